This design comes from an exercise in tuning for small area on the open sky130 flow, not from production work. The RTL was checked by simulation tests, not by an equivalence proof against the original design. The runs stand in the order in which they began. Some may have run side by side, so a run need not build on the results above it, and the first need not be the original design. The series may have gaps, and a smaller design here may also do less where the tests do not look. No driver is modelled on the clock port, so clocking that relies on it looks cheaper here than on a real chip.

<file path="run.sh">
#!/bin/bash
# synth_recipe.tcl (not shown) runs the flow's synth.tcl, then flattens the netlist and writes it again
# the make line also repeats each setting of config.mk as NAME=value (left out here)
make -C /OpenROAD-flow-scripts/flow DESIGN_CONFIG=/design/flow/config.mk WORK_HOME=/design/flow/orfs CLKGATE_MAP_FILE= SYNTH_SCRIPT=/design/flow/synth_recipe.tcl finish
</file>
<file path="config.mk">
export PLATFORM = sky130hd
export DESIGN_NAME = freqMeter
export DESIGN_NICKNAME = freqMeter
export VERILOG_FILES = /design/flow/design.v
export SDC_FILE = /design/flow/constraint.sdc
export NUM_CORES = 4
export LEC_CHECK = 0
export CAP_MARGIN = 20
export CORE_MARGIN = 2
export CORE_UTILIZATION = 40
export SLEW_MARGIN = 20
</file>
<file path="constraint.sdc">
create_clock -name core_clock -period 100.0 [get_ports {clk}]
set_input_delay 20.0000 -clock core_clock [delete_from_list [all_inputs] [get_ports {clk}]]
set_output_delay 20.0000 -clock core_clock [all_outputs]
set_load 0.01 [all_outputs]
</file>
<file path="design.v">
`timescale 1ns / 1ps
module freqMeter(clk, rst, signal, d, z);
  input clk;                          
  input rst;                          
  input signal;                       
  output reg [1:4]d;                  
  output reg [7:0]z;                  
  reg [19:0]counter;                  
  reg [19:0]counted;                  
  reg [15:0] period;                  
  reg isLowPeriod;                    
  reg [7:0] x;                        
  reg [5:0]signalPast;                
  reg [15:0] c;
  reg [3:0] w;
  always @(posedge clk) begin
    if (rst) begin                                         
      counter <= 0;                                        
      counted <= 10000;
      signalPast <= 6'b010101;
      c <= 16'b0;
    end else begin
    if (signalPast == 6'b000000 && signal == 1) begin      
      counted <= counter;                                  
      counter <= 0;                                        
    end else begin                                         
      counter <= counter + 1;                              
    end                                                    
    signalPast <= {signalPast[4:0], signal};
    c <= c+1;
    end
  end
  always @(*) begin
    period = counted / 10;
    isLowPeriod = period < 1000;
  end
  always @(*) begin
    if (isLowPeriod) begin
      x[7:4] = (period       - period % 100)/100;
      x[3:0] = (period % 100 - period % 10 )/10 ;
    end else begin
      x[7:4] = (period        - period % 1000)/1000;
      x[3:0] = (period % 1000 - period % 100 )/100 ;
    end
  end
  always @(*) begin
    case (c[15:14])
      2'b00: begin d[1]=1'b1; d[2]=1'b0; d[3]=1'b1; d[4]=1'b1; w=4'b1111; z[0] = isLowPeriod ? 1 : 0; end
      2'b01: begin d[1]=1'b1; d[2]=1'b1; d[3]=1'b0; d[4]=1'b1; w=x[7:4];  z[0] = isLowPeriod ? 0 : 1; end
      default: begin d[1]=1'b1; d[2]=1'b1; d[3]=1'b1; d[4]=1'b0; w=x[3:0];  z[0] = 0;                   end
    endcase
    case (w)
      4'b0000 :  z[7:1] = 7'b1111110;
      4'b0001 :  z[7:1] = 7'b0110000;
      4'b0010 :  z[7:1] = 7'b1101101; 
      4'b0011 :  z[7:1] = 7'b1111001;
      4'b0100 :	 z[7:1] = 7'b0110011;
      4'b0101 :	 z[7:1] = 7'b1011011;  
      4'b0110 :	 z[7:1] = 7'b1011111;
      4'b0111 :	 z[7:1] = 7'b1110000;
      4'b1000 :  z[7:1] = 7'b1111111;
      4'b1001 :  z[7:1] = 7'b1111011;
      default :  z[7:1] = 7'b0000000;
    endcase
  end
endmodule
</file>
==> results of run 1 <==
[critical path: cells and delay by family, from the launching register on]
kind | cells | cell delay (ns)
DFF | 1 | 0.76
xor gates and xnor gates | 13 | 4.52
buffers and inverters | 4 | 0.77
and+or+nand+nor | 52 | 11.63
muxes | 3 | 1.18
AOI/OAI and AO/OA | 75 | 19.37
adders and majority gates | 9 | 3.20
[metal layers]
metal  track usage [%]  up-vias  wire length (um)
met3              1.15       71              3740
met1              30.1    15700             42300
met5                 0        -                 0
met4              3.12        0               979
met2              36.1      850             40200
li1                  -    17000                 -
[logic make-up after synthesis]
kind of cell | count (synthesis) | synth area share, %
buffers and inverters | 439 | 6.59
DFF | 61 | 4.05
muxes | 106 | 3.66
adders and majority gates | 147 | 5.72
AOI/OAI and AO/OA | 1633 | 38.3
other | 2 | 0.0249
and+or+nand+nor | 1818 | 30.1
xor gates and xnor gates | 388 | 11.5
[cell usage after synthesis (24+ instances only)]
master and n:
sky130_fd_sc_hd__a211o_1 27, sky130_fd_sc_hd__a211oi_1 53, sky130_fd_sc_hd__a21o_1 87, sky130_fd_sc_hd__a21oi_1 352, sky130_fd_sc_hd__a22oi_1 25, sky130_fd_sc_hd__a31oi_1 57
sky130_fd_sc_hd__and2_1 66, sky130_fd_sc_hd__and3_1 55, sky130_fd_sc_hd__buf_2 53, sky130_fd_sc_hd__buf_4 39, sky130_fd_sc_hd__clkbuf_1 107, sky130_fd_sc_hd__dfxtp_1 61
sky130_fd_sc_hd__ha_1 102, sky130_fd_sc_hd__inv_1 197, sky130_fd_sc_hd__maj3_1 45, sky130_fd_sc_hd__mux2_2 31, sky130_fd_sc_hd__mux2i_1 72, sky130_fd_sc_hd__nand2_1 428
sky130_fd_sc_hd__nand2b_1 55, sky130_fd_sc_hd__nand3_1 167, sky130_fd_sc_hd__nand4_1 56, sky130_fd_sc_hd__nor2_1 490, sky130_fd_sc_hd__nor2b_1 43, sky130_fd_sc_hd__nor3_1 159
sky130_fd_sc_hd__nor4_1 42, sky130_fd_sc_hd__o2111ai_1 24, sky130_fd_sc_hd__o211ai_1 54, sky130_fd_sc_hd__o21a_1 59, sky130_fd_sc_hd__o21ai_0 293, sky130_fd_sc_hd__o21ai_1 57
sky130_fd_sc_hd__o21bai_1 25, sky130_fd_sc_hd__o22ai_1 39, sky130_fd_sc_hd__o31ai_1 56, sky130_fd_sc_hd__or2_2 42, sky130_fd_sc_hd__or3_1 48, sky130_fd_sc_hd__xnor2_1 255
sky130_fd_sc_hd__xor2_1 127
[sequential cells by signal, indices dropped and copies added (netlist names)]
name / flops
counted: 19
signalPast: 6
counter: 20
c: 16
[layout by cell type (no fill, tap or decap), types with 59 or more instances in the layout]
master / instances
sky130_fd_sc_hd__xor2_1: 127
sky130_fd_sc_hd__nor2_1: 489
sky130_fd_sc_hd__a21o_1: 87
sky130_fd_sc_hd__xnor2_1: 255
sky130_fd_sc_hd__ha_1: 102
sky130_fd_sc_hd__dfxtp_1: 61
sky130_fd_sc_hd__mux2i_1: 72
sky130_fd_sc_hd__nor3_1: 157
sky130_fd_sc_hd__nand2_1: 428
sky130_fd_sc_hd__nand3_1: 167
sky130_fd_sc_hd__a21oi_1: 352
sky130_fd_sc_hd__and2_1: 66
sky130_fd_sc_hd__inv_1: 197
sky130_fd_sc_hd__o21a_1: 59
sky130_fd_sc_hd__o21ai_0: 293
[metrics by stage]
| stage | setup slack, ns | hold WS, ns | area (sq um) |
|---|---|---|---|
| after floorplan | 46.91 | 0.418 | 30200 |
| after global placement | 40.51 | 0.427 | 30700 |
| after detailed placement | 39.42 | 0.429 | 30700 |
| after CTS | 38.87 | 0.441 | 31000 |
| after global routing | 33.99 | 0.463 | 31000 |
| final | 38.12 | 0.443 | 31000 |
[path summary, 6_finish.rpt]
kind              cells past startpoint             to  slack, ns
setup / recovery                    156           z[3]      38.12
hold / removal                        1  signalPast[2]       0.44
setup reg to reg                      4    counter[19]      97.93
hold reg to reg                       1  signalPast[2]       0.44
[area by class of cell]
class	count	area, sq um	share of cell area (%)
Clock inverter	7	98.8	0.319
Timing Repair Buffer	58	465	1.50
Inverter	206	776	2.50
Tap cell	969	1210	3.91
Sequential cell	61	1220	3.94
Clock buffer	9	225	0.726
Multi-Input combinational cell	4099	27000	87.1
==> impl_metrics.yaml, run 1 <==
clock_tree:
  cts_made_buffers: 9
  clock_sink_count: 61
  cts-htree-levels: 3
  clock_tree.root_cell: "sky130_fd_sc_hd__clkbuf_16"
  cts_hold_buf: 0
  worstSkewPairLatency_ns: 0.33
  post-cts-setup-buffer-count: 0
  clock_tree_from_tritoncts: "yes"
  post_cts_resize_count: 0
  cts.clk_slew.worst_paths_ns: 0.06
  clock_tree.buffer_depth: 2
synth:
  synth_edf_count: 0
  ys_seq_elements: 61
  post_synth_num_cell_types: 154
  syn-cell-area_sq_um: 30200
  synth.top_cells.by_area: "sky130_fd_sc_hd__xnor2_1, sky130_fd_sc_hd__nor2_1, sky130_fd_sc_hd__a21oi_1"
  synth_seq_area_share_pct: 4.05
  post_synthesis_cell_count: 4594
  postSynthAreaPerCell_sq_um: 6.57
  ys.flop_type: "sky130_fd_sc_hd__dfxtp_1"
  synth_top_area_share_pct: 7.40
  asyncSetResetFlopFracSynth_pct: 0
  yosys.area.top_type: "sky130_fd_sc_hd__xnor2_1"
  warning_count_from_the_yosys_run: 1
placed_design:
  globalplace.congestion: 0.910
  dpl.cell_count: 5392
  io_buffer_count: 13
  dpl.hpwl_um: 68100
sta:
  worstMarginPinSlew_ns: 1.04
  period_minus_slack_ns: 61.88
  grt_setup_unrepaired: "no"
  period_share_pct: 61.9
  report.final.setup_viol: 0
  drv_slew: 0
  timing.slew.headroom_pct: 30.2
  final_hold_viol_count: 0
  setup_total_negative_slack_ns: 0
  clk_skew_ns: 0.00500
  timing.fmax_mhz: 16.2
worst_setup_path:
  cp_slowest_stage_delay_ns: 0.93
  critical_path_peak_fanout: 21
  critPathRequiredTime_ns: 80.00
  cpMaxStageDelayCell: "sky130_fd_sc_hd__o41ai_2"
  worstSetupStartpointType: "flop"
  critical_path.endpoint_type: "output port"
  worst_path_class_setup: "flop to output port"
  startpoint: "counted[15]"
  rr_startpoint: "signalPast[2]"
  worst_path_arrival_time_ns: 41.88
  critical_path.most_common_cell: "sky130_fd_sc_hd__a21oi_1"
final_layout:
  design.final.nets: 4540
  fin_util_pct: 41.6
  ratio_of_cells_with_drive_above_1_in_the_final_layout_pct: 6.67
  syn2layout_area_growth_pct: 2.80
  layoutNonFillerInstCount: 5409
  antennaDiodeCount: 0
  fillerInstances: 7933
floorplan:
  ioPinCount: 15
  die_height_um: 279
  row_count: 100
  design.die.area_sq_um: 77700
  initial_core_utilization_pct: 40.5
  die_width_um: 279
  floorplan.core_area_sq_um: 74600
detailed_routing:
  drt_iter0_drc: 2908
  detail-route-antenna-nets: 0
  route.vias.total: 33600
  routed_wl_um: 87300
  vias_per_cell: 6.20
  routed_wire_length_per_instance_um: 16.1
  firstDrtPassIters: 6
  route.detailed.drc: 0
global_route:
  grt_start_max_net_pins: 42
  antenna_violations_before_repair: 0
  grt_overflow_total: 0
  number_of_global_route_vias_before_repair: 29400
  grt_pass1_wl_um: 146000
  grt_util_all_layers_pct: 21.2
hold_path:
  min_from: "signalPast[1]"
  hp-class: "flop to flop"
flow_run:
  max-cap-violations: 0
run_status:
  outcome: "finished clean"
Power of run 1 is left out: the tool's default activity adds up to more than one toggle a clock period on the data nets, which glitch-free logic cannot reach.
==> run 2: changes to the inputs <==
==> design.v (replaced) <==
`timescale 1ns / 1ps
module freqMeter(clk, rst, signal, d, z);
  input clk;
  input rst;
  input signal;
  output reg [1:4] d;
  output reg [7:0] z;
  reg [6:0] pre;
  reg [3:0] T;
  reg [3:0] H;
  reg [6:0] K;
  reg       f;
  reg [2:0] run;                      
  reg       lowP;                     
  reg [3:0] hi;                       
  reg [3:0] lo;                       
  reg [15:0] c;
  wire edge_in = signal & (run == 3'd6);
  wire pre99 = pre[6] & pre[5] & pre[1] & pre[0];
  wire T9    = T[3] & T[0];
  wire H9    = H[3] & H[0];
  wire wrapP = K[6] & K[0] & H[2] & H[0] & T[1] & T[0] &
               pre[5] & pre[4] & pre[3] & pre[1] & pre[0];           
  wire wrapC = f & K[5] & K[2] & K[1] & K[0] & H[1] & H[0] & T[1] &
               pre[3] & pre[2] & pre[1] & pre[0];                   
  wire kzero = (K == 7'd0);
  always @(posedge clk) begin
    if (rst) begin
      pre <= 0; T <= 0; H <= 0; K <= 0; f <= 0;
      run <= 3'd0;
      lowP <= 1'b0; hi <= 4'd1; lo <= 4'd0;
      c <= 16'b0;
    end else begin
      if (edge_in) begin
        lowP <= kzero;
        hi   <= kzero ? H : K[3:0];
        lo   <= kzero ? T : H;
      end
      if (edge_in || wrapC) begin
        pre <= 0; T <= 0; H <= 0; K <= 0; f <= 0;
      end else if (wrapP) begin
        pre <= 0; T <= 0; H <= 0; K <= 0; f <= 1'b1;
      end else begin
        pre <= pre99 ? 7'd0 : pre + 7'd1;
        if (pre99) begin
          T <= T9 ? 4'd0 : T + 4'd1;
          if (T9) begin
            H <= H9 ? 4'd0 : H + 4'd1;
            if (H9) K <= K + 7'd1;
          end
        end
      end
      run <= signal ? 3'd0 : (run == 3'd6 ? 3'd6 : run + 3'd1);
      c <= c + 16'd1;
    end
  end
  reg [3:0] w;
  always @(*) begin
    case (c[15:14])
      2'b00:   begin d = 4'b1011; w = 4'b1111; z[0] = lowP;  end
      2'b01:   begin d = 4'b1101; w = hi;      z[0] = ~lowP; end
      default: begin d = 4'b1110; w = lo;      z[0] = 1'b0;  end
    endcase
    case (w)
      4'd0: z[7:1] = 7'b1111110;
      4'd1: z[7:1] = 7'b0110000;
      4'd2: z[7:1] = 7'b1101101;
      4'd3: z[7:1] = 7'b1111001;
      4'd4: z[7:1] = 7'b0110011;
      4'd5: z[7:1] = 7'b1011011;
      4'd6: z[7:1] = 7'b1011111;
      4'd7: z[7:1] = 7'b1110000;
      4'd8: z[7:1] = 7'b1111111;
      4'd9: z[7:1] = 7'b1111011;
      default: z[7:1] = 7'b0000000;
    endcase
  end
endmodule
==> impl_metrics.yaml, run 2 <==
synth:
  syn-cell-area_sq_um: 2660
  ys_seq_elements: 51
  synth_mux_area_share_pct: 2.44
  synth_seq_area_share_pct: 38.3
  post_synthesis_cell_count: 307
  asyncSetResetFlopFracSynth_pct: 0
  post_synth_num_cell_types: 53
  synth.top_cells.by_count: "sky130_fd_sc_hd__dfxtp_1, sky130_fd_sc_hd__nor2_1, sky130_fd_sc_hd__nand2_1"
  synth_compound_area_share_pct: 9.87
  yosys.area.top_type: "sky130_fd_sc_hd__dfxtp_1"
  ys.flop_type: "sky130_fd_sc_hd__dfxtp_1"
  synthAdderAreaFrac_pct: 6.58
  synth.top_cells.by_area: "sky130_fd_sc_hd__dfxtp_1, sky130_fd_sc_hd__xnor2_1, sky130_fd_sc_hd__ha_1"
  cell_with_the_most_instances_after_synthesis: "sky130_fd_sc_hd__dfxtp_1"
  synth_xor_area_share_pct: 9.21
  warning_count_from_the_yosys_run: 1
  synth_top_family_by_area: "simple AND/OR/NAND/NOR gates"
  postSynthAreaPerCell_sq_um: 8.67
  synth_edf_count: 0
  synth_top_area_share_pct: 38.3
  post_synth_and_or_nand_nor_area_fraction_pct: 28.7
global_route:
  grt_pass1_wl_um: 8780
  grt_start_max_net_pins: 33
  number_of_global_route_vias_before_repair: 1938
  grt_util_all_layers_pct: 14.4
  antenna_violations_before_repair: 0
  grt_overflow_total: 0
detailed_routing:
  routed_wl_um: 4930
  route.vias.total: 2018
  vias_per_cell: 5.16
  firstDrtPassIters: 4
  route.detailed.drc: 0
  routed_wire_length_per_instance_um: 12.6
  detail-route-antenna-nets: 0
  drt_iter0_drc: 111
worst_setup_path:
  cp_slowest_stage_delay_ns: 0.54
  worst_path_class_setup: "flop to output port"
  critical_path_peak_fanout: 10
  worst_path_arrival_time_ns: 2.87
  critPathRequiredTime_ns: 80.00
  worstSetupStartpointType: "flop"
  cpLargestDelayFamily: "buffers and inverters"
  critical_path.most_common_cell: "sky130_fd_sc_hd__inv_1"
  critical_path.endpoint_type: "output port"
  crit_chain: "or3b_2 -> o21ai_0 -> inv_1 -> ha_1 -> inv_1 -> a21oi_1 -> nor2_1 -> clkdlybuf4s50_1"
  cpMaxStageDelayCell: "sky130_fd_sc_hd__clkdlybuf4s50_1"
  timing.critical_path.buf_inv: 3
clock_tree:
  clock_tree_from_tritoncts: "yes"
  clock_tree.buffer_depth: 2
  cts-htree-levels: 2
  worstSkewPairLatency_ns: 0.31
  cts_made_buffers: 5
  post-cts-setup-buffer-count: 0
  clock_sink_count: 51
  cts_hold_buf: 0
  post_cts_resize_count: 0
  cts.clk_slew.worst_paths_ns: 0.10
  clock_tree.root_cell: "sky130_fd_sc_hd__clkbuf_8"
placed_design:
  io_buffer_count: 13
  globalplace.congestion: 0.787
  dpl.cell_count: 383
  dpl.hpwl_um: 3440
final_layout:
  multi_input_area_sq_um: 1520
  largest-register: "c"
  design.final.nets: 330
  largest_register_ffs: 16
  fillerInstances: 621
  layoutNonFillerInstCount: 391
  ratio_of_cells_with_drive_above_1_in_the_final_layout_pct: 8.28
  syn2layout_area_growth_pct: 10.0
  layout.cells.most_common_list: "sky130_fd_sc_hd__dfxtp_1, sky130_fd_sc_hd__nor2_1, sky130_fd_sc_hd__nand2_1, sky130_fd_sc_hd__xnor2_1, sky130_fd_sc_hd__nor3_1"
  seqCellArea_sq_um: 1020
  antennaDiodeCount: 0
  reg.largest.list: "c x16, K x7, pre x7"
  most_common_library_cell_in_the_layout_ignoring_fill_and_taps: "sky130_fd_sc_hd__dfxtp_1"
floorplan:
  die_width_um: 85.6
  floorplan.core_area_sq_um: 6390
  initial_core_utilization_pct: 41.7
  row_count: 29
  die_height_um: 85.6
  ioPinCount: 15
  design.die.area_sq_um: 7320
sta:
  grt_setup_unrepaired: "no"
  timing.fmax_mhz: 43.7
  clk_skew_ns: 0.0135
  worstMarginPinSlew_ns: 0.945
  final_hold_viol_count: 0
  period_minus_slack_ns: 22.87
  period_share_pct: 22.9
  timing.slew.headroom_pct: 37.0
  drv_slew: 0
  report.final.setup_viol: 0
  setup_total_negative_slack_ns: 0
run_status:
  outcome: "finished clean"
hold_path:
  hp-class: "flop to flop"
flow_run:
  max-cap-violations: 0
run 2: cell types whose count changed in the layout (fill, tap and decap cells not counted), moves of 186 or more:
cell / change
sky130_fd_sc_hd__nor2_1: -447
sky130_fd_sc_hd__nand2_1: -396
sky130_fd_sc_hd__a21oi_1: -343
sky130_fd_sc_hd__o21ai_0: -288
sky130_fd_sc_hd__xnor2_1: -234
sky130_fd_sc_hd__inv_1: -186
run 2: area by class of cell:
class                   instances  area share, %
repair buffers                 14           4.70
clock buffers                   6           2.82
inverters                      11           1.41
clock inverters                 2           1.20
multi-input cells             230           51.7
well taps                      77           3.29
flip-flops and latches         51           34.9
run 2: layer usage:
| layer | up-vias | part of all wire [%] | global-route usage (%) |
|---|---|---|---|
| met1 | 903 | 51 | 19.6 |
| met5 | - | 0 | 0 |
| li1 | 1074 | - | - |
| met4 | 0 | 1.3 | 4.76 |
| met3 | 7 | 3.8 | 2.98 |
| met2 | 34 | 43 | 22.9 |
run 2: logic make-up (layout without fill, tap and decap cells):
logic type,count (synthesis),count (layout)
AND/OR/NAND/NOR,143,143
other,1,1
flip-flops,51,51
AO/OA/AOI/OAI,38,38
buffers and inverters,26,33
adder cells (fa/ha/maj),14,14
multiplexers,6,6
XOR/XNOR,28,28
run 2: path summary, 6_finish.rpt:
path | start | end | slack, ns | depth (start not counted)
worst max register to register | K[0] | H[2] | 97.87 | 4
worst min-delay path | run[0] | run[0] | 0.46 | 1
worst min register to register | run[0] | run[0] | 0.46 | 1
worst max-delay path | c[14] | z[6] | 77.13 | 8
run 2: per-stage QoR:
stage	util [%]	hold WS, ns	worst slack (ns)	cell area [sq um]
floorplan	-	0.427	78.18	2660
global placement	44.0	0.444	77.57	2810
detailed placement	44.0	0.455	77.48	2810
CTS	45.9	0.469	77.12	2930
global route	45.9	0.500	76.92	2930
finish	45.9	0.460	77.13	2930
Power of run 2 is not shown: the default activity estimate is doubtful for this run.
==> run 3: changes to the inputs <==
==> design.v (replaced) <==
`timescale 1ns / 1ps
module freqMeter(clk, rst, signal, d, z);
  input clk;
  input rst;
  input signal;
  output reg [1:4] d;
  output reg [7:0] z;
  reg [13:0] L;
  reg [1:0]  p;
  wire lz13  = ~|L[12:0];
  wire lzero = lz13 & ~L[13];
  wire lfb   = L[13] ^ L[11] ^ L[1] ^ L[0] ^ lz13;
  reg [2:0] run;
  wire edge_in = signal & (run == 3'd6);
  reg [6:0] pre;
  reg [3:0] T;
  reg [3:0] H;
  reg [6:0] K;
  wire pre99 = (pre[5:0] == 6'b011001);               
  wire pre15 = pre[2] & pre[5] & ~pre[6];             
  wire pre59 = ~pre[0] & pre[1] & ~pre[5] & pre[6];   
  wire pfb   = pre[6] ^ pre[2] ^ pre99;
  wire T9 = T[3] & T[0];
  wire H9 = H[3] & H[0];
  wire cT = pre99;
  wire cH = cT & T9;
  wire cK = cH & H9;
  wire wrapP = K[6] & ~K[5] & ~K[4] & K[0] & H[2] & H[0] & T[1] & T[0] & pre59;
  wire wrapC = K[6] & K[5] & K[4] & K[2] & K[1] & K[0] & H[1] & H[0] & T[1] & pre15;
  wire clrA = edge_in | wrapC;
  wire clrB = clrA | wrapP;
  wire kzero = (K[3:0] == 4'd0) & ~K[5] & (K[6] == K[4]);
  reg       lowP;
  reg [3:0] x;
  reg [3:0] mid;
  always @(posedge clk) begin
    if (rst) begin
      L <= 14'd1;
      p <= 2'd0;
      run <= 3'd0;
      pre <= 7'd50;
      T <= 4'd0;
      H <= 4'd0;
      K <= 7'd0;
      lowP <= 1'b0;
      x <= 4'd1;
      mid <= 4'd0;
    end else begin
      L <= {L[12:0], lfb};
      if (lzero) p <= p + 2'd1;
      run <= signal ? 3'd0 : (run == 3'd6 ? 3'd6 : run + 3'd1);
      if (edge_in) begin
        lowP <= kzero;
        mid  <= H;
        x    <= kzero ? T : K[3:0];
      end
      if (clrB) begin
        pre <= 7'd50;
        T <= 4'd0;
        H <= 4'd0;
        K[3:0] <= 4'd0;
      end else begin
        pre <= {pre[5:0], pfb};
        if (cT) T <= T9 ? 4'd0 : T + 4'd1;
        if (cH) H <= H9 ? 4'd0 : H + 4'd1;
        if (cK) K[3:0] <= K[3:0] + 4'd1;
      end
      if (clrA)
        K[6:4] <= 3'd0;
      else if (wrapP)
        K[4] <= 1'b1;
      else if (cK && K[3:0] == 4'd15)
        K[6:4] <= K[6:4] + 3'd1;
    end
  end
  wire ph0  = (p == 2'd0);
  wire ph1  = (p == 2'd1);
  wire selx = ph1 ^ lowP;
  reg [3:0] w;
  always @(*) begin
    d[1] = 1'b1;
    d[2] = ~ph0;
    d[3] = ~ph1;
    d[4] = ph0 | ph1;
    z[0] = ph0 ? lowP : (ph1 & ~lowP);
    w = ph0 ? 4'hF : (selx ? x : mid);
    case (w)
      4'd0: z[7:1] = 7'b1111110;
      4'd1: z[7:1] = 7'b0110000;
      4'd2: z[7:1] = 7'b1101101;
      4'd3: z[7:1] = 7'b1111001;
      4'd4: z[7:1] = 7'b0110011;
      4'd5: z[7:1] = 7'b1011011;
      4'd6: z[7:1] = 7'b1011111;
      4'd7: z[7:1] = 7'b1110000;
      4'd8: z[7:1] = 7'b1111111;
      4'd9: z[7:1] = 7'b1111011;
      default: z[7:1] = 7'b0000000;
    endcase
  end
endmodule
==> impl_metrics.yaml, run 3 <==
worst_setup_path:
  critical_path.most_common_cell: "sky130_fd_sc_hd__ha_1"
  r2r_depth: 5
  cp_slowest_stage_delay_ns: 0.56
  cpMaxStageDelayCell: "sky130_fd_sc_hd__clkdlybuf4s50_1"
  critical_path.endpoint_type: "output port"
  crit_chain: "inv_1 -> ha_1 -> ha_1 -> nor2b_1 -> a211oi_1 -> inv_1 -> ha_1 -> nor3_1 -> o21ai_0 -> o21ai_0 -> clkdlybuf4s50_1"
  regToRegSetupSlack_ns: 97.94
  worst_path_class_setup: "flop to output port"
  critPathRequiredTime_ns: 80.00
  worstSetupStartpointType: "flop"
  critical_path_peak_fanout: 8
  worst_path_arrival_time_ns: 3.16
floorplan:
  initial_core_utilization_pct: 41.3
  design.die.area_sq_um: 6710
  ioPinCount: 15
  row_count: 28
  floorplan.core_area_sq_um: 5890
  die_width_um: 81.9
  die_height_um: 81.9
placed_design:
  io_buffer_count: 13
  dpl.hpwl_um: 3100
  globalplace.congestion: 0.726
  dpl.cell_count: 342
synth:
  synth_seq_area_share_pct: 41.2
  postSynthAreaPerCell_sq_um: 9.23
  cell_with_the_most_instances_after_synthesis: "sky130_fd_sc_hd__dfxtp_1"
  synth.top_cells.by_count: "sky130_fd_sc_hd__dfxtp_1, sky130_fd_sc_hd__nand2_1, sky130_fd_sc_hd__nor2b_1"
  syn-cell-area_sq_um: 2430
  warning_count_from_the_yosys_run: 1
  asyncSetResetFlopFracSynth_pct: 0
  yosys.area.top_type: "sky130_fd_sc_hd__dfxtp_1"
  synth_top_area_share_pct: 41.2
  synth.top_cells.by_area: "sky130_fd_sc_hd__dfxtp_1, sky130_fd_sc_hd__ha_1, sky130_fd_sc_hd__nor2b_1"
  post_synthesis_cell_count: 263
  ys_seq_elements: 50
  synth_edf_count: 0
  ys.flop_type: "sky130_fd_sc_hd__dfxtp_1"
  post_synth_num_cell_types: 46
sta:
  period_minus_slack_ns: 23.16
  timing.fmax_mhz: 43.2
  worstMarginPinSlew_ns: 0.715
  clk_skew_ns: 0.0129
  timing.slew.headroom_pct: 52.4
  final_hold_viol_count: 0
  drv_slew: 0
  period_share_pct: 23.2
  report.final.setup_viol: 0
  setup_total_negative_slack_ns: 0
  grt_setup_unrepaired: "no"
global_route:
  gr-max-usage-layer: "met2"
  grt_util_met2_pct: 22.8
  grt_pass1_wl_um: 7450
  antenna_violations_before_repair: 0
  number_of_global_route_vias_before_repair: 1605
  grt_util_all_layers_pct: 14.5
  use_met1_pct: 18.7
  groute.layer.met3.usage_pct: 4.62
  grt_start_max_net_pins: 33
  grt_overflow_total: 0
clock_tree:
  post_cts_resize_count: 0
  cts_made_buffers: 5
  clock_tree_from_tritoncts: "yes"
  cts-htree-levels: 2
  worstSkewPairLatency_ns: 0.32
  clock_tree.root_cell: "sky130_fd_sc_hd__clkbuf_8"
  cts_hold_buf: 0
  post-cts-setup-buffer-count: 0
  clock_tree.buffer_depth: 2
  cts.clk_slew.worst_paths_ns: 0.11
  clock_sink_count: 50
final_layout:
  layout.cells.most_common_list: "sky130_fd_sc_hd__dfxtp_1, sky130_fd_sc_hd__nand2_1, sky130_fd_sc_hd__nor2b_1, sky130_fd_sc_hd__ha_1, sky130_fd_sc_hd__nor2_1"
  largest_register_ffs: 14
  largest-register: "L"
  layoutNonFillerInstCount: 350
  design.final.nets: 293
  reg.largest.list: "L x14, K x7, pre x7"
  antennaDiodeCount: 0
  syn2layout_area_growth_pct: 11.5
  most_common_library_cell_in_the_layout_ignoring_fill_and_taps: "sky130_fd_sc_hd__dfxtp_1"
  ratio_of_cells_with_drive_above_1_in_the_final_layout_pct: 9.09
detailed_routing:
  routed_wl_um: 4470
  route.detailed.drc: 0
  detail-route-antenna-nets: 0
  firstDrtPassIters: 5
  vias_per_cell: 5.11
  route.vias.total: 1790
  drt_iter0_drc: 47
  routed_wire_length_per_instance_um: 12.8
flow_run:
  max-cap-violations: 0
hold_path:
  hp-class: "flop to flop"
  timing.hold.worst_path_depth: 2
run_status:
  outcome: "finished clean"
run 3: per-layer routing:
metal  vias up  wire length, um
met2        33             1900
li1        936                -
met1       817             2350
met3         4              169
met4         0               38
met5         -                0
run 3: worst max-delay path, delay by kind of cell (launching register included):
kind / cells / cell delay (ns)
DFF: 1 / 0.35
and+or+nand+nor: 2 / 0.24
adders and majority gates: 3 / 0.79
buffers and inverters: 3 / 0.75
AOI/OAI and AO/OA: 3 / 0.70
run 3: final timing paths:
path,start,endpoint
worst max register to register,run[0],pre[5]
worst min-delay path,mid[1],mid[1]
worst min register to register,mid[1],mid[1]
worst max-delay path,p[1],z[7]
run 3: layout make-up:
cell class | count | area, sq um
fillers | 576 | 3180
multi-input cells | 191 | 1330
flip-flops and latches | 50 | 1000
repair buffers | 14 | 138
well taps | 75 | 93.8
clock buffers | 5 | 68.8
inverters | 12 | 45.0
clock inverters | 3 | 28.8
run 3: kinds of logic (layout without fill, tap and decap cells):
group | count (synthesis) | count (layout) | share of synthesized area [%]
xor gates and xnor gates | 15 | 15 | 5.41
other | 1 | 1 | 0.154
AOI/OAI and AO/OA | 34 | 34 | 9.02
and+or+nand+nor | 115 | 115 | 27.8
muxes | 10 | 10 | 4.28
DFF | 50 | 50 | 41.2
buffers and inverters | 22 | 34 | 3.92
adders and majority gates | 16 | 16 | 8.24
run 3: metrics by stage:
step	instance area [sq um]	hold WS (ns)	setup slack, ns	utilization (%)
6_report	2710	0.454	76.84	46.0
3_3_place_gp	2610	0.442	77.29	44.3
2_1_floorplan	2430	0.432	77.82	-
3_5_place_dp	2610	0.445	77.21	44.3
4_1_cts	2710	0.459	76.84	46.0
5_1_grt	2710	0.479	76.50	46.0
Power of run 3 is not shown: the default activity estimate is doubtful for this run.
==> run 4: changes to the inputs <==
--- a/config.mk
+++ b/config.mk
@@ -10,2 +10,5 @@
 export CORE_UTILIZATION = 40
+export CTS_BUF_LIST = sky130_fd_sc_hd__clkbuf_16
+export CTS_CLUSTER_DIAMETER = 500
+export CTS_CLUSTER_SIZE = 100
 export SLEW_MARGIN = 20
==> impl_metrics.yaml, run 4 <==
final_layout:
  antennaDiodeCount: 0
  fillerInstances: 568
  largest-register: "L"
  multi_input_area_sq_um: 1330
  largest_register_ffs: 14
  ratio_of_cells_with_drive_above_1_in_the_final_layout_pct: 9.09
  syn2layout_area_growth_pct: 13.8
  design.final.nets: 293
  layout.cells.most_common_list: "sky130_fd_sc_hd__dfxtp_1, sky130_fd_sc_hd__nand2_1, sky130_fd_sc_hd__nor2b_1, sky130_fd_sc_hd__ha_1, sky130_fd_sc_hd__nor2_1"
  reg.largest.list: "L x14, K x7, pre x7"
  seqCellArea_sq_um: 1000
  layoutNonFillerInstCount: 350
  most_common_library_cell_in_the_layout_ignoring_fill_and_taps: "sky130_fd_sc_hd__dfxtp_1"
global_route:
  grt_util_all_layers_pct: 14.4
  grt_start_max_net_pins: 33
  grt_pass1_wl_um: 7480
  antenna_violations_before_repair: 0
  number_of_global_route_vias_before_repair: 1621
  grt_overflow_total: 0
clock_tree:
  clock_tree.root_cell: "sky130_fd_sc_hd__clkbuf_16"
  clock_tree_from_tritoncts: "yes"
  cts-htree-levels: 2
  worstSkewPairLatency_ns: 0.29
  post_cts_resize_count: 0
  clock_tree.buffer_depth: 2
  cts_hold_buf: 0
  clock_sink_count: 50
  cts_made_buffers: 5
  post-cts-setup-buffer-count: 0
  cts.clk_slew.worst_paths_ns: 0.07
sta:
  final_hold_viol_count: 0
  grt_setup_unrepaired: "no"
  setup_total_negative_slack_ns: 0
  clk_skew_ns: 0.00662
  period_share_pct: 23.1
  drv_slew: 0
  timing.fmax_mhz: 43.2
  period_minus_slack_ns: 23.12
  report.final.setup_viol: 0
  timing.final.ws_setup_ns: 76.88
  worstMarginPinSlew_ns: 0.718
  timing.slew.headroom_pct: 52.2
synth:
  syn-cell-area_sq_um: 2430
  post_synthesis_cell_count: 263
  synth_edf_count: 0
  asyncSetResetFlopFracSynth_pct: 0
  ys_seq_elements: 50
  synth_top_area_share_pct: 41.2
  warning_count_from_the_yosys_run: 1
  post_synth_num_cell_types: 46
  synth_seq_area_share_pct: 41.2
  ys.flop_type: "sky130_fd_sc_hd__dfxtp_1"
  postSynthAreaPerCell_sq_um: 9.23
  cell_with_the_most_instances_after_synthesis: "sky130_fd_sc_hd__dfxtp_1"
  synth.top_cells.by_area: "sky130_fd_sc_hd__dfxtp_1, sky130_fd_sc_hd__ha_1, sky130_fd_sc_hd__nor2b_1"
  synth.top_cells.by_count: "sky130_fd_sc_hd__dfxtp_1, sky130_fd_sc_hd__nand2_1, sky130_fd_sc_hd__nor2b_1"
  yosys.area.top_type: "sky130_fd_sc_hd__dfxtp_1"
detailed_routing:
  firstDrtPassIters: 4
  routed_wire_length_per_instance_um: 12.6
  detail-route-antenna-nets: 0
  route.vias.total: 1788
  vias_per_cell: 5.11
  route.detailed.drc: 0
  routed_wl_um: 4420
  drt_iter0_drc: 71
worst_setup_path:
  worstReg2RegEnd: "pre[5]"
  worstSetupEndpoint: "z[7]"
  worstSetupStartpointType: "flop"
  critical_path.endpoint_type: "output port"
  rr_startpoint: "run[0]"
  worst_path_arrival_time_ns: 3.12
  startpoint: "p[1]"
  r2r_depth: 5
  regToRegSetupSlack_ns: 97.95
  worst_path_class_setup: "flop to output port"
  critical_path_peak_fanout: 8
  critPathRequiredTime_ns: 80.00
placed_design:
  dpl.hpwl_um: 3100
  globalplace.congestion: 0.726
  dpl.cell_count: 342
  io_buffer_count: 13
  dp_worst_setup_slack_ns: 77.21
floorplan:
  initial_core_utilization_pct: 41.3
  die_height_um: 81.9
  ioPinCount: 15
  floorplan.core_area_sq_um: 5890
  design.die.area_sq_um: 6710
  die_width_um: 81.9
  row_count: 28
hold_path:
  timing.hold.worst_path_depth: 2
  hp-class: "flop to flop"
flow_run:
  max-cap-violations: 0
run_status:
  outcome: "finished clean"
-- run 4: layer usage --
metal  share of wire [%]  vias to the layer above  GRT usage [%]
met3                 3.8                        4           3.63
met2                  43                       35           23.2
li1                    -                      937              -
met4                0.77                        0           5.00
met1                  52                      812           18.6
met5                   0                        -              0
-- run 4: worst min-delay path by stage --
stage / start / end
finish: mid[1] / mid[1]
global route: mid[3] / mid[3]
CTS: mid[1] / mid[1]
detailed placement: mid[3] / mid[3]
global placement: mid[3] / mid[3]
floorplan: run[0] / run[0]
-- run 4: cell type report --
type / count / area share, %
Inverter: 12 / 1.63
Tap cell: 75 / 3.40
Clock inverter: 3 / 1.04
Clock buffer: 5 / 4.53
Sequential cell: 50 / 36.2
Multi-Input combinational cell: 191 / 48.2
Timing Repair Buffer: 14 / 4.98
-- run 4: worst max-delay path, stage by stage, from the launching register on --
cell and delay, ns:
sky130_fd_sc_hd__dfxtp_1 0.34, sky130_fd_sc_hd__inv_1 0.06, sky130_fd_sc_hd__ha_1 0.19, sky130_fd_sc_hd__ha_1 0.40, sky130_fd_sc_hd__nor2b_1 0.07, sky130_fd_sc_hd__a211oi_1 0.47, sky130_fd_sc_hd__inv_1 0.13, sky130_fd_sc_hd__ha_1 0.20
sky130_fd_sc_hd__nor3_1 0.17, sky130_fd_sc_hd__o21ai_0 0.11, sky130_fd_sc_hd__o21ai_0 0.12, sky130_fd_sc_hd__clkdlybuf4s50_1 0.56
-- run 4: kinds of logic (layout without fill, tap and decap cells) --
logic type	Yosys count	in the layout	share of synthesized area, %
xor gates and xnor gates	15	15	5.41
other	1	1	0.154
and+or+nand+nor	115	115	27.8
muxes	10	10	4.28
AOI/OAI and AO/OA	34	34	9.02
DFF	50	50	41.2
buffers and inverters	22	34	3.92
adders and majority gates	16	16	8.24
-- run 4: per-stage QoR --
stage	hold slack [ns]	utilization [%]	area, sq um
2_1_floorplan	0.432	-	2430
3_3_place_gp	0.442	44.3	2610
3_5_place_dp	0.445	44.3	2610
4_1_cts	0.455	47.0	2760
5_1_grt	0.475	47.0	2760
6_report	0.449	47.0	2760
Power of run 4 is not shown: the default activity estimate is doubtful for this run.
==> run 5: changes to the inputs <==
--- a/config.mk
+++ b/config.mk
@@ -10,3 +10,2 @@
 export CORE_UTILIZATION = 40
-export CTS_BUF_LIST = sky130_fd_sc_hd__clkbuf_16
 export CTS_CLUSTER_DIAMETER = 500
==> impl_metrics.yaml, run 5 <==
synth:
  synth_top_area_share_pct: 41.2
  ys.flop_type: "sky130_fd_sc_hd__dfxtp_1"
  post_synthesis_cell_count: 263
  post_synth_num_cell_types: 46
  asyncSetResetFlopFracSynth_pct: 0
  postSynthAreaPerCell_sq_um: 9.23
  synth.top_cells.by_count: "sky130_fd_sc_hd__dfxtp_1, sky130_fd_sc_hd__nand2_1, sky130_fd_sc_hd__nor2b_1"
  syn-cell-area_sq_um: 2430
  yosys.area.top_type: "sky130_fd_sc_hd__dfxtp_1"
  synth_edf_count: 0
  synth.top_cells.by_area: "sky130_fd_sc_hd__dfxtp_1, sky130_fd_sc_hd__ha_1, sky130_fd_sc_hd__nor2b_1"
  synth_seq_area_share_pct: 41.2
  warning_count_from_the_yosys_run: 1
  ys_seq_elements: 50
  cell_with_the_most_instances_after_synthesis: "sky130_fd_sc_hd__dfxtp_1"
final_layout:
  design.final.nets: 293
  layout.cells.most_common_list: "sky130_fd_sc_hd__dfxtp_1, sky130_fd_sc_hd__nand2_1, sky130_fd_sc_hd__nor2b_1, sky130_fd_sc_hd__ha_1, sky130_fd_sc_hd__nor2_1"
  ratio_of_cells_with_drive_above_1_in_the_final_layout_pct: 9.09
  seqCellArea_sq_um: 1000
  reg.largest.list: "L x14, K x7, pre x7"
  largest_register_ffs: 14
  largest-register: "L"
  multi_input_area_sq_um: 1330
  syn2layout_area_growth_pct: 11.5
  most_common_library_cell_in_the_layout_ignoring_fill_and_taps: "sky130_fd_sc_hd__dfxtp_1"
  antennaDiodeCount: 0
  fillerInstances: 576
global_route:
  grt_start_max_net_pins: 33
  number_of_global_route_vias_before_repair: 1605
  grt_util_all_layers_pct: 14.5
  grt_pass1_wl_um: 7450
  grt_overflow_total: 0
  antenna_violations_before_repair: 0
sta:
  timing.fmax_mhz: 43.2
  period_share_pct: 23.2
  grt_setup_unrepaired: "no"
  period_minus_slack_ns: 23.16
  timing.slew.headroom_pct: 52.4
  clk_skew_ns: 0.0129
  report.final.setup_viol: 0
  drv_slew: 0
  final_hold_viol_count: 0
  setup_total_negative_slack_ns: 0
  fin_worst_hold_slack_ns: 0.454
  worstMarginPinSlew_ns: 0.715
clock_tree:
  clock_tree.buffer_depth: 2
  cts.clk_slew.worst_paths_ns: 0.11
  clock_tree_from_tritoncts: "yes"
  post-cts-setup-buffer-count: 0
  cts_hold_buf: 0
  post_cts_resize_count: 0
  cts_made_buffers: 5
  clock_sink_count: 50
  clock_tree.root_cell: "sky130_fd_sc_hd__clkbuf_8"
  cts-htree-levels: 2
  worstSkewPairLatency_ns: 0.32
worst_setup_path:
  critical_path_peak_fanout: 8
  worstSetupStartpointType: "flop"
  critPathRequiredTime_ns: 80.00
  worst_path_class_setup: "flop to output port"
  critical_path.endpoint_type: "output port"
  worst_path_arrival_time_ns: 3.16
detailed_routing:
  drt_iter0_drc: 47
  routed_wire_length_per_instance_um: 12.8
  route.vias.total: 1790
  detail-route-antenna-nets: 0
  vias_per_cell: 5.11
  route.detailed.drc: 0
  firstDrtPassIters: 5
  routed_wl_um: 4470
floorplan:
  die_width_um: 81.9
  die_height_um: 81.9
  design.die.area_sq_um: 6710
  ioPinCount: 15
  initial_core_utilization_pct: 41.3
  row_count: 28
  floorplan.core_area_sq_um: 5890
run_status:
  outcome: "finished clean"
placed_design:
  dpl.hpwl_um: 3100
  io_buffer_count: 13
  globalplace.congestion: 0.726
hold_path:
  hp-class: "flop to flop"
flow_run:
  max-cap-violations: 0
==> run 5: final timing paths <==
kind                from      to  slack [ns]  depth (start not counted)
hold / removal    mid[1]  mid[1]        0.45                          2
setup / recovery    p[1]    z[7]       76.84                         11
setup reg to reg  run[0]  pre[5]       97.94                          5
hold reg to reg   mid[1]  mid[1]        0.45                          2
==> run 5: worst max-delay path, stage by stage, from the launching register on <==
cell,delay [ns]
sky130_fd_sc_hd__dfxtp_1,0.35
sky130_fd_sc_hd__inv_1,0.06
sky130_fd_sc_hd__ha_1,0.19
sky130_fd_sc_hd__ha_1,0.40
sky130_fd_sc_hd__nor2b_1,0.07
sky130_fd_sc_hd__a211oi_1,0.47
sky130_fd_sc_hd__inv_1,0.13
sky130_fd_sc_hd__ha_1,0.20
sky130_fd_sc_hd__nor3_1,0.17
sky130_fd_sc_hd__o21ai_0,0.11
sky130_fd_sc_hd__o21ai_0,0.12
sky130_fd_sc_hd__clkdlybuf4s50_1,0.56
==> run 5: cells by family (layout without fill, tap and decap cells) <==
group / count (synthesis) / in the layout / synth area share (%)
buf+inv: 22 / 34 / 3.92
xor+xnor: 15 / 15 / 5.41
fa+ha+maj: 16 / 16 / 8.24
compound gates: 34 / 34 / 9.02
mux: 10 / 10 / 4.28
flops: 50 / 50 / 41.2
simple gates: 115 / 115 / 27.8
other cells: 1 / 1 / 0.154
==> run 5: per-stage QoR <==
step | cell area (sq um) | instances | worst slack, ns | utilization [%]
finish | 2710 | 350 | 76.84 | 46.0
global route | 2710 | 350 | 76.50 | 46.0
CTS | 2710 | 350 | 76.84 | 46.0
detailed placement | 2610 | 342 | 77.21 | 44.3
global placement | 2610 | 342 | 77.29 | 44.3
floorplan | 2430 | 263 | 77.82 | -
==> run 5: area by class of cell <==
class | instances | share of cell area (%)
flip-flops and latches | 50 | 37.0
well taps | 75 | 3.47
clock inverters | 3 | 1.06
inverters | 12 | 1.66
multi-input cells | 191 | 49.2
clock buffers | 5 | 2.54
repair buffers | 14 | 5.08
==> run 5: per-layer routing <==
| layer | up-vias | GRT usage (%) | wire length [um] |
|---|---|---|---|
| met4 | 0 | 4.50 | 38 |
| met2 | 33 | 22.8 | 1900 |
| met1 | 817 | 18.7 | 2350 |
| met5 | - | 0 | 0 |
| met3 | 4 | 4.62 | 169 |
| li1 | 936 | - | - |
Power of run 5 is not shown: the default activity estimate is doubtful for this run.
==> run 6: changes to the inputs <==
==> flow/run.sh (new file) <==
#!/bin/bash
# Layout flow: the standard flow, except that synthesis maps the logic with an
# area-oriented ABC script (flow/area.abc) and skips the adder extraction, and
# the ports get the smallest buffer cell.
set -euo pipefail
W=$(pwd)
F=$W/flow

# ORFS's synth.tcl with the ABC script replaced
sed 's|^  log_cmd abc {\*}\$abc_args$|  set abc_args [list -script $::env(MY_ABC_SCRIPT) {*}$lib_args {*}$lib_dont_use_args -constr $::env(OBJECTS_DIR)/abc.constr]\n  log_cmd abc {*}$abc_args|' \
  "$FLOW_HOME/scripts/synth.tcl" > "$W/my_synth_core.tcl"
grep -q 'MY_ABC_SCRIPT' "$W/my_synth_core.tcl"

export MY_SYNTH_CORE=$W/my_synth_core.tcl
export MY_ABC_SCRIPT=$F/area.abc

make -C "$FLOW_HOME" DESIGN_CONFIG="$W/config.mk" WORK_HOME="$W/orfs" CLKGATE_MAP_FILE= \
  SYNTH_SCRIPT="$F/synth.tcl" ADDER_MAP_FILE= synth > "$W/synth.log" 2>&1

bash "$W/standard.sh" finish "BUFFER_PORTS_ARGS=-buffer_cell sky130_fd_sc_hd__buf_1" > "$W/layout.log" 2>&1
==> flow/area.abc (new file) <==
&get -n
&st
&dch
&nf -R 1000
&put
==> flow/synth.tcl (new file) <==
# Standard synthesis (synth_recipe.tcl) with an area-oriented ABC mapping and
# without the adder extraction step; registers are mapped exactly as in the
# standard synthesis.
proc synth {args} { yosys synth -nofsm -noshare {*}$args }
source $::env(MY_SYNTH_CORE)
# left out here: clear keep_hierarchy, flatten, clean up, hide names made inside functions, write 1_2_yosys.v
==> standard.sh (new file) <==
#!/bin/bash
# synth_recipe.tcl (not shown) runs the flow's synth.tcl, then flattens the netlist and writes it again
# the make line also repeats each setting of config.mk as NAME=value (left out here)
make -C /OpenROAD-flow-scripts/flow DESIGN_CONFIG=/design/flow/config.mk WORK_HOME=/design/flow/orfs CLKGATE_MAP_FILE= SYNTH_SCRIPT=/design/flow/synth_recipe.tcl "${@:-finish}"
--- a/config.mk
+++ b/config.mk
@@ -10,4 +10,2 @@
 export CORE_UTILIZATION = 40
-export CTS_CLUSTER_DIAMETER = 500
-export CTS_CLUSTER_SIZE = 100
 export SLEW_MARGIN = 20
removed: run.sh
==> impl_metrics.yaml, run 6 <==
sta:
  period_share_pct: 22.3
  grt_setup_unrepaired: "no"
  timing.final.ws_setup_ns: 77.66
  drv_slew: 0
  final_hold_viol_count: 0
  timing.fmax_mhz: 44.8
  setup_total_negative_slack_ns: 0
  clk_skew_ns: 0.0104
  timing.slew.headroom_pct: 56.7
  worstMarginPinSlew_ns: 0.644
  report.final.setup_viol: 0
  period_minus_slack_ns: 22.34
clock_tree:
  cts-htree-levels: 2
  clock_tree_from_tritoncts: "yes"
  post_cts_resize_count: 0
  post-cts-setup-buffer-count: 0
  cts.clk_slew.worst_paths_ns: 0.09
  clock_sink_count: 50
  worstSkewPairLatency_ns: 0.30
  clock_tree.buffer_depth: 2
  clock_tree.root_cell: "sky130_fd_sc_hd__clkbuf_8"
  cts_made_buffers: 5
  cts_hold_buf: 0
final_layout:
  largest-register: "L"
  fin_util_pct: 46.3
  most_common_library_cell_in_the_layout_ignoring_fill_and_taps: "sky130_fd_sc_hd__dfxtp_1"
  fillerInstances: 474
  reg.largest.list: "L x14, K x7, pre x7"
  antennaDiodeCount: 0
  ratio_of_cells_with_drive_above_1_in_the_final_layout_pct: 3.35
  syn2layout_area_growth_pct: 11.8
  largest_register_ffs: 14
  design.final.nets: 241
  layout.cells.most_common_list: "sky130_fd_sc_hd__dfxtp_1, sky130_fd_sc_hd__nor2_1, sky130_fd_sc_hd__nor3_1, sky130_fd_sc_hd__a21oi_1, sky130_fd_sc_hd__nor2b_1"
hold_path:
  hp-class: "flop to flop"
synth:
  ys.flop_type: "sky130_fd_sc_hd__dfxtp_1"
  asyncSetResetFlopFracSynth_pct: 0
  warning_count_from_the_yosys_run: 1
  cell_with_the_most_instances_after_synthesis: "sky130_fd_sc_hd__dfxtp_1"
  ys_seq_elements: 50
  postSynthAreaPerCell_sq_um: 8.91
  synth.top_cells.by_count: "sky130_fd_sc_hd__dfxtp_1, sky130_fd_sc_hd__nor2_1, sky130_fd_sc_hd__nor3_1"
  synth.top_cells.by_area: "sky130_fd_sc_hd__dfxtp_1, sky130_fd_sc_hd__nor2_1, sky130_fd_sc_hd__nor3_1"
  post_synth_num_cell_types: 28
  synth_edf_count: 0
  yosys.area.top_type: "sky130_fd_sc_hd__dfxtp_1"
  post_synthesis_cell_count: 218
  synth_seq_area_share_pct: 51.5
  syn-cell-area_sq_um: 1940
  synth_top_area_share_pct: 51.5
worst_setup_path:
  critical_path_peak_fanout: 6
  cp_slowest_stage_delay_ns: 0.40
  worstSetupStartpointType: "flop"
  cpMaxStageDelayCell: "sky130_fd_sc_hd__dfxtp_1"
  timing.critical_path.buf_inv: 1
  worst_path_arrival_time_ns: 2.34
  worst_path_class_setup: "flop to output port"
  critical_path.endpoint_type: "output port"
  crit_chain: "nor2b_1 -> xor2_1 -> nand2_1 -> nand3_1 -> nor2_1 -> a31oi_1 -> nor3_1 -> buf_1"
  critPathRequiredTime_ns: 80.00
  cpLargestDelayFamily: "simple AND/OR/NAND/NOR gates"
placed_design:
  globalplace.congestion: 0.831
  dp_worst_setup_slack_ns: 78.00
  io_buffer_count: 13
  dpl.hpwl_um: 2540
floorplan:
  row_count: 25
  die_height_um: 73.7
  die_width_um: 73.7
  floorplan.core_area_sq_um: 4690
  ioPinCount: 15
  design.die.area_sq_um: 5430
  initial_core_utilization_pct: 41.4
detailed_routing:
  routed_wire_length_per_instance_um: 12.6
  vias_per_cell: 5.31
  firstDrtPassIters: 4
  route.detailed.drc: 0
  drt_iter0_drc: 82
  detail-route-antenna-nets: 0
  routed_wl_um: 3680
  route.vias.total: 1555
global_route:
  number_of_global_route_vias_before_repair: 1349
  antenna_violations_before_repair: 0
  grt_util_all_layers_pct: 15.1
  grt_start_max_net_pins: 30
  grt_pass1_wl_um: 6270
  grt_overflow_total: 0
flow_run:
  max-cap-violations: 0
run_status:
  outcome: "finished clean"
[run 6: cell types whose count changed after synthesis, moves of 5 or more]
cell	delta
sky130_fd_sc_hd__a21oi_1	+5
sky130_fd_sc_hd__and3_1	+8
sky130_fd_sc_hd__clkbuf_1	-7
sky130_fd_sc_hd__ha_1	-16
sky130_fd_sc_hd__inv_1	-12
sky130_fd_sc_hd__mux2i_1	-7
sky130_fd_sc_hd__nand2_1	-8
sky130_fd_sc_hd__nand2b_1	-6
sky130_fd_sc_hd__nand4_1	-6
sky130_fd_sc_hd__nor2_1	+18
sky130_fd_sc_hd__nor3_1	+6
sky130_fd_sc_hd__or3_1	+5
[run 6: path summary, 6_finish.rpt]
check        slack [ns]     end  startpoint  cells after the start
max               77.66    z[3]        p[0]                      8
max reg2reg       97.67    K[6]      pre[0]                      8
min                0.45  pre[4]      pre[3]                      1
min reg2reg        0.45  pre[4]      pre[3]                      1
[run 6: per-stage QoR]
step / hold WS (ns) / cells / area, sq um
after floorplan: 0.416 / 218 / 1940
after global placement: 0.429 / 285 / 2060
final: 0.454 / 293 / 2170
after global routing: 0.478 / 293 / 2170
after CTS: 0.455 / 293 / 2160
after detailed placement: 0.434 / 285 / 2060
[run 6: routing by layer]
layer | routed length, um | GRT usage, %
met5 | 0 | 0
met4 | 47 | 6.06
met3 | 143 | 4.66
met2 | 1530 | 21.3
met1 | 1960 | 21.2
[run 6: cells by family after synthesis]
group,share of synthesized area [%]
simple gates,31.4
flops,51.5
compound gates,10.1
xor+xnor,5.86
buf+inv,0.967
other cells,0.193
[run 6: final cells by class]
type | count | area (sq um) | share of cell area (%)
Timing Repair Buffer | 14 | 56.3 | 2.59
Clock buffer | 7 | 76.3 | 3.52
Inverter | 3 | 11.3 | 0.519
Tap cell | 54 | 67.6 | 3.11
Sequential cell | 50 | 1000 | 46.1
Clock inverter | 1 | 30.0 | 1.38
Multi-Input combinational cell | 164 | 928 | 42.8
Power of run 6 is not shown: the default activity estimate is doubtful for this run.
==> run 7: changes to the inputs <==
--- a/design.v
+++ b/design.v
@@ -7,13 +7,18 @@
   output reg [7:0] z;
-  reg [13:0] L;
-  reg [1:0]  p;
+  localparam [13:0] L_INV = 14'b01010101010101;
+  reg  [13:0] Ls;                     
+  wire [13:0] L = Ls ^ L_INV;
+  reg  [1:0]  p;
   wire lz13  = ~|L[12:0];
-  wire lzero = lz13 & ~L[13];
+  wire lzero = lz13 & ~L[13];         
   wire lfb   = L[13] ^ L[11] ^ L[1] ^ L[0] ^ lz13;
-  reg [2:0] run;
-  wire edge_in = signal & (run == 3'd6);
-  reg [6:0] pre;
-  reg [3:0] T;
-  reg [3:0] H;
-  reg [6:0] K;
+  reg  [2:0] run;
+  wire run_in = ~((run == 3'b100) | (run == 3'b001));
+  wire edge_in = signal & (run == 3'b111);
+  localparam [6:0] PRE_INV = 7'b0110010;
+  reg  [6:0] preS;                    
+  wire [6:0] pre = preS ^ PRE_INV;
+  reg  [3:0] T;
+  reg  [3:0] H;
+  reg  [6:0] K;
   wire pre99 = (pre[5:0] == 6'b011001);               
@@ -37,6 +42,6 @@
     if (rst) begin
-      L <= 14'd1;
+      Ls <= 14'd1 ^ L_INV;
       p <= 2'd0;
-      run <= 3'd0;
-      pre <= 7'd50;
+      run <= 3'b100;
+      preS <= 7'd50 ^ PRE_INV;
       T <= 4'd0;
@@ -48,5 +53,5 @@
     end else begin
-      L <= {L[12:0], lfb};
+      Ls <= {L[12:0], lfb} ^ L_INV;
       if (lzero) p <= p + 2'd1;
-      run <= signal ? 3'd0 : (run == 3'd6 ? 3'd6 : run + 3'd1);
+      run <= signal ? 3'b100 : {run[1:0], run_in};
       if (edge_in) begin
@@ -57,3 +62,3 @@
       if (clrB) begin
-        pre <= 7'd50;
+        preS <= 7'd50 ^ PRE_INV;
         T <= 4'd0;
@@ -62,3 +67,3 @@
       end else begin
-        pre <= {pre[5:0], pfb};
+        preS <= {pre[5:0], pfb} ^ PRE_INV;
         if (cT) T <= T9 ? 4'd0 : T + 4'd1;
==> flow/run.sh (replaced) <==
#!/bin/bash
# Layout flow: the standard flow, except that
#  - synthesis skips the adder extraction and maps the logic with several
#    area-oriented ABC scripts (flow/abc), keeping the smallest result;
#    registers and their names are as in the standard synthesis;
#  - the ports get the smallest buffer cell;
#  - CTS adds no dummy loads.
set -euo pipefail
W=$(pwd)
F=$W/flow

# ORFS's synth.tcl with its abc call replaced by flow/abc_pick.tcl
python3 - "$FLOW_HOME/scripts/synth.tcl" "$W/my_synth_core.tcl" "$F/abc_pick.tcl" <<'PY'
import sys
src, dst, pick = sys.argv[1:4]
s = open(src).read()
old = "  log_cmd abc {*}$abc_args\n"
assert s.count(old) == 1
s = s.replace(old, "  source " + pick + "\n")
open(dst, "w").write(s)
PY

export MY_SYNTH_CORE=$W/my_synth_core.tcl
export MY_ABC_DIR=$F/abc

make -C "$FLOW_HOME" DESIGN_CONFIG="$W/config.mk" WORK_HOME="$W/orfs" CLKGATE_MAP_FILE= \
  SYNTH_SCRIPT="$F/synth.tcl" ADDER_MAP_FILE= synth > "$W/synth.log" 2>&1
grep ABC_PICK "$W/orfs/logs/sky130hd/freqMeter/base/1_2_yosys.log" >> "$W/synth.log" || true

bash "$W/standard.sh" finish "BUFFER_PORTS_ARGS=-buffer_cell sky130_fd_sc_hd__buf_1" \
  "CTS_ARGS=-sink_clustering_enable -repair_clock_nets -dont_use_dummy_load" > "$W/layout.log" 2>&1
==> flow/abc/a1.abc (new file) <==
&get -n
&st
&dch
&nf -R 1000
&put
==> flow/abc/a2.abc (new file) <==
&get -n
&st
&dch -x
&nf -R 1000
&put
==> flow/abc/a3.abc (new file) <==
strash
dch -f
amap
==> flow/abc/a4.abc (new file) <==
strash
dch -f
amap -F 10 -A 10
==> flow/abc/a5.abc (new file) <==
&get -n
&st
&dch
&nf -R 1000 -F 10 -A 10 -C 32
&put
==> flow/abc/a6.abc (new file) <==
&get -n
&deepsyn -T 30
&dch
&nf -R 1000
&put
==> flow/abc/a7.abc (new file) <==
&get -n
&deepsyn -T 30
&put
dch -f
amap
==> flow/abc/a8.abc (new file) <==
strash
ifraig
dch -f
amap
==> flow/abc_pick.tcl (new file) <==
# Replaces ORFS's single abc call: maps the logic with each script in
# MY_ABC_DIR and keeps the one with the smallest cell area.
design -save pre_abc
set best_area -1
set best_script ""
foreach s [lsort [glob $::env(MY_ABC_DIR)/*.abc]] {
  design -load pre_abc
  abc -script $s {*}$lib_args {*}$lib_dont_use_args -constr $::env(OBJECTS_DIR)/abc.constr
  set st [tee -q -s result.string stat {*}$lib_args]
  if {[regexp {Chip area for module[^:]*:\s*([0-9.]+)} $st -> area]} {
    puts "ABC_PICK [file tail $s] area $area"
    if {$best_area < 0 || $area < $best_area} {
      set best_area $area
      set best_script $s
      design -save best_abc
    }
  }
}
puts "ABC_PICK best [file tail $best_script] area $best_area"
design -load best_abc
--- a/flow/synth.tcl
+++ b/flow/synth.tcl
@@ -1,2 +1,3 @@
-# Standard synthesis (synth_recipe.tcl) with an area-oriented ABC mapping and
+# Standard synthesis (synth_recipe.tcl) with the logic mapped by several
+# area-oriented ABC scripts (flow/abc/*.abc, the smallest result is kept) and
 # without the adder extraction step; registers are mapped exactly as in the
removed: flow/area.abc
==> impl_metrics.yaml, run 7 <==
run_status:
  outcome: "finished clean"
detailed_routing:
  route.detailed.drc: 0
  route.met3.wl_um: 152
  dr_wl_met2_um: 1440
  routedLengthMet1_um: 1670
  route.vias.total: 1430
  vias_per_cell: 5.28
  detail-route-antenna-nets: 0
  routed_wl_um: 3290
  routed_wire_length_per_instance_um: 12.1
  drt_iter0_drc: 49
  dr.max_layer_used: "met4"
  firstDrtPassIters: 4
global_route:
  grt_start_max_net_pins: 25
  antenna_violations_before_repair: 0
  grt_pass1_wl_um: 5910
  grt_util_all_layers_pct: 14.6
  number_of_global_route_vias_before_repair: 1334
  grt_overflow_total: 0
synth:
  yosys.area.top_type: "sky130_fd_sc_hd__dfxtp_1"
  synth_top_family_by_area: "simple AND/OR/NAND/NOR gates"
  ys_seq_elements: 50
  asyncSetResetFlopFracSynth_pct: 0
  post_synth_num_cell_types: 38
  synth_top_area_share_pct: 53.8
  warning_count_from_the_yosys_run: 1
  synth_seq_area_share_pct: 53.8
  synth.top_cells.by_count: "sky130_fd_sc_hd__dfxtp_1, sky130_fd_sc_hd__nor2_1, sky130_fd_sc_hd__nand2_1"
  synth_mux_area_share_pct: 0.605
  synthAdderAreaFrac_pct: 0
  synth.top_cells.by_area: "sky130_fd_sc_hd__dfxtp_1, sky130_fd_sc_hd__nor2_1, sky130_fd_sc_hd__a21oi_1"
  ys.flop_type: "sky130_fd_sc_hd__dfxtp_1"
  synth_edf_count: 0
  post_synth_and_or_nand_nor_area_fraction_pct: 25.7
  postSynthAreaPerCell_sq_um: 9.26
  cell_with_the_most_instances_after_synthesis: "sky130_fd_sc_hd__dfxtp_1"
  syn-cell-area_sq_um: 1860
  synth_xor_area_share_pct: 4.23
  synth_compound_area_share_pct: 14.1
  post_synthesis_cell_count: 201
clock_tree:
  post-cts-setup-buffer-count: 0
  cts.clk_slew.worst_paths_ns: 0.09
  worstSkewPairLatency_ns: 0.30
  cts_hold_buf: 0
  cts-htree-levels: 2
  clock_tree_from_tritoncts: "yes"
  clock_tree.root_cell: "sky130_fd_sc_hd__clkbuf_8"
  cts_made_buffers: 5
  clock_sink_count: 50
  clock_tree.buffer_depth: 2
  post_cts_resize_count: 0
final_layout:
  seqCellArea_sq_um: 1000
  antennaDiodeCount: 0
  largest_register_ffs: 14
  design.final.nets: 224
  ratio_of_cells_with_drive_above_1_in_the_final_layout_pct: 2.74
  syn2layout_area_growth_pct: 9.81
  layout.cells.most_common_list: "sky130_fd_sc_hd__dfxtp_1, sky130_fd_sc_hd__nor2_1, sky130_fd_sc_hd__nand2_1, sky130_fd_sc_hd__buf_1, sky130_fd_sc_hd__a21oi_1"
  reg.largest.list: "Ls x14, K x7, preS x7"
  most_common_library_cell_in_the_layout_ignoring_fill_and_taps: "sky130_fd_sc_hd__dfxtp_1"
  fillerInstances: 443
  multi_input_area_sq_um: 835
  largest-register: "Ls"
sta:
  period_minus_slack_ns: 22.43
  clk_skew_ns: 0.0274
  report.final.setup_viol: 0
  final_hold_viol_count: 0
  timing.fmax_mhz: 44.6
  drv_slew: 0
  period_share_pct: 22.4
  setup_total_negative_slack_ns: 0
  grt_setup_unrepaired: "no"
  timing.slew.headroom_pct: 46.3
  worstMarginPinSlew_ns: 0.805
worst_setup_path:
  timing.critical_path.buf_inv: 1
  worst_path_class_setup: "flop to output port"
  crit_chain: "xnor2_1 -> mux2_1 -> o21ai_0 -> o21ai_0 -> a21oi_1 -> o21bai_1 -> buf_1"
  worst_path_arrival_time_ns: 2.43
  cpMaxStageDelayCell: "sky130_fd_sc_hd__mux2_1"
  cp_slowest_stage_delay_ns: 0.42
  critical_path.endpoint_type: "output port"
  critical_path_peak_fanout: 6
  worstSetupStartpointType: "flop"
  critical_path.most_common_cell: "sky130_fd_sc_hd__o21ai_0"
  critPathRequiredTime_ns: 80.00
  cpLargestDelayFamily: "compound AO/OA/AOI/OAI gates"
floorplan:
  die_height_um: 72.2
  row_count: 24
  die_width_um: 72.2
  design.die.area_sq_um: 5220
  initial_core_utilization_pct: 42.2
  ioPinCount: 15
  floorplan.core_area_sq_um: 4410
placed_design:
  globalplace.congestion: 0.755
  io_buffer_count: 13
  dpl.hpwl_um: 2380
flow_run:
  max-cap-violations: 0
hold_path:
  hp-class: "flop to flop"
run 7: cell count changes in the layout (fill, tap and decap cells not counted), moves of 4 or more:
cell	delta
sky130_fd_sc_hd__a211oi_1	-5
sky130_fd_sc_hd__a21oi_1	-5
sky130_fd_sc_hd__a22o_1	+4
sky130_fd_sc_hd__nand2b_1	+6
sky130_fd_sc_hd__nand3_1	-5
sky130_fd_sc_hd__nand4_1	+4
sky130_fd_sc_hd__nor2b_1	-11
sky130_fd_sc_hd__nor3_1	-8
sky130_fd_sc_hd__or3_1	-4
run 7: worst paths after layout:
kind,to,from,slack [ns],depth (start not counted)
max,z[5],p[1],77.57,7
min,Ls[8],Ls[7],0.40,1
max reg2reg,K[6],preS[5],97.14,10
min reg2reg,Ls[8],Ls[7],0.40,1
run 7: routing by layer:
| metal | up-vias | GRT usage [%] |
|---|---|---|
| met2 | 25 | 22.3 |
| met1 | 651 | 19.0 |
| met3 | 4 | 5.42 |
| met4 | 0 | 5.03 |
| met5 | - | 0 |
| li1 | 750 | - |
run 7: worst register-to-register path: stages, from the launching register on:
cell                      delay [ns]
sky130_fd_sc_hd__dfxtp_1        0.37
sky130_fd_sc_hd__nand2_1        0.06
sky130_fd_sc_hd__nor4_1         0.41
sky130_fd_sc_hd__and2_0         0.38
sky130_fd_sc_hd__and3_1         0.38
sky130_fd_sc_hd__and3_1         0.25
sky130_fd_sc_hd__and2_0         0.27
sky130_fd_sc_hd__and3_1         0.29
sky130_fd_sc_hd__nand3_1        0.13
sky130_fd_sc_hd__xor2_1         0.17
sky130_fd_sc_hd__nor2_1         0.05
run 7: area by class of cell:
class                      instances  area share, %
clock buffer                       5           3.37
inverter                           5          0.918
tap                               52           3.18
multi-input combinational        145           40.8
sequential                        50           49.0
timing repair buffer              14           2.75
run 7: through the flow:
| step | utilization, % | cells | setup WS (ns) | area, sq um | hold slack, ns |
|---|---|---|---|---|---|
| after floorplan | - | 201 | 78.08 | 1860 | 0.370 |
| after global placement | 44.8 | 266 | 77.67 | 1980 | 0.375 |
| after detailed placement | 44.8 | 266 | 77.55 | 1980 | 0.379 |
| after CTS | 46.3 | 271 | 77.56 | 2040 | 0.407 |
| after global routing | 46.3 | 271 | 77.25 | 2040 | 0.431 |
| final | 46.3 | 271 | 77.57 | 2040 | 0.402 |
run 7: logic make-up (layout without fill, tap and decap cells):
logic type / Yosys count / count (layout)
AOI/OAI and AO/OA: 39 / 39
xor gates and xnor gates: 9 / 9
buffers and inverters: 6 / 24
DFF: 50 / 50
muxes: 1 / 1
other: 1 / 1
and+or+nand+nor: 95 / 95
Power of run 7 is not shown: the default activity estimate is doubtful for this run.
==> run 8: changes to the inputs <==
--- a/flow/run.sh
+++ b/flow/run.sh
@@ -30,2 +30,3 @@
 bash "$W/standard.sh" finish "BUFFER_PORTS_ARGS=-buffer_cell sky130_fd_sc_hd__buf_1" \
-  "CTS_ARGS=-sink_clustering_enable -repair_clock_nets -dont_use_dummy_load" > "$W/layout.log" 2>&1
+  "CTS_ARGS=-sink_clustering_enable -repair_clock_nets -dont_use_dummy_load" \
+  "POST_CTS_TCL=$F/clkresize.tcl" > "$W/layout.log" 2>&1
==> flow/clkresize.tcl (new file) <==
# POST_CTS_TCL hook: size each clock buffer that CTS placed to the smallest
# clkbuf cell whose flip-flop clock pins keep a slew (placement estimate)
# under CLK_SLEW_TARGET, leaves first, then the root.
set db [ord::get_db]
set block [ord::get_db_block]
set sizes {sky130_fd_sc_hd__clkbuf_1 sky130_fd_sc_hd__clkbuf_2 sky130_fd_sc_hd__clkbuf_4 sky130_fd_sc_hd__clkbuf_8 sky130_fd_sc_hd__clkbuf_16}
set limit [expr {[info exists ::env(CLK_SLEW_TARGET)] ? $::env(CLK_SLEW_TARGET) : 1.2e-10}]

proc pin_slew {pin} {
  set w 0
  foreach p {slew_max_rise slew_max_fall} {
    set s [get_property $pin $p]
    if {$s > $w} { set w $s }
  }
  return $w
}
proc sinks_slew {pins} {
  estimate_parasitics -placement
  set w 0
  foreach pin $pins { set s [pin_slew $pin]; if {$s > $w} { set w $s } }
  return $w
}
proc clk_pins_of {net} {
  set pins {}
  foreach it [$net getITerms] {
    if {[[$it getMTerm] getName] eq "CLK"} {
      lappend pins [get_pins [[$it getInst] getName]/CLK]
    }
  }
  return $pins
}

set all_clk_pins [get_pins -hierarchical */CLK]
set leaves {}
set roots {}
foreach inst [$block getInsts] {
  set m [[$inst getMaster] getName]
  if {![string match "sky130_fd_sc_hd__clkbuf_*" $m]} { continue }
  set a [[$inst findITerm A] getNet]
  if {$a ne "NULL" && [$a getName] eq "clk"} { lappend roots $inst } else { lappend leaves $inst }
}
puts "clkresize: start, worst clock-pin slew [sinks_slew $all_clk_pins]"
foreach inst $leaves {
  set pins [clk_pins_of [[$inst findITerm X] getNet]]
  if {[llength $pins] == 0} { continue }
  foreach cell $sizes {
    $inst swapMaster [$db findMaster $cell]
    set s [sinks_slew $pins]
    if {$s <= $limit} { break }
  }
  puts "clkresize: leaf [$inst getName] ([llength $pins] sinks) -> [[$inst getMaster] getName], slew $s"
}
set base [sinks_slew $all_clk_pins]
foreach inst $roots {
  foreach cell $sizes {
    $inst swapMaster [$db findMaster $cell]
    set s [sinks_slew $all_clk_pins]
    if {$s <= [expr {max($limit, $base)}]} { break }
  }
  puts "clkresize: root [$inst getName] -> [[$inst getMaster] getName], worst slew $s"
}
detailed_placement
check_placement -verbose
estimate_parasitics -placement
repair_timing -hold -hold_margin 0
detailed_placement
check_placement -verbose
puts "clkresize: end, worst clock-pin slew [sinks_slew $all_clk_pins]"
--- a/config.mk
+++ b/config.mk
@@ -9,3 +9,3 @@
 export CORE_MARGIN = 2
-export CORE_UTILIZATION = 40
+export CORE_UTILIZATION = 60
 export SLEW_MARGIN = 20
==> impl_metrics.yaml, run 8 <==
sta:
  final_hold_viol_count: 0
  worstMarginPinSlew_ns: 0.814
  report.final.setup_viol: 0
  setup_total_negative_slack_ns: 0
  period_minus_slack_ns: 22.50
  drv_slew: 0
  timing.slew.headroom_pct: 45.7
  fin_worst_hold_slack_ns: 0.395
  clk_skew_ns: 0.00800
  grt_setup_unrepaired: "no"
  timing.fmax_mhz: 44.4
  period_share_pct: 22.5
synth:
  syn-cell-area_sq_um: 1860
  asyncSetResetFlopFracSynth_pct: 0
  ys.flop_type: "sky130_fd_sc_hd__dfxtp_1"
  synth_seq_area_share_pct: 53.8
  cell_with_the_most_instances_after_synthesis: "sky130_fd_sc_hd__dfxtp_1"
  synth_edf_count: 0
  post_synth_num_cell_types: 38
  synth.top_cells.by_count: "sky130_fd_sc_hd__dfxtp_1, sky130_fd_sc_hd__nor2_1, sky130_fd_sc_hd__nand2_1"
  ys_seq_elements: 50
  post_synthesis_cell_count: 201
  synth_top_area_share_pct: 53.8
  postSynthAreaPerCell_sq_um: 9.26
  yosys.area.top_type: "sky130_fd_sc_hd__dfxtp_1"
  warning_count_from_the_yosys_run: 1
  synth.top_cells.by_area: "sky130_fd_sc_hd__dfxtp_1, sky130_fd_sc_hd__nor2_1, sky130_fd_sc_hd__a21oi_1"
clock_tree:
  clock_sink_count: 50
  cts.clk_slew.worst_paths_ns: 0.06
  clock_tree_from_tritoncts: "yes"
  worstSkewPairLatency_ns: 0.37
global_route:
  grt_util_all_layers_pct: 22.1
  groute.layer.met3.usage_pct: 6.71
  grt_util_met2_pct: 38.2
  antenna_violations_before_repair: 0
  grt_overflow_total: 0
  grt_pass1_wl_um: 5890
  number_of_global_route_vias_before_repair: 1406
  gr-max-usage-layer: "met2"
  use_met1_pct: 25.5
  grt_start_max_net_pins: 25
final_layout:
  most_common_library_cell_in_the_layout_ignoring_fill_and_taps: "sky130_fd_sc_hd__dfxtp_1"
  ratio_of_cells_with_drive_above_1_in_the_final_layout_pct: 2.29
  largest-register: "Ls"
  layout.cells.most_common_list: "sky130_fd_sc_hd__dfxtp_1, sky130_fd_sc_hd__nor2_1, sky130_fd_sc_hd__nand2_1, sky130_fd_sc_hd__buf_1, sky130_fd_sc_hd__a21oi_1"
  fillerInstances: 238
  reg.largest.list: "Ls x14, K x7, preS x7"
  fin_util_pct: 68.3
  multi_input_area_sq_um: 835
  design.final.nets: 223
  seqCellArea_sq_um: 1000
  largest_register_ffs: 14
  syn2layout_area_growth_pct: 10.2
  antennaDiodeCount: 0
flow_run:
  max-cap-violations: 0
detailed_routing:
  vias_per_cell: 6.00
  route.detailed.drc: 0
  route.vias.total: 1505
  routed_wire_length_per_instance_um: 13.7
  detail-route-antenna-nets: 0
  drt_iter0_drc: 115
  routed_wl_um: 3450
  firstDrtPassIters: 4
floorplan:
  row_count: 20
  die_height_um: 59.7
  design.die.area_sq_um: 3560
  initial_core_utilization_pct: 62.0
  die_width_um: 59.7
  floorplan.core_area_sq_um: 3000
  ioPinCount: 15
hold_path:
  hp-class: "flop to flop"
run_status:
  outcome: "finished clean"
placed_design:
  dpl.hpwl_um: 2560
  globalplace.congestion: 0.779
  io_buffer_count: 13
worst_setup_path:
  worstSetupStartpointType: "flop"
  worst_path_arrival_time_ns: 2.50
  critical_path_peak_fanout: 6
  worst_path_class_setup: "flop to output port"
  critical_path.endpoint_type: "output port"
  critPathRequiredTime_ns: 80.00
## run 8: cell counts after synthesis
Identical to the previous run, type by type.
## run 8: through the flow
| stage | setup slack [ns] | std cells | area, sq um |
|---|---|---|---|
| 3_5_place_dp | 77.48 | 246 | 1940 |
| 6_report | 77.50 | 251 | 2050 |
| 2_1_floorplan | 78.08 | 201 | 1860 |
| 5_1_grt | 77.24 | 251 | 2050 |
| 3_3_place_gp | 77.65 | 246 | 1940 |
## run 8: path summary, 6_finish.rpt
| kind | start | end | slack [ns] | depth (start not counted) |
|---|---|---|---|---|
| max | p[1] | z[5] | 77.50 | 7 |
| min | Ls[5] | Ls[6] | 0.39 | 1 |
| max reg2reg | preS[5] | K[6] | 97.02 | 10 |
| min reg2reg | Ls[5] | Ls[6] | 0.39 | 1 |
## run 8: cells by family (layout without fill, tap and decap cells)
kind of cell	count (synthesis)	in the layout	share of synthesized area [%]
AO/OA/AOI/OAI	39	39	14.1
buffers and inverters	6	23	1.41
XOR/XNOR	9	9	4.23
flip-flops	50	50	53.8
AND/OR/NAND/NOR	95	95	25.7
other	1	1	0.201
multiplexers	1	1	0.605
## run 8: final cells by class
class                      instances  area share [%]
inverter                           5           0.915
sequential                        50            48.8
clock buffer                       5            5.24
tap                               33            2.01
timing repair buffer              13            2.38
multi-input combinational        145            40.7
## run 8: critical path, cell delays in order, from the launching register on
cell,delay [ns]
sky130_fd_sc_hd__dfxtp_1,0.36
sky130_fd_sc_hd__xnor2_1,0.34
sky130_fd_sc_hd__mux2_1,0.42
sky130_fd_sc_hd__o21ai_0,0.32
sky130_fd_sc_hd__o21ai_0,0.20
sky130_fd_sc_hd__a21oi_1,0.19
sky130_fd_sc_hd__o21bai_1,0.13
sky130_fd_sc_hd__buf_1,0.16
## run 8: routing by layer
layer  vias to the layer above  routed length (um)
met5                         -                   0
met4                         0                  88
met3                        12                 184
met2                        37                1690
met1                       707                1490
li1                        749                   -
Power of run 8 is not shown: the default activity estimate is doubtful for this run.
==> run 9: changes to the inputs <==
--- a/config.mk
+++ b/config.mk
@@ -9,3 +9,3 @@
 export CORE_MARGIN = 2
-export CORE_UTILIZATION = 60
+export CORE_UTILIZATION = 40
 export SLEW_MARGIN = 20
==> impl_metrics.yaml, run 9 <==
run_status:
  outcome: "finished clean"
final_layout:
  largest-register: "Ls"
  fillerInstances: 439
  layoutNonFillerInstCount: 271
  layout.cells.most_common_list: "sky130_fd_sc_hd__dfxtp_1, sky130_fd_sc_hd__nor2_1, sky130_fd_sc_hd__nand2_1, sky130_fd_sc_hd__buf_1, sky130_fd_sc_hd__a21oi_1"
  antennaDiodeCount: 0
  reg.largest.list: "Ls x14, K x7, preS x7"
  post-route-cell-area_sq_um: 2090
  ratio_of_cells_with_drive_above_1_in_the_final_layout_pct: 2.74
  largest_register_ffs: 14
  syn2layout_area_growth_pct: 12.2
  design.final.nets: 224
  most_common_library_cell_in_the_layout_ignoring_fill_and_taps: "sky130_fd_sc_hd__dfxtp_1"
worst_setup_path:
  rr_startpoint: "preS[5]"
  worstReg2RegEnd: "K[6]"
  critical_path_peak_fanout: 6
  startpoint: "p[1]"
  worst_path_arrival_time_ns: 2.43
  critical_path.endpoint_type: "output port"
  worst_path_class_setup: "flop to output port"
  critPathRequiredTime_ns: 80.00
  r2r_depth: 10
  regToRegSetupSlack_ns: 97.14
  worstSetupEndpoint: "z[5]"
  worstSetupStartpointType: "flop"
detailed_routing:
  vias_per_cell: 5.26
  drt_iter0_drc: 62
  routed_wl_um: 3340
  route.detailed.drc: 0
  firstDrtPassIters: 4
  detail-route-antenna-nets: 0
  routed_wire_length_per_instance_um: 12.3
  route.vias.total: 1425
synth:
  synth_edf_count: 0
  ys.flop_type: "sky130_fd_sc_hd__dfxtp_1"
  postSynthAreaPerCell_sq_um: 9.26
  ys_seq_elements: 50
  asyncSetResetFlopFracSynth_pct: 0
  synth.top_cells.by_count: "sky130_fd_sc_hd__dfxtp_1, sky130_fd_sc_hd__nor2_1, sky130_fd_sc_hd__nand2_1"
  synth_seq_area_share_pct: 53.8
  synth_top_area_share_pct: 53.8
  warning_count_from_the_yosys_run: 1
  syn-cell-area_sq_um: 1860
  post_synth_num_cell_types: 38
  cell_with_the_most_instances_after_synthesis: "sky130_fd_sc_hd__dfxtp_1"
  post_synthesis_cell_count: 201
  synth.top_cells.by_area: "sky130_fd_sc_hd__dfxtp_1, sky130_fd_sc_hd__nor2_1, sky130_fd_sc_hd__a21oi_1"
  yosys.area.top_type: "sky130_fd_sc_hd__dfxtp_1"
sta:
  grt_setup_unrepaired: "no"
  drv_slew: 0
  period_minus_slack_ns: 22.43
  report.final.setup_viol: 0
  clk_skew_ns: 0.0176
  worstMarginPinSlew_ns: 0.795
  timing.fmax_mhz: 44.6
  period_share_pct: 22.4
  timing.slew.headroom_pct: 47.0
  final_hold_viol_count: 0
  setup_total_negative_slack_ns: 0
floorplan:
  die_width_um: 72.2
  row_count: 24
  ioPinCount: 15
  design.die.area_sq_um: 5220
  die_height_um: 72.2
  initial_core_utilization_pct: 42.2
  floorplan.core_area_sq_um: 4410
placed_design:
  globalplace.congestion: 0.755
  dpl.cell_count: 266
  dpl.hpwl_um: 2380
  io_buffer_count: 13
  placement.cell_area_sq_um: 1980
hold_path:
  hp-class: "flop to flop"
clock_tree:
  clock_sink_count: 50
  cts.clk_slew.worst_paths_ns: 0.07
  worstSkewPairLatency_ns: 0.31
  clock_tree_from_tritoncts: "yes"
global_route:
  grt_overflow_total: 0
  grt_pass1_wl_um: 5950
  number_of_global_route_vias_before_repair: 1347
  grt_start_max_net_pins: 25
  antenna_violations_before_repair: 0
  grt_util_all_layers_pct: 14.7
flow_run:
  max-cap-violations: 0
==> run 9: cell counts after synthesis <==
No cell type changed its count.
==> run 9: kinds of logic after synthesis <==
logic type	share of synthesized area, %
xor gates and xnor gates	4.23
and+or+nand+nor	25.7
other	0.201
AOI/OAI and AO/OA	14.1
DFF	53.8
buffers and inverters	1.41
muxes	0.605
==> run 9: how the worst min path moves through the flow <==
stage	start	to	slack (ns)	depth (start not counted)
global route	Ls[5]	Ls[6]	0.42	1
detailed placement	Ls[3]	Ls[4]	0.38	1
finish	Ls[7]	Ls[8]	0.40	1
floorplan	Ls[7]	Ls[8]	0.37	1
global placement	Ls[7]	Ls[8]	0.37	1
==> run 9: critical path, cell delays in order (launching register included) <==
cell	delay, ns
sky130_fd_sc_hd__dfxtp_1	0.35
sky130_fd_sc_hd__xnor2_1	0.34
sky130_fd_sc_hd__mux2_1	0.42
sky130_fd_sc_hd__o21ai_0	0.34
sky130_fd_sc_hd__o21ai_0	0.19
sky130_fd_sc_hd__a21oi_1	0.19
sky130_fd_sc_hd__o21bai_1	0.13
sky130_fd_sc_hd__buf_1	0.16
==> run 9: final cells by class <==
cell class              count  area [sq um]  area share (%)
clock buffers               5           114            5.45
inverters                   5          18.8           0.898
multi-input cells         145           835            39.9
flip-flops and latches     50          1000            47.9
well taps                  52          65.1            3.11
repair buffers             14          56.3            2.69
==> run 9: layer usage <==
layer  track usage (%)  routed length [um]  vias to the layer above
met5                 0                   0                        -
met4              5.03                  18                        0
met3              5.42                  82                        2
met2              22.7                1520                       16
met1              18.9                1730                      657
li1                  -                   -                      750
==> run 9: through the flow <==
step / setup WS, ns / util (%) / hold WS [ns]
3_5_place_dp: 77.55 / 44.8 / 0.379
2_1_floorplan: 78.08 / - / 0.370
3_3_place_gp: 77.67 / 44.8 / 0.375
6_report: 77.57 / 47.3 / 0.396
5_1_grt: 77.25 / 47.3 / 0.425
Power of run 9 is not shown: the default activity estimate is doubtful for this run.
==> run 10: changes to the inputs <==
--- a/flow/clkresize.tcl
+++ b/flow/clkresize.tcl
@@ -2,3 +2,3 @@
 # clkbuf cell whose flip-flop clock pins keep a slew (placement estimate)
-# under CLK_SLEW_TARGET, leaves first, then the root.
+# under CLK_SLEW_TARGET (ns), leaves first, then the root.
 set db [ord::get_db]
@@ -6,3 +6,3 @@
 set sizes {sky130_fd_sc_hd__clkbuf_1 sky130_fd_sc_hd__clkbuf_2 sky130_fd_sc_hd__clkbuf_4 sky130_fd_sc_hd__clkbuf_8 sky130_fd_sc_hd__clkbuf_16}
-set limit [expr {[info exists ::env(CLK_SLEW_TARGET)] ? $::env(CLK_SLEW_TARGET) : 1.2e-10}]
+set limit [expr {[info exists ::env(CLK_SLEW_TARGET)] ? $::env(CLK_SLEW_TARGET) : 0.12}]
 
--- a/config.mk
+++ b/config.mk
@@ -9,3 +9,3 @@
 export CORE_MARGIN = 2
-export CORE_UTILIZATION = 40
+export CORE_UTILIZATION = 60
 export SLEW_MARGIN = 20
==> impl_metrics.yaml, run 10 <==
detailed_routing:
  routed_wl_um: 3390
  firstDrtPassIters: 4
  vias_per_cell: 5.92
  routed_wire_length_per_instance_um: 13.5
  detail-route-antenna-nets: 0
  route.vias.total: 1487
  drt_iter0_drc: 119
  route.detailed.drc: 0
synth:
  synth_edf_count: 0
  synth.top_cells.by_count: "sky130_fd_sc_hd__dfxtp_1, sky130_fd_sc_hd__nor2_1, sky130_fd_sc_hd__nand2_1"
  asyncSetResetFlopFracSynth_pct: 0
  post_synth_num_cell_types: 38
  synth_seq_area_share_pct: 53.8
  cell_with_the_most_instances_after_synthesis: "sky130_fd_sc_hd__dfxtp_1"
  post_synthesis_cell_count: 201
  postSynthAreaPerCell_sq_um: 9.26
  syn-cell-area_sq_um: 1860
  warning_count_from_the_yosys_run: 1
  synth_top_area_share_pct: 53.8
  ys.flop_type: "sky130_fd_sc_hd__dfxtp_1"
  ys_seq_elements: 50
  synth.top_cells.by_area: "sky130_fd_sc_hd__dfxtp_1, sky130_fd_sc_hd__nor2_1, sky130_fd_sc_hd__a21oi_1"
  yosys.area.top_type: "sky130_fd_sc_hd__dfxtp_1"
run_status:
  outcome: "finished clean"
final_layout:
  syn2layout_area_growth_pct: 6.59
  layoutNonFillerInstCount: 251
  largest_register_ffs: 14
  ratio_of_cells_with_drive_above_1_in_the_final_layout_pct: 1.83
  most_common_library_cell_in_the_layout_ignoring_fill_and_taps: "sky130_fd_sc_hd__dfxtp_1"
  largest-register: "Ls"
  reg.largest.list: "Ls x14, K x7, preS x7"
  design.final.nets: 223
  antennaDiodeCount: 0
  layout.cells.most_common_list: "sky130_fd_sc_hd__dfxtp_1, sky130_fd_sc_hd__nor2_1, sky130_fd_sc_hd__nand2_1, sky130_fd_sc_hd__buf_1, sky130_fd_sc_hd__a21oi_1"
floorplan:
  die_height_um: 59.7
  initial_core_utilization_pct: 62.0
  floorplan.core_area_sq_um: 3000
  ioPinCount: 15
  design.die.area_sq_um: 3560
  die_width_um: 59.7
  row_count: 20
worst_setup_path:
  worstSetupStartpointType: "flop"
  worst_path_arrival_time_ns: 2.67
  worst_path_class_setup: "flop to output port"
  critical_path.endpoint_type: "output port"
  critPathRequiredTime_ns: 80.00
  critical_path_peak_fanout: 6
clock_tree:
  clock_tree_from_tritoncts: "yes"
  cts.clk_slew.worst_paths_ns: 0.11
  clock_sink_count: 50
  worstSkewPairLatency_ns: 0.51
sta:
  setup_total_negative_slack_ns: 0
  final_hold_viol_count: 0
  report.final.setup_viol: 0
  grt_setup_unrepaired: "no"
  timing.slew.headroom_pct: 46.0
  period_minus_slack_ns: 22.67
  drv_slew: 0
  clk_skew_ns: 0.0283
  worstMarginPinSlew_ns: 0.811
  period_share_pct: 22.7
  timing.fmax_mhz: 44.1
global_route:
  antenna_violations_before_repair: 0
  grt_util_all_layers_pct: 21.9
  grt_overflow_total: 0
  number_of_global_route_vias_before_repair: 1381
  grt_pass1_wl_um: 5810
  grt_start_max_net_pins: 25
placed_design:
  io_buffer_count: 13
  globalplace.congestion: 0.779
  dpl.cell_count: 246
  dpl.hpwl_um: 2560
hold_path:
  hp-class: "flop to flop"
flow_run:
  max-cap-violations: 0
-- run 10: metal layers --
metal / wire length [um] / up-vias / GRT usage [%]
met5: 0 / - / 0
met2: 1710 / 35 / 37.7
met1: 1470 / 696 / 25.2
met3: 144 / 8 / 7.36
met4: 61 / 0 / 7.62
li1: - / 748 / -
-- run 10: final timing paths --
path	from	slack (ns)	cells after the start	end
max	p[1]	77.33	7	z[5]
min	Ls[5]	0.40	1	Ls[6]
max reg2reg	preS[5]	97.01	10	K[6]
min reg2reg	Ls[5]	0.40	1	Ls[6]
-- run 10: logic make-up after synthesis --
logic type | synth area share, %
AND/OR/NAND/NOR | 25.7
flip-flops | 53.8
AO/OA/AOI/OAI | 14.1
XOR/XNOR | 4.23
buffers and inverters | 1.41
multiplexers | 0.605
other | 0.201
-- run 10: critical path: stages, from the launching register on --
cell                       delay (ns)
sky130_fd_sc_hd__dfxtp_1         0.38
sky130_fd_sc_hd__xnor2_1         0.34
sky130_fd_sc_hd__mux2_1          0.43
sky130_fd_sc_hd__or3_1           0.38
sky130_fd_sc_hd__o21ai_0         0.25
sky130_fd_sc_hd__a21oi_1         0.09
sky130_fd_sc_hd__o21bai_1        0.16
sky130_fd_sc_hd__buf_1           0.13
-- run 10: cell type report --
| class | instances | area [sq um] |
|---|---|---|
| clock buffers | 5 | 40.0 |
| fillers | 250 | 1020 |
| inverters | 5 | 18.8 |
| multi-input cells | 145 | 835 |
| flip-flops and latches | 50 | 1000 |
| well taps | 33 | 41.3 |
| repair buffers | 13 | 48.8 |
-- run 10: per-stage QoR --
step	hold slack, ns	util (%)	area, sq um	setup slack, ns
6_report	0.401	66.1	1980	77.33
3_3_place_gp	0.374	64.8	1940	77.65
2_1_floorplan	0.370	-	1860	78.08
5_1_grt	0.426	66.1	1980	77.05
3_5_place_dp	0.384	64.8	1940	77.48
Power of run 10 is not shown: the default activity estimate is doubtful for this run.
==> run 11: changes to the inputs <==
--- a/config.mk
+++ b/config.mk
@@ -9,3 +9,3 @@
 export CORE_MARGIN = 2
-export CORE_UTILIZATION = 60
+export CORE_UTILIZATION = 40
 export SLEW_MARGIN = 20
==> impl_metrics.yaml, run 11 <==
clock_tree:
  cts.clk_slew.worst_paths_ns: 0.10
  worstSkewPairLatency_ns: 0.51
  clock_tree_from_tritoncts: "yes"
  clock_sink_count: 50
hold_path:
  hp-class: "flop to flop"
  min_from: "Ls[7]"
synth:
  post_synthesis_cell_count: 201
  warning_count_from_the_yosys_run: 1
  synth_top_area_share_pct: 53.8
  asyncSetResetFlopFracSynth_pct: 0
  synth.top_cells.by_area: "sky130_fd_sc_hd__dfxtp_1, sky130_fd_sc_hd__nor2_1, sky130_fd_sc_hd__a21oi_1"
  yosys.area.top_type: "sky130_fd_sc_hd__dfxtp_1"
  post_synth_num_cell_types: 38
  ys.flop_type: "sky130_fd_sc_hd__dfxtp_1"
  synth_seq_area_share_pct: 53.8
  synth.top_cells.by_count: "sky130_fd_sc_hd__dfxtp_1, sky130_fd_sc_hd__nor2_1, sky130_fd_sc_hd__nand2_1"
  syn-cell-area_sq_um: 1860
  synthAdderAreaFrac_pct: 0
  synth_top_family_by_area: "simple AND/OR/NAND/NOR gates"
  cell_with_the_most_instances_after_synthesis: "sky130_fd_sc_hd__dfxtp_1"
  synth_compound_area_share_pct: 14.1
  ys_seq_elements: 50
  post_synth_and_or_nand_nor_area_fraction_pct: 25.7
  synth_xor_area_share_pct: 4.23
  synth_edf_count: 0
  synth_mux_area_share_pct: 0.605
  postSynthAreaPerCell_sq_um: 9.26
worst_setup_path:
  regToRegSetupSlack_ns: 97.10
  critical_path.most_common_cell: "sky130_fd_sc_hd__o21ai_0"
  critical_path_peak_fanout: 6
  worstReg2RegEnd: "K[6]"
  critPathRequiredTime_ns: 80.00
  timing.critical_path.buf_inv: 1
  startpoint: "p[1]"
  cp_slowest_stage_delay_ns: 0.42
  rr_startpoint: "preS[5]"
  cpLargestDelayFamily: "compound AO/OA/AOI/OAI gates"
  crit_chain: "xnor2_1 -> mux2_1 -> o21ai_0 -> o21ai_0 -> a21oi_1 -> o21bai_1 -> buf_1"
  critical_path.endpoint_type: "output port"
  worst_path_arrival_time_ns: 2.61
  timing.critical_path.depth: 7
  r2r_depth: 10
  worstSetupEndpoint: "z[5]"
  worst_path_class_setup: "flop to output port"
  cpMaxStageDelayCell: "sky130_fd_sc_hd__mux2_1"
  worstSetupStartpointType: "flop"
global_route:
  grt_start_max_net_pins: 25
  number_of_global_route_vias_before_repair: 1335
  antenna_violations_before_repair: 0
  grt_util_all_layers_pct: 14.6
  grt_overflow_total: 0
  grt_pass1_wl_um: 5910
final_layout:
  syn2layout_area_growth_pct: 8.60
  layout.cells.most_common_list: "sky130_fd_sc_hd__dfxtp_1, sky130_fd_sc_hd__nor2_1, sky130_fd_sc_hd__nand2_1, sky130_fd_sc_hd__buf_1, sky130_fd_sc_hd__a21oi_1"
  largest_register_ffs: 14
  reg.largest.list: "Ls x14, K x7, preS x7"
  fillerInstances: 447
  ratio_of_cells_with_drive_above_1_in_the_final_layout_pct: 2.28
  layoutNonFillerInstCount: 271
  seqCellArea_sq_um: 1000
  most_common_library_cell_in_the_layout_ignoring_fill_and_taps: "sky130_fd_sc_hd__dfxtp_1"
  design.final.nets: 224
  largest-register: "Ls"
  antennaDiodeCount: 0
  multi_input_area_sq_um: 835
floorplan:
  row_count: 24
  die_height_um: 72.2
  ioPinCount: 15
  initial_core_utilization_pct: 42.2
  die_width_um: 72.2
  floorplan.core_area_sq_um: 4410
  design.die.area_sq_um: 5220
placed_design:
  dp_worst_setup_slack_ns: 77.55
  dpl.hpwl_um: 2380
  globalplace.congestion: 0.755
  dpl.cell_count: 266
  io_buffer_count: 13
sta:
  grt_setup_unrepaired: "no"
  setup_total_negative_slack_ns: 0
  period_share_pct: 22.6
  period_minus_slack_ns: 22.61
  final_hold_viol_count: 0
  timing.fmax_mhz: 44.2
  timing.final.ws_setup_ns: 77.39
  timing.slew.headroom_pct: 46.0
  worstMarginPinSlew_ns: 0.810
  clk_skew_ns: 0.0336
  drv_slew: 0
  report.final.setup_viol: 0
detailed_routing:
  firstDrtPassIters: 4
  routed_wire_length_per_instance_um: 12.1
  detail-route-antenna-nets: 0
  vias_per_cell: 5.25
  drt_iter0_drc: 44
  route.detailed.drc: 0
  routed_wl_um: 3280
  route.vias.total: 1424
run_status:
  outcome: "finished clean"
flow_run:
  max-cap-violations: 0
-- run 11: through the flow --
step                instance area, sq um  utilization (%)  hold slack, ns
detailed placement                  1980             44.8           0.379
floorplan                           1860                -           0.370
global placement                    1980             44.8           0.375
finish                              2020             45.8           0.403
global route                        2020             45.8           0.434
-- run 11: kinds of logic (layout without fill, tap and decap cells) --
| logic type | after synthesis | count (layout) |
|---|---|---|
| muxes | 1 | 1 |
| xor gates and xnor gates | 9 | 9 |
| AOI/OAI and AO/OA | 39 | 39 |
| other | 1 | 1 |
| and+or+nand+nor | 95 | 95 |
| DFF | 50 | 50 |
| buffers and inverters | 6 | 24 |
-- run 11: worst min path at each step --
stage,to,slack [ns],depth (start not counted)
2_1_floorplan,Ls[8],0.37,1
3_3_place_gp,Ls[8],0.37,1
3_5_place_dp,Ls[4],0.38,1
5_1_grt,Ls[3],0.43,1
6_report,Ls[8],0.40,1
-- run 11: layer usage --
layer	GRT usage (%)	share of wire (%)	vias up
li1	-	-	750
met1	19.0	51	653
met2	22.3	45	21
met3	5.42	4.1	0
met4	5.03	0	0
met5	0	0	-
-- run 11: cell type report --
class	instances	share of cell area (%)
Sequential cell	50	49.5
Clock buffer	5	2.29
Inverter	5	0.928
Tap cell	52	3.22
Multi-Input combinational cell	145	41.3
Timing Repair Buffer	14	2.78
Power of run 11 is not shown: the default activity estimate is doubtful for this run.
==> run 12: changes to the inputs <==
--- a/design.v
+++ b/design.v
@@ -37,2 +37,9 @@
   wire kzero = (K[3:0] == 4'd0) & ~K[5] & (K[6] == K[4]);
+  wire [3:0] T_n = clrB ? 4'd0 : (cT ? (T9 ? 4'd0 : T + 4'd1) : T);
+  wire [3:0] H_n = clrB ? 4'd0 : (cH ? (H9 ? 4'd0 : H + 4'd1) : H);
+  wire [3:0] K_nl = clrB ? 4'd0 : (cK ? K[3:0] + 4'd1 : K[3:0]);
+  wire [2:0] K_nh = clrA ? 3'd0 :
+                    wrapP ? {K[6:5], 1'b1} :
+                    ((cK && K[3:0] == 4'd15) ? K[6:4] + 3'd1 : K[6:4]);
+  wire [6:0] K_n = {K_nh, K_nl};
   reg       lowP;
@@ -59,21 +66,8 @@
         mid  <= H;
-        x    <= kzero ? T : K[3:0];
+        x    <= K[3:0] | (T & {4{kzero}});
       end
-      if (clrB) begin
-        preS <= 7'd50 ^ PRE_INV;
-        T <= 4'd0;
-        H <= 4'd0;
-        K[3:0] <= 4'd0;
-      end else begin
-        preS <= {pre[5:0], pfb} ^ PRE_INV;
-        if (cT) T <= T9 ? 4'd0 : T + 4'd1;
-        if (cH) H <= H9 ? 4'd0 : H + 4'd1;
-        if (cK) K[3:0] <= K[3:0] + 4'd1;
-      end
-      if (clrA)
-        K[6:4] <= 3'd0;
-      else if (wrapP)
-        K[4] <= 1'b1;
-      else if (cK && K[3:0] == 4'd15)
-        K[6:4] <= K[6:4] + 3'd1;
+      preS <= (clrB ? 7'd50 : {pre[5:0], pfb}) ^ PRE_INV;
+      T <= T_n;
+      H <= H_n;
+      K <= K_n;
     end
@@ -90,3 +84,3 @@
     z[0] = ph0 ? lowP : (ph1 & ~lowP);
-    w = ph0 ? 4'hF : (selx ? x : mid);
+    w = selx ? x : mid;
     case (w)
@@ -104,2 +98,3 @@
     endcase
+    if (ph0) z[7:1] = 7'b0000000;
   end
--- a/flow/run.sh
+++ b/flow/run.sh
@@ -5,4 +5,7 @@
 #    registers and their names are as in the standard synthesis;
-#  - the ports get the smallest buffer cell;
-#  - CTS adds no dummy loads.
+#  - the ports, and the output that is a constant, get the smallest buffer
+#    cell;
+#  - CTS adds no dummy loads, and each clock buffer it places is then sized
+#    down to the smallest one that keeps the flip-flop clock-pin slews under
+#    115 ps (flow/clkresize.tcl).
 set -euo pipefail
@@ -26,3 +29,4 @@
 make -C "$FLOW_HOME" DESIGN_CONFIG="$W/config.mk" WORK_HOME="$W/orfs" CLKGATE_MAP_FILE= \
-  SYNTH_SCRIPT="$F/synth.tcl" ADDER_MAP_FILE= synth > "$W/synth.log" 2>&1
+  SYNTH_SCRIPT="$F/synth.tcl" ADDER_MAP_FILE= \
+  "MIN_BUF_CELL_AND_PORTS=sky130_fd_sc_hd__buf_1 A X" synth > "$W/synth.log" 2>&1
 grep ABC_PICK "$W/orfs/logs/sky130hd/freqMeter/base/1_2_yosys.log" >> "$W/synth.log" || true
==> flow/abc/a6s1.abc (new file) <==
&get -n
&deepsyn -T 30 -S 1
&dch
&nf -R 1000
&put
==> flow/abc/a6s2.abc (new file) <==
&get -n
&deepsyn -T 30 -S 2
&dch
&nf -R 1000
&put
==> flow/abc/a6s4.abc (new file) <==
&get -n
&deepsyn -T 30 -S 4
&dch
&nf -R 1000
&put
--- a/flow/clkresize.tcl
+++ b/flow/clkresize.tcl
@@ -6,3 +6,3 @@
 set sizes {sky130_fd_sc_hd__clkbuf_1 sky130_fd_sc_hd__clkbuf_2 sky130_fd_sc_hd__clkbuf_4 sky130_fd_sc_hd__clkbuf_8 sky130_fd_sc_hd__clkbuf_16}
-set limit [expr {[info exists ::env(CLK_SLEW_TARGET)] ? $::env(CLK_SLEW_TARGET) : 0.12}]
+set limit [expr {[info exists ::env(CLK_SLEW_TARGET)] ? $::env(CLK_SLEW_TARGET) : 0.115}]
 
--- a/config.mk
+++ b/config.mk
@@ -9,3 +9,3 @@
 export CORE_MARGIN = 2
-export CORE_UTILIZATION = 40
+export CORE_UTILIZATION = 65
 export SLEW_MARGIN = 20
==> impl_metrics.yaml, run 12 <==
synth:
  synth.top_cells.by_area: "sky130_fd_sc_hd__dfxtp_1, sky130_fd_sc_hd__nor2_1, sky130_fd_sc_hd__nor3_1"
  yosys.area.top_type: "sky130_fd_sc_hd__dfxtp_1"
  postSynthAreaPerCell_sq_um: 9.19
  synth_edf_count: 0
  post_synthesis_cell_count: 201
  synth_seq_area_share_pct: 54.2
  ys_seq_elements: 50
  cell_with_the_most_instances_after_synthesis: "sky130_fd_sc_hd__dfxtp_1"
  synth_top_area_share_pct: 54.2
  warning_count_from_the_yosys_run: 1
  syn-cell-area_sq_um: 1850
  synth.top_cells.by_count: "sky130_fd_sc_hd__dfxtp_1, sky130_fd_sc_hd__nor2_1, sky130_fd_sc_hd__nor3_1"
  asyncSetResetFlopFracSynth_pct: 0
  post_synth_num_cell_types: 35
  ys.flop_type: "sky130_fd_sc_hd__dfxtp_1"
sta:
  period_share_pct: 22.7
  drv_slew: 0
  report.final.setup_viol: 0
  timing.fmax_mhz: 44.1
  setup_total_negative_slack_ns: 0
  period_minus_slack_ns: 22.69
  grt_setup_unrepaired: "no"
  worstMarginPinSlew_ns: 0.990
  clk_skew_ns: 0.0286
  final_hold_viol_count: 0
  timing.slew.headroom_pct: 33.5
  fin_worst_hold_slack_ns: 0.413
worst_setup_path:
  worstReg2RegEnd: "T[3]"
  regToRegSetupSlack_ns: 96.89
  worstSetupStartpointType: "input port"
  critical_path.endpoint_type: "flop"
  rr_startpoint: "run[0]"
  worstSetupEndpoint: "T[3]"
  critPathRequiredTime_ns: 100.30
  r2r_depth: 9
  startpoint: "rst"
  worst_path_class_setup: "input port to flop"
  critical_path_peak_fanout: 22
  worst_path_arrival_time_ns: 22.99
floorplan:
  floorplan.core_area_sq_um: 2730
  ioPinCount: 15
  die_width_um: 57.3
  die_height_um: 57.3
  design.die.area_sq_um: 3280
  initial_core_utilization_pct: 67.6
  row_count: 19
final_layout:
  ratio_of_cells_with_drive_above_1_in_the_final_layout_pct: 2.29
  fin_util_pct: 72.1
  most_common_library_cell_in_the_layout_ignoring_fill_and_taps: "sky130_fd_sc_hd__dfxtp_1"
  largest_register_ffs: 14
  largest-register: "Ls"
  antennaDiodeCount: 0
  layout.cells.most_common_list: "sky130_fd_sc_hd__dfxtp_1, sky130_fd_sc_hd__nor2_1, sky130_fd_sc_hd__nor3_1, sky130_fd_sc_hd__buf_1, sky130_fd_sc_hd__a21oi_1"
  syn2layout_area_growth_pct: 6.78
  reg.largest.list: "Ls x14, K x7, preS x7"
  layoutNonFillerInstCount: 249
  design.final.nets: 223
placed_design:
  dpl.hpwl_um: 2440
  io_buffer_count: 13
  dpl.cell_count: 244
  globalplace.congestion: 0.867
clock_tree:
  clock_tree_from_tritoncts: "yes"
  cts.clk_slew.worst_paths_ns: 0.11
  clock_sink_count: 50
  worstSkewPairLatency_ns: 0.38
detailed_routing:
  detail-route-antenna-nets: 0
  drt_iter0_drc: 118
  route.detailed.drc: 0
  routed_wire_length_per_instance_um: 13.1
  routed_wl_um: 3260
  firstDrtPassIters: 5
  vias_per_cell: 5.76
  route.vias.total: 1433
global_route:
  antenna_violations_before_repair: 0
  grt_util_all_layers_pct: 22.5
  grt_pass1_wl_um: 5580
  grt_start_max_net_pins: 23
  number_of_global_route_vias_before_repair: 1345
  grt_overflow_total: 0
run_status:
  outcome: "finished clean"
flow_run:
  max-cap-violations: 0
hold_path:
  hp-class: "flop to flop"
run 12: cell count changes in the layout (fill, tap and decap cells not counted), moves of 3 or more:
| cell | delta |
|---|---|
| sky130_fd_sc_hd__nor3_1 | +5 |
| sky130_fd_sc_hd__clkinv_1 | +3 |
| sky130_fd_sc_hd__nor2_1 | +3 |
| sky130_fd_sc_hd__nand2_1 | -4 |
| sky130_fd_sc_hd__and2_0 | +4 |
run 12: cell type report:
type | instances | area (sq um)
Sequential cell | 50 | 1000
Multi-Input combinational cell | 142 | 812
Fill cell | 214 | 762
Timing Repair Buffer | 13 | 48.8
Clock buffer | 5 | 41.3
Tap cell | 31 | 38.8
Inverter | 8 | 30.0
run 12: worst max-delay path: stages:
cell                      delay (ns)
sky130_fd_sc_hd__buf_1          0.30
sky130_fd_sc_hd__nor3_1         0.90
sky130_fd_sc_hd__nor2_1         0.34
sky130_fd_sc_hd__o21ai_0        0.28
sky130_fd_sc_hd__or2_0          0.68
sky130_fd_sc_hd__a21oi_1        0.15
sky130_fd_sc_hd__nand2_1        0.16
sky130_fd_sc_hd__a21oi_1        0.08
sky130_fd_sc_hd__nor2b_1        0.10
run 12: worst min path at each step:
stage                     cells past startpoint  startpoint     end  slack [ns]
after global placement                        1       Ls[9]  Ls[10]        0.38
after detailed placement                      1       Ls[9]  Ls[10]        0.39
after floorplan                               1       Ls[7]   Ls[8]        0.37
after global routing                          1       Ls[9]  Ls[10]        0.43
final                                         1       Ls[5]   Ls[6]        0.41
run 12: per-layer routing:
metal,track usage (%),wire length (um),vias up
met5,0,0,-
li1,-,-,741
met1,26.0,1440,647
met3,8.62,180,7
met2,36.3,1560,38
met4,12.0,76,0
run 12: metrics by stage:
step,worst slack (ns),instance area (sq um)
floorplan,77.92,1850
finish,77.31,1970
global route,76.84,1970
global placement,77.21,1930
detailed placement,77.00,1930
run 12: cell families after synthesis:
logic type                Yosys count  synth area share (%)
and+or+nand+nor                    99                  27.0
xor gates and xnor gates            9                  4.27
muxes                               2                  1.08
DFF                                50                  54.2
buffers and inverters               9                  1.83
AOI/OAI and AO/OA                  31                  11.4
other                               1                 0.203
Power of run 12 is not shown: the default activity estimate is doubtful for this run.
==> run 13: changes to the inputs <==
--- a/config.mk
+++ b/config.mk
@@ -8,4 +8,4 @@
 export CAP_MARGIN = 20
-export CORE_MARGIN = 2
-export CORE_UTILIZATION = 65
+export CORE_AREA = 2.5 2.5 59.5 59.5
+export DIE_AREA = 0 0 62 62
 export SLEW_MARGIN = 20
==> impl_metrics.yaml, run 13 <==
run_status:
  outcome: "finished clean"
floorplan:
  initial_core_utilization_pct: 60.0
  ioPinCount: 15
  design.die.area_sq_um: 3840
  floorplan.core_area_sq_um: 3080
  die_height_um: 62
  die_width_um: 62
  row_count: 20
synth:
  post_synth_and_or_nand_nor_area_fraction_pct: 27.0
  synth_xor_area_share_pct: 4.27
  postSynthAreaPerCell_sq_um: 9.19
  warning_count_from_the_yosys_run: 1
  synth.top_cells.by_area: "sky130_fd_sc_hd__dfxtp_1, sky130_fd_sc_hd__nor2_1, sky130_fd_sc_hd__nor3_1"
  synth_seq_area_share_pct: 54.2
  yosys.area.top_type: "sky130_fd_sc_hd__dfxtp_1"
  asyncSetResetFlopFracSynth_pct: 0
  cell_with_the_most_instances_after_synthesis: "sky130_fd_sc_hd__dfxtp_1"
  syn-cell-area_sq_um: 1850
  synth.top_cells.by_count: "sky130_fd_sc_hd__dfxtp_1, sky130_fd_sc_hd__nor2_1, sky130_fd_sc_hd__nor3_1"
  ys_seq_elements: 50
  synth_edf_count: 0
  synth_top_family_by_area: "simple AND/OR/NAND/NOR gates"
  synth_mux_area_share_pct: 1.08
  synthAdderAreaFrac_pct: 0
  synth_compound_area_share_pct: 11.4
  ys.flop_type: "sky130_fd_sc_hd__dfxtp_1"
  post_synth_num_cell_types: 35
  synth_top_area_share_pct: 54.2
  post_synthesis_cell_count: 201
worst_setup_path:
  cp_slowest_stage_delay_ns: 0.40
  critical_path_peak_fanout: 5
  worstSetupStartpointType: "flop"
  crit_chain: "xnor2_1 -> mux2i_1 -> nand4_1 -> a22oi_1 -> and2_0 -> a22oi_1 -> buf_1"
  worst_path_arrival_time_ns: 2.59
  regToRegSetupSlack_ns: 96.96
  cpMaxStageDelayCell: "sky130_fd_sc_hd__xnor2_1"
  critical_path.most_common_cell: "sky130_fd_sc_hd__a22oi_1"
  worst_path_class_setup: "flop to output port"
  critical_path.endpoint_type: "output port"
  critPathRequiredTime_ns: 80.00
global_route:
  grt_overflow_total: 0
  number_of_global_route_vias_before_repair: 1295
  antenna_violations_before_repair: 0
  grt_pass1_wl_um: 5490
  grt_util_all_layers_pct: 19.6
  grt_start_max_net_pins: 23
sta:
  period_share_pct: 22.6
  setup_total_negative_slack_ns: 0
  final_hold_viol_count: 0
  worstMarginPinSlew_ns: 0.989
  timing.fmax_mhz: 44.3
  clk_skew_ns: 0.0246
  timing.slew.headroom_pct: 33.6
  drv_slew: 0
  period_minus_slack_ns: 22.59
  grt_setup_unrepaired: "no"
  report.final.setup_viol: 0
hold_path:
  hp-class: "flop to flop"
final_layout:
  syn2layout_area_growth_pct: 7.93
  antennaDiodeCount: 0
  multi_input_area_sq_um: 812
  seqCellArea_sq_um: 1000
  fillerInstances: 267
  ratio_of_cells_with_drive_above_1_in_the_final_layout_pct: 1.83
  layout.cells.most_common_list: "sky130_fd_sc_hd__dfxtp_1, sky130_fd_sc_hd__nor2_1, sky130_fd_sc_hd__nor3_1, sky130_fd_sc_hd__buf_1, sky130_fd_sc_hd__a21oi_1"
  largest-register: "Ls"
  most_common_library_cell_in_the_layout_ignoring_fill_and_taps: "sky130_fd_sc_hd__dfxtp_1"
  reg.largest.list: "Ls x14, K x7, preS x7"
  largest_register_ffs: 14
  design.final.nets: 223
clock_tree:
  clock_tree_from_tritoncts: "yes"
  cts.clk_slew.worst_paths_ns: 0.10
  worstSkewPairLatency_ns: 0.49
  clock_sink_count: 50
placed_design:
  globalplace.congestion: 0.853
  dpl.hpwl_um: 2550
  io_buffer_count: 13
detailed_routing:
  route.vias.total: 1450
  routed_wire_length_per_instance_um: 12.7
  firstDrtPassIters: 4
  drt_iter0_drc: 54
  route.detailed.drc: 0
  routed_wl_um: 3340
  detail-route-antenna-nets: 0
  vias_per_cell: 5.53
flow_run:
  max-cap-violations: 0
[run 13: cell count changes in the layout (fill, tap and decap cells not counted)]
cell,delta
sky130_fd_sc_hd__clkbuf_1,+1
sky130_fd_sc_hd__clkbuf_8,+1
sky130_fd_sc_hd__clkbuf_4,-1
sky130_fd_sc_hd__clkbuf_2,-1
[run 13: final timing paths]
check	startpoint	cells past startpoint	endpoint
worst max-delay path	lowP	7	z[6]
worst min-delay path	Ls[9]	1	Ls[10]
worst max register to register	run[0]	9	T[3]
worst min register to register	Ls[9]	1	Ls[10]
[run 13: layout make-up]
class	instances	share of cell area, %
Sequential cell	50	50.2
Multi-Input combinational cell	142	40.7
Tap cell	44	2.76
Timing Repair Buffer	13	2.45
Clock buffer	5	2.32
Inverter	8	1.51
[run 13: cell families (layout without fill, tap and decap cells)]
logic type | count (synthesis) | after routing
multiplexers | 2 | 2
XOR/XNOR | 9 | 9
other | 1 | 1
AO/OA/AOI/OAI | 31 | 31
flip-flops | 50 | 50
buffers and inverters | 9 | 26
AND/OR/NAND/NOR | 99 | 99
[run 13: per-layer routing]
layer	track usage, %	wire length [um]	vias up
met5	0	0	-
met4	9.42	55	0
met3	6.21	168	8
met2	31.3	1600	50
met1	23.9	1520	653
li1	-	-	739
[run 13: through the flow]
stage	util, %	setup slack [ns]	instances	area (sq um)	hold slack (ns)
floorplan	-	77.92	201	1850	0.370
global placement	63.3	77.18	257	1950	0.382
detailed placement	63.3	76.98	257	1950	0.388
global route	64.8	77.13	262	1990	0.429
finish	64.8	77.41	262	1990	0.406
[run 13: critical path, delay by kind of cell (launching register included)]
family	cells	cell delay, ns
AOI/OAI and AO/OA	2	0.39
and+or+nand+nor	2	0.45
DFF	1	0.38
xor gates and xnor gates	1	0.40
buffers and inverters	1	0.14
muxes	1	0.33
Power of run 13 is not shown: the default activity estimate is doubtful for this run.
==> run 14: changes to the inputs <==
==> flow/abc/a10.abc (new file) <==
&get -n
&deepsyn -T 90 -S 2
&put
dch -f
amap
==> flow/abc/a6s3.abc (new file) <==
&get -n
&deepsyn -T 30 -S 3
&dch
&nf -R 1000
&put
==> flow/abc/a6s5.abc (new file) <==
&get -n
&deepsyn -T 30 -S 5
&dch
&nf -R 1000
&put
==> flow/abc/a6s6.abc (new file) <==
&get -n
&deepsyn -T 30 -S 6
&dch
&nf -R 1000
&put
==> flow/abc/a9s1.abc (new file) <==
&get -n
&deepsyn -T 90 -S 1
&dch
&nf -R 1000
&put
==> flow/abc/a9s2.abc (new file) <==
&get -n
&deepsyn -T 90 -S 2
&dch
&nf -R 1000
&put
==> flow/abc_pick.tcl (replaced) <==
# Replaces ORFS's single abc call: maps the logic with each script in
# MY_ABC_DIR, in parallel yosys processes that start from the same design,
# and keeps the mapping with the smallest cell area. Only the combinational
# logic changes; the registers are left as they are.
set pick_dir $::env(OBJECTS_DIR)/abc_pick
file delete -force $pick_dir
file mkdir $pick_dir
set top $::env(DESIGN_NAME)
write_rtlil $pick_dir/pre.il
set scripts [lsort [glob $::env(MY_ABC_DIR)/*.abc]]
set yosys_exe [info nameofexecutable]
set max_jobs [expr {[info exists ::env(MY_ABC_JOBS)] ? $::env(MY_ABC_JOBS) : 4}]
set abc_opts [concat $lib_args $lib_dont_use_args [list -constr $::env(OBJECTS_DIR)/abc.constr]]

proc pick_start {i s} {
  global pick_dir top yosys_exe abc_opts
  set ys $pick_dir/c$i.ys
  set f [open $ys w]
  puts $f "read_rtlil $pick_dir/pre.il"
  puts $f "abc -script $s $abc_opts"
  puts $f "tee -q -o $pick_dir/c$i.stat stat [lrange $abc_opts 0 1]"
  puts $f "select $top"
  puts $f "write_rtlil -selected $pick_dir/c$i.il"
  close $f
  exec sh -c "'$yosys_exe' -q -l '$pick_dir/c$i.log' -s '$ys' >/dev/null 2>&1; echo \$? > '$pick_dir/c$i.done'" &
}

set n [llength $scripts]
set next 0
set running {}
while {1} {
  set still {}
  foreach i $running { if {![file exists $pick_dir/c$i.done]} { lappend still $i } }
  set running $still
  while {[llength $running] < $max_jobs && $next < $n} {
    pick_start $next [lindex $scripts $next]
    lappend running $next
    incr next
  }
  if {$next >= $n && [llength $running] == 0} { break }
  after 500
}

set best -1
set best_area -1
for {set i 0} {$i < $n} {incr i} {
  set name [file tail [lindex $scripts $i]]
  set rc [string trim [exec cat $pick_dir/c$i.done]]
  if {$rc ne "0" || ![file exists $pick_dir/c$i.stat] || ![file exists $pick_dir/c$i.il]} {
    puts "ABC_PICK $name failed"
    continue
  }
  set st [exec cat $pick_dir/c$i.stat]
  if {[regexp {Chip area for module[^:]*:\s*([0-9.]+)} $st -> area]} {
    puts "ABC_PICK $name area $area"
    if {$best < 0 || $area < $best_area} { set best $i; set best_area $area }
  }
}
if {$best < 0} { error "abc_pick: no ABC script gave a result" }
puts "ABC_PICK best [file tail [lindex $scripts $best]] area $best_area"
delete $top
read_rtlil $pick_dir/c$best.il
hierarchy -top $top
==> impl_metrics.yaml, run 14 <==
run_status:
  error_message: "ERROR: TCL interpreter returned an error: abc_pick: no ABC script gave a result"
  haltStage: "synthesis (1_2_yosys)"
  outcome: "aborted with a tool error"
synth:
  warning_count_from_the_yosys_run: 1
==> run 15: changes to the inputs <==
--- a/flow/abc_pick.tcl
+++ b/flow/abc_pick.tcl
@@ -10,3 +10,4 @@
 set scripts [lsort [glob $::env(MY_ABC_DIR)/*.abc]]
-set yosys_exe [info nameofexecutable]
+set yosys_exe [expr {[info exists ::env(YOSYS_EXE)] && $::env(YOSYS_EXE) ne "" ? $::env(YOSYS_EXE) : [auto_execok yosys]}]
+puts "ABC_PICK yosys: $yosys_exe"
 set max_jobs [expr {[info exists ::env(MY_ABC_JOBS)] ? $::env(MY_ABC_JOBS) : 4}]
==> impl_metrics.yaml, run 15 <==
synth:
  synth_seq_area_share_pct: 54.3
  ys_seq_elements: 50
  post_synthesis_cell_count: 225
  syn-cell-area_sq_um: 1840
  synth.top_cells.by_count: "sky130_fd_sc_hd__dfxtp_1, sky130_fd_sc_hd__nor2_1, sky130_fd_sc_hd__clkinv_1"
  warning_count_from_the_yosys_run: 1
  postSynthAreaPerCell_sq_um: 8.19
  asyncSetResetFlopFracSynth_pct: 0
  yosys.area.top_type: "sky130_fd_sc_hd__dfxtp_1"
  ys.flop_type: "sky130_fd_sc_hd__dfxtp_1"
  post_synth_num_cell_types: 27
  synth.top_cells.by_area: "sky130_fd_sc_hd__dfxtp_1, sky130_fd_sc_hd__nor2_1, sky130_fd_sc_hd__clkinv_1"
  synth_top_area_share_pct: 54.3
  synth_edf_count: 0
  cell_with_the_most_instances_after_synthesis: "sky130_fd_sc_hd__dfxtp_1"
sta:
  clk_skew_ns: 0.0235
  setup_total_negative_slack_ns: 0
  drv_slew: 0
  period_minus_slack_ns: 22.92
  timing.slew.headroom_pct: 55.9
  grt_setup_unrepaired: "no"
  worstMarginPinSlew_ns: 0.653
  timing.final.ws_setup_ns: 77.08
  report.final.setup_viol: 0
  final_hold_viol_count: 0
  timing.fmax_mhz: 43.6
  period_share_pct: 22.9
placed_design:
  dpl.cell_count: 281
  dp_worst_setup_slack_ns: 77.35
  io_buffer_count: 13
  dpl.hpwl_um: 2640
  globalplace.congestion: 0.880
final_layout:
  layout.cells.most_common_list: "sky130_fd_sc_hd__dfxtp_1, sky130_fd_sc_hd__nor2_1, sky130_fd_sc_hd__clkinv_1, sky130_fd_sc_hd__nand2_1, sky130_fd_sc_hd__o21ai_0"
  design.final.nets: 247
  antennaDiodeCount: 0
  largest_register_ffs: 14
  syn2layout_area_growth_pct: 7.95
  reg.largest.list: "Ls x14, K x7, preS x7"
  layoutNonFillerInstCount: 286
  largest-register: "Ls"
  fillerInstances: 299
  ratio_of_cells_with_drive_above_1_in_the_final_layout_pct: 1.65
  most_common_library_cell_in_the_layout_ignoring_fill_and_taps: "sky130_fd_sc_hd__dfxtp_1"
run_status:
  outcome: "finished clean"
floorplan:
  floorplan.core_area_sq_um: 3080
  ioPinCount: 15
  row_count: 20
  die_width_um: 62
  die_height_um: 62
  design.die.area_sq_um: 3840
  initial_core_utilization_pct: 59.8
global_route:
  grt_util_all_layers_pct: 20.0
  grt_util_met2_pct: 34.1
  grt_pass1_wl_um: 5580
  antenna_violations_before_repair: 0
  grt_overflow_total: 0
  number_of_global_route_vias_before_repair: 1338
  grt_start_max_net_pins: 16
  use_met1_pct: 24.4
  groute.layer.met3.usage_pct: 4.35
  gr-max-usage-layer: "met2"
worst_setup_path:
  worst_path_class_setup: "flop to output port"
  critPathRequiredTime_ns: 80.00
  critical_path_peak_fanout: 5
  worst_path_arrival_time_ns: 2.92
  critical_path.endpoint_type: "output port"
  worstSetupStartpointType: "flop"
detailed_routing:
  routed_wl_um: 3330
  detail-route-antenna-nets: 0
  firstDrtPassIters: 4
  vias_per_cell: 5.29
  routed_wire_length_per_instance_um: 11.7
  route.detailed.drc: 0
  drt_iter0_drc: 69
  route.vias.total: 1514
flow_run:
  max-cap-violations: 0
clock_tree:
  worstSkewPairLatency_ns: 0.50
  clock_sink_count: 50
  cts.clk_slew.worst_paths_ns: 0.10
  clock_tree_from_tritoncts: "yes"
hold_path:
  hp-class: "flop to flop"
-- run 15: cell families after synthesis --
| kind of cell | after synthesis | synth area share [%] |
|---|---|---|
| DFF | 50 | 54.3 |
| AOI/OAI and AO/OA | 43 | 15.1 |
| other | 1 | 0.204 |
| and+or+nand+nor | 101 | 24.3 |
| buffers and inverters | 30 | 6.11 |
-- run 15: critical path, cell delays in order (launching register included) --
cell and delay [ns]:
sky130_fd_sc_hd__dfxtp_1 0.38, sky130_fd_sc_hd__clkinv_1 0.13, sky130_fd_sc_hd__o22ai_1 0.31, sky130_fd_sc_hd__clkinv_1 0.22, sky130_fd_sc_hd__o22ai_1 0.29, sky130_fd_sc_hd__nand2_1 0.14
sky130_fd_sc_hd__or2_0 0.25, sky130_fd_sc_hd__o21ai_0 0.13, sky130_fd_sc_hd__clkinv_1 0.16, sky130_fd_sc_hd__o31a_1 0.30, sky130_fd_sc_hd__buf_1 0.13
-- run 15: path summary, 6_finish.rpt --
kind | from | end | slack, ns | cells past startpoint
hold / removal | Ls[7] | Ls[8] | 0.39 | 1
hold reg to reg | Ls[7] | Ls[8] | 0.39 | 1
setup reg to reg | preS[0] | K[6] | 97.32 | 14
setup / recovery | p[1] | z[6] | 77.08 | 10
-- run 15: area by class of cell --
class / instances / area [sq um] / area share, %
Sequential cell: 50 / 1000 / 50.3
Tap cell: 44 / 55.1 / 2.77
Inverter: 29 / 109 / 5.48
Multi-Input combinational cell: 145 / 728 / 36.6
Clock buffer: 5 / 46.3 / 2.33
Timing Repair Buffer: 13 / 48.8 / 2.45
-- run 15: metrics by stage --
step | hold slack (ns) | cell area (sq um) | utilization [%]
2_1_floorplan | 0.358 | 1840 | -
3_5_place_dp | 0.366 | 1940 | 63.1
5_1_grt | 0.407 | 1990 | 64.6
3_3_place_gp | 0.363 | 1940 | 63.1
6_report | 0.389 | 1990 | 64.6
-- run 15: metal layers --
layer / vias up / share of wire, %
met4: 0 / 1.3
li1: 796 / -
met5: - / 0
met2: 30 / 48
met1: 681 / 47
met3: 7 / 3.8
Power of run 15 is not shown: the default activity estimate is doubtful for this run.
==> run 16: changes to the inputs <==
--- a/flow/run.sh
+++ b/flow/run.sh
@@ -34,3 +34,3 @@
 bash "$W/standard.sh" finish "BUFFER_PORTS_ARGS=-buffer_cell sky130_fd_sc_hd__buf_1" \
-  "CTS_ARGS=-sink_clustering_enable -repair_clock_nets -dont_use_dummy_load" \
+  "CTS_ARGS=-sink_clustering_enable -repair_clock_nets -dont_use_dummy_load -sink_clustering_size 13 -sink_clustering_max_diameter 25" \
   "POST_CTS_TCL=$F/clkresize.tcl" > "$W/layout.log" 2>&1
--- a/config.mk
+++ b/config.mk
@@ -10,2 +10,3 @@
 export DIE_AREA = 0 0 62 62
+export PLACE_DENSITY = 0.9
 export SLEW_MARGIN = 20
==> impl_metrics.yaml, run 16 <==
detailed_routing:
  drt_iter0_drc: 59
  route.vias.total: 1552
  routed_wl_um: 3400
  firstDrtPassIters: 4
  detail-route-antenna-nets: 0
  route.detailed.drc: 0
  routed_wire_length_per_instance_um: 11.9
  vias_per_cell: 5.43
floorplan:
  die_width_um: 62
  design.die.area_sq_um: 3840
  row_count: 20
  ioPinCount: 15
  floorplan.core_area_sq_um: 3080
  die_height_um: 62
  initial_core_utilization_pct: 59.8
synth:
  synth_seq_area_share_pct: 54.3
  synth.top_cells.by_area: "sky130_fd_sc_hd__dfxtp_1, sky130_fd_sc_hd__nor2_1, sky130_fd_sc_hd__clkinv_1"
  ys.flop_type: "sky130_fd_sc_hd__dfxtp_1"
  post_synth_num_cell_types: 27
  warning_count_from_the_yosys_run: 1
  cell_with_the_most_instances_after_synthesis: "sky130_fd_sc_hd__dfxtp_1"
  synth.top_cells.by_count: "sky130_fd_sc_hd__dfxtp_1, sky130_fd_sc_hd__nor2_1, sky130_fd_sc_hd__clkinv_1"
  asyncSetResetFlopFracSynth_pct: 0
  yosys.area.top_type: "sky130_fd_sc_hd__dfxtp_1"
  postSynthAreaPerCell_sq_um: 8.19
  post_synthesis_cell_count: 225
  synth_top_area_share_pct: 54.3
  ys_seq_elements: 50
  synth_edf_count: 0
  syn-cell-area_sq_um: 1840
worst_setup_path:
  timing.critical_path.buf_inv: 4
  critical_path_peak_fanout: 5
  worst_path_class_setup: "flop to output port"
  cp_slowest_stage_delay_ns: 0.38
  critPathRequiredTime_ns: 80.00
  crit_chain: "clkinv_1 -> o22ai_1 -> clkinv_1 -> o22ai_1 -> nand2_1 -> or2_0 -> o21ai_0 -> clkinv_1 -> o31a_1 -> buf_1"
  worst_path_arrival_time_ns: 2.95
  cpMaxStageDelayCell: "sky130_fd_sc_hd__dfxtp_1"
  worstSetupStartpointType: "flop"
  cpLargestDelayFamily: "compound AO/OA/AOI/OAI gates"
  critical_path.most_common_cell: "sky130_fd_sc_hd__clkinv_1"
  critical_path.endpoint_type: "output port"
global_route:
  grt_overflow_total: 0
  grt_pass1_wl_um: 5740
  antenna_violations_before_repair: 0
  groute.layer.met3.usage_pct: 7.87
  grt_start_max_net_pins: 15
  gr-max-usage-layer: "met2"
  grt_util_met2_pct: 32.4
  number_of_global_route_vias_before_repair: 1374
  use_met1_pct: 25.5
  grt_util_all_layers_pct: 20.7
final_layout:
  most_common_library_cell_in_the_layout_ignoring_fill_and_taps: "sky130_fd_sc_hd__dfxtp_1"
  largest-register: "Ls"
  reg.largest.list: "Ls x14, K x7, preS x7"
  ratio_of_cells_with_drive_above_1_in_the_final_layout_pct: 1.65
  layout.cells.most_common_list: "sky130_fd_sc_hd__dfxtp_1, sky130_fd_sc_hd__nor2_1, sky130_fd_sc_hd__clkinv_1, sky130_fd_sc_hd__nand2_1, sky130_fd_sc_hd__o21ai_0"
  syn2layout_area_growth_pct: 8.29
  design.final.nets: 247
  largest_register_ffs: 14
  antennaDiodeCount: 0
sta:
  timing.fmax_mhz: 43.6
  clk_skew_ns: 0.0370
  period_minus_slack_ns: 22.95
  grt_setup_unrepaired: "no"
  setup_total_negative_slack_ns: 0
  timing.slew.headroom_pct: 56.3
  drv_slew: 0
  period_share_pct: 22.9
  worstMarginPinSlew_ns: 0.647
  final_hold_viol_count: 0
  report.final.setup_viol: 0
placed_design:
  globalplace.congestion: 0.924
  io_buffer_count: 13
  dpl.hpwl_um: 2590
hold_path:
  hp-class: "flop to flop"
clock_tree:
  worstSkewPairLatency_ns: 0.57
  clock_tree_from_tritoncts: "yes"
  clock_sink_count: 50
  cts.clk_slew.worst_paths_ns: 0.09
run_status:
  outcome: "finished clean"
flow_run:
  max-cap-violations: 0
## run 16: changes by cell type in the layout (fill, tap and decap cells not counted)
cell,change
sky130_fd_sc_hd__clkbuf_8,+1
sky130_fd_sc_hd__clkbuf_4,-1
## run 16: cells by family after synthesis
group                  after synthesis  synth area share (%)
other                                1                 0.204
and+or+nand+nor                    101                  24.3
buffers and inverters               30                  6.11
AOI/OAI and AO/OA                   43                  15.1
DFF                                 50                  54.3
## run 16: path summary, 6_finish.rpt
check	from	end	slack [ns]	cells past startpoint
hold / removal	Ls[3]	Ls[4]	0.39	1
setup reg to reg	preS[0]	K[6]	97.36	14
setup / recovery	p[1]	z[6]	77.05	10
hold reg to reg	Ls[3]	Ls[4]	0.39	1
## run 16: cell type report
| cell class | instances | area, sq um |
|---|---|---|
| timing repair buffer | 13 | 48.8 |
| multi-input combinational | 145 | 728 |
| inverter | 29 | 109 |
| fill | 262 | 1080 |
| clock buffer | 5 | 52.6 |
| tap | 44 | 55.1 |
| sequential | 50 | 1000 |
## run 16: layer usage
layer,share of wire (%),vias up
met4,2.7,0
met3,5.2,10
met2,45,41
met1,47,697
li1,-,804
met5,0,-
## run 16: stage by stage
stage,area [sq um],util [%],worst slack [ns],instances,hold slack (ns)
finish,1990,64.8,77.05,286,0.389
global route,1990,64.8,76.71,286,0.406
detailed placement,1940,63.1,77.35,281,0.371
global placement,1940,63.1,77.55,281,0.365
floorplan,1840,-,77.83,225,0.358
Power of run 16 is not shown: the default activity estimate is doubtful for this run.
==> run 17: changes to the inputs <==
--- a/flow/run.sh
+++ b/flow/run.sh
@@ -34,3 +34,3 @@
 bash "$W/standard.sh" finish "BUFFER_PORTS_ARGS=-buffer_cell sky130_fd_sc_hd__buf_1" \
-  "CTS_ARGS=-sink_clustering_enable -repair_clock_nets -dont_use_dummy_load -sink_clustering_size 13 -sink_clustering_max_diameter 25" \
+  "CTS_ARGS=-sink_clustering_enable -repair_clock_nets -dont_use_dummy_load" \
   "POST_CTS_TCL=$F/clkresize.tcl" > "$W/layout.log" 2>&1
==> impl_metrics.yaml, run 17 <==
sta:
  drv_slew: 0
  timing.slew.headroom_pct: 56.3
  worstMarginPinSlew_ns: 0.647
  clk_skew_ns: 0.0370
  timing.fmax_mhz: 43.6
  period_share_pct: 22.9
  period_minus_slack_ns: 22.95
  report.final.setup_viol: 0
  final_hold_viol_count: 0
  grt_setup_unrepaired: "no"
  setup_total_negative_slack_ns: 0
clock_tree:
  worstSkewPairLatency_ns: 0.57
  cts.clk_slew.worst_paths_ns: 0.09
  clock_sink_count: 50
  clock_tree_from_tritoncts: "yes"
detailed_routing:
  vias_per_cell: 5.43
  firstDrtPassIters: 4
  routed_wire_length_per_instance_um: 11.9
  drt_iter0_drc: 59
  route.detailed.drc: 0
  route.vias.total: 1552
  routed_wl_um: 3400
  detail-route-antenna-nets: 0
flow_run:
  max-cap-violations: 0
worst_setup_path:
  cpLargestDelayFamily: "compound AO/OA/AOI/OAI gates"
  cp_slowest_stage_delay_ns: 0.38
  timing.critical_path.buf_inv: 4
  critical_path.most_common_cell: "sky130_fd_sc_hd__clkinv_1"
  critical_path_peak_fanout: 5
  worstSetupStartpointType: "flop"
  crit_chain: "clkinv_1 -> o22ai_1 -> clkinv_1 -> o22ai_1 -> nand2_1 -> or2_0 -> o21ai_0 -> clkinv_1 -> o31a_1 -> buf_1"
  critical_path.endpoint_type: "output port"
  worst_path_arrival_time_ns: 2.95
  worst_path_class_setup: "flop to output port"
  cpMaxStageDelayCell: "sky130_fd_sc_hd__dfxtp_1"
  critPathRequiredTime_ns: 80.00
final_layout:
  seqCellArea_sq_um: 1000
  design.final.nets: 247
  post-route-cell-area_sq_um: 1990
  reg.largest.list: "Ls x14, K x7, preS x7"
  fin_util_pct: 64.8
  syn2layout_area_growth_pct: 8.29
  largest_register_ffs: 14
  multi_input_area_sq_um: 728
  ratio_of_cells_with_drive_above_1_in_the_final_layout_pct: 1.65
  antennaDiodeCount: 0
  fillerInstances: 262
  most_common_library_cell_in_the_layout_ignoring_fill_and_taps: "sky130_fd_sc_hd__dfxtp_1"
  layout.cells.most_common_list: "sky130_fd_sc_hd__dfxtp_1, sky130_fd_sc_hd__nor2_1, sky130_fd_sc_hd__clkinv_1, sky130_fd_sc_hd__nand2_1, sky130_fd_sc_hd__o21ai_0"
  largest-register: "Ls"
synth:
  yosys.area.top_type: "sky130_fd_sc_hd__dfxtp_1"
  postSynthAreaPerCell_sq_um: 8.19
  synth_edf_count: 0
  cell_with_the_most_instances_after_synthesis: "sky130_fd_sc_hd__dfxtp_1"
  post_synth_num_cell_types: 27
  post_synthesis_cell_count: 225
  synth.top_cells.by_area: "sky130_fd_sc_hd__dfxtp_1, sky130_fd_sc_hd__nor2_1, sky130_fd_sc_hd__clkinv_1"
  asyncSetResetFlopFracSynth_pct: 0
  warning_count_from_the_yosys_run: 1
  synth.top_cells.by_count: "sky130_fd_sc_hd__dfxtp_1, sky130_fd_sc_hd__nor2_1, sky130_fd_sc_hd__clkinv_1"
  synth_top_area_share_pct: 54.3
  ys.flop_type: "sky130_fd_sc_hd__dfxtp_1"
  ys_seq_elements: 50
  syn-cell-area_sq_um: 1840
  synth_seq_area_share_pct: 54.3
global_route:
  grt_overflow_total: 0
  antenna_violations_before_repair: 0
  grt_pass1_wl_um: 5740
  grt_util_all_layers_pct: 20.7
  number_of_global_route_vias_before_repair: 1374
  grt_start_max_net_pins: 15
floorplan:
  initial_core_utilization_pct: 59.8
  design.die.area_sq_um: 3840
  die_width_um: 62
  row_count: 20
  floorplan.core_area_sq_um: 3080
  ioPinCount: 15
  die_height_um: 62
placed_design:
  dpl.hpwl_um: 2590
  io_buffer_count: 13
  placement.cell_area_sq_um: 1940
  globalplace.congestion: 0.924
run_status:
  outcome: "finished clean"
hold_path:
  hp-class: "flop to flop"
==> run 17: cell counts after synthesis <==
No cell type changed its count.
==> run 17: worst register-to-register path, stage by stage (launching register included) <==
cell                       delay, ns
sky130_fd_sc_hd__dfxtp_1        0.39
sky130_fd_sc_hd__nand4_1        0.11
sky130_fd_sc_hd__nor3_1         0.26
sky130_fd_sc_hd__nand2_1        0.12
sky130_fd_sc_hd__nor2_1         0.21
sky130_fd_sc_hd__nand2_1        0.18
sky130_fd_sc_hd__nor2_1         0.18
sky130_fd_sc_hd__nand2_1        0.09
sky130_fd_sc_hd__nor2_1         0.20
sky130_fd_sc_hd__nand2_1        0.10
sky130_fd_sc_hd__nor2_1         0.19
sky130_fd_sc_hd__clkinv_1       0.11
sky130_fd_sc_hd__nor2_1         0.17
sky130_fd_sc_hd__nor2_1         0.06
sky130_fd_sc_hd__a211oi_1       0.20
==> run 17: cells by family (layout without fill, tap and decap cells) <==
| kind of cell | after synthesis | after routing | share of synthesized area [%] |
|---|---|---|---|
| and+or+nand+nor | 101 | 101 | 24.3 |
| DFF | 50 | 50 | 54.3 |
| AOI/OAI and AO/OA | 43 | 43 | 15.1 |
| buffers and inverters | 30 | 47 | 6.11 |
| other | 1 | 1 | 0.204 |
==> run 17: path summary, 6_finish.rpt <==
path                               from  cells after the start  slack [ns]  endpoint
worst min register to register    Ls[3]                      1        0.39     Ls[4]
worst max-delay path               p[1]                     10       77.05      z[6]
worst max register to register  preS[0]                     14       97.36      K[6]
worst min-delay path              Ls[3]                      1        0.39     Ls[4]
==> run 17: final cells by class <==
class	count	share of cell area, %
flip-flops and latches	50	50.2
multi-input cells	145	36.5
inverters	29	5.46
well taps	44	2.76
clock buffers	5	2.63
repair buffers	13	2.45
==> run 17: per-stage QoR <==
step / hold slack (ns) / instances / setup WS [ns]
2_1_floorplan: 0.358 / 225 / 77.83
3_3_place_gp: 0.365 / 281 / 77.55
3_5_place_dp: 0.371 / 281 / 77.35
5_1_grt: 0.406 / 286 / 76.71
6_report: 0.389 / 286 / 77.05
==> run 17: per-layer routing <==
layer	routed length [um]	up-vias	track usage, %	share of wire [%]
li1	-	804	-	-
met1	1600	697	25.5	47
met2	1530	41	32.4	45
met3	177	10	7.87	5.2
met4	91	0	8.81	2.7
met5	0	-	0	0
Power of run 17 is not shown: the default activity estimate is doubtful for this run.
==> run 18: changes to the inputs <==
==> flow/abc/a11s1e2.abc (new file) <==
&get -n
&deepsyn -T 40 -S 1
&dch
&nf -R 1000 -E 2
&put
==> flow/abc/a11s1e5.abc (new file) <==
&get -n
&deepsyn -T 40 -S 1
&dch
&nf -R 1000 -E 5
&put
==> flow/abc/a11s6e2.abc (new file) <==
&get -n
&deepsyn -T 40 -S 6
&dch
&nf -R 1000 -E 2
&put
==> flow/abc/a11s6e5.abc (new file) <==
&get -n
&deepsyn -T 40 -S 6
&dch
&nf -R 1000 -E 5
&put
--- a/config.mk
+++ b/config.mk
@@ -10,3 +10,2 @@
 export DIE_AREA = 0 0 62 62
-export PLACE_DENSITY = 0.9
 export SLEW_MARGIN = 20
==> impl_metrics.yaml, run 18 <==
worst_setup_path:
  worst_path_arrival_time_ns: 2.92
  r2r_depth: 14
  worstReg2RegEnd: "K[6]"
  critical_path.endpoint_type: "output port"
  regToRegSetupSlack_ns: 97.32
  worstSetupStartpointType: "flop"
  worst_path_class_setup: "flop to output port"
  rr_startpoint: "preS[0]"
  critPathRequiredTime_ns: 80.00
  critical_path_peak_fanout: 5
sta:
  worstMarginPinSlew_ns: 0.653
  report.final.setup_viol: 0
  setup_total_negative_slack_ns: 0
  period_minus_slack_ns: 22.92
  clk_skew_ns: 0.0235
  timing.slew.headroom_pct: 55.9
  drv_slew: 0
  grt_setup_unrepaired: "no"
  period_share_pct: 22.9
  final_hold_viol_count: 0
  timing.fmax_mhz: 43.6
run_status:
  outcome: "finished clean"
placed_design:
  globalplace.congestion: 0.880
  io_buffer_count: 13
  dpl.hpwl_um: 2640
clock_tree:
  cts.clk_slew.worst_paths_ns: 0.10
  clock_tree_from_tritoncts: "yes"
  worstSkewPairLatency_ns: 0.50
  clock_sink_count: 50
global_route:
  groute.layer.met3.usage_pct: 4.35
  grt_start_max_net_pins: 16
  use_met1_pct: 24.4
  number_of_global_route_vias_before_repair: 1338
  gr-max-usage-layer: "met2"
  grt_pass1_wl_um: 5580
  grt_util_all_layers_pct: 20.0
  grt_overflow_total: 0
  antenna_violations_before_repair: 0
  grt_util_met2_pct: 34.1
final_layout:
  largest-register: "Ls"
  reg.largest.list: "Ls x14, K x7, preS x7"
  ratio_of_cells_with_drive_above_1_in_the_final_layout_pct: 1.65
  design.final.nets: 247
  layout.cells.most_common_list: "sky130_fd_sc_hd__dfxtp_1, sky130_fd_sc_hd__nor2_1, sky130_fd_sc_hd__clkinv_1, sky130_fd_sc_hd__nand2_1, sky130_fd_sc_hd__o21ai_0"
  syn2layout_area_growth_pct: 7.95
  largest_register_ffs: 14
  most_common_library_cell_in_the_layout_ignoring_fill_and_taps: "sky130_fd_sc_hd__dfxtp_1"
  antennaDiodeCount: 0
floorplan:
  floorplan.core_area_sq_um: 3080
  die_width_um: 62
  die_height_um: 62
  initial_core_utilization_pct: 59.8
  ioPinCount: 15
  design.die.area_sq_um: 3840
  row_count: 20
synth:
  post_synthesis_cell_count: 225
  postSynthAreaPerCell_sq_um: 8.19
  ys.flop_type: "sky130_fd_sc_hd__dfxtp_1"
  synth_edf_count: 0
  synth.top_cells.by_count: "sky130_fd_sc_hd__dfxtp_1, sky130_fd_sc_hd__nor2_1, sky130_fd_sc_hd__clkinv_1"
  warning_count_from_the_yosys_run: 1
  synth_top_area_share_pct: 54.3
  asyncSetResetFlopFracSynth_pct: 0
  ys_seq_elements: 50
  syn-cell-area_sq_um: 1840
  post_synth_num_cell_types: 27
  synth_seq_area_share_pct: 54.3
  synth.top_cells.by_area: "sky130_fd_sc_hd__dfxtp_1, sky130_fd_sc_hd__nor2_1, sky130_fd_sc_hd__clkinv_1"
  yosys.area.top_type: "sky130_fd_sc_hd__dfxtp_1"
  cell_with_the_most_instances_after_synthesis: "sky130_fd_sc_hd__dfxtp_1"
detailed_routing:
  routed_wl_um: 3330
  route.detailed.drc: 0
  route.vias.total: 1514
  firstDrtPassIters: 4
  routed_wire_length_per_instance_um: 11.7
  vias_per_cell: 5.29
  detail-route-antenna-nets: 0
  drt_iter0_drc: 69
hold_path:
  hp-class: "flop to flop"
  min_delay_worst_endpoint: "Ls[8]"
  min_from: "Ls[7]"
  timing.hold.worst_path_depth: 1
flow_run:
  max-cap-violations: 0
run 18: metrics by stage:
step	utilization (%)	instance area, sq um	setup slack (ns)	hold slack, ns	cells
after floorplan	-	1840	77.83	0.358	225
after global routing	64.6	1990	76.83	0.407	286
after detailed placement	63.1	1940	77.35	0.366	281
after global placement	63.1	1940	77.55	0.363	281
final	64.6	1990	77.08	0.389	286
run 18: layout make-up:
class / instances / area [sq um]
sequential: 50 / 1000
timing repair buffer: 13 / 48.8
fill: 299 / 1090
inverter: 29 / 109
clock buffer: 5 / 46.3
multi-input combinational: 145 / 728
tap: 44 / 55.1
run 18: cell families (layout without fill, tap and decap cells):
group / Yosys count / after routing / synth area share, %
other: 1 / 1 / 0.204
flip-flops: 50 / 50 / 54.3
AND/OR/NAND/NOR: 101 / 101 / 24.3
buffers and inverters: 30 / 47 / 6.11
AO/OA/AOI/OAI: 43 / 43 / 15.1
run 18: layer usage:
layer / wire [um] / part of all wire (%)
met4: 43 / 1.3
met2: 1600 / 48
met1: 1570 / 47
met3: 127 / 3.8
met5: 0 / 0
run 18: worst max path at each step:
stage | to | from | slack, ns
finish | z[6] | p[1] | 77.08
global route | z[6] | lowP | 76.83
detailed placement | T[3] | rst | 77.35
global placement | T[3] | rst | 77.55
floorplan | z[6] | p[1] | 77.83
run 18: worst max-delay path: stages, from the launching register on:
cell and delay (ns):
sky130_fd_sc_hd__dfxtp_1 0.38, sky130_fd_sc_hd__clkinv_1 0.13, sky130_fd_sc_hd__o22ai_1 0.31, sky130_fd_sc_hd__clkinv_1 0.22, sky130_fd_sc_hd__o22ai_1 0.29, sky130_fd_sc_hd__nand2_1 0.14
sky130_fd_sc_hd__or2_0 0.25, sky130_fd_sc_hd__o21ai_0 0.13, sky130_fd_sc_hd__clkinv_1 0.16, sky130_fd_sc_hd__o31a_1 0.30, sky130_fd_sc_hd__buf_1 0.13
Power of run 18 is not shown: the default activity estimate is doubtful for this run.

re-timing with driven ports:
The results above use ideal ports. As a check the final layouts listed here were re-extracted and re-timed, cells and wires unchanged. Step 1 sets driving cells, clkbuf_16 on the clock port and buf_2 on the other inputs (assumed; they add their load-dependent delay and slew). Step 2 adds t to the input delays and takes it off the output delays; t is the mean of the earliest and latest rising clock arrival at the registers after step 1. Input paths then give back, and output paths get back, about the clock's delay inside the block. Slacks: ideal ports / drivers / drivers and shift; pairs: ideal ports / drivers.
run	t, ns	setup WS [ns]	worst setup path at the end	latest minus earliest clock arrival (ns)	worst register clock-pin slew, ns
run 1	0.376	38.123 / 38.077 / 38.453	register to output	0.006 / 0.006	0.06 / 0.06
run 2	0.328	77.132 / 77.103 / 77.431	register to output	0.014 / 0.014	0.10 / 0.10
run 3	0.343	76.836 / 76.808 / 77.151	register to output	0.013 / 0.013	0.11 / 0.11
run 4	0.322	76.878 / 76.848 / 77.169	register to output	0.007 / 0.007	0.07 / 0.07
run 5	0.343	76.836 / 76.808 / 77.151	register to output	0.013 / 0.013	0.11 / 0.11
run 6	0.325	77.661 / 77.631 / 77.956	register to output	0.011 / 0.011	0.09 / 0.09
run 7	0.318	77.573 / 77.547 / 77.584	input to register	0.028 / 0.027	0.09 / 0.09
run 8	0.390	77.498 / 77.476 / 77.427	input to register	0.008 / 0.008	0.06 / 0.06
run 9	0.330	77.571 / 77.545 / 77.576	input to register	0.017 / 0.018	0.07 / 0.07
run 10	0.514	77.334 / 77.312 / 77.437	input to register	0.029 / 0.029	0.11 / 0.11
run 11	0.516	77.389 / 77.365 / 77.610	input to register	0.034 / 0.034	0.11 / 0.11
run 12	0.394	77.310 / 77.312 / 76.918	input to register	0.030 / 0.030	0.11 / 0.11
run 13	0.502	77.412 / 77.392 / 76.953	input to register	0.025 / 0.025	0.10 / 0.10
run 15	0.508	77.081 / 77.060 / 77.305	input to register	0.023 / 0.023	0.10 / 0.10
run 16	0.573	77.051 / 77.028 / 77.275	input to register	0.037 / 0.037	0.11 / 0.11
run 17	0.573	77.051 / 77.028 / 77.275	input to register	0.037 / 0.037	0.11 / 0.11
run 18	0.508	77.081 / 77.060 / 77.305	input to register	0.023 / 0.023	0.10 / 0.10
After both steps every run listed still meets setup and hold. The setup slack of run 13, which loses most, moves by -0.020 ns with the drivers and by -0.459 ns with both steps.
